What follows belongs to an exercise in optimizing a design on an open flow for small area; a production flow would make more cautious choices. RTL that was checked went through simulation tests only; none was proved equivalent to the original. The runs stand in the order in which they began. Some may have run side by side, so a run need not build on the results above it, and the first need not be the original design. Not every run is shown, and edits may drop behaviour that the tests do not exercise. For runs 3 and 4, only the layout was checked, not whether the RTL still works. The clock port is modelled as an ideal driver; clocking choices that lean on that would not hold on a real chip. Power is estimated from default activity; no workload was simulated.

$ cat design.v
module decimal_to_7segment_digit(
	input [3:0] decimal,
	output reg [6:0] segments
);
	localparam num0 = 7'b1111110;
	localparam num1 = 7'b0110000;
	localparam num2 = 7'b1101101;
	localparam num3 = 7'b1111001;
	localparam num4 = 7'b0110011;
	localparam num5 = 7'b1011011;
	localparam num6 = 7'b1011111;
	localparam num7 = 7'b1110000;
	localparam num8 = 7'b1111111;
	localparam num9 = 7'b1110011;
	localparam error = 7'b1001111;
	always @ (decimal) begin
		case (decimal)
			4'd0 : segments <= num0;
			4'd1 : segments <= num1;
			4'd2 : segments <= num2;
			4'd3 : segments <= num3;
			4'd4 : segments <= num4;
			4'd5 : segments <= num5;
			4'd6 : segments <= num6;
			4'd7 : segments <= num7;
			4'd8 : segments <= num8;
			4'd9 : segments <= num9;
			default : segments <= error;
		endcase
	end
endmodule
module display(
	input wire clk,
	input wire user_btn,
	output wire [2:0] rgb_led,
	output wire digit_anode1,
	output wire digit_anode2,
	output wire digit_anode3,
	output wire digit_anode4,
	output wire segmentA,
	output wire segmentB,
	output wire segmentC,
	output wire segmentD,
	output wire segmentE,
	output wire segmentF,
	output wire segmentG
);
	localparam five_millis = 'd12;
	localparam one_second = 'd240;
	reg [27:0] one_second_timer;
	reg [19:0] counter;
	always @(posedge clk) begin
		if (user_btn == 0) begin
			counter <= 0;
			one_second_timer <= 0;
		end
		else if (one_second_timer == one_second) begin
			one_second_timer <= 0;
			if (counter == 10_000) counter <= 0;
			else counter <= counter + 1;
		end
		else one_second_timer <= one_second_timer + 1;
	end
	wire [3:0] counter_digit_thousands;
	wire [3:0] counter_digit_cents;
	wire [3:0] counter_digit_tens;
	wire [3:0] counter_digit_ones;
	assign counter_digit_thousands = counter >= 'd1000 ? counter / 'd1000 % 'd10 : 0;
	assign counter_digit_cents = counter >= 'd100 ? counter / 'd100 % 'd10 : 0;
	assign counter_digit_tens = counter >= 'd10 ? counter / 'd10 % 'd10 : 0;
	assign counter_digit_ones = counter >= 'd1 ? counter / 'd1 % 'd10 : 0;
	wire [6:0] digit1_out;
	wire [6:0] digit2_out;
	wire [6:0] digit3_out;
	wire [6:0] digit4_out;
	decimal_to_7segment_digit digit1_converter (counter_digit_thousands, digit1_out);
	decimal_to_7segment_digit digit2_converter (counter_digit_cents, digit2_out);
	decimal_to_7segment_digit digit3_converter (counter_digit_tens, digit3_out);
	decimal_to_7segment_digit digit4_converter (counter_digit_ones, digit4_out);
	reg [19:0] display_timer;
	reg [3:0] digit_selector;
	reg [6:0] segments_out;
	assign rgb_led = 3'b111;
	assign {digit_anode1, digit_anode2, digit_anode3, digit_anode4} = ~digit_selector;
	assign {segmentA, segmentB, segmentC, segmentD, segmentE, segmentF, segmentG} = segments_out;
	always @(posedge clk) begin
		if (user_btn == 0) begin
			display_timer <= 0;
			digit_selector <= 4'b0001;
			segments_out <= 7'b0000000;
		end
		else if (display_timer == five_millis) begin
			display_timer <= 0;
			digit_selector <= {digit_selector[2:0], digit_selector[3]};
		end
		else if (display_timer == 1) begin
			case (digit_selector)
				4'b1000 : segments_out <= digit1_out;
				4'b0100 : segments_out <= digit2_out;
				4'b0010 : segments_out <= digit3_out;
				4'b0001 : segments_out <= digit4_out;
			endcase
			display_timer <= display_timer + 1;
		end
		else display_timer <= display_timer + 1;
	end
endmodule
$ cat run.sh
#!/bin/bash
# synth_recipe.tcl (not shown) runs the flow's synth.tcl, then flattens the netlist and writes it again
# the make line also repeats each setting of config.mk as NAME=value (left out here)
make -C /OpenROAD-flow-scripts/flow DESIGN_CONFIG=/design/flow/config.mk WORK_HOME=/design/flow/orfs CLKGATE_MAP_FILE= SYNTH_SCRIPT=/design/flow/synth_recipe.tcl finish
$ cat config.mk
export PLATFORM = sky130hd
export DESIGN_NAME = display
export DESIGN_NICKNAME = display
export VERILOG_FILES = /design/flow/design.v
export SDC_FILE = /design/flow/constraint.sdc
export NUM_CORES = 4
export LEC_CHECK = 0
export CAP_MARGIN = 20
export CORE_MARGIN = 2
export CORE_UTILIZATION = 40
export SLEW_MARGIN = 20
$ cat constraint.sdc
create_clock -name core_clock -period 20.0 [get_ports {clk}]
set_input_delay 4.0000 -clock core_clock [delete_from_list [all_inputs] [get_ports {clk}]]
set_output_delay 4.0000 -clock core_clock [all_outputs]
set_load 0.01 [all_outputs]
==> qor_table.md, run 1 <==
| Metric | This run |
| --- | --- |
| Run status | timing/DRC/antenna clean |
| Register bit total from synthesis | 79 |
| Cell at the root of the clock tree | clkbuf_16 |
| # IOs | 16 |
| Worst endpoint data arrival time | 11730 ps |
| Number of global-route vias before repair | 13900 |
| Hold buffer count at cts | 0 |
| Number of flops mapped to enable cells by yosys | 0 |
| Number of remaining DRC errors | 0 |
| Antenna diode count | 0 |
| Fmax | 87.0 MHz |
| Wire per inst | 17.2 um |
| Critical path required time | 20230 ps |
| Post-DP HPWL | 30500 um |
| Number of buffers added on ports | 12 |
| Master of the slowest instance on the critical path | a2111oi_0 |
| Gates resized, CTS repair | 0 |
| Worst hold-check slack | 462 ps |
| Routability congestion estimate from global placement | 0.868 |
| Starting density of the core | 40.6% |
| Vias per Instance | 6.40 |
| Number of H-tree levels | 3 |
| Core Rows | 68 |
| Area inside the core boundary | 34500 um^2 |
| Met2 routed wirelength | 19400 um |
| Slack of the critical path | 8500 ps |
| Antenna violations before repair | 0 |
| Most common library cell in the layout ignoring fill and taps | nor2_1 |
| Endpoint of the worst hold path | segments_out[0] |
| Cells after Synth | 2027 |
| Maximum fanout count along the critical path | 33 |
| Category of the critical setup timing path | flop to flop |
| Post-CTS setup buffers | 0 |
| Layout overhead on the synthesized area | 4.36% |
| Worst hold stages | 2 |
| Largest net degree at the start of global routing | 43 |
| Worst skew pair latency | 360 ps |
| Die W | 191 um |
| Worst min path class | flop to flop |
| Clock period minus worst slack | 11500 ps |
| Die extent in y | 191 um |
| Pre-antenna DRT Iters | 5 |
| Final WL | 41400 um |
| Unrepaired setup endpoints after global routing | no |
| Worst Reg2Reg Path Length in Cells | 37 |
| Final layout net count | 1990 |
| Iter 0 DRT Violations | 1355 |
| Leading cell types in the layout, fill and taps excluded | nor2_1, nand2_1, a21oi_1, o21ai_0, nand3_1 |
| Pin slew with the least headroom to its limit | 1060 ps |
| Top cell family by delay on the critical path | compound AO/OA/AOI/OAI gates |
| Clk pin slew, worst setup/hold paths | 70 ps |
| Max incr delay on CP | 810 ps |
| Cell area after synthesis | 14000 um^2 |
| Yosys Warn Count | 2 |
| Fraction of synthesis flops using an asynchronous set or reset pin | 0% |
| Startpoint of the lowest-slack register-to-register path | counter[19] |
| Worst setup EP type | flop |
| WL met1 | 19500 um |
| Number of maximum-capacitance violations | 0 |
| Final-report hold violation count | 0 |
| Cell seen most often among critical-path stages | inv_1 |
| Sum of negative setup slack | 0 ps |
| Largest clock skew in the final design | 9.83 ps |
| Overall overflow remaining after global route | 0 |
| Number of distinct standard cells referenced by the synthesized netlist | 127 |
| Largest buffer count on any clock path | 2 |
| Utilization after layout | 42.3% |
| Share of the cycle needed by the critical path after routing | 57.5% |
| Global-route total usage across every layer | 22.0% |
| Part of the Yosys area used for sequential elements | 11.3% |
| Setup slack of the most critical reg-to-reg path | 8500 ps |
| Number of vias after detailed routing | 15400 |
| Clock net sink count | 79 |
| Dpl ws | 8470 ps |
| TritonCTS clock tree | built |
| Slew headroom | 28.9% |
| Share of post-route cells with drive strength above 1 | 9.17% |
| Die area | 36500 um^2 |
| Average footprint of a synthesized cell | 6.91 um^2 |
| DRT antenna net count | 0 |
| Uppermost layer routed | met4 |
| CTS Buf Count | 9 |
| Fill cell count | 3599 |
| Startpoint type of the worst setup path | flop |
| Setup Viol. Count Final | 0 |
| Worst min-delay path startpoint | segments_out[0] |
| Global-route wire length before repair | 68900 um |
| Dominant synthesized flop cell | dfxtp_1 |
| Number of buffer and inverter instances along the worst setup path | 4 |
| Met3 wire length | 2120 um |
| R2r endpoint | segments_out[4] |
| Final Max Slew Viols | 0 |
-- cell families (layout without fill, tap and decap cells) --
family                     Yosys count  count (layout)  synth area share [%]
xor gates and xnor gates           120             120                  7.50
AOI/OAI and AO/OA                  696             696                  37.4
buffers and inverters              196             120                  5.98
adders and majority gates           49              49                  4.23
DFF                                 79              79                  11.3
and+or+nand+nor                    842             842                  30.2
muxes                               44              44                  3.39
other                                1               3                0.0268
-- worst max path at each step --
stage                            to  slack (ps)         from  depth (start not counted)
floorplan           segments_out[4]       10990  counter[18]                         42
global placement    segments_out[4]        8660  counter[19]                         39
detailed placement  segments_out[4]        8470  counter[19]                         38
CTS                 segments_out[4]        8410  counter[19]                         38
global route        segments_out[4]        7560  counter[19]                         38
finish              segments_out[4]        8500  counter[19]                         37
-- cells in the mapped netlist, drive strengths merged, types with 16 or more instances --
cell	n	area, um^2
o21a	27	203
a31oi	48	349
or2	25	156
nand2	168	633
buf	58	319
a21o	17	128
a22oi	17	133
nor2b	16	103
and3	30	189
a211oi	26	230
dfxtp	79	1580
o211ai	36	285
or3	33	216
o2111ai	22	193
o31ai	23	198
ha	40	500
xor2	43	377
xnor2	77	674
o22ai	21	138
nor3	72	375
a221oi	18	241
nor2	234	898
clkbuf	70	263
nand3	108	546
o21ai	138	724
a21oi	121	621
inv	66	248
mux2	16	180
and2	30	193
nand2b	17	106
nand4	35	219
mux2i	28	295
nor4	23	150
-- per-stage QoR --
step / instances / cell area, um^2
finish: 2408 / 14600
global route: 2408 / 14600
CTS: 2408 / 14600
detailed placement: 2392 / 14300
global placement: 2392 / 14300
floorplan: 2029 / 14000
-- state kept, by name, summed over array words and instances (netlist names) --
signal            cells
counter              20
one_second_timer     28
display_timer        20
digit_selector        4
segments_out          7
-- layer usage --
layer	vias up	track usage, %
li1	7551	-
met1	7326	30.2
met2	492	37.8
met3	35	2.18
met4	0	3.70
met5	-	0
-- worst min-delay path, cell delays in order, from the launching register on --
cell	delay, ps
dfxtp_1	320
nand2_1	50
o21ai_1	50
-- area by class of cell --
cell class                 count  area (um^2)  area share, %
multi-input combinational   1754        11600           79.5
clock inverter                 7         72.6          0.496
clock buffer                   9          225           1.54
sequential                    79         1580           10.8
inverter                      68          255           1.75
timing repair buffer          36          300           2.05
tap                          455          569           3.89
Power of run 1 is not shown: the default activity estimate is doubtful for this run.
==> run 2: changes to the inputs <==
==> design.v (replaced) <==
module decimal_to_7segment_digit(
	input [3:0] decimal,
	output [6:0] segments
);
	wire [15:0] code = 16'd1 << decimal;
	assign segments[6] = |(code & 16'b0000001111101101);  
	assign segments[5] = |(code & 16'b0000001110011111);  
	assign segments[4] = |(code & 16'b0000001111111011);  
	assign segments[3] = |(code & 16'b0000000101101101);  
	assign segments[2] = |(code & 16'b0000000101000101);  
	assign segments[1] = |(code & 16'b0000001101110001);  
	assign segments[0] = |(code & 16'b0000001101111100);  
endmodule
module display(
	input wire clk,
	input wire user_btn,
	output wire [2:0] rgb_led,
	output wire digit_anode1,
	output wire digit_anode2,
	output wire digit_anode3,
	output wire digit_anode4,
	output wire segmentA,
	output wire segmentB,
	output wire segmentC,
	output wire segmentD,
	output wire segmentE,
	output wire segmentF,
	output wire segmentG
);
	wire rst = ~user_btn;
	reg [7:0] t;
	reg [3:0] d;
	wire t_end = &t[7:4];           
	wire d_end = d[3] & d[2];       
	wire d_one = d == 4'd1;
	always @(posedge clk) begin
		if (rst | t_end) t <= 0;
		else t <= t + 1'b1;
		if (rst | d_end) d <= 0;
		else d <= d + 1'b1;
	end
	reg [3:0] c0, c1, c2, c3;
	reg c4;
	wire inc0 = t_end & ~c4;
	wire inc1 = inc0 & (c0 == 4'd9);
	wire inc2 = inc1 & (c1 == 4'd9);
	wire inc3 = inc2 & (c2 == 4'd9);
	wire inc4 = inc3 & (c3 == 4'd9);
	always @(posedge clk) begin
		if (rst) begin
			c0 <= 0; c1 <= 0; c2 <= 0; c3 <= 0; c4 <= 0;
		end else begin
			if (inc0) c0 <= (c0 == 4'd9) ? 4'd0 : c0 + 1'b1;
			if (inc1) c1 <= (c1 == 4'd9) ? 4'd0 : c1 + 1'b1;
			if (inc2) c2 <= (c2 == 4'd9) ? 4'd0 : c2 + 1'b1;
			if (inc3) c3 <= (c3 == 4'd9) ? 4'd0 : c3 + 1'b1;
			if (t_end) c4 <= inc4;
		end
	end
	reg [1:0] s;
	reg [3:0] l;
	always @(posedge clk) begin
		if (rst) begin
			s <= 0;
			l <= 4'd15;
		end else if (d_end) s <= s + 1'b1;
		else if (d_one) begin
			case (s)
				2'd0: l <= c0;
				2'd1: l <= c1;
				2'd2: l <= c2;
				2'd3: l <= c3;
			endcase
		end
	end
	wire [6:0] seg;
	decimal_to_7segment_digit conv (l, seg);
	assign rgb_led = 3'b111;
	assign digit_anode4 = ~(s == 2'd0);
	assign digit_anode3 = ~(s == 2'd1);
	assign digit_anode2 = ~(s == 2'd2);
	assign digit_anode1 = ~(s == 2'd3);
	assign {segmentA, segmentB, segmentC, segmentD, segmentE, segmentF, segmentG} = seg;
endmodule
==> qor_table.md, run 2 <==
| Metric | This run |
| --- | --- |
| Fraction of synthesis flops using an asynchronous set or reset pin | 0% |
| Master of the slowest instance on the critical path | clkdlybuf4s50_1 |
| Average footprint of a synthesized cell | 8.35 um^2 |
| Die W | 72.4 um |
| Vias per Instance | 5.29 |
| Cell area power density | 67.9 nW/um^2 |
| Starting density of the core | 42.3% |
| DRT antenna net count | 0 |
| Register ranked first by flip-flop count | t |
| Number of flops mapped to enable cells by yosys | 0 |
| Most common library cell in the layout ignoring fill and taps | dfxtp_1 |
| Synth Area in Simple Gates | 25.8% |
| Worst setup EP type | primary output |
| Post-CTS setup buffers | 0 |
| Number of buffer and inverter instances along the worst setup path | 1 |
| Layout overhead on the synthesized area | 11.6% |
| Clock net sink count | 35 |
| Category of the critical setup timing path | flop to primary output |
| Cells after Synth | 224 |
| Iter 0 DRT Violations | 81 |
| Cell leakage power | 0.744 nW |
| Antenna violations before repair | 0 |
| Clock period minus worst slack | 5860 ps |
| Worst min path class | flop to flop |
| Register bit total from synthesis | 35 |
| TritonCTS clock tree | built |
| Final Max Slew Viols | 0 |
| Proportion of netlist area held by the largest area contributor | 37.5% |
| R2r endpoint | c4 |
| Slack of the critical path | 14140 ps |
| Worst Reg2Reg Path Length in Cells | 4 |
| Number of distinct standard cells referenced by the synthesized netlist | 49 |
| Critical path required time | 16000 ps |
| Stages on worst setup path | 4 |
| Leading cell types in the layout, fill and taps excluded | dfxtp_1, nand2_1, nor2_1, inv_1, a21oi_1 |
| Yosys Warn Count | 1 |
| Cell area after synthesis | 1870 um^2 |
| Wire per inst | 12.5 um |
| Worst vdd rail ir drop | 0.0305 mV |
| Die area | 5240 um^2 |
| Post-Place Cells | 276 |
| Number of vias after detailed routing | 1502 |
| Antenna diode count | 0 |
| Largest clock skew in the final design | 4.74 ps |
| Post-DP HPWL | 2530 um |
| CTS Buf Count | 5 |
| Area inside the core boundary | 4410 um^2 |
| Worst endpoint data arrival time | 1860 ps |
| Largest family of logic cells by synthesized area | simple AND/OR/NAND/NOR gates |
| Share of post-route cells with drive strength above 1 | 6.03% |
| Sum of negative setup slack | 0 ps |
| # IOs | 16 |
| Pin slew with the least headroom to its limit | 638 ps |
| Number of buffers added on ports | 12 |
| Cell at the root of the clock tree | clkbuf_8 |
| Run status | timing/DRC/antenna clean |
| Part of the Yosys area used for sequential elements | 37.5% |
| Startpoint type of the worst setup path | flop |
| Final WL | 3560 um |
| Multiplexer fraction of the synthesized cell area | 2.21% |
| Number of maximum-capacitance violations | 0 |
| Worst skew pair latency | 280 ps |
| Maximum fanout count along the critical path | 9 |
| Die extent in y | 72.4 um |
| Final-report hold violation count | 0 |
| Pre-antenna DRT Iters | 4 |
| Largest buffer count on any clock path | 2 |
| Fraction of synthesized cell area in xor and xnor cells | 5.15% |
| Final layout net count | 241 |
| Max FFs per register | 8 |
| Core Rows | 24 |
| Top post-synthesis cells by area | dfxtp_1, ha_1, nand2_1 |
| Slew headroom | 57.4% |
| Post-synthesis share of cell area spent on full adders, half adders and majority gates | 5.35% |
| Setup slack of the most critical reg-to-reg path | 17980 ps |
| Leading cell types by count after synthesis | dfxtp_1, nand2_1, nor2_1 |
| Global-route total usage across every layer | 14.4% |
| Cell Count, Final, Fillers Out | 284 |
| Startpoint of the lowest-slack register-to-register path | c0[0] |
| Max incr delay on CP | 550 ps |
| Dominant synthesized flop cell | dfxtp_1 |
| Post-synthesis cell type with the largest combined area | dfxtp_1 |
| Largest net degree at the start of global routing | 21 |
| Fmax | 171 MHz |
| Share of the cycle needed by the critical path after routing | 29.3% |
| Hold buffer count at cts | 0 |
| Dominant cell by count in the synthesized netlist | dfxtp_1 |
| Number of global-route vias before repair | 1348 |
| Cells along the critical path | or2_2, xnor2_1, a31oi_1, clkdlybuf4s50_1 |
| Post-synthesis compound-gate area fraction | 16.7% |
| Number of H-tree levels | 2 |
| Gates resized, CTS repair | 0 |
| Top cell family by delay on the critical path | buffers and inverters |
| Dpl ws | 14340 ps |
| Number of remaining DRC errors | 0 |
| Overall overflow remaining after global route | 0 |
| Utilization after layout | 47.3% |
| Unrepaired setup endpoints after global routing | no |
| Launching instance or port of the critical path | l[1] |
| Global-route wire length before repair | 5970 um |
| Routability congestion estimate from global placement | 0.809 |
| Critical path capture point | segmentG |
| Clk pin slew, worst setup/hold paths | 70 ps |
| Worst hold-check slack | 455 ps |
| Setup Viol. Count Final | 0 |
## run 2: area by class of cell
class                           instances  area, um^2
Sequential cell                        35         701
Inverter                               15        56.3
Timing Repair Buffer                   12         120
Tap cell                               52        65.1
Fill cell                             435        2330
Clock buffer                            8         100
Multi-Input combinational cell        162        1040
## run 2: worst min-delay path by stage
stage                     startpoint  endpoint  slack (ps)  depth (start not counted)
after global routing            t[0]      t[0]         490                          1
after CTS                       t[0]      t[0]         450                          1
after detailed placement        t[0]      t[0]         440                          1
after global placement          t[0]      t[0]         430                          1
after floorplan                 t[0]      t[0]         420                          1
final                           t[0]      t[0]         450                          1
## run 2: through the flow
stage / power, mW / area, um^2
3_5_place_dp: 0.0875 / 1990
6_report: 0.142 / 2090
2_1_floorplan: 0.0836 / 1880
3_3_place_gp: 0.0875 / 1990
4_1_cts: 0.143 / 2090
5_1_grt: 0.148 / 2090
## run 2: kinds of logic (layout without fill, tap and decap cells)
family                   count (synthesis)  after routing
buffers and inverters                   29             35
AO/OA/AOI/OAI                           47             47
AND/OR/NAND/NOR                         89             89
other                                    1              3
flip-flops                              35             35
adder cells (fa/ha/maj)                  8              8
multiplexers                             4              4
XOR/XNOR                                11             11
## run 2: where the power goes
part           switching (mW)  total, mW  leakage [nW]  internal, mW
registers             0.00264     0.0742         0.284        0.0716
logic                 0.00571     0.0117         0.409       0.00596
clock network          0.0243     0.0557        0.0515        0.0314
total                  0.0326      0.142         0.744         0.109
## run 2: metal layers
| layer | routed length (um) | GRT usage (%) | vias up |
|---|---|---|---|
| met3 | 146 | 3.47 | 7 |
| met4 | 61 | 6.71 | 0 |
| met2 | 1530 | 22.4 | 34 |
| li1 | - | - | 793 |
| met1 | 1830 | 18.8 | 668 |
| met5 | 0 | 0 | - |
==> run 3: changes to the inputs <==
--- a/design.v
+++ b/design.v
@@ -30,48 +30,55 @@
 	wire rst = ~user_btn;
 	reg [7:0] t;
 	reg [3:0] d;
-	wire t_end = &t[7:4];           
+	wire tick = &t[7:4];            
 	wire d_end = d[3] & d[2];       
 	wire d_one = d == 4'd1;
 	always @(posedge clk) begin
-		if (rst | t_end) t <= 0;
+		if (rst | tick) t <= 0;
 		else t <= t + 1'b1;
 		if (rst | d_end) d <= 0;
 		else d <= d + 1'b1;
 	end
-	reg [3:0] c0, c1, c2, c3;
-	reg c4;
-	wire inc0 = t_end & ~c4;
-	wire inc1 = inc0 & (c0 == 4'd9);
-	wire inc2 = inc1 & (c1 == 4'd9);
-	wire inc3 = inc2 & (c2 == 4'd9);
-	wire inc4 = inc3 & (c3 == 4'd9);
+	reg [1:0] s;
+	always @(posedge clk) begin
+		if (rst) s <= 0;
+		else if (d_end) s <= s + 1'b1;
+	end
+	reg [3:0] n0, n1, n2, n3;
+	reg cf;       
+	reg p;        
+	reg f;        
+	wire [1:0] ph = s + d[1:0];
+	wire ones_ent = ph == 2'd0;
+	wire thou_ent = ph == 2'd3;
+	wire step = tick | p;
+	wire c_in = ones_ent ? (step & ~f) : cf;
+	wire n3_9 = n3[3] & n3[0];
+	wire c_out = c_in & n3_9;
+	wire [3:0] n3_inc = n3_9 ? 4'd0 : n3 + 1'b1;
 	always @(posedge clk) begin
 		if (rst) begin
-			c0 <= 0; c1 <= 0; c2 <= 0; c3 <= 0; c4 <= 0;
+			n0 <= 0; n1 <= 0; n2 <= 0; n3 <= 0;
+			cf <= 0; p <= 0; f <= 0;
 		end else begin
-			if (inc0) c0 <= (c0 == 4'd9) ? 4'd0 : c0 + 1'b1;
-			if (inc1) c1 <= (c1 == 4'd9) ? 4'd0 : c1 + 1'b1;
-			if (inc2) c2 <= (c2 == 4'd9) ? 4'd0 : c2 + 1'b1;
-			if (inc3) c3 <= (c3 == 4'd9) ? 4'd0 : c3 + 1'b1;
-			if (t_end) c4 <= inc4;
+			n0 <= c_in ? n3_inc : n3;
+			n1 <= n0;
+			n2 <= n1;
+			n3 <= n2;
+			cf <= c_out & ~thou_ent;
+			p <= step & ~ones_ent;
+			f <= (f & ~(ones_ent & step)) | (c_out & thou_ent);
 		end
 	end
-	reg [1:0] s;
+	wire lower9 = (s == 2'd0) | (n1[3] & n1[0] & ((s == 2'd1) |
+	              (n2[3] & n2[0] & ((s == 2'd2) | (n3_9)))));
+	wire corr = p & ~f & lower9;
+	wire n0_9 = n0[3] & n0[0];
+	wire [3:0] sample = corr ? (n0_9 ? 4'd0 : n0 + 1'b1) : n0;
 	reg [3:0] l;
 	always @(posedge clk) begin
-		if (rst) begin
-			s <= 0;
-			l <= 4'd15;
-		end else if (d_end) s <= s + 1'b1;
-		else if (d_one) begin
-			case (s)
-				2'd0: l <= c0;
-				2'd1: l <= c1;
-				2'd2: l <= c2;
-				2'd3: l <= c3;
-			endcase
-		end
+		if (rst) l <= 4'd15;
+		else if (d_one) l <= sample;
 	end
 	wire [6:0] seg;
 	decimal_to_7segment_digit conv (l, seg);
==> flow/run.sh (new file) <==
#!/bin/bash
cp standard.sh standard_sh.log
cp config.mk config_mk.log
bash standard.sh > standard_run.log 2>&1
==> standard.sh (new file) <==
#!/bin/bash
# synth_recipe.tcl (not shown) runs the flow's synth.tcl, then flattens the netlist and writes it again
# the make line also repeats each setting of config.mk as NAME=value (left out here)
make -C /OpenROAD-flow-scripts/flow DESIGN_CONFIG=/design/flow/config.mk WORK_HOME=/design/flow/orfs CLKGATE_MAP_FILE= SYNTH_SCRIPT=/design/flow/synth_recipe.tcl "${@:-finish}"
removed: run.sh
==> qor_table.md, run 3 <==
| Metric | This run |
| --- | --- |
| Run status | timing/DRC/antenna clean |
| Worst vdd rail ir drop | 0.0371 mV |
| Top post-synthesis cells by area | dfxtp_1, ha_1, and2_1 |
| Utilization after layout | 46.1% |
| Worst hold-check slack | 435 ps |
| Unrepaired setup endpoints after global routing | no |
| Dominant cell by count in the synthesized netlist | dfxtp_1 |
| Clk pin slew, worst setup/hold paths | 70 ps |
| Met2 demand-to-capacity share in global routing | 21.3% |
| Share of power burned in the clock network | 33.5% |
| Largest buffer count on any clock path | 2 |
| Post-Place Cells | 256 |
| Largest net degree at the start of global routing | 27 |
| Sequential power share | 56.3% |
| Cell leakage power | 0.753 nW |
| Pre-antenna DRT Iters | 3 |
| Fraction of synthesis flops using an asynchronous set or reset pin | 0% |
| FF/Latch Area | 741 um^2 |
| Final layout net count | 223 |
| Final Max Slew Viols | 0 |
| Average footprint of a synthesized cell | 8.88 um^2 |
| GR Layer Usage met1 | 18.3% |
| Overall overflow remaining after global route | 0 |
| Yosys Warn Count | 1 |
| Met3 capacity usage during global routing | 3.42% |
| Number of flops mapped to enable cells by yosys | 0 |
| Total power after layout | 0.140 mW |
| Final WL | 3160 um |
| Area of the multi-input gates | 952 um^2 |
| Hold buffer count at cts | 0 |
| Iter 0 DRT Violations | 86 |
| TritonCTS clock tree | built |
| Pin slew with the least headroom to its limit | 845 ps |
| Worst Reg2Reg Path Length in Cells | 4 |
| Slew headroom | 43.5% |
| Post-DP HPWL | 2290 um |
| Number of buffers added on ports | 12 |
| Global-route wire length before repair | 5450 um |
| Leading cell types by count after synthesis | dfxtp_1, nor2_1, nand2_1 |
| Core Rows | 24 |
| Starting density of the core | 41.1% |
| Vias per Instance | 5.21 |
| Fmax | 169 MHz |
| Post-CTS setup buffers | 0 |
| Cells after Synth | 200 |
| Gates resized, CTS repair | 0 |
| R2r endpoint | n0[3] |
| Startpoint of the lowest-slack register-to-register path | s[1] |
| Number of remaining DRC errors | 0 |
| Share of the cycle needed by the critical path after routing | 29.5% |
| Worst min path class | flop to flop |
| Most common library cell in the layout ignoring fill and taps | dfxtp_1 |
| Area inside the core boundary | 4320 um^2 |
| Number of maximum-capacitance violations | 0 |
| Worst min-delay path startpoint | n2[2] |
| Combinational cell fraction of total power | 10.2% |
| Critical path required time | 20140 ps |
| Cell Count, Final, Fillers Out | 262 |
| Antenna violations before repair | 0 |
| Setup slack of the most critical reg-to-reg path | 18170 ps |
| Antenna diode count | 0 |
| Wire per inst | 12.1 um |
| Maximum fanout count along the critical path | 26 |
| Die area | 4990 um^2 |
| Dominant synthesized flop cell | dfxtp_1 |
| Worst skew pair latency | 280 ps |
| Post-synthesis cell type with the largest combined area | dfxtp_1 |
| Reported net switching power | 0.0345 mW |
| CTS Buf Count | 5 |
| Worst endpoint data arrival time | 6040 ps |
| Die W | 70.6 um |
| Register bit total from synthesis | 37 |
| Worst setup EP type | flop |
| Max FFs per register | 8 |
| Total internal power | 0.106 mW |
| Setup Viol. Count Final | 0 |
| Largest clock skew in the final design | 5.02 ps |
| Leading cell types in the layout, fill and taps excluded | dfxtp_1, nor2_1, nand2_1, and2_1, clkdlybuf4s50_1 |
| Routability congestion estimate from global placement | 0.781 |
| Final-report hold violation count | 0 |
| Die extent in y | 70.6 um |
| Cell at the root of the clock tree | clkbuf_8 |
| Share of post-route cells with drive strength above 1 | 4.29% |
| Startpoint type of the worst setup path | primary input |
| Part of the Yosys area used for sequential elements | 41.7% |
| # IOs | 16 |
| Layout overhead on the synthesized area | 12.3% |
| Clock net sink count | 37 |
| Number of distinct standard cells referenced by the synthesized netlist | 47 |
| Clock period minus worst slack | 5900 ps |
| Worst hold stages | 1 |
| Global-route total usage across every layer | 14.0% |
| Number of H-tree levels | 2 |
| Register ranked first by flip-flop count | t |
| Endpoint of the worst hold path | n3[2] |
| Fill cell count | 447 |
| Number of global-route vias before repair | 1168 |
| Sum of negative setup slack | 0 ps |
| Switching share of power | 24.6% |
| GRT Max-Usage Layer | met2 |
| Proportion of netlist area held by the largest area contributor | 41.7% |
| Category of the critical setup timing path | primary input to flop |
| Cell area power density | 70.4 nW/um^2 |
| DRT antenna net count | 0 |
| Number of vias after detailed routing | 1364 |
| Cell area after synthesis | 1780 um^2 |
run 3: cell count changes after synthesis, sizes merged, moves of 3 or more:
cell / change
a2111oi: +3
a21oi: -5
a222oi: -4
a41oi: +3
and2: +14
clkbuf: -4
inv: -5
nand2: -9
nand4: -3
nor2b: -3
nor3: +5
o21ai: -7
or3: -7
xor2: -3
run 3: kinds of logic (layout without fill, tap and decap cells):
kind of cell	count (synthesis)	count (layout)	share of synthesized area (%)
and+or+nand+nor	84	84	25.1
other	1	3	0.211
adders and majority gates	10	10	7.05
buffers and inverters	21	29	5.07
muxes	4	4	2.26
xor gates and xnor gates	7	7	4.37
AOI/OAI and AO/OA	36	36	14.2
DFF	37	37	41.7
run 3: worst max path at each step:
stage                         from       end  slack [ps]  cells after the start
after floorplan               l[1]  segmentD       14850                      3
after global placement    user_btn      l[0]       13870                      4
after detailed placement  user_btn      l[0]       13790                      4
after CTS                     l[1]  segmentD       14080                      4
after global routing          l[1]  segmentD       13930                      4
final                     user_btn      l[0]       14100                      4
run 3: layout make-up:
type | instances | share of cell area (%)
Clock inverter | 1 | 0.251
Multi-Input combinational cell | 144 | 47.8
Inverter | 11 | 2.07
Tap cell | 52 | 3.26
Clock buffer | 5 | 3.45
Timing Repair Buffer | 12 | 6.03
Sequential cell | 37 | 37.2
run 3: stage by stage:
stage / setup WS [ps] / cell area [um^2]
after floorplan: 14850 / 1780
after global placement: 13870 / 1920
after detailed placement: 13790 / 1920
after CTS: 14080 / 1990
after global routing: 13930 / 1990
final: 14100 / 1990
run 3: layer usage:
metal  share of wire (%)  vias to the layer above
met5                   0                        -
met4                 1.9                        0
met3                 2.3                        4
met2                  45                       14
met1                  50                      629
li1                    -                      717
run 3: critical path, cell delays in order:
cell,delay [ps]
clkdlybuf4s50_1,1000
clkinv_1,470
a2111oi_0,480
a311oi_1,90
run 3: power by group through the flow:
stage	combinational [mW]	clock, mW	sequential, mW
3_3_place_gp	0.0145	0	0.0807
4_1_cts	0.0146	0.0488	0.0790
6_report	0.0144	0.0470	0.0790
5_1_grt	0.0162	0.0531	0.0794
3_5_place_dp	0.0145	0	0.0807
2_1_floorplan	0.0123	0	0.0784
==> run 4: changes to the inputs <==
==> flow/run.sh (replaced) <==
#!/bin/bash
# Standard layout, with an area-oriented ABC script in synthesis (registers
# untouched), smaller port buffers and a smaller clock tree.
set -euo pipefail
W=$PWD
sed -e "s#SYNTH_SCRIPT=[^ ]*#SYNTH_SCRIPT=$W/flow/my_synth.tcl#" standard.sh > my_standard.sh
export MY_ABC_SCRIPT=$W/flow/area.abc
export BUFFER_PORTS_ARGS="-buffer_cell sky130_fd_sc_hd__buf_1"
export CTS_ARGS="-sink_clustering_enable -repair_clock_nets -dont_use_dummy_load -buf_list {sky130_fd_sc_hd__clkbuf_2 sky130_fd_sc_hd__clkbuf_4}"
bash my_standard.sh > make_flow.log 2>&1
==> flow/area.abc (new file) <==
strash
dc2
dc2
dch -f
amap
topo
==> flow/my_synth.tcl (new file) <==
proc synth {args} { yosys synth -nofsm -noshare {*}$args }
proc extract_fa {args} { }
proc abc {args} {
  set out {}
  set skip 0
  foreach a $args {
    if {$skip} { set skip 0; continue }
    if {$a eq "-script" || $a eq "-D"} { set skip 1; continue }
    lappend out $a
  }
  yosys abc -script $::env(MY_ABC_SCRIPT) {*}$out
}
source $::env(SCRIPTS_DIR)/synth.tcl
# left out here: clear keep_hierarchy, flatten, clean up, hide names made inside functions, write 1_2_yosys.v
==> qor_table.md, run 4 <==
| Metric | This run |
| --- | --- |
| Hold buffer count at cts | 0 |
| Die W | 64.0 um |
| Setup Viol. Count Final | 0 |
| Cell area power density | 76.9 nW/um^2 |
| Number of flops mapped to enable cells by yosys | 0 |
| Post-synthesis cell type with the largest combined area | dfxtp_1 |
| Iter 0 DRT Violations | 35 |
| Switching share of power | 24.8% |
| Layout overhead on the synthesized area | 8.70% |
| Run status | timing/DRC/antenna clean |
| Largest net degree at the start of global routing | 22 |
| Number of global-route vias before repair | 1090 |
| Fraction of synthesis flops using an asynchronous set or reset pin | 0% |
| Die area | 4090 um^2 |
| Clock period minus worst slack | 5590 ps |
| Final Max Slew Viols | 0 |
| Worst setup EP type | primary output |
| Vias per Instance | 4.93 |
| Worst endpoint data arrival time | 1590 ps |
| Number of maximum-capacitance violations | 0 |
| Leading cell types in the layout, fill and taps excluded | nor2_1, dfxtp_1, clkinv_1, nand2_1 |
| Top post-synthesis cells by area | dfxtp_1, nor2_1, clkinv_1 |
| Reported net switching power | 0.0299 mW |
| Worst vdd rail ir drop | 0.0419 mV |
| Category of the critical setup timing path | flop to primary output |
| Leading cell types by count after synthesis | nor2_1, dfxtp_1, clkinv_1 |
| Share of the cycle needed by the critical path after routing | 27.9% |
| Routability congestion estimate from global placement | 0.777 |
| Starting density of the core | 42.5% |
| Register bit total from synthesis | 37 |
| Global-route wire length before repair | 4350 um |
| Number of buffers added on ports | 12 |
| Fill cell count | 348 |
| TritonCTS clock tree | built |
| Utilization after layout | 46.1% |
| Most common library cell in the layout ignoring fill and taps | nor2_1 |
| CTS Buf Count | 5 |
| Post-CTS setup buffers | 0 |
| Final WL | 2580 um |
| Cell leakage power | 0.574 nW |
| Number of remaining DRC errors | 0 |
| Unrepaired setup endpoints after global routing | no |
| Worst min path class | flop to flop |
| Max FFs per register | 8 |
| Yosys Warn Count | 1 |
| Worst skew pair latency | 340 ps |
| Largest buffer count on any clock path | 2 |
| Cells after Synth | 181 |
| Final layout net count | 201 |
| Number of vias after detailed routing | 1198 |
| Total internal power | 0.0904 mW |
| Sequential power share | 63.9% |
| Clock net sink count | 37 |
| Gates resized, CTS repair | 0 |
| Antenna violations before repair | 0 |
| FF/Latch Area | 741 um^2 |
| Share of power burned in the clock network | 27.6% |
| Overall overflow remaining after global route | 0 |
| Post-DP HPWL | 2000 um |
| Global-route total usage across every layer | 13.9% |
| Critical path required time | 16000 ps |
| DRT antenna net count | 0 |
| Share of post-route cells with drive strength above 1 | 2.54% |
| Sum of negative setup slack | 0 ps |
| Pin slew with the least headroom to its limit | 841 ps |
| Clk pin slew, worst setup/hold paths | 100 ps |
| Number of H-tree levels | 2 |
| Part of the Yosys area used for sequential elements | 51.5% |
| Slew headroom | 43.3% |
| Final-report hold violation count | 0 |
| Area inside the core boundary | 3390 um^2 |
| Largest clock skew in the final design | 18.7 ps |
| Area of the multi-input gates | 601 um^2 |
| Register ranked first by flip-flop count | t |
| # IOs | 16 |
| Fmax | 179 MHz |
| Die extent in y | 64.0 um |
| Combinational cell fraction of total power | 8.5% |
| Startpoint type of the worst setup path | flop |
| Maximum fanout count along the critical path | 5 |
| Dominant synthesized flop cell | dfxtp_1 |
| Pre-antenna DRT Iters | 4 |
| Number of distinct standard cells referenced by the synthesized netlist | 27 |
| Cell at the root of the clock tree | clkbuf_4 |
| Dominant cell by count in the synthesized netlist | nor2_1 |
| Core Rows | 21 |
| Wire per inst | 10.6 um |
| Average footprint of a synthesized cell | 7.95 um^2 |
| Antenna diode count | 0 |
| Proportion of netlist area held by the largest area contributor | 51.5% |
| Cell area after synthesis | 1440 um^2 |
## run 4: final cells by class
class	count	area share, %
Tap cell	46	3.68
Clock buffer	5	2.40
Sequential cell	37	47.4
Inverter	22	5.28
Timing Repair Buffer	12	2.88
Multi-Input combinational cell	121	38.4
## run 4: critical path, cell delays in order (launching register included)
cell and delay (ps):
dfxtp_1 420, clkinv_1 160, nor2_1 210, nor2_1 60, a21oi_1 130, o21bai_1 130, buf_1 160
## run 4: path summary, 6_finish.rpt
kind         endpoint  cells past startpoint  start  slack [ps]
max          segmentD                      6   l[0]       14410
min             n2[0]                      2  n1[0]         420
max reg2reg     n0[3]                     12   s[1]       17750
min reg2reg     n2[0]                      2  n1[0]         420
## run 4: logic make-up after synthesis
kind of cell	after synthesis	share of synthesized area, %
and+or+nand+nor	82	25.0
DFF	37	51.5
AOI/OAI and AO/OA	36	15.9
buffers and inverters	25	7.30
other	1	0.261
## run 4: routing by layer
metal | GRT usage (%) | routed length (um) | vias up
li1 | - | - | 622
met1 | 14.4 | 1140 | 538
met2 | 23.6 | 1220 | 30
met3 | 6.34 | 153 | 8
met4 | 6.52 | 69 | 0
met5 | 0 | 0 | -
## run 4: per-stage QoR
step	instance area [um^2]	setup slack (ps)	total power, mW	hold WS (ps)	cells
global placement	1530	14630	0.0885	409	238
floorplan	1450	15010	0.0862	400	183
detailed placement	1530	14540	0.0889	410	238
global route	1560	14250	0.127	439	243
finish	1560	14410	0.120	422	243
CTS	1560	14400	0.122	426	243
## run 4: power by group through the flow
stage / sequential, mW / clock [mW] / combinational, mW
detailed placement: 0.0786 / 0 / 0.0103
CTS: 0.0769 / 0.0346 / 0.0103
floorplan: 0.0782 / 0 / 0.00803
global placement: 0.0785 / 0 / 0.0100
global route: 0.0772 / 0.0381 / 0.0116
finish: 0.0769 / 0.0332 / 0.0102
==> run 5: changes to the inputs <==
--- a/design.v
+++ b/design.v
@@ -28,14 +28,17 @@
 	output wire segmentG
 );
 	wire rst = ~user_btn;
-	reg [7:0] t;
+	localparam [7:0] TM = 8'haa;
+	reg [7:0] ty;
+	wire [7:0] tx = ty ^ TM;
+	wire tick = ~|tx[6:0];
+	wire tz = rst | tick;
+	always @(posedge clk)
+		ty <= (tz ? 8'h51 : {tx[6:0], tx[7] ^ ~(tx[0] ^ tx[1])}) ^ TM;
 	reg [3:0] d;
-	wire tick = &t[7:4];            
 	wire d_end = d[3] & d[2];       
 	wire d_one = d == 4'd1;
 	always @(posedge clk) begin
-		if (rst | tick) t <= 0;
-		else t <= t + 1'b1;
 		if (rst | d_end) d <= 0;
 		else d <= d + 1'b1;
 	end
@@ -44,7 +47,9 @@
 		if (rst) s <= 0;
 		else if (d_end) s <= s + 1'b1;
 	end
-	reg [3:0] n0, n1, n2, n3;
+	reg [3:0] n0, n1y, n2, n3y;
+	wire [3:0] n1 = ~n1y;
+	wire [3:0] n3 = ~n3y;
 	reg cf;       
 	reg p;        
 	reg f;        
@@ -58,13 +63,13 @@
 	wire [3:0] n3_inc = n3_9 ? 4'd0 : n3 + 1'b1;
 	always @(posedge clk) begin
 		if (rst) begin
-			n0 <= 0; n1 <= 0; n2 <= 0; n3 <= 0;
+			n0 <= 0; n1y <= 4'hf; n2 <= 0; n3y <= 4'hf;
 			cf <= 0; p <= 0; f <= 0;
 		end else begin
 			n0 <= c_in ? n3_inc : n3;
-			n1 <= n0;
+			n1y <= ~n0;
 			n2 <= n1;
-			n3 <= n2;
+			n3y <= ~n2;
 			cf <= c_out & ~thou_ent;
 			p <= step & ~ones_ent;
 			f <= (f & ~(ones_ent & step)) | (c_out & thou_ent);
==> qor_table.md, run 5 <==
| Metric | This run |
| --- | --- |
| DRT antenna net count | 0 |
| # IOs | 16 |
| Yosys Warn Count | 1 |
| Setup slack of the most critical reg-to-reg path | 17540 ps |
| Most common library cell in the layout ignoring fill and taps | dfxtp_1 |
| Core Rows | 21 |
| Run status | timing/DRC/antenna clean |
| Largest buffer count on any clock path | 2 |
| Gates resized, CTS repair | 0 |
| Fraction of synthesis flops using an asynchronous set or reset pin | 0% |
| Starting density of the core | 41.4% |
| Register ranked first by flip-flop count | ty |
| Hold buffer count at cts | 0 |
| Slew headroom | 41.5% |
| Number of distinct standard cells referenced by the synthesized netlist | 26 |
| Pin slew with the least headroom to its limit | 869 ps |
| Max FFs per register | 8 |
| Startpoint type of the worst setup path | flop |
| Leading cell types by count after synthesis | dfxtp_1, nor2_1, clkinv_1 |
| Worst min-delay path startpoint | n2[1] |
| Post-synthesis cell type with the largest combined area | dfxtp_1 |
| Sequential power share | 63.8% |
| Share of post-route cells with drive strength above 1 | 2.73% |
| Cell area power density | 82.1 nW/um^2 |
| Worst vdd rail ir drop | 0.0524 mV |
| Unrepaired setup endpoints after global routing | no |
| Largest net degree at the start of global routing | 18 |
| Antenna diode count | 0 |
| Number of vias after detailed routing | 1115 |
| Worst Reg2Reg Path Length in Cells | 11 |
| Number of H-tree levels | 2 |
| Total internal power | 0.0920 mW |
| Pre-antenna DRT Iters | 4 |
| Average footprint of a synthesized cell | 8.20 um^2 |
| Worst setup EP type | primary output |
| Number of global-route vias before repair | 1056 |
| Master of the slowest instance on the critical path | dfxtp_1 |
| Cells after Synth | 167 |
| Number of flops mapped to enable cells by yosys | 0 |
| Overall overflow remaining after global route | 0 |
| Final-report hold violation count | 0 |
| Die extent in y | 62.5 um |
| Startpoint of the lowest-slack register-to-register path | ty[6] |
| Fmax | 182 MHz |
| Layout overhead on the synthesized area | 9.13% |
| Sum of negative setup slack | 0 ps |
| Cells along the critical path | clkinv_1, nor2_1, nor2_1, o21ai_0, buf_1 |
| Leading cell types in the layout, fill and taps excluded | dfxtp_1, nor2_1, clkinv_1, nand2_1 |
| Setup Viol. Count Final | 0 |
| Cell leakage power | 0.531 nW |
| Vias per Instance | 4.87 |
| Critical path required time | 16000 ps |
| Reported net switching power | 0.0307 mW |
| Largest clock skew in the final design | 26.8 ps |
| Top post-synthesis cells by area | dfxtp_1, nor2_1, clkinv_1 |
| Maximum fanout count along the critical path | 5 |
| Final WL | 2530 um |
| Cell seen most often among critical-path stages | nor2_1 |
| Post-DP HPWL | 1930 um |
| Combinational cell fraction of total power | 9.3% |
| Category of the critical setup timing path | flop to primary output |
| Worst skew pair latency | 350 ps |
| Clk pin slew, worst setup/hold paths | 80 ps |
| Endpoint of the worst hold path | n3y[1] |
| Die area | 3910 um^2 |
| Worst hold-check slack | 370 ps |
| Clock period minus worst slack | 5490 ps |
| Switching share of power | 25.0% |
| Post-CTS setup buffers | 0 |
| Max incr delay on CP | 370 ps |
| Proportion of netlist area held by the largest area contributor | 54.1% |
| Register bit total from synthesis | 37 |
| Cell area after synthesis | 1370 um^2 |
| Worst endpoint data arrival time | 1490 ps |
| Number of remaining DRC errors | 0 |
| Share of power burned in the clock network | 26.9% |
| Global-route wire length before repair | 4400 um |
| Routability congestion estimate from global placement | 0.785 |
| Wire per inst | 11.0 um |
| Fill cell count | 347 |
| Final layout net count | 187 |
| Global-route total usage across every layer | 14.3% |
| CTS Buf Count | 5 |
| Area inside the core boundary | 3310 um^2 |
| Final Max Slew Viols | 0 |
| Cell at the root of the clock tree | clkbuf_4 |
| Iter 0 DRT Violations | 30 |
| Dominant cell by count in the synthesized netlist | dfxtp_1 |
| Part of the Yosys area used for sequential elements | 54.1% |
| TritonCTS clock tree | built |
| R2r endpoint | n0[3] |
| Clock net sink count | 37 |
| Share of the cycle needed by the critical path after routing | 27.4% |
| Antenna violations before repair | 0 |
| Worst min path class | flop to flop |
| Worst hold stages | 1 |
| Number of buffers added on ports | 12 |
| Die W | 62.5 um |
| Number of maximum-capacitance violations | 0 |
| Dominant synthesized flop cell | dfxtp_1 |
run 5: cell types whose count changed in the layout (fill, tap and decap cells not counted), moves of 4 or more:
cell     before  now
nor2b_1       9    1
or3_1         2    6
nor2_1       41   33
nor3_1        6    1
run 5: critical path, delay by kind of cell (launching register included):
kind	cells	cell delay, ps
AOI/OAI and AO/OA	1	180
buffers and inverters	2	310
DFF	1	370
and+or+nand+nor	2	310
run 5: layer usage:
metal	vias to the layer above	GRT usage (%)	wire [um]
met3	5	3.78	93
met4	0	9.17	50
met1	503	15.1	1150
met2	18	25.1	1240
li1	589	-	-
met5	-	0	0
run 5: through the flow:
step | utilization (%) | cells | power (mW) | area, um^2 | worst slack (ps)
3_3_place_gp | 44.0 | 224 | 0.0908 | 1460 | 14360
3_5_place_dp | 44.0 | 224 | 0.0914 | 1460 | 14230
6_report | 45.2 | 229 | 0.123 | 1500 | 14510
4_1_cts | 45.2 | 229 | 0.124 | 1500 | 14510
2_1_floorplan | - | 169 | 0.0883 | 1380 | 15030
5_1_grt | 45.2 | 229 | 0.130 | 1500 | 14380
run 5: cell families after synthesis:
group | share of synthesized area, %
AOI/OAI and AO/OA | 15.7
buffers and inverters | 7.40
DFF | 54.1
other | 0.274
and+or+nand+nor | 22.6
run 5: worst max path at each step:
| stage | startpoint | to | slack, ps | depth (start not counted) |
|---|---|---|---|---|
| after floorplan | l[1] | segmentA | 15030 | 4 |
| after global placement | user_btn | f | 14360 | 4 |
| after detailed placement | user_btn | f | 14230 | 4 |
| after CTS | l[0] | segmentD | 14510 | 5 |
| after global routing | l[0] | segmentD | 14380 | 5 |
| final | l[1] | segmentA | 14510 | 5 |
run 5: layout make-up:
class | count | area [um^2] | share of cell area (%)
clock buffers | 5 | 37.5 | 2.51
repair buffers | 12 | 45.0 | 3.01
well taps | 46 | 57.6 | 3.85
multi-input cells | 108 | 536 | 35.8
flip-flops and latches | 37 | 741 | 49.5
inverters | 21 | 78.8 | 5.27
run 5: power by group through the flow:
stage | clock network [mW] | logic (mW) | registers, mW
floorplan | 0 | 0.00876 | 0.0795
global placement | 0 | 0.0109 | 0.0799
detailed placement | 0 | 0.0114 | 0.0800
CTS | 0.0345 | 0.0114 | 0.0783
global route | 0.0381 | 0.0130 | 0.0786
finish | 0.0331 | 0.0114 | 0.0783
==> run 6: changes to the inputs <==
==> flow/run.sh (replaced) <==
#!/bin/bash
# Standard layout, with an area-oriented ABC script in synthesis (registers
# untouched), smaller port buffers and a smaller clock tree.
set -euo pipefail
W=$PWD
sed -e "s#SYNTH_SCRIPT=[^ ]*#SYNTH_SCRIPT=$W/flow/my_synth.tcl#" standard.sh > my_standard.sh
export MY_ABC_SCRIPT=$W/flow/area.abc
export BUFFER_PORTS_ARGS="-buffer_cell sky130_fd_sc_hd__buf_1"
export CTS_ARGS="-repair_clock_nets -dont_use_dummy_load -buf_list {sky130_fd_sc_hd__clkbuf_16}"
bash my_standard.sh > make_flow.log 2>&1
==> qor_table.md, run 6 <==
| Metric | This run |
| --- | --- |
| Unrepaired setup endpoints after global routing | no |
| Clock net sink count | 37 |
| Share of power burned in the clock network | 43.2% |
| Final WL | 2520 um |
| Part of the Yosys area used for sequential elements | 54.1% |
| Cells after Synth | 167 |
| Antenna violations before repair | 0 |
| Post-CTS setup buffers | 0 |
| Cell at the root of the clock tree | clkbuf_16 |
| Fmax | 184 MHz |
| Clk pin slew, worst setup/hold paths | 50 ps |
| Setup slack of the most critical reg-to-reg path | 17580 ps |
| Share of post-route cells with drive strength above 1 | 2.73% |
| Sequential power share | 49.6% |
| Cell area power density | 100 nW/um^2 |
| Critical path capture point | f |
| Slew headroom | 41.3% |
| Area inside the core boundary | 3310 um^2 |
| Number of buffers added on ports | 12 |
| DRT antenna net count | 0 |
| Wire per inst | 11.0 um |
| Dominant synthesized flop cell | dfxtp_1 |
| Number of distinct standard cells referenced by the synthesized netlist | 26 |
| Share of the cycle needed by the critical path after routing | 27.2% |
| TritonCTS clock tree | built |
| Fraction of synthesis flops using an asynchronous set or reset pin | 0% |
| Vias per Instance | 4.91 |
| Die area | 3910 um^2 |
| Iter 0 DRT Violations | 23 |
| Sum of negative setup slack | 0 ps |
| Number of flops mapped to enable cells by yosys | 0 |
| Leading cell types by count after synthesis | dfxtp_1, nor2_1, clkinv_1 |
| # IOs | 16 |
| Final-report hold violation count | 0 |
| Core Rows | 21 |
| Worst skew pair latency | 280 ps |
| Antenna diode count | 0 |
| Pin slew with the least headroom to its limit | 873 ps |
| Global-route total usage across every layer | 14.4% |
| Run status | timing/DRC/antenna clean |
| Most common library cell in the layout ignoring fill and taps | dfxtp_1 |
| Worst vdd rail ir drop | 0.0659 mV |
| Gates resized, CTS repair | 0 |
| Average footprint of a synthesized cell | 8.20 um^2 |
| Number of vias after detailed routing | 1125 |
| CTS Buf Count | 5 |
| Max FFs per register | 8 |
| Pre-antenna DRT Iters | 4 |
| Cell leakage power | 0.570 nW |
| Global-route wire length before repair | 4410 um |
| Category of the critical setup timing path | primary input to flop |
| Largest net degree at the start of global routing | 18 |
| Switching share of power | 21.5% |
| Yosys Warn Count | 1 |
| Total internal power | 0.124 mW |
| R2r endpoint | n0[3] |
| Launching instance or port of the critical path | user_btn |
| Worst min path class | flop to flop |
| Number of H-tree levels | 2 |
| Leading cell types in the layout, fill and taps excluded | dfxtp_1, nor2_1, clkinv_1, nand2_1 |
| Maximum fanout count along the critical path | 17 |
| Largest clock skew in the final design | 10.7 ps |
| Die extent in y | 62.5 um |
| Final layout net count | 187 |
| Startpoint of the lowest-slack register-to-register path | ty[6] |
| Overall overflow remaining after global route | 0 |
| Worst setup EP type | flop |
| Worst endpoint data arrival time | 5610 ps |
| Die W | 62.5 um |
| Reported net switching power | 0.0340 mW |
| Final Max Slew Viols | 0 |
| Post-DP HPWL | 1930 um |
| Register bit total from synthesis | 37 |
| Proportion of netlist area held by the largest area contributor | 54.1% |
| Setup Viol. Count Final | 0 |
| Number of remaining DRC errors | 0 |
| Utilization after layout | 47.8% |
| Hold buffer count at cts | 0 |
| Post-synthesis cell type with the largest combined area | dfxtp_1 |
| Cell area after synthesis | 1370 um^2 |
| Combinational cell fraction of total power | 7.2% |
| Register ranked first by flip-flop count | ty |
| Number of maximum-capacitance violations | 0 |
| Clock period minus worst slack | 5440 ps |
| Largest buffer count on any clock path | 2 |
| Critical path required time | 20170 ps |
| Routability congestion estimate from global placement | 0.785 |
| Dominant cell by count in the synthesized netlist | dfxtp_1 |
| Worst hold-check slack | 361 ps |
| Startpoint type of the worst setup path | primary input |
| Worst Reg2Reg Path Length in Cells | 11 |
| Starting density of the core | 41.4% |
| Top post-synthesis cells by area | dfxtp_1, nor2_1, clkinv_1 |
| Layout overhead on the synthesized area | 15.5% |
| Number of global-route vias before repair | 1053 |
-- run 6: final cells by class --
type                       instances  area, um^2
inverter                          21        78.8
tap                               46        57.6
clock buffer                       5         125
fill                             334        1730
sequential                        37         741
timing repair buffer              12        45.0
multi-input combinational        108         536
-- run 6: how the worst min path moves through the flow --
stage / startpoint / to / slack [ps] / cells after the start
after floorplan: n2[1] / n3y[1] / 340 / 1
after global placement: n2[1] / n3y[1] / 350 / 1
after detailed placement: n2[2] / n3y[2] / 350 / 1
after CTS: n2[1] / n3y[1] / 360 / 1
after global routing: n2[1] / n3y[1] / 380 / 1
final: n2[2] / n3y[2] / 360 / 1
-- run 6: logic make-up after synthesis --
group	Yosys count	synth area share, %
DFF	37	54.1
buffers and inverters	24	7.40
AOI/OAI and AO/OA	35	15.7
and+or+nand+nor	70	22.6
other	1	0.274
-- run 6: power by group through the flow --
stage	Clock [mW]	Combinational (mW)	Sequential, mW
final	0.0684	0.0113	0.0785
after global routing	0.0741	0.0130	0.0787
after CTS	0.0707	0.0114	0.0785
after detailed placement	0	0.0114	0.0800
after global placement	0	0.0109	0.0799
after floorplan	0	0.00876	0.0795
-- run 6: worst max-delay path: stages --
cell and delay [ps]:
buf_1 400, clkinv_1 530, or3_1 530, o32ai_1 130
-- run 6: through the flow --
step,setup WS [ps],instance area [um^2],power [mW],std cells
floorplan,15030,1380,0.0883,169
global placement,14360,1460,0.0908,224
detailed placement,14230,1460,0.0914,224
CTS,14540,1580,0.161,229
global route,14360,1580,0.166,229
finish,14560,1580,0.158,229
-- run 6: per-layer routing --
metal	vias up	global-route usage, %	routed length (um)
li1	592	-	-
met1	510	15.0	1110
met2	17	25.7	1260
met3	6	5.41	104
met4	0	6.67	55
met5	-	0	0
==> run 7: changes to the inputs <==
--- a/flow/run.sh
+++ b/flow/run.sh
@@ -6,5 +6,5 @@
 sed -e "s#SYNTH_SCRIPT=[^ ]*#SYNTH_SCRIPT=$W/flow/my_synth.tcl#" standard.sh > my_standard.sh
 export MY_ABC_SCRIPT=$W/flow/area.abc
 export BUFFER_PORTS_ARGS="-buffer_cell sky130_fd_sc_hd__buf_1"
-export CTS_ARGS="-repair_clock_nets -dont_use_dummy_load -buf_list {sky130_fd_sc_hd__clkbuf_16}"
+export CTS_ARGS="-sink_clustering_enable -repair_clock_nets -dont_use_dummy_load -sink_clustering_size 50 -sink_clustering_max_diameter 500 -buf_list {sky130_fd_sc_hd__clkbuf_8}"
 bash my_standard.sh > make_flow.log 2>&1
==> qor_table.md, run 7 <==
| Metric | This run |
| --- | --- |
| Run status | timing/DRC/antenna clean |
| Number of buffers added on ports | 12 |
| Slew headroom | 40.7% |
| Number of vias after detailed routing | 1108 |
| Worst Reg2Reg Path Length in Cells | 11 |
| Critical path required time | 20180 ps |
| Proportion of netlist area held by the largest area contributor | 54.1% |
| Part of the Yosys area used for sequential elements | 54.1% |
| DRT antenna net count | 0 |
| Most common library cell in the layout ignoring fill and taps | dfxtp_1 |
| Cell area after synthesis | 1370 um^2 |
| Number of maximum-capacitance violations | 0 |
| Antenna diode count | 0 |
| Leading cell types by count after synthesis | dfxtp_1, nor2_1, clkinv_1 |
| Cell at the root of the clock tree | clkbuf_8 |
| Final Max Slew Viols | 0 |
| Post-DP Area | 1460 um^2 |
| Clk pin slew, worst setup/hold paths | 60 ps |
| Startpoint of the lowest-slack register-to-register path | ty[6] |
| Number of global-route vias before repair | 1058 |
| Leading cell types in the layout, fill and taps excluded | dfxtp_1, nor2_1, clkinv_1, nand2_1 |
| TritonCTS clock tree | built |
| Layout overhead on the synthesized area | 11.4% |
| Die extent in y | 62.5 um |
| Final WL | 2550 um |
| Hold buffer count at cts | 0 |
| Unrepaired setup endpoints after global routing | no |
| Pre-antenna DRT Iters | 4 |
| Starting density of the core | 41.4% |
| Fraction of synthesis flops using an asynchronous set or reset pin | 0% |
| Sum of negative setup slack | 0 ps |
| Category of the critical setup timing path | primary input to flop |
| Worst hold stages | 1 |
| R2r endpoint | n0[3] |
| Routability congestion estimate from global placement | 0.785 |
| Clock period minus worst slack | 5430 ps |
| Gates resized, CTS repair | 0 |
| Worst setup EP type | flop |
| Worst vdd rail ir drop | 0.0588 mV |
| Largest clock skew in the final design | 14.5 ps |
| Largest net degree at the start of global routing | 18 |
| Cell area power density | 88.2 nW/um^2 |
| Pin slew with the least headroom to its limit | 882 ps |
| Dominant synthesized flop cell | dfxtp_1 |
| Cells after Synth | 167 |
| Startpoint type of the worst setup path | primary input |
| Overall overflow remaining after global route | 0 |
| Global-route total usage across every layer | 14.5% |
| Fill cell count | 338 |
| Maximum fanout count along the critical path | 17 |
| Number of H-tree levels | 2 |
| Largest buffer count on any clock path | 2 |
| Master of the slowest instance on the critical path | or3_1 |
| Dominant cell by count in the synthesized netlist | dfxtp_1 |
| Setup slack of the most critical reg-to-reg path | 17560 ps |
| Global-route wire length before repair | 4400 um |
| Post-synthesis cell type with the largest combined area | dfxtp_1 |
| Iter 0 DRT Violations | 21 |
| Worst skew pair latency | 290 ps |
| Endpoint of the worst hold path | n3y[1] |
| Wire per inst | 11.1 um |
| Register bit total from synthesis | 37 |
| Vias per Instance | 4.84 |
| # IOs | 16 |
| Share of the cycle needed by the critical path after routing | 27.1% |
| Top post-synthesis cells by area | dfxtp_1, nor2_1, clkinv_1 |
| Clock net sink count | 37 |
| Average footprint of a synthesized cell | 8.20 um^2 |
| Worst endpoint data arrival time | 5600 ps |
| Fmax | 184 MHz |
| Final-report hold violation count | 0 |
| Yosys Warn Count | 1 |
| Setup Viol. Count Final | 0 |
| Number of remaining DRC errors | 0 |
| Number of distinct standard cells referenced by the synthesized netlist | 26 |
| Final standard cell area without fillers | 1530 um^2 |
| Final layout net count | 187 |
| Die area | 3910 um^2 |
| Cell leakage power | 0.544 nW |
| Area inside the core boundary | 3310 um^2 |
| Worst hold-check slack | 364 ps |
| Die W | 62.5 um |
| Max incr delay on CP | 530 ps |
| Post-CTS setup buffers | 0 |
| CTS Buf Count | 5 |
| Register ranked first by flip-flop count | ty |
| Post-DP HPWL | 1930 um |
| Antenna violations before repair | 0 |
| Worst min path class | flop to flop |
| Cells along the critical path | buf_1, clkinv_1, or3_1, o32ai_1 |
| Number of flops mapped to enable cells by yosys | 0 |
| Share of post-route cells with drive strength above 1 | 2.73% |
| Max FFs per register | 8 |
| Worst min-delay path startpoint | n2[1] |
| Core Rows | 21 |
==> run 7: cell types whose count changed in the layout (fill, tap and decap cells not counted) <==
| cell | delta |
|---|---|
| clkbuf_16 | -5 |
| clkbuf_8 | +5 |
==> run 7: worst max-delay path, delay by kind of cell <==
kind | cells | cell delay (ps)
buffers and inverters | 2 | 920
AND/OR/NAND/NOR | 1 | 530
AO/OA/AOI/OAI | 1 | 150
==> run 7: final cells by class <==
type                    instances  area, um^2  share of cell area, %
flip-flops and latches         37         741                   48.5
inverters                      21        78.8                   5.16
clock buffers                   5        68.8                   4.51
multi-input cells             108         536                   35.1
well taps                      46        57.6                   3.77
repair buffers                 12        45.0                   2.95
==> run 7: power by group <==
group	internal [mW]	leakage, nW	switching [mW]
Sequential	0.0764	0.302	0.00198
Clock	0.0224	0.0359	0.0226
Combinational	0.00398	0.206	0.00735
==> run 7: routing by layer <==
metal / global-route usage (%) / wire [um] / up-vias
li1: - / - / 584
met2: 25.3 / 1280 / 12
met4: 8.33 / 65 / 0
met3: 5.41 / 73 / 5
met5: 0 / 0 / -
met1: 14.9 / 1130 / 507
==> run 7: metrics by stage <==
step | power [mW] | util, % | std cells | worst slack (ps)
6_report | 0.135 | 46.1 | 229 | 14570
5_1_grt | 0.141 | 46.1 | 229 | 14380
3_5_place_dp | 0.0914 | 44.0 | 224 | 14230
3_3_place_gp | 0.0908 | 44.0 | 224 | 14360
2_1_floorplan | 0.0883 | - | 169 | 15030
4_1_cts | 0.137 | 46.1 | 229 | 14540
==> run 7: cells by family after synthesis <==
family | count (synthesis) | synth area share [%]
other | 1 | 0.274
and+or+nand+nor | 70 | 22.6
AOI/OAI and AO/OA | 35 | 15.7
buffers and inverters | 24 | 7.40
DFF | 37 | 54.1
==> run 7: worst max path at each step <==
stage / start / to / slack, ps / cells after the start
final: user_btn / f / 14570 / 4
after global routing: user_btn / f / 14380 / 4
after CTS: user_btn / f / 14540 / 4
after detailed placement: user_btn / f / 14230 / 4
after global placement: user_btn / f / 14360 / 4
after floorplan: l[1] / segmentA / 15030 / 4
==> run 8: changes to the inputs <==
==> flow/run.sh (replaced) <==
#!/bin/bash
# Standard layout, with an area-oriented ABC script in synthesis (registers
# untouched), smaller port buffers and a smaller clock tree.
set -euo pipefail
W=$PWD
sed -e "s#SYNTH_SCRIPT=[^ ]*#SYNTH_SCRIPT=$W/flow/my_synth.tcl#" standard.sh > my_standard.sh
export MY_ABC_SCRIPT=$W/flow/area.abc
export BUFFER_PORTS_ARGS="-buffer_cell sky130_fd_sc_hd__buf_1"
export CTS_ARGS="-sink_clustering_enable -repair_clock_nets -dont_use_dummy_load -sink_clustering_size 20 -sink_clustering_max_diameter 200 -buf_list {sky130_fd_sc_hd__clkbuf_4}"
bash my_standard.sh > make_flow.log 2>&1
==> qor_table.md, run 8 <==
| Metric | This run |
| --- | --- |
| DRT antenna net count | 0 |
| Gates resized, CTS repair | 0 |
| Number of flops mapped to enable cells by yosys | 0 |
| Unrepaired setup endpoints after global routing | no |
| Vias per Instance | 4.87 |
| Register ranked first by flip-flop count | ty |
| Core Rows | 21 |
| Die extent in y | 62.5 um |
| Share of post-route cells with drive strength above 1 | 2.73% |
| Worst vdd rail ir drop | 0.0524 mV |
| Worst hold stages | 1 |
| Clock period minus worst slack | 5490 ps |
| Largest clock skew in the final design | 26.8 ps |
| Die area | 3910 um^2 |
| Antenna violations before repair | 0 |
| Largest net degree at the start of global routing | 18 |
| Die W | 62.5 um |
| Worst setup EP type | primary output |
| Number of H-tree levels | 2 |
| Proportion of netlist area held by the largest area contributor | 54.1% |
| Yosys Warn Count | 1 |
| R2r endpoint | n0[3] |
| CTS Buf Count | 5 |
| Sum of negative setup slack | 0 ps |
| Routability congestion estimate from global placement | 0.785 |
| Endpoint of the worst hold path | n3y[1] |
| Cells after Synth | 167 |
| Share of the cycle needed by the critical path after routing | 27.4% |
| TritonCTS clock tree | built |
| Setup Viol. Count Final | 0 |
| Hold buffer count at cts | 0 |
| Dominant cell by count in the synthesized netlist | dfxtp_1 |
| Post-CTS setup buffers | 0 |
| Setup slack of the most critical reg-to-reg path | 17540 ps |
| Overall overflow remaining after global route | 0 |
| Final Max Slew Viols | 0 |
| Number of buffers added on ports | 12 |
| Number of remaining DRC errors | 0 |
| Final-report hold violation count | 0 |
| Iter 0 DRT Violations | 30 |
| Most common library cell in the layout ignoring fill and taps | dfxtp_1 |
| Post-DP HPWL | 1930 um |
| Antenna diode count | 0 |
| Final WL | 2530 um |
| Part of the Yosys area used for sequential elements | 54.1% |
| Worst endpoint data arrival time | 1490 ps |
| Cell area after synthesis | 1370 um^2 |
| Startpoint of the lowest-slack register-to-register path | ty[6] |
| Worst skew pair latency | 350 ps |
| Register bit total from synthesis | 37 |
| Clock net sink count | 37 |
| Fraction of synthesis flops using an asynchronous set or reset pin | 0% |
| # IOs | 16 |
| Cell at the root of the clock tree | clkbuf_4 |
| Leading cell types by count after synthesis | dfxtp_1, nor2_1, clkinv_1 |
| Slew headroom | 41.5% |
| Global-route total usage across every layer | 14.3% |
| Average footprint of a synthesized cell | 8.20 um^2 |
| Top post-synthesis cells by area | dfxtp_1, nor2_1, clkinv_1 |
| Number of global-route vias before repair | 1056 |
| Dominant synthesized flop cell | dfxtp_1 |
| Wire per inst | 11.0 um |
| Number of vias after detailed routing | 1115 |
| Pre-antenna DRT Iters | 4 |
| Worst Reg2Reg Path Length in Cells | 11 |
| Number of distinct standard cells referenced by the synthesized netlist | 26 |
| Fmax | 182 MHz |
| Maximum fanout count along the critical path | 5 |
| Number of maximum-capacitance violations | 0 |
| Cell leakage power | 0.531 nW |
| Largest buffer count on any clock path | 2 |
| Cell area power density | 82.1 nW/um^2 |
| Global-route wire length before repair | 4400 um |
| Leading cell types in the layout, fill and taps excluded | dfxtp_1, nor2_1, clkinv_1, nand2_1 |
| Clk pin slew, worst setup/hold paths | 80 ps |
| Final layout net count | 187 |
| Layout overhead on the synthesized area | 9.13% |
| Critical path required time | 16000 ps |
| Run status | timing/DRC/antenna clean |
| Worst min-delay path startpoint | n2[1] |
| Category of the critical setup timing path | flop to primary output |
| Worst min path class | flop to flop |
| Post-synthesis cell type with the largest combined area | dfxtp_1 |
| Starting density of the core | 41.4% |
| Pin slew with the least headroom to its limit | 869 ps |
| Startpoint type of the worst setup path | flop |
| Worst hold-check slack | 370 ps |
| Area inside the core boundary | 3310 um^2 |
| Max FFs per register | 8 |
-- run 8: stage by stage --
step	instance area, um^2	std cells	utilization [%]	setup WS [ps]	power, mW
floorplan	1380	169	-	15030	0.0883
global placement	1460	224	44.0	14360	0.0908
detailed placement	1460	224	44.0	14230	0.0914
CTS	1500	229	45.2	14510	0.124
global route	1500	229	45.2	14380	0.130
finish	1500	229	45.2	14510	0.123
-- run 8: final cells by class --
type,instances,area [um^2]
clock buffers,5,37.5
fillers,347,1820
inverters,21,78.8
multi-input cells,108,536
flip-flops and latches,37,741
well taps,46,57.6
repair buffers,12,45.0
-- run 8: power by group --
group          total [mW]  switching, mW  internal (mW)
Clock              0.0331         0.0213         0.0117
Combinational      0.0114        0.00738        0.00398
Sequential         0.0783        0.00199         0.0763
Total               0.123         0.0307         0.0920
-- run 8: critical path: stages, from the launching register on --
cell      delay (ps)
dfxtp_1          370
clkinv_1         140
nor2_1           210
nor2_1           100
o21ai_0          180
buf_1            170
-- run 8: logic make-up after synthesis --
logic type,Yosys count,synth area share [%]
buffers and inverters,24,7.40
other,1,0.274
DFF,37,54.1
and+or+nand+nor,70,22.6
AOI/OAI and AO/OA,35,15.7
-- run 8: worst max-delay path by stage --
stage | start | to | cells after the start
floorplan | l[1] | segmentA | 4
global placement | user_btn | f | 4
detailed placement | user_btn | f | 4
CTS | l[0] | segmentD | 5
global route | l[0] | segmentD | 5
finish | l[1] | segmentA | 5
-- run 8: routing by layer --
metal	global-route usage, %	up-vias	part of all wire, %
li1	-	589	-
met1	15.1	503	45
met2	25.1	18	49
met3	3.78	5	3.7
met4	9.17	0	2.0
met5	0	-	0
==> run 9: changes to the inputs <==
--- a/design.v
+++ b/design.v
@@ -2,14 +2,13 @@
 	input [3:0] decimal,
 	output [6:0] segments
 );
-	wire [15:0] code = 16'd1 << decimal;
-	assign segments[6] = |(code & 16'b0000001111101101);  
-	assign segments[5] = |(code & 16'b0000001110011111);  
-	assign segments[4] = |(code & 16'b0000001111111011);  
-	assign segments[3] = |(code & 16'b0000000101101101);  
-	assign segments[2] = |(code & 16'b0000000101000101);  
-	assign segments[1] = |(code & 16'b0000001101110001);  
-	assign segments[0] = |(code & 16'b0000001101111100);  
+	assign segments[6] = (~decimal[0] & ~decimal[2]) | (decimal[0] & ~decimal[1] & decimal[2]) | (decimal[1] & ~decimal[3]) | (~decimal[1] & decimal[3]);  
+	assign segments[5] = (~decimal[0] & ~decimal[1]) | (~decimal[2]) | (decimal[0] & decimal[1] & ~decimal[3]);  
+	assign segments[4] = (~decimal[1]) | (decimal[0] & ~decimal[2]) | (~decimal[0] & decimal[3]) | (decimal[2] & ~decimal[3]);  
+	assign segments[3] = (~decimal[0] & decimal[1]) | (~decimal[0] & ~decimal[2]) | (decimal[1] & ~decimal[2]) | (decimal[0] & ~decimal[1] & decimal[2]);  
+	assign segments[2] = (~decimal[0] & decimal[1]) | (~decimal[0] & ~decimal[2]);  
+	assign segments[1] = (~decimal[0] & ~decimal[1]) | (~decimal[0] & decimal[2]) | (~decimal[1] & decimal[2]) | (~decimal[2] & decimal[3]);  
+	assign segments[0] = (~decimal[0] & decimal[2]) | (~decimal[1] & decimal[2]) | (~decimal[1] & decimal[3]) | (decimal[1] & ~decimal[2] & ~decimal[3]);  
 endmodule
 module display(
 	input wire clk,
@@ -52,34 +51,44 @@
 	wire [3:0] n3 = ~n3y;
 	reg cf;       
 	reg p;        
-	reg f;        
 	wire [1:0] ph = s + d[1:0];
 	wire ones_ent = ph == 2'd0;
 	wire thou_ent = ph == 2'd3;
 	wire step = tick | p;
-	wire c_in = ones_ent ? (step & ~f) : cf;
+	wire n0_10 = n0[3] & n0[1];
+	wire ones_step = ones_ent & step;
+	wire wrap = ones_step & n0_10;
+	wire c_in = ones_ent ? (step & ~n0_10) : cf;
 	wire n3_9 = n3[3] & n3[0];
 	wire c_out = c_in & n3_9;
-	wire [3:0] n3_inc = n3_9 ? 4'd0 : n3 + 1'b1;
+	wire [3:0] n3_inc;
+	assign n3_inc[0] = ~n3[0];
+	assign n3_inc[1] = (~n3[0] & n3[1]) | (n3[0] & ~n3[1] & (~n3[3] | thou_ent));
+	assign n3_inc[2] = (~n3[0] & n3[2]) | (~n3[1] & n3[2]) | (n3[0] & n3[1] & ~n3[2]);
+	assign n3_inc[3] = (n3[0] & n3[1] & n3[2]) | (~n3[0] & n3[3]) | (n3[3] & thou_ent);
 	always @(posedge clk) begin
 		if (rst) begin
-			n0 <= 0; n1y <= 4'hf; n2 <= 0; n3y <= 4'hf;
-			cf <= 0; p <= 0; f <= 0;
+			n0 <= 0; n2 <= 0; n3y <= 4'hf;
+			cf <= 0; p <= 0;
 		end else begin
 			n0 <= c_in ? n3_inc : n3;
-			n1y <= ~n0;
 			n2 <= n1;
 			n3y <= ~n2;
 			cf <= c_out & ~thou_ent;
 			p <= step & ~ones_ent;
-			f <= (f & ~(ones_ent & step)) | (c_out & thou_ent);
 		end
+		if (rst | wrap) n1y <= 4'hf;
+		else n1y <= ~n0;
 	end
 	wire lower9 = (s == 2'd0) | (n1[3] & n1[0] & ((s == 2'd1) |
 	              (n2[3] & n2[0] & ((s == 2'd2) | (n3_9)))));
-	wire corr = p & ~f & lower9;
-	wire n0_9 = n0[3] & n0[0];
-	wire [3:0] sample = corr ? (n0_9 ? 4'd0 : n0 + 1'b1) : n0;
+	wire corr = p & lower9;
+	wire [3:0] n0_inc;
+	assign n0_inc[0] = ~n0[0];
+	assign n0_inc[1] = (~n0[0] & n0[1]) | (n0[0] & ~n0[1] & ~n0[3]);
+	assign n0_inc[2] = (~n0[0] & n0[2]) | (~n0[1] & n0[2]) | (n0[0] & n0[1] & ~n0[2]);
+	assign n0_inc[3] = (n0[0] & n0[1] & n0[2]) | (~n0[0] & n0[3]);
+	wire [3:0] sample = corr ? n0_inc : n0;
 	reg [3:0] l;
 	always @(posedge clk) begin
 		if (rst) l <= 4'd15;
==> flow/run.sh (replaced) <==
#!/bin/bash
# Standard layout, with area-oriented ABC scripts in synthesis (registers
# untouched), smaller port buffers and a smaller clock tree.
set -euo pipefail
W=$PWD
sed -e "s#SYNTH_SCRIPT=[^ ]*#SYNTH_SCRIPT=$W/flow/my_synth.tcl#" standard.sh > my_standard.sh
export MY_FLOW_DIR=$W/flow
export BUFFER_PORTS_ARGS="-buffer_cell sky130_fd_sc_hd__buf_1"
export CTS_ARGS="-sink_clustering_enable -repair_clock_nets -dont_use_dummy_load -buf_list {sky130_fd_sc_hd__clkbuf_2 sky130_fd_sc_hd__clkbuf_4}"
bash my_standard.sh > make_flow.log 2>&1
==> flow/abc_1.script (new file) <==
strash
dc2
dc2
dch -f
amap
topo
==> flow/abc_2.script (new file) <==
strash
&get -n
&deepsyn -T 10
&put
dch -f
amap
topo
==> flow/abc_3.script (new file) <==
strash
&get -n
&deepsyn -T 10 -S 5
&put
dch -f
amap
topo
==> flow/abc_4.script (new file) <==
strash
&get -n
&deepsyn -T 10
&put
dch -f
map -a
topo
==> flow/abc_5.script (new file) <==
strash
&get -n
&deepsyn -T 10 -S 9
&put
dc2
dch -f
amap
topo
==> flow/my_synth.tcl (replaced) <==
# The standard flow's synthesis script, with the technology mapping step replaced: ABC
# maps the combinational logic with several area-oriented scripts and the
# smallest result is kept. Registers are not touched.
proc synth {args} { yosys synth -nofsm -noshare {*}$args }
proc extract_fa {args} { }
proc abc {args} {
  set out {}
  set skip 0
  foreach a $args {
    if {$skip} { set skip 0; continue }
    if {$a eq "-script" || $a eq "-D"} { set skip 1; continue }
    lappend out $a
  }
  set libs {}
  foreach lib $::env(LIB_FILES) { lappend libs -liberty $lib }
  yosys design -save pre_abc
  set best -1
  set best_script {}
  set i 0
  foreach script [lsort [glob $::env(MY_FLOW_DIR)/abc_*.script]] {
    incr i
    yosys design -load pre_abc
    yosys abc -script $script {*}$out
    set st_file $::env(RESULTS_DIR)/abc_stat.txt
    yosys tee -q -o $st_file stat {*}$libs
    set fh [open $st_file]
    set st [read $fh]
    close $fh
    regexp {Chip area for module [^:]*: ([0-9.]+)} $st -> area
    puts "MY_ABC $script area $area"
    yosys design -save abc_result_$i
    if {$best < 0 || $area < $best} {
      set best $area
      set best_script $script
      set best_i $i
    }
  }
  puts "MY_ABC best $best_script area $best"
  yosys design -load abc_result_$best_i
}
source $::env(SCRIPTS_DIR)/synth.tcl
# left out here: clear keep_hierarchy, flatten, clean up, hide names made inside functions, write 1_2_yosys.v
removed: flow/area.abc
==> qor_table.md, run 9 <==
| Metric | This run |
| --- | --- |
| Number of maximum-capacitance violations | 0 |
| Cells after Synth | 158 |
| Number of remaining DRC errors | 0 |
| Hold buffer count at cts | 0 |
| Register ranked first by flip-flop count | ty |
| Post-synthesis share of cell area spent on full adders, half adders and majority gates | 0% |
| Worst min path class | flop to flop |
| Worst vdd rail ir drop | 0.0450 mV |
| Average footprint of a synthesized cell | 8.21 um^2 |
| Category of the critical setup timing path | flop to primary output |
| Antenna diode count | 0 |
| Post-DP HPWL | 1710 um |
| Pin slew with the least headroom to its limit | 688 ps |
| Wire per inst | 10.7 um |
| Number of H-tree levels | 2 |
| Clk pin slew, worst setup/hold paths | 100 ps |
| Max FFs per register | 8 |
| Setup slack of the most critical reg-to-reg path | 17880 ps |
| Dominant synthesized flop cell | dfxtp_1 |
| Post-synthesis compound-gate area fraction | 14.7% |
| Die extent in y | 61.0 um |
| Sum of negative setup slack | 0 ps |
| Register bit total from synthesis | 36 |
| Largest clock skew in the final design | 16.3 ps |
| Worst skew pair latency | 340 ps |
| Number of global-route vias before repair | 977 |
| R2r endpoint | n0[1] |
| Stages on worst setup path | 5 |
| Proportion of netlist area held by the largest area contributor | 55.5% |
| Sequential power share | 62.4% |
| Number of vias after detailed routing | 1076 |
| Leading cell types in the layout, fill and taps excluded | dfxtp_1, nor2_1, nand2_1, clkinv_1, buf_1 |
| Dominant cell by count in the synthesized netlist | dfxtp_1 |
| Run status | timing/DRC/antenna clean |
| Number of distinct standard cells referenced by the synthesized netlist | 23 |
| Final WL | 2340 um |
| Iter 0 DRT Violations | 35 |
| Top cell family by delay on the critical path | flip-flops |
| Die W | 61.0 um |
| Reported net switching power | 0.0320 mW |
| Number of flops mapped to enable cells by yosys | 0 |
| Worst hold stages | 1 |
| Worst endpoint data arrival time | 1420 ps |
| Core Rows | 20 |
| Most common library cell in the layout ignoring fill and taps | dfxtp_1 |
| Fmax | 185 MHz |
| Gates resized, CTS repair | 0 |
| Routability congestion estimate from global placement | 0.791 |
| Cells along the critical path | clkinv_1, o22ai_1, nor2_1, nor2_1, buf_1 |
| Share of post-route cells with drive strength above 1 | 2.87% |
| Top post-synthesis cells by area | dfxtp_1, nor2_1, nand2_1 |
| Area inside the core boundary | 3080 um^2 |
| Layout overhead on the synthesized area | 9.45% |
| Yosys Warn Count | 1 |
| Final-report hold violation count | 0 |
| Worst setup EP type | primary output |
| Share of power burned in the clock network | 26.6% |
| Synth Area in Simple Gates | 23.7% |
| FF/Latch Area | 721 um^2 |
| Fill cell count | 329 |
| Master of the slowest instance on the critical path | dfxtp_1 |
| Switching share of power | 26.0% |
| Fraction of synthesis flops using an asynchronous set or reset pin | 0% |
| Max incr delay on CP | 440 ps |
| Fraction of synthesized cell area in xor and xnor cells | 0% |
| Clock period minus worst slack | 5420 ps |
| Cell leakage power | 0.515 nW |
| Post-synthesis cell type with the largest combined area | dfxtp_1 |
| Final Max Slew Viols | 0 |
| Part of the Yosys area used for sequential elements | 55.5% |
| Post-CTS setup buffers | 0 |
| Final layout net count | 178 |
| Number of buffers added on ports | 12 |
| Maximum fanout count along the critical path | 6 |
| Multiplexer fraction of the synthesized cell area | 0% |
| Share of the cycle needed by the critical path after routing | 27.1% |
| # IOs | 16 |
| Setup Viol. Count Final | 0 |
| Endpoint of the worst hold path | n3y[2] |
| Worst min-delay path startpoint | n2[2] |
| Overall overflow remaining after global route | 0 |
| Global-route wire length before repair | 4180 um |
| Area of the multi-input gates | 509 um^2 |
| Antenna violations before repair | 0 |
| Clock net sink count | 36 |
| Startpoint of the lowest-slack register-to-register path | s[1] |
| Total internal power | 0.0911 mW |
| Combinational cell fraction of total power | 11.0% |
| Leading cell types by count after synthesis | dfxtp_1, nor2_1, nand2_1 |
| Unrepaired setup endpoints after global routing | no |
| Number of buffer and inverter instances along the worst setup path | 2 |
| CTS Buf Count | 5 |
| Largest buffer count on any clock path | 2 |
| Pre-antenna DRT Iters | 4 |
| Cell at the root of the clock tree | clkbuf_4 |
| Die area | 3720 um^2 |
| Cell area after synthesis | 1300 um^2 |
| Critical path required time | 16000 ps |
| Startpoint type of the worst setup path | flop |
| Worst Reg2Reg Path Length in Cells | 11 |
| Largest net degree at the start of global routing | 18 |
| Utilization after layout | 46.1% |
| Starting density of the core | 42.2% |
| TritonCTS clock tree | built |
| Cell area power density | 86.7 nW/um^2 |
| Global-route total usage across every layer | 15.8% |
| DRT antenna net count | 0 |
| Vias per Instance | 4.94 |
| Largest family of logic cells by synthesized area | simple AND/OR/NAND/NOR gates |
| Cell seen most often among critical-path stages | nor2_1 |
| Slew headroom | 54.1% |
-- run 9: logic make-up (layout without fill, tap and decap cells) --
family,Yosys count,after routing
compound gates,29,29
buf+inv,17,31
flops,36,36
other cells,1,3
simple gates,75,75
-- run 9: area by class of cell --
type / instances / area share [%]
clock buffer: 5 / 2.64
inverter: 14 / 3.70
multi-input combinational: 107 / 35.9
sequential: 36 / 50.7
tap: 44 / 3.88
timing repair buffer: 12 / 3.17
-- run 9: worst max-delay path by stage --
stage	from	end	slack, ps
2_1_floorplan	l[3]	segmentC	15060
3_3_place_gp	user_btn	ty[0]	14380
3_5_place_dp	user_btn	ty[0]	14290
4_1_cts	l[1]	segmentG	14580
5_1_grt	l[1]	segmentG	14450
6_report	l[1]	segmentG	14580
-- run 9: metrics by stage --
step / instance area (um^2) / power, mW / worst slack [ps] / hold slack, ps / cells
CTS: 1420 / 0.125 / 14580 / 380 / 218
finish: 1420 / 0.123 / 14580 / 379 / 218
global route: 1420 / 0.131 / 14450 / 396 / 218
detailed placement: 1380 / 0.0922 / 14290 / 355 / 213
floorplan: 1310 / 0.0882 / 15060 / 350 / 160
global placement: 1380 / 0.0919 / 14380 / 354 / 213
-- run 9: worst register-to-register path: stages (launching register included) --
cell and delay, ps:
dfxtp_1 440, clkinv_1 160, o22ai_1 210, o21ai_0 120, o21ai_0 170, nor2_1 100, a22oi_1 230, nor2_1 100
o21ai_0 140, nor3_1 100, o21a_1 180, nor3_1 110
-- run 9: routing by layer --
metal,track usage (%),vias to the layer above,wire length [um]
met2,23.2,22,1020
met5,0,-,0
met1,19.9,488,1130
li1,-,560,-
met4,7.14,0,38
met3,7.04,6,143
-- run 9: power groups by stage --
stage               Combinational (mW)  Sequential, mW  Clock, mW
CTS                             0.0137          0.0768     0.0345
global route                    0.0157          0.0773     0.0377
finish                          0.0136          0.0768     0.0327
detailed placement              0.0137          0.0784          0
floorplan                       0.0103          0.0779          0
global placement                0.0134          0.0785          0
==> run 10: changes to the inputs <==
--- a/design.v
+++ b/design.v
@@ -30,10 +30,11 @@
 	localparam [7:0] TM = 8'haa;
 	reg [7:0] ty;
 	wire [7:0] tx = ty ^ TM;
-	wire tick = ~|tx[6:0];
-	wire tz = rst | tick;
+	wire t52 = ~|tx[5:2];
+	wire tick = tx[6] & t52 & ~tx[1] & ~tx[0];
+	wire win = ~tx[7] & ~tx[6] & t52;
 	always @(posedge clk)
-		ty <= (tz ? 8'h51 : {tx[6:0], tx[7] ^ ~(tx[0] ^ tx[1])}) ^ TM;
+		ty <= ((rst | tick) ? 8'h00 : {tx[6:0], tx[7] ^ ~(tx[2] & tx[6])}) ^ TM;
 	reg [3:0] d;
 	wire d_end = d[3] & d[2];       
 	wire d_one = d == 4'd1;
@@ -47,51 +48,45 @@
 		else if (d_end) s <= s + 1'b1;
 	end
 	reg [3:0] n0, n1y, n2, n3y;
-	wire [3:0] n1 = ~n1y;
-	wire [3:0] n3 = ~n3y;
 	reg cf;       
-	reg p;        
 	wire [1:0] ph = s + d[1:0];
 	wire ones_ent = ph == 2'd0;
 	wire thou_ent = ph == 2'd3;
-	wire step = tick | p;
-	wire n0_10 = n0[3] & n0[1];
-	wire ones_step = ones_ent & step;
-	wire wrap = ones_step & n0_10;
-	wire c_in = ones_ent ? (step & ~n0_10) : cf;
-	wire n3_9 = n3[3] & n3[0];
+	wire n0_9 = (n0[0] & n0[3]);
+	wire n1_9 = (~n1y[0] & ~n1y[3]);
+	wire n2_9 = (n2[0] & n2[3]);
+	wire n3_9 = (~n3y[0] & ~n3y[3]);
+	wire n0_10 = (n0[1] & n0[3]);
+	wire lower9 = (ph == 2'd0) | (n0_9 & ((ph == 2'd1) | (n1_9 & ((ph == 2'd2) | n2_9))));
+	wire wrap = ones_ent & (tick | win) & n0_10 & ~n3_9;
+	wire c_in = tick ? (lower9 & ~wrap) : (win & (ones_ent ? ~wrap : cf));
 	wire c_out = c_in & n3_9;
 	wire [3:0] n3_inc;
-	assign n3_inc[0] = ~n3[0];
-	assign n3_inc[1] = (~n3[0] & n3[1]) | (n3[0] & ~n3[1] & (~n3[3] | thou_ent));
-	assign n3_inc[2] = (~n3[0] & n3[2]) | (~n3[1] & n3[2]) | (n3[0] & n3[1] & ~n3[2]);
-	assign n3_inc[3] = (n3[0] & n3[1] & n3[2]) | (~n3[0] & n3[3]) | (n3[3] & thou_ent);
+	assign n3_inc[0] = (n3y[0] & n3y[1]) | (n3y[0] & n3y[3]);
+	assign n3_inc[1] = (n3y[0] & ~n3y[1] & n3y[3]) | (~n3y[0] & n3y[1] & n3y[3]) | (~n3y[0] & n3y[1] & thou_ent);
+	assign n3_inc[2] = (n3y[0] & ~n3y[2]) | (n3y[1] & ~n3y[2]) | (~n3y[0] & ~n3y[1] & n3y[2]);
+	assign n3_inc[3] = (~n3y[0] & ~n3y[1] & ~n3y[2]) | (n3y[0] & n3y[1] & ~n3y[3]) | (~n3y[0] & ~n3y[3] & thou_ent);
 	always @(posedge clk) begin
 		if (rst) begin
-			n0 <= 0; n2 <= 0; n3y <= 4'hf;
-			cf <= 0; p <= 0;
+			n0 <= 4'h0; n2 <= 4'h0; n3y <= 4'h5;
+			cf <= 0;
 		end else begin
-			n0 <= c_in ? n3_inc : n3;
-			n2 <= n1;
+			n0 <= c_in ? n3_inc : ~n3y;
+			n2 <= ~n1y;
 			n3y <= ~n2;
 			cf <= c_out & ~thou_ent;
-			p <= step & ~ones_ent;
 		end
 		if (rst | wrap) n1y <= 4'hf;
 		else n1y <= ~n0;
 	end
-	wire lower9 = (s == 2'd0) | (n1[3] & n1[0] & ((s == 2'd1) |
-	              (n2[3] & n2[0] & ((s == 2'd2) | (n3_9)))));
-	wire corr = p & lower9;
-	wire [3:0] n0_inc;
-	assign n0_inc[0] = ~n0[0];
-	assign n0_inc[1] = (~n0[0] & n0[1]) | (n0[0] & ~n0[1] & ~n0[3]);
-	assign n0_inc[2] = (~n0[0] & n0[2]) | (~n0[1] & n0[2]) | (n0[0] & n0[1] & ~n0[2]);
-	assign n0_inc[3] = (n0[0] & n0[1] & n0[2]) | (~n0[0] & n0[3]);
-	wire [3:0] sample = corr ? n0_inc : n0;
+	wire [3:0] sample;
+	assign sample[0] = (n0[0]);
+	assign sample[1] = (n0[1]);
+	assign sample[2] = (n0[2]);
+	assign sample[3] = (n0[3]);
 	reg [3:0] l;
 	always @(posedge clk) begin
-		if (rst) l <= 4'd15;
+		if (rst) l <= 4'hf;
 		else if (d_one) l <= sample;
 	end
 	wire [6:0] seg;
==> qor_table.md, run 10 <==
| Metric | This run |
| --- | --- |
| Part of the Yosys area used for sequential elements | 55.0% |
| Worst min path class | flop to flop |
| Iter 0 DRT Violations | 25 |
| DRT antenna net count | 0 |
| Cell leakage power | 0.519 nW |
| Top cell family by delay on the critical path | flip-flops |
| Number of H-tree levels | 2 |
| Number of buffers added on ports | 12 |
| Dominant synthesized flop cell | dfxtp_1 |
| # IOs | 16 |
| Die extent in y | 60.5 um |
| CTS Buf Count | 5 |
| Clock net sink count | 35 |
| Largest buffer count on any clock path | 2 |
| Largest clock skew in the final design | 30.6 ps |
| Register ranked first by flip-flop count | ty |
| Startpoint type of the worst setup path | flop |
| FF/Latch Area | 701 um^2 |
| Leading cell types by count after synthesis | nor2_1, dfxtp_1, nand2_1 |
| Max incr delay on CP | 450 ps |
| Final Max Slew Viols | 0 |
| Number of flops mapped to enable cells by yosys | 0 |
| Number of buffer and inverter instances along the worst setup path | 2 |
| Yosys Warn Count | 1 |
| Area inside the core boundary | 3050 um^2 |
| Starting density of the core | 41.8% |
| Post-synthesis cell type with the largest combined area | dfxtp_1 |
| Dominant cell by count in the synthesized netlist | nor2_1 |
| Worst skew pair latency | 340 ps |
| Core Rows | 20 |
| Worst setup EP type | primary output |
| Fmax | 179 MHz |
| Dpl ws | 14330 ps |
| Pin slew with the least headroom to its limit | 552 ps |
| Cell area power density | 87.6 nW/um^2 |
| Share of post-route cells with drive strength above 1 | 2.98% |
| Gates resized, CTS repair | 0 |
| Worst hold-check slack | 362 ps |
| Worst endpoint data arrival time | 1580 ps |
| Maximum fanout count along the critical path | 7 |
| Cell area after synthesis | 1270 um^2 |
| Clk pin slew, worst setup/hold paths | 110 ps |
| Run status | timing/DRC/antenna clean |
| Pre-antenna DRT Iters | 4 |
| Die area | 3650 um^2 |
| Slew headroom | 62.7% |
| Category of the critical setup timing path | flop to primary output |
| Proportion of netlist area held by the largest area contributor | 55.0% |
| Share of the cycle needed by the critical path after routing | 27.9% |
| Register bit total from synthesis | 35 |
| Vias per Instance | 4.78 |
| Largest net degree at the start of global routing | 16 |
| Global-route wire length before repair | 3970 um |
| Unrepaired setup endpoints after global routing | no |
| Antenna diode count | 0 |
| Wire per inst | 10.6 um |
| Post-DP HPWL | 1700 um |
| Number of remaining DRC errors | 0 |
| Max FFs per register | 8 |
| Cell at the root of the clock tree | clkbuf_4 |
| Hold buffer count at cts | 0 |
| Fraction of synthesis flops using an asynchronous set or reset pin | 0% |
| Average footprint of a synthesized cell | 8.39 um^2 |
| Number of distinct standard cells referenced by the synthesized netlist | 22 |
| Sum of negative setup slack | 0 ps |
| Critical path required time | 16000 ps |
| Final WL | 2240 um |
| Final layout net count | 172 |
| Leading cell types in the layout, fill and taps excluded | nor2_1, dfxtp_1, nand2_1, clkinv_1, buf_1 |
| Layout overhead on the synthesized area | 9.62% |
| Number of global-route vias before repair | 915 |
| Overall overflow remaining after global route | 0 |
| Cells along the critical path | clkinv_1, nor3_1, o22ai_1, buf_1 |
| Number of maximum-capacitance violations | 0 |
| TritonCTS clock tree | built |
| Post-CTS setup buffers | 0 |
| Routability congestion estimate from global placement | 0.716 |
| Global-route total usage across every layer | 15.2% |
| Master of the slowest instance on the critical path | dfxtp_1 |
| Top post-synthesis cells by area | dfxtp_1, nor2_1, nand2_1 |
| Number of vias after detailed routing | 1014 |
| Setup Viol. Count Final | 0 |
| Cells after Synth | 152 |
| Fill cell count | 311 |
| Worst vdd rail ir drop | 0.0432 mV |
| Most common library cell in the layout ignoring fill and taps | nor2_1 |
| Slack of the critical path | 14420 ps |
| Die W | 60.5 um |
| Area of the multi-input gates | 514 um^2 |
| Final-report hold violation count | 0 |
| Antenna violations before repair | 0 |
| Clock period minus worst slack | 5580 ps |
-- run 10: changes by cell type after synthesis, sizes merged, moves of 2 or more --
cell / before / now
nand2: 24 / 17
nor2b: 0 / 4
o21a: 1 / 4
o21ai: 7 / 4
a22oi: 2 / 0
clkinv: 14 / 12
nor4b: 0 / 2
-- run 10: cells by family (layout without fill, tap and decap cells) --
| family | after synthesis | in the layout | synth area share (%) |
|---|---|---|---|
| AO/OA/AOI/OAI | 27 | 27 | 14.2 |
| buffers and inverters | 15 | 29 | 5.30 |
| flip-flops | 35 | 35 | 55.0 |
| other | 1 | 3 | 0.294 |
| AND/OR/NAND/NOR | 74 | 74 | 25.2 |
-- run 10: worst paths after layout --
path,startpoint,to,slack (ps),cells past startpoint
setup / recovery,l[0],segmentC,14420,4
hold / removal,n2[2],n3y[2],360,1
setup reg to reg,s[1],n0[3],17650,15
hold reg to reg,n2[2],n3y[2],360,1
-- run 10: area by class of cell --
cell class / instances / area share [%]
sequential: 35 / 50.1
multi-input combinational: 104 / 36.8
clock buffer: 5 / 2.69
tap: 44 / 3.94
inverter: 12 / 3.22
timing repair buffer: 12 / 3.22
-- run 10: power by group --
part	switching (mW)	internal (mW)
Sequential	0.00307	0.0728
Clock	0.0200	0.0117
Combinational	0.00910	0.00571
Total	0.0322	0.0903
-- run 10: layer usage --
| metal | up-vias | GRT usage, % | part of all wire, % |
|---|---|---|---|
| met5 | - | 0 | 0 |
| met4 | 0 | 6.52 | 1.9 |
| met3 | 5 | 7.04 | 3.7 |
| met2 | 7 | 22.2 | 45 |
| met1 | 458 | 19.4 | 49 |
| li1 | 544 | - | - |
-- run 10: through the flow --
stage          area, um^2  utilization, %  std cells  power [mW]
2_1_floorplan        1280               -        154      0.0881
3_3_place_gp         1360            44.5        207      0.0922
3_5_place_dp         1360            44.5        207      0.0924
4_1_cts              1400            45.8        212       0.124
5_1_grt              1400            45.8        212       0.130
6_report             1400            45.8        212       0.122
==> run 11: changes to the inputs <==
==> flow/run.sh (replaced) <==
#!/bin/bash
# Standard layout, with area-oriented ABC scripts in synthesis (registers
# untouched), smaller port buffers and a smaller clock tree.
set -euo pipefail
W=$PWD
sed -e "s#SYNTH_SCRIPT=[^ ]*#SYNTH_SCRIPT=$W/flow/my_synth.tcl#" standard.sh > my_standard.sh
export MY_FLOW_DIR=$W/flow
export BUFFER_PORTS_ARGS="-buffer_cell sky130_fd_sc_hd__buf_1"
export CTS_ARGS="-sink_clustering_enable -repair_clock_nets -dont_use_dummy_load -sink_clustering_size 12 -buf_list {sky130_fd_sc_hd__clkbuf_4}"
export SKIP_REPAIR_TIE_FANOUT=1
bash my_standard.sh > make_flow.log 2>&1
==> qor_table.md, run 11 <==
| Metric | This run |
| --- | --- |
| Largest clock skew in the final design | 16.4 ps |
| Routability congestion estimate from global placement | 0.830 |
| Core Rows | 20 |
| Pin slew with the least headroom to its limit | 517 ps |
| TritonCTS clock tree | built |
| Launching instance or port of the critical path | l[0] |
| Fill cell count | 321 |
| Final layout net count | 170 |
| Global-route total usage across every layer | 14.8% |
| R2r endpoint | n0[3] |
| Switching share of power | 26.5% |
| Dominant synthesized flop cell | dfxtp_1 |
| Dominant cell by count in the synthesized netlist | nor2_1 |
| Average footprint of a synthesized cell | 8.39 um^2 |
| Cells along the critical path | clkinv_1, nor3_1, o22ai_1, buf_1 |
| Cell area power density | 88.3 nW/um^2 |
| Wire per inst | 10.7 um |
| Register ranked first by flip-flop count | ty |
| Reported net switching power | 0.0325 mW |
| Worst min path class | flop to flop |
| CTS Buf Count | 5 |
| Final Max Slew Viols | 0 |
| Pre-antenna DRT Iters | 4 |
| DRT antenna net count | 0 |
| Part of the Yosys area used for sequential elements | 55.0% |
| Worst vdd rail ir drop | 0.0381 mV |
| Sequential power share | 61.8% |
| Yosys Warn Count | 1 |
| Number of distinct standard cells referenced by the synthesized netlist | 22 |
| Max incr delay on CP | 460 ps |
| Number of H-tree levels | 2 |
| Die extent in y | 60.5 um |
| Utilization after layout | 45.5% |
| Gates resized, CTS repair | 0 |
| Setup slack of the most critical reg-to-reg path | 17570 ps |
| Combinational cell fraction of total power | 12.2% |
| Global-route wire length before repair | 3840 um |
| Category of the critical setup timing path | flop to primary output |
| Number of vias after detailed routing | 1028 |
| Worst setup EP type | primary output |
| Largest net degree at the start of global routing | 16 |
| Vias per Instance | 4.90 |
| Fraction of synthesis flops using an asynchronous set or reset pin | 0% |
| Critical path required time | 16000 ps |
| Post-synthesis cell type with the largest combined area | dfxtp_1 |
| Slack of the critical path | 14380 ps |
| Number of maximum-capacitance violations | 0 |
| Leading cell types by count after synthesis | nor2_1, dfxtp_1, nand2_1 |
| Worst skew pair latency | 330 ps |
| Overall overflow remaining after global route | 0 |
| Layout overhead on the synthesized area | 9.03% |
| Dpl ws | 14310 ps |
| Startpoint type of the worst setup path | flop |
| Post-CTS setup buffers | 0 |
| Number of global-route vias before repair | 933 |
| Final WL | 2260 um |
| Most common library cell in the layout ignoring fill and taps | nor2_1 |
| Starting density of the core | 41.8% |
| Leading cell types in the layout, fill and taps excluded | nor2_1, dfxtp_1, nand2_1, clkinv_1, buf_1 |
| Cell leakage power | 0.512 nW |
| Die area | 3650 um^2 |
| Maximum fanout count along the critical path | 7 |
| Slew headroom | 65.2% |
| Share of post-route cells with drive strength above 1 | 3.01% |
| Number of buffers added on ports | 12 |
| Master of the slowest instance on the critical path | dfxtp_1 |
| Share of the cycle needed by the critical path after routing | 28.1% |
| Share of power burned in the clock network | 26.1% |
| Antenna diode count | 0 |
| Hold buffer count at cts | 0 |
| Cell at the root of the clock tree | clkbuf_4 |
| Iter 0 DRT Violations | 23 |
| Post-DP HPWL | 1690 um |
| Startpoint of the lowest-slack register-to-register path | s[1] |
| Area inside the core boundary | 3050 um^2 |
| Die W | 60.5 um |
| Number of remaining DRC errors | 0 |
| Worst endpoint data arrival time | 1620 ps |
| Unrepaired setup endpoints after global routing | no |
| Critical path capture point | segmentC |
| Setup Viol. Count Final | 0 |
| Cells after Synth | 152 |
| Sum of negative setup slack | 0 ps |
| Run status | timing/DRC/antenna clean |
| Max FFs per register | 8 |
| Clk pin slew, worst setup/hold paths | 100 ps |
| Worst Reg2Reg Path Length in Cells | 15 |
| Clock period minus worst slack | 5620 ps |
| # IOs | 16 |
| Final-report hold violation count | 0 |
| Total internal power | 0.0903 mW |
| Cell area after synthesis | 1270 um^2 |
| Largest buffer count on any clock path | 2 |
| Clock net sink count | 35 |
| Worst hold-check slack | 374 ps |
| Number of flops mapped to enable cells by yosys | 0 |
| Register bit total from synthesis | 35 |
| Proportion of netlist area held by the largest area contributor | 55.0% |
| Fmax | 178 MHz |
| Antenna violations before repair | 0 |
| Top post-synthesis cells by area | dfxtp_1, nor2_1, nand2_1 |
[run 11: cell counts after synthesis]
No cell type changed its count.
[run 11: cell families (layout without fill, tap and decap cells)]
group                  count (synthesis)  in the layout  synth area share, %
and+or+nand+nor                       74             74                 25.2
DFF                                   35             35                 55.0
AOI/OAI and AO/OA                     27             27                 14.2
buffers and inverters                 15             29                 5.30
other                                  1              1                0.294
[run 11: area by class of cell]
type                    count  area, um^2  share of cell area [%]
clock buffers               5        37.5                    2.70
inverters                  12        45.0                    3.24
multi-input cells         102         507                    36.5
flip-flops and latches     35         701                    50.4
well taps                  44        55.1                    3.96
repair buffers             12        45.0                    3.24
[run 11: through the flow]
step,std cells,cell area [um^2],total power [mW]
final,210,1390,0.123
after global routing,210,1390,0.129
after CTS,210,1390,0.124
after detailed placement,205,1350,0.0924
after global placement,205,1350,0.0920
after floorplan,152,1270,0.0881
[run 11: worst min path at each step]
stage	startpoint	end	slack, ps	cells past startpoint
2_1_floorplan	n2[2]	n3y[2]	350	1
3_3_place_gp	n2[2]	n3y[2]	360	1
3_5_place_dp	n2[2]	n3y[2]	360	1
4_1_cts	n2[0]	n3y[0]	380	1
5_1_grt	n2[0]	n3y[0]	390	1
6_report	n2[0]	n3y[0]	370	1
[run 11: worst max-delay path, delay by kind of cell (launching register included)]
family,cells,cell delay [ps]
AO/OA/AOI/OAI,1,150
AND/OR/NAND/NOR,1,380
flip-flops,1,460
buffers and inverters,2,300
[run 11: power by group through the flow]
| stage | Combinational [mW] | Sequential, mW | Clock (mW) |
|---|---|---|---|
| after floorplan | 0.0115 | 0.0766 | 0 |
| after global placement | 0.0146 | 0.0774 | 0 |
| after detailed placement | 0.0150 | 0.0774 | 0 |
| after CTS | 0.0151 | 0.0758 | 0.0334 |
| after global routing | 0.0169 | 0.0764 | 0.0361 |
| final | 0.0150 | 0.0758 | 0.0320 |
[run 11: metal layers]
metal	part of all wire, %	GRT usage [%]	vias up
met5	0	0	-
met4	3.2	9.01	0
met3	4.7	7.04	9
met2	45	22.2	16
li1	-	-	538
met1	47	17.2	465
==> run 12: changes to the inputs <==
==> flow/run.sh (replaced) <==
#!/bin/bash
# Standard layout, with area-oriented ABC scripts in synthesis (registers
# untouched), smaller port buffers and a smaller clock tree.
set -euo pipefail
W=$PWD
sed -e "s#SYNTH_SCRIPT=[^ ]*#SYNTH_SCRIPT=$W/flow/my_synth.tcl#" standard.sh > my_standard.sh
export MY_FLOW_DIR=$W/flow
export BUFFER_PORTS_ARGS="-buffer_cell sky130_fd_sc_hd__buf_1"
export CTS_ARGS="-sink_clustering_enable -repair_clock_nets -dont_use_dummy_load -sink_clustering_size 8 -root_buf sky130_fd_sc_hd__clkbuf_4 -sink_clustering_buffer sky130_fd_sc_hd__clkbuf_2 -buf_list {sky130_fd_sc_hd__clkbuf_2 sky130_fd_sc_hd__clkbuf_4}"
bash my_standard.sh > make_flow.log 2>&1
==> qor_table.md, run 12 <==
| Metric | This run |
| --- | --- |
| DRT antenna net count | 0 |
| Pin slew with the least headroom to its limit | 552 ps |
| Routability congestion estimate from global placement | 0.716 |
| Share of power burned in the clock network | 25.9% |
| Number of buffers added on ports | 12 |
| Slack of the critical path | 14420 ps |
| Number of flops mapped to enable cells by yosys | 0 |
| Leading cell types in the layout, fill and taps excluded | nor2_1, dfxtp_1, nand2_1, clkinv_1, buf_1 |
| Slew headroom | 62.7% |
| Worst min-delay path startpoint | n2[2] |
| Final Max Slew Viols | 0 |
| Number of remaining DRC errors | 0 |
| Fraction of synthesis flops using an asynchronous set or reset pin | 0% |
| TritonCTS clock tree | built |
| Startpoint type of the worst setup path | flop |
| Reported net switching power | 0.0322 mW |
| Average footprint of a synthesized cell | 8.39 um^2 |
| Critical path required time | 16000 ps |
| Die W | 60.5 um |
| Hold buffer count at cts | 0 |
| Clock period minus worst slack | 5580 ps |
| Iter 0 DRT Violations | 25 |
| Final WL | 2240 um |
| Startpoint of the lowest-slack register-to-register path | s[1] |
| Category of the critical setup timing path | flop to primary output |
| Post-DP HPWL | 1700 um |
| Yosys Warn Count | 1 |
| Dominant synthesized flop cell | dfxtp_1 |
| Register bit total from synthesis | 35 |
| Fmax | 179 MHz |
| Max FFs per register | 8 |
| Part of the Yosys area used for sequential elements | 55.0% |
| Register ranked first by flip-flop count | ty |
| Number of global-route vias before repair | 915 |
| Run status | timing/DRC/antenna clean |
| Worst setup EP type | primary output |
| Dpl ws | 14330 ps |
| Cell area after synthesis | 1270 um^2 |
| Cell at the root of the clock tree | clkbuf_4 |
| Area inside the core boundary | 3050 um^2 |
| Cells after Synth | 152 |
| Final layout net count | 172 |
| Post-CTS setup buffers | 0 |
| Launching instance or port of the critical path | l[0] |
| Core Rows | 20 |
| Fill cell count | 311 |
| Share of post-route cells with drive strength above 1 | 2.98% |
| Worst min path class | flop to flop |
| Leading cell types by count after synthesis | nor2_1, dfxtp_1, nand2_1 |
| Number of H-tree levels | 2 |
| Worst skew pair latency | 340 ps |
| Number of maximum-capacitance violations | 0 |
| Antenna violations before repair | 0 |
| Switching share of power | 26.3% |
| Wire per inst | 10.6 um |
| Largest clock skew in the final design | 30.6 ps |
| Largest net degree at the start of global routing | 16 |
| Top post-synthesis cells by area | dfxtp_1, nor2_1, nand2_1 |
| Cell area power density | 87.6 nW/um^2 |
| Overall overflow remaining after global route | 0 |
| Combinational cell fraction of total power | 12.1% |
| Sum of negative setup slack | 0 ps |
| Worst endpoint data arrival time | 1580 ps |
| Dominant cell by count in the synthesized netlist | nor2_1 |
| Antenna diode count | 0 |
| Worst vdd rail ir drop | 0.0432 mV |
| Share of the cycle needed by the critical path after routing | 27.9% |
| Worst Reg2Reg Path Length in Cells | 15 |
| Area of the multi-input gates | 514 um^2 |
| CTS Buf Count | 5 |
| Maximum fanout count along the critical path | 7 |
| Largest buffer count on any clock path | 2 |
| Clk pin slew, worst setup/hold paths | 110 ps |
| Die extent in y | 60.5 um |
| Post-synthesis cell type with the largest combined area | dfxtp_1 |
| Setup Viol. Count Final | 0 |
| Layout overhead on the synthesized area | 9.62% |
| Global-route total usage across every layer | 15.2% |
| Number of distinct standard cells referenced by the synthesized netlist | 22 |
| Pre-antenna DRT Iters | 4 |
| Vias per Instance | 4.78 |
| Number of vias after detailed routing | 1014 |
| Die area | 3650 um^2 |
| Sequential power share | 62.0% |
| Unrepaired setup endpoints after global routing | no |
| Total internal power | 0.0903 mW |
| Most common library cell in the layout ignoring fill and taps | nor2_1 |
| Proportion of netlist area held by the largest area contributor | 55.0% |
| Clock net sink count | 35 |
| Gates resized, CTS repair | 0 |
| Starting density of the core | 41.8% |
| Final-report hold violation count | 0 |
| Cell leakage power | 0.519 nW |
| Worst hold stages | 1 |
| Global-route wire length before repair | 3970 um |
| FF/Latch Area | 701 um^2 |
| # IOs | 16 |
run 12: changes by cell type in the layout (fill, tap and decap cells not counted), sizes merged:
| cell | change |
|---|---|
| conb | +2 |
run 12: logic make-up after synthesis:
kind of cell	count (synthesis)	share of synthesized area, %
buffers and inverters	15	5.30
AO/OA/AOI/OAI	27	14.2
flip-flops	35	55.0
AND/OR/NAND/NOR	74	25.2
other	1	0.294
run 12: power groups by stage:
stage	combinational (mW)	clock (mW)	sequential (mW)
CTS	0.0149	0.0329	0.0759
global placement	0.0147	0	0.0775
global route	0.0172	0.0368	0.0765
floorplan	0.0115	0	0.0766
detailed placement	0.0149	0	0.0775
finish	0.0148	0.0317	0.0759
run 12: final timing paths:
check                                end  slack, ps
worst max-delay path            segmentC      14420
worst min-delay path              n3y[2]        360
worst max register to register     n0[3]      17650
worst min register to register    n3y[2]        360
run 12: worst max-delay path, stage by stage (launching register included):
cell and delay [ps]:
dfxtp_1 450, clkinv_1 140, nor3_1 380, o22ai_1 150, buf_1 140
run 12: per-stage QoR:
| step | total power [mW] | hold slack [ps] | utilization (%) | instances | instance area [um^2] |
|---|---|---|---|---|---|
| floorplan | 0.0881 | 350 | - | 154 | 1280 |
| global route | 0.130 | 375 | 45.8 | 212 | 1400 |
| global placement | 0.0922 | 362 | 44.5 | 207 | 1360 |
| finish | 0.122 | 362 | 45.8 | 212 | 1400 |
| detailed placement | 0.0924 | 363 | 44.5 | 207 | 1360 |
| CTS | 0.124 | 367 | 45.8 | 212 | 1400 |
run 12: layer usage:
| metal | track usage, % | part of all wire, % | vias to the layer above |
|---|---|---|---|
| li1 | - | - | 544 |
| met1 | 19.4 | 49 | 458 |
| met2 | 22.2 | 45 | 7 |
| met3 | 7.04 | 3.7 | 5 |
| met4 | 6.52 | 1.9 | 0 |
| met5 | 0 | 0 | - |
run 12: area by class of cell:
cell class,instances,share of cell area [%]
clock buffers,5,2.69
flip-flops and latches,35,50.1
repair buffers,12,3.22
multi-input cells,104,36.8
well taps,44,3.94
inverters,12,3.22
==> run 13: changes to the inputs <==
==> flow/run.sh (replaced) <==
#!/bin/bash
# Standard layout, with area-oriented ABC scripts in synthesis (registers
# untouched), smaller port buffers and a smaller clock tree.
set -euo pipefail
W=$PWD
sed -e "s#SYNTH_SCRIPT=[^ ]*#SYNTH_SCRIPT=$W/flow/my_synth.tcl#" standard.sh > my_standard.sh
export MY_FLOW_DIR=$W/flow
export BUFFER_PORTS_ARGS="-buffer_cell sky130_fd_sc_hd__buf_1"
export CTS_ARGS="-repair_clock_nets -dont_use_dummy_load -wire_unit 200 -buf_list {sky130_fd_sc_hd__clkbuf_8}"
export SKIP_REPAIR_TIE_FANOUT=1
bash my_standard.sh > make_flow.log 2>&1
==> qor_table.md, run 13 <==
| Metric | This run |
| --- | --- |
| Most common library cell in the layout ignoring fill and taps | nor2_1 |
| Number of remaining DRC errors | 0 |
| Run status | timing/DRC/antenna clean |
| Unrepaired setup endpoints after global routing | no |
| Cell area power density | 94.8 nW/um^2 |
| Post-DP Area | 1350 um^2 |
| Clk pin slew, worst setup/hold paths | 60 ps |
| Worst endpoint data arrival time | 1560 ps |
| Antenna diode count | 0 |
| Dominant synthesized flop cell | dfxtp_1 |
| Number of distinct standard cells referenced by the synthesized netlist | 22 |
| Final WL | 2250 um |
| Clock period minus worst slack | 5560 ps |
| Number of H-tree levels | 2 |
| Number of vias after detailed routing | 1030 |
| Number of flops mapped to enable cells by yosys | 0 |
| Die area | 3650 um^2 |
| Largest buffer count on any clock path | 2 |
| Largest net degree at the start of global routing | 16 |
| # IOs | 16 |
| Register ranked first by flip-flop count | ty |
| Antenna violations before repair | 0 |
| Sum of negative setup slack | 0 ps |
| Cell leakage power | 0.525 nW |
| Fraction of synthesis flops using an asynchronous set or reset pin | 0% |
| Number of buffers added on ports | 12 |
| Dominant cell by count in the synthesized netlist | nor2_1 |
| Startpoint of the lowest-slack register-to-register path | s[1] |
| Hold buffer count at cts | 0 |
| Part of the Yosys area used for sequential elements | 55.0% |
| Yosys Warn Count | 1 |
| Post-synthesis cell type with the largest combined area | dfxtp_1 |
| Register bit total from synthesis | 35 |
| Startpoint type of the worst setup path | flop |
| Die extent in y | 60.5 um |
| Vias per Instance | 4.90 |
| Die W | 60.5 um |
| CTS Buf Count | 5 |
| Maximum fanout count along the critical path | 7 |
| Largest clock skew in the final design | 9.47 ps |
| Category of the critical setup timing path | flop to primary output |
| Worst hold-check slack | 374 ps |
| Pre-antenna DRT Iters | 4 |
| Proportion of netlist area held by the largest area contributor | 55.0% |
| Worst Reg2Reg Path Length in Cells | 15 |
| Setup slack of the most critical reg-to-reg path | 17570 ps |
| Gates resized, CTS repair | 0 |
| Area inside the core boundary | 3050 um^2 |
| Routability congestion estimate from global placement | 0.830 |
| Average footprint of a synthesized cell | 8.39 um^2 |
| Iter 0 DRT Violations | 32 |
| Worst min path class | flop to flop |
| Starting density of the core | 41.8% |
| Share of the cycle needed by the critical path after routing | 27.8% |
| Worst min-delay path startpoint | n1y[1] |
| Cell area after synthesis | 1270 um^2 |
| Post-DP HPWL | 1690 um |
| Global-route wire length before repair | 3830 um |
| Layout overhead on the synthesized area | 11.5% |
| Worst setup EP type | primary output |
| Number of global-route vias before repair | 948 |
| Leading cell types in the layout, fill and taps excluded | nor2_1, dfxtp_1, nand2_1, clkinv_1, buf_1 |
| Cells after Synth | 152 |
| Worst skew pair latency | 280 ps |
| R2r endpoint | n0[3] |
| Final Max Slew Viols | 0 |
| Setup Viol. Count Final | 0 |
| Number of maximum-capacitance violations | 0 |
| Wire per inst | 10.7 um |
| Final standard cell area without fillers | 1420 um^2 |
| Final layout net count | 170 |
| Cell at the root of the clock tree | clkbuf_8 |
| Pin slew with the least headroom to its limit | 521 ps |
| Global-route total usage across every layer | 14.6% |
| Slew headroom | 64.9% |
| Worst hold stages | 1 |
| Top post-synthesis cells by area | dfxtp_1, nor2_1, nand2_1 |
| DRT antenna net count | 0 |
| Fmax | 180 MHz |
| Max FFs per register | 8 |
| Leading cell types by count after synthesis | nor2_1, dfxtp_1, nand2_1 |
| Final-report hold violation count | 0 |
| Clock net sink count | 35 |
| Critical path required time | 16000 ps |
| Overall overflow remaining after global route | 0 |
| Endpoint of the worst hold path | n2[1] |
| Share of post-route cells with drive strength above 1 | 3.01% |
| TritonCTS clock tree | built |
| Worst vdd rail ir drop | 0.0390 mV |
| Core Rows | 20 |
| Post-CTS setup buffers | 0 |
-- run 13: power by group --
group	switching [mW]	internal, mW
clock	0.0214	0.0224
combinational	0.00926	0.00571
sequential	0.00302	0.0730
total	0.0337	0.101
-- run 13: critical path: stages, from the launching register on --
cell	delay (ps)
dfxtp_1	450
clkinv_1	160
nor3_1	380
o22ai_1	150
buf_1	140
-- run 13: area by class of cell --
| cell class | instances | area, um^2 |
|---|---|---|
| Fill cell | 319 | 1630 |
| Inverter | 12 | 45.0 |
| Clock buffer | 5 | 68.8 |
| Multi-Input combinational cell | 102 | 507 |
| Timing Repair Buffer | 12 | 45.0 |
| Tap cell | 44 | 55.1 |
| Sequential cell | 35 | 701 |
-- run 13: logic make-up after synthesis --
group,Yosys count,share of synthesized area [%]
flops,35,55.0
compound gates,27,14.2
other cells,1,0.294
buf+inv,15,5.30
simple gates,74,25.2
-- run 13: through the flow --
step / power, mW / utilization, % / std cells / setup WS, ps
detailed placement: 0.0924 / 44.3 / 205 / 14310
floorplan: 0.0881 / - / 152 / 14980
CTS: 0.136 / 46.6 / 210 / 14430
global placement: 0.0920 / 44.3 / 205 / 14380
finish: 0.135 / 46.6 / 210 / 14440
global route: 0.141 / 46.6 / 210 / 14320
-- run 13: worst max path at each step --
| stage | from | slack [ps] | end | cells after the start |
|---|---|---|---|---|
| 2_1_floorplan | l[0] | 14980 | segmentC | 3 |
| 3_3_place_gp | user_btn | 14380 | ty[0] | 5 |
| 3_5_place_dp | user_btn | 14310 | ty[0] | 5 |
| 4_1_cts | l[0] | 14430 | segmentC | 4 |
| 5_1_grt | l[0] | 14320 | segmentC | 4 |
| 6_report | l[0] | 14440 | segmentC | 4 |
-- run 13: per-layer routing --
metal,GRT usage (%),part of all wire [%],vias to the layer above
li1,-,-,537
met1,17.1,47,468
met2,22.7,46,17
met3,6.40,4.8,8
met4,8.07,2.8,0
met5,0,0,-
==> run 14: changes to the inputs <==
--- a/flow/run.sh
+++ b/flow/run.sh
@@ -6,6 +6,6 @@
 sed -e "s#SYNTH_SCRIPT=[^ ]*#SYNTH_SCRIPT=$W/flow/my_synth.tcl#" standard.sh > my_standard.sh
 export MY_FLOW_DIR=$W/flow
 export BUFFER_PORTS_ARGS="-buffer_cell sky130_fd_sc_hd__buf_1"
-export CTS_ARGS="-repair_clock_nets -dont_use_dummy_load -wire_unit 200 -buf_list {sky130_fd_sc_hd__clkbuf_8}"
+export CTS_ARGS="-sink_clustering_enable -sink_clustering_levels 1 -sink_clustering_size 40 -sink_clustering_max_diameter 1000 -repair_clock_nets -dont_use_dummy_load -buf_list {sky130_fd_sc_hd__clkbuf_8}"
 export SKIP_REPAIR_TIE_FANOUT=1
 bash my_standard.sh > make_flow.log 2>&1
==> qor_table.md, run 14 <==
| Metric | This run |
| --- | --- |
| Sequential power share | 56.4% |
| Cells along the critical path | clkinv_1, nor3_1, o22ai_1, buf_1 |
| Wire per inst | 10.7 um |
| Clock net sink count | 35 |
| Category of the critical setup timing path | flop to primary output |
| Register bit total from synthesis | 35 |
| Cell leakage power | 0.525 nW |
| Number of global-route vias before repair | 948 |
| Master of the slowest instance on the critical path | dfxtp_1 |
| Clock period minus worst slack | 5560 ps |
| Largest clock skew in the final design | 9.47 ps |
| Dominant synthesized flop cell | dfxtp_1 |
| Starting density of the core | 41.8% |
| Most common library cell in the layout ignoring fill and taps | nor2_1 |
| Worst Reg2Reg Path Length in Cells | 15 |
| Startpoint type of the worst setup path | flop |
| Register ranked first by flip-flop count | ty |
| Core Rows | 20 |
| Die area | 3650 um^2 |
| Utilization after layout | 46.6% |
| Fill cell count | 319 |
| Routability congestion estimate from global placement | 0.830 |
| Vias per Instance | 4.90 |
| Run status | timing/DRC/antenna clean |
| Yosys Warn Count | 1 |
| Final WL | 2250 um |
| Area inside the core boundary | 3050 um^2 |
| Dominant cell by count in the synthesized netlist | nor2_1 |
| Antenna diode count | 0 |
| Number of buffer and inverter instances along the worst setup path | 2 |
| Setup Viol. Count Final | 0 |
| Worst endpoint data arrival time | 1560 ps |
| Maximum fanout count along the critical path | 7 |
| Number of remaining DRC errors | 0 |
| Final-report hold violation count | 0 |
| Number of distinct standard cells referenced by the synthesized netlist | 22 |
| Cell at the root of the clock tree | clkbuf_8 |
| Overall overflow remaining after global route | 0 |
| Fraction of synthesized cell area in xor and xnor cells | 0% |
| Cells after Synth | 152 |
| Cell area after synthesis | 1270 um^2 |
| Number of buffers added on ports | 12 |
| Switching share of power | 25.0% |
| Leading cell types by count after synthesis | nor2_1, dfxtp_1, nand2_1 |
| Global-route wire length before repair | 3830 um |
| Worst hold stages | 1 |
| Pin slew with the least headroom to its limit | 521 ps |
| Launching instance or port of the critical path | l[0] |
| Average footprint of a synthesized cell | 8.39 um^2 |
| Unrepaired setup endpoints after global routing | no |
| Layout overhead on the synthesized area | 11.5% |
| Multiplexer fraction of the synthesized cell area | 0% |
| Combinational cell fraction of total power | 11.1% |
| Largest family of logic cells by synthesized area | simple AND/OR/NAND/NOR gates |
| Hold buffer count at cts | 0 |
| Leading cell types in the layout, fill and taps excluded | nor2_1, dfxtp_1, nand2_1, clkinv_1, buf_1 |
| Number of H-tree levels | 2 |
| Pre-antenna DRT Iters | 4 |
| Worst min path class | flop to flop |
| Clk pin slew, worst setup/hold paths | 60 ps |
| Die W | 60.5 um |
| Worst hold-check slack | 374 ps |
| Share of the cycle needed by the critical path after routing | 27.8% |
| Max incr delay on CP | 450 ps |
| Fraction of synthesis flops using an asynchronous set or reset pin | 0% |
| Largest net degree at the start of global routing | 16 |
| Number of vias after detailed routing | 1030 |
| Antenna violations before repair | 0 |
| Startpoint of the lowest-slack register-to-register path | s[1] |
| Slew headroom | 64.9% |
| Stages on worst setup path | 4 |
| Part of the Yosys area used for sequential elements | 55.0% |
| Post-DP HPWL | 1690 um |
| Final Max Slew Viols | 0 |
| Worst setup EP type | primary output |
| Iter 0 DRT Violations | 32 |
| Total internal power | 0.101 mW |
| Max FFs per register | 8 |
| Post-synthesis compound-gate area fraction | 14.2% |
| Critical path required time | 16000 ps |
| Post-synthesis cell type with the largest combined area | dfxtp_1 |
| Sum of negative setup slack | 0 ps |
| Post-CTS setup buffers | 0 |
| # IOs | 16 |
| Post-synthesis share of cell area spent on full adders, half adders and majority gates | 0% |
| Gates resized, CTS repair | 0 |
| Share of post-route cells with drive strength above 1 | 3.01% |
| Number of maximum-capacitance violations | 0 |
| Largest buffer count on any clock path | 2 |
| Proportion of netlist area held by the largest area contributor | 55.0% |
| DRT antenna net count | 0 |
| Synth Area in Simple Gates | 25.2% |
| Reported net switching power | 0.0337 mW |
| Cell area power density | 94.8 nW/um^2 |
| Number of flops mapped to enable cells by yosys | 0 |
| CTS Buf Count | 5 |
| Global-route total usage across every layer | 14.6% |
| Die extent in y | 60.5 um |
| Fmax | 180 MHz |
| Worst vdd rail ir drop | 0.0390 mV |
| Worst min-delay path startpoint | n1y[1] |
| Worst skew pair latency | 280 ps |
| Share of power burned in the clock network | 32.5% |
| TritonCTS clock tree | built |
| Top cell family by delay on the critical path | flip-flops |
| Final layout net count | 170 |
| Top post-synthesis cells by area | dfxtp_1, nor2_1, nand2_1 |
## run 14: cell counts in the layout (fill, tap and decap cells not counted)
No cell type changed its count.
## run 14: layout make-up
cell class | count | area (um^2) | share of cell area (%)
tap | 44 | 55.1 | 3.87
clock buffer | 5 | 68.8 | 4.84
inverter | 12 | 45.0 | 3.17
timing repair buffer | 12 | 45.0 | 3.17
sequential | 35 | 701 | 49.3
multi-input combinational | 102 | 507 | 35.7
## run 14: stage by stage
step / cells / power (mW) / cell area, um^2 / setup WS [ps]
2_1_floorplan: 152 / 0.0881 / 1270 / 14980
3_3_place_gp: 205 / 0.0920 / 1350 / 14380
3_5_place_dp: 205 / 0.0924 / 1350 / 14310
4_1_cts: 210 / 0.136 / 1420 / 14430
5_1_grt: 210 / 0.141 / 1420 / 14320
6_report: 210 / 0.135 / 1420 / 14440
## run 14: cell families (layout without fill, tap and decap cells)
kind of cell | after synthesis | after routing
buf+inv | 15 | 29
simple gates | 74 | 74
other cells | 1 | 1
flops | 35 | 35
compound gates | 27 | 27
## run 14: power groups by stage
stage                     Clock [mW]  Sequential [mW]  Combinational, mW
after floorplan                    0           0.0766             0.0115
after global placement             0           0.0774             0.0146
after detailed placement           0           0.0774             0.0150
after CTS                     0.0452           0.0759             0.0151
after global routing          0.0476           0.0765             0.0170
final                         0.0438           0.0760             0.0150
## run 14: layer usage
layer,vias to the layer above,track usage (%),wire length (um)
met1,468,17.1,1050
met4,0,8.07,64
met3,8,6.40,107
met5,-,0,0
li1,537,-,-
met2,17,22.7,1030
## run 14: final timing paths
check                                 to  slack, ps
worst min-delay path               n2[1]        370
worst min register to register     n2[1]        370
worst max-delay path            segmentC      14440
worst max register to register     n0[3]      17570
==> run 15: changes to the inputs <==
--- a/design.v
+++ b/design.v
@@ -2,13 +2,13 @@
 	input [3:0] decimal,
 	output [6:0] segments
 );
-	assign segments[6] = (~decimal[0] & ~decimal[2]) | (decimal[0] & ~decimal[1] & decimal[2]) | (decimal[1] & ~decimal[3]) | (~decimal[1] & decimal[3]);  
-	assign segments[5] = (~decimal[0] & ~decimal[1]) | (~decimal[2]) | (decimal[0] & decimal[1] & ~decimal[3]);  
-	assign segments[4] = (~decimal[1]) | (decimal[0] & ~decimal[2]) | (~decimal[0] & decimal[3]) | (decimal[2] & ~decimal[3]);  
-	assign segments[3] = (~decimal[0] & decimal[1]) | (~decimal[0] & ~decimal[2]) | (decimal[1] & ~decimal[2]) | (decimal[0] & ~decimal[1] & decimal[2]);  
+	assign segments[6] = (decimal[1]) | (~decimal[0] & ~decimal[2]) | (~decimal[2] & decimal[3]);  
+	assign segments[5] = (decimal[0] & ~decimal[1]) | (~decimal[2]) | (decimal[0] & ~decimal[3]);  
+	assign segments[4] = (decimal[0]) | (~decimal[1] & ~decimal[2]) | (decimal[1] & decimal[2]);  
+	assign segments[3] = (~decimal[0] & decimal[1]) | (~decimal[0] & ~decimal[2]) | (decimal[1] & ~decimal[2]) | (decimal[1] & decimal[3]);  
 	assign segments[2] = (~decimal[0] & decimal[1]) | (~decimal[0] & ~decimal[2]);  
-	assign segments[1] = (~decimal[0] & ~decimal[1]) | (~decimal[0] & decimal[2]) | (~decimal[1] & decimal[2]) | (~decimal[2] & decimal[3]);  
-	assign segments[0] = (~decimal[0] & decimal[2]) | (~decimal[1] & decimal[2]) | (~decimal[1] & decimal[3]) | (decimal[1] & ~decimal[2] & ~decimal[3]);  
+	assign segments[1] = (~decimal[0] & ~decimal[1] & ~decimal[2]) | (~decimal[0] & decimal[1] & decimal[2]) | (decimal[3]);  
+	assign segments[0] = (~decimal[0] & decimal[1]) | (decimal[1] & ~decimal[2]) | (decimal[3]);  
 endmodule
 module display(
 	input wire clk,
@@ -80,13 +80,13 @@
 		else n1y <= ~n0;
 	end
 	wire [3:0] sample;
-	assign sample[0] = (n0[0]);
-	assign sample[1] = (n0[1]);
+	assign sample[0] = (n0[0]) | (~n0[1] & n0[2]);
+	assign sample[1] = (n0[0] & n0[2]) | (n0[1] & ~n0[3]);
 	assign sample[2] = (n0[2]);
-	assign sample[3] = (n0[3]);
+	assign sample[3] = (~n0[1] & n0[2]) | (~n0[1] & n0[3]);
 	reg [3:0] l;
 	always @(posedge clk) begin
-		if (rst) l <= 4'hf;
+		if (rst) l <= 4'h4;
 		else if (d_one) l <= sample;
 	end
 	wire [6:0] seg;
==> flow/run.sh (replaced) <==
#!/bin/bash
# Standard layout, with area-oriented ABC scripts in synthesis (registers
# untouched), smaller port buffers, a smaller clock tree, and one tie cell
# for the constant outputs.
set -euo pipefail
W=$PWD
sed -e "s#SYNTH_SCRIPT=[^ ]*#SYNTH_SCRIPT=$W/flow/my_synth.tcl#" standard.sh > my_standard.sh
export MY_FLOW_DIR=$W/flow
export BUFFER_PORTS_ARGS="-buffer_cell sky130_fd_sc_hd__buf_1"
export CTS_ARGS="-sink_clustering_enable -repair_clock_nets -dont_use_dummy_load -buf_list {sky130_fd_sc_hd__clkbuf_2 sky130_fd_sc_hd__clkbuf_4}"
export SKIP_REPAIR_TIE_FANOUT=1
bash my_standard.sh > make_flow.log 2>&1
==> flow/abc_x08.script (new file) <==
strash
&get -n
&deepsyn -T 8 -S 2
&put
dc2
dch -f
amap
topo
==> flow/abc_x10.script (new file) <==
strash
&get -n
&deepsyn -T 8 -S 3
&put
dch -f
amap
topo
==> flow/abc_x11.script (new file) <==
strash
&get -n
&deepsyn -T 8 -S 3
&put
dc2
dch -f
amap
topo
==> flow/abc_x12.script (new file) <==
strash
&get -n
&deepsyn -T 8 -S 3
&put
dch -f
map -a
topo
==> flow/abc_x22.script (new file) <==
strash
&get -n
&deepsyn -T 8 -S 7
&put
dch -f
amap
topo
==> qor_table.md, run 15 <==
| Metric | This run |
| --- | --- |
| Run status | timing/DRC/antenna clean |
| Startpoint type of the worst setup path | primary input |
| Master of the slowest instance on the critical path | or3_1 |
| Largest net degree at the start of global routing | 18 |
| Worst skew pair latency | 330 ps |
| Core Rows | 20 |
| Global-route wire length before repair | 3890 um |
| Fill cell count | 321 |
| Global-route total usage across every layer | 15.2% |
| Worst hold stages | 1 |
| Share of the cycle needed by the critical path after routing | 28.1% |
| Die W | 60.0 um |
| Top post-synthesis cells by area | dfxtp_1, nor2_1, nand2_1 |
| Max FFs per register | 8 |
| Category of the critical setup timing path | primary input to flop |
| Area inside the core boundary | 3030 um^2 |
| GRT Max-Usage Layer | met2 |
| Overall overflow remaining after global route | 0 |
| Leading cell types by count after synthesis | dfxtp_1, nor2_1, nand2_1 |
| Part of the Yosys area used for sequential elements | 55.9% |
| Fmax | 178 MHz |
| Sum of negative setup slack | 0 ps |
| Gates resized, CTS repair | 0 |
| Met2 demand-to-capacity share in global routing | 24.2% |
| Cell leakage power | 0.497 nW |
| Pre-antenna DRT Iters | 4 |
| Met3 capacity usage during global routing | 6.49% |
| Fraction of synthesis flops using an asynchronous set or reset pin | 0% |
| Most common library cell in the layout ignoring fill and taps | dfxtp_1 |
| Cell area power density | 86.5 nW/um^2 |
| CTS Buf Count | 5 |
| Number of vias after detailed routing | 1025 |
| Worst setup EP type | flop |
| Largest clock skew in the final design | 17.5 ps |
| Starting density of the core | 41.4% |
| Worst min path class | flop to flop |
| Dominant cell by count in the synthesized netlist | dfxtp_1 |
| Die extent in y | 60.0 um |
| Post-CTS setup buffers | 0 |
| Final Max Slew Viols | 0 |
| DRT antenna net count | 0 |
| Pin slew with the least headroom to its limit | 530 ps |
| Proportion of netlist area held by the largest area contributor | 55.9% |
| Setup Viol. Count Final | 0 |
| Post-DP HPWL | 1690 um |
| Final-report hold violation count | 0 |
| Post-synthesis cell type with the largest combined area | dfxtp_1 |
| TritonCTS clock tree | built |
| Number of flops mapped to enable cells by yosys | 0 |
| Number of maximum-capacitance violations | 0 |
| Worst endpoint data arrival time | 5830 ps |
| Number of buffers added on ports | 12 |
| Cell at the root of the clock tree | clkbuf_4 |
| Final WL | 2200 um |
| Utilization after layout | 45.2% |
| Die area | 3600 um^2 |
| Largest buffer count on any clock path | 2 |
| Final layout net count | 167 |
| Cell area after synthesis | 1250 um^2 |
| Cells along the critical path | buf_1, clkinv_1, or3_1, nor4_1, a211oi_1, nor2_1, nor2_1 |
| Yosys Warn Count | 1 |
| Clock period minus worst slack | 5620 ps |
| Critical path required time | 20210 ps |
| Share of post-route cells with drive strength above 1 | 3.07% |
| Layout overhead on the synthesized area | 9.18% |
| Register ranked first by flip-flop count | ty |
| Hold buffer count at cts | 0 |
| Average footprint of a synthesized cell | 8.41 um^2 |
| Unrepaired setup endpoints after global routing | no |
| Worst Reg2Reg Path Length in Cells | 11 |
| Cells after Synth | 149 |
| Antenna violations before repair | 0 |
| Cell seen most often among critical-path stages | nor2_1 |
| Max incr delay on CP | 540 ps |
| # IOs | 16 |
| Routability congestion estimate from global placement | 0.754 |
| GR Layer Usage met1 | 17.7% |
| Antenna diode count | 0 |
| Slew headroom | 64.1% |
| Register bit total from synthesis | 35 |
| Number of H-tree levels | 2 |
| Wire per inst | 10.6 um |
| Iter 0 DRT Violations | 55 |
| Leading cell types in the layout, fill and taps excluded | dfxtp_1, nor2_1, nand2_1, clkinv_1, buf_1 |
| Number of remaining DRC errors | 0 |
| Clock net sink count | 35 |
| Maximum fanout count along the critical path | 17 |
| Clk pin slew, worst setup/hold paths | 100 ps |
| Worst hold-check slack | 357 ps |
| Vias per Instance | 4.95 |
| Number of distinct standard cells referenced by the synthesized netlist | 25 |
| Number of global-route vias before repair | 911 |
| Worst vdd rail ir drop | 0.0319 mV |
| Dominant synthesized flop cell | dfxtp_1 |
==> run 15: worst paths after layout <==
kind                            startpoint     end  slack, ps
worst min-delay path                 n2[1]  n3y[1]        360
worst max-delay path              user_btn   n0[3]      14380
worst min register to register       n2[1]  n3y[1]        360
worst max register to register       ty[2]   n0[3]      17490
==> run 15: layer usage <==
layer  routed length (um)  share of wire [%]
met1                 1010                 46
met2                 1020                 46
met3                  135                6.1
met4                   31                1.4
met5                    0                  0
==> run 15: area by class of cell <==
| class | count | area [um^2] | area share [%] |
|---|---|---|---|
| Clock buffer | 5 | 37.5 | 2.74 |
| Tap cell | 44 | 55.1 | 4.02 |
| Inverter | 14 | 52.6 | 3.84 |
| Timing Repair Buffer | 12 | 45.0 | 3.29 |
| Sequential cell | 35 | 701 | 51.2 |
| Multi-Input combinational cell | 97 | 478 | 34.9 |
==> run 15: where the power goes <==
group,total (mW),switching (mW),internal (mW),leakage (nW)
Clock,0.0314,0.0197,0.0117,0.0230
Sequential,0.0751,0.00249,0.0726,0.287
Combinational,0.0119,0.00767,0.00423,0.187
==> run 15: worst max-delay path, delay by kind of cell <==
kind	cells	cell delay (ps)
buffers and inverters	2	680
AND/OR/NAND/NOR	4	1070
AO/OA/AOI/OAI	1	80
==> run 15: cells by family after synthesis <==
logic type | synth area share, %
AND/OR/NAND/NOR | 22.5
flip-flops | 55.9
AO/OA/AOI/OAI | 15.4
buffers and inverters | 5.99
other | 0.299
==> run 15: stage by stage <==
stage / power (mW) / instance area (um^2) / setup slack (ps) / std cells
6_report: 0.118 / 1370 / 14380 / 207
5_1_grt: 0.126 / 1370 / 14140 / 207
4_1_cts: 0.121 / 1370 / 14400 / 207
3_5_place_dp: 0.0888 / 1330 / 14070 / 202
3_3_place_gp: 0.0886 / 1330 / 14210 / 202
2_1_floorplan: 0.0855 / 1250 / 14700 / 149
==> run 16: changes to the inputs <==
--- a/flow/run.sh
+++ b/flow/run.sh
@@ -7,6 +7,8 @@
 sed -e "s#SYNTH_SCRIPT=[^ ]*#SYNTH_SCRIPT=$W/flow/my_synth.tcl#" standard.sh > my_standard.sh
 export MY_FLOW_DIR=$W/flow
 export BUFFER_PORTS_ARGS="-buffer_cell sky130_fd_sc_hd__buf_1"
-export CTS_ARGS="-sink_clustering_enable -repair_clock_nets -dont_use_dummy_load -buf_list {sky130_fd_sc_hd__clkbuf_2 sky130_fd_sc_hd__clkbuf_4}"
+export CTS_ARGS="-clk_nets clk -repair_clock_nets -dont_use_dummy_load"
+export PRE_CTS_TCL=$W/flow/manual_cts.tcl
+export MY_CLK_NET=clk MY_CLK_BUF=sky130_fd_sc_hd__clkbuf_4 MY_CLK_NBUF=4
 export SKIP_REPAIR_TIE_FANOUT=1
 bash my_standard.sh > make_flow.log 2>&1
==> flow/manual_cts.tcl (new file) <==
# Drive the registers' clock pins from a few clock buffers fed by the clock
# port, split by position, instead of TritonCTS's two-level tree.
set block [ord::get_db_block]
set clknet [$block findNet $::env(MY_CLK_NET)]
set master [[ord::get_db] findMaster $::env(MY_CLK_BUF)]
set nb $::env(MY_CLK_NBUF)
set sinks {}
foreach it [$clknet getITerms] {
  set inst [$it getInst]
  lappend sinks [list [lindex [$inst getLocation] 0] $it]
}
set sinks [lsort -integer -index 0 $sinks]
set n [llength $sinks]
for {set b 0} {$b < $nb} {incr b} {
  set inst [odb::dbInst_create $block $master clkbuf_man_$b]
  set net [odb::dbNet_create $block clk_man_$b]
  $net setSigType CLOCK
  set lo [expr {$b * $n / $nb}]
  set hi [expr {($b + 1) * $n / $nb}]
  set sx 0; set sy 0
  for {set i $lo} {$i < $hi} {incr i} {
    set it [lindex [lindex $sinks $i] 1]
    set loc [[$it getInst] getLocation]
    set sx [expr {$sx + [lindex $loc 0]}]
    set sy [expr {$sy + [lindex $loc 1]}]
    $it disconnect
    $it connect $net
  }
  [$inst findITerm A] connect $clknet
  [$inst findITerm X] connect $net
  $inst setLocation [expr {$sx / ($hi - $lo)}] [expr {$sy / ($hi - $lo)}]
  $inst setPlacementStatus PLACED
}
global_connect
==> qor_table.md, run 16 <==
| Metric | This run |
| --- | --- |
| Switching share of power | 25.2% |
| Leading cell types in the layout, fill and taps excluded | dfxtp_1, nor2_1, nand2_1, clkinv_1, buf_1 |
| Cell area after synthesis | 1250 um^2 |
| Routability congestion estimate from global placement | 0.754 |
| Core Rows | 20 |
| Clock period minus worst slack | 5650 ps |
| Post-DP Area | 1330 um^2 |
| Top post-synthesis cells by area | dfxtp_1, nor2_1, nand2_1 |
| # IOs | 16 |
| Fill cell count | 318 |
| Worst skew pair latency | 420 ps |
| Final layout net count | 169 |
| Worst min path class | flop to flop |
| Pre-antenna DRT Iters | 4 |
| R2r endpoint | n0[1] |
| Register ranked first by flip-flop count | ty |
| Number of maximum-capacitance violations | 0 |
| Fraction of synthesis flops using an asynchronous set or reset pin | 0% |
| Final WL | 2220 um |
| Die extent in y | 60.0 um |
| Starting density of the core | 41.4% |
| Setup Viol. Count Final | 0 |
| Part of the Yosys area used for sequential elements | 55.9% |
| Antenna violations before repair | 0 |
| Worst Reg2Reg Path Length in Cells | 10 |
| Post-synthesis compound-gate area fraction | 15.4% |
| Clk pin slew, worst setup/hold paths | 100 ps |
| Multiplexer fraction of the synthesized cell area | 0% |
| Dominant synthesized flop cell | dfxtp_1 |
| Reported net switching power | 0.0314 mW |
| Share of post-route cells with drive strength above 1 | 4.24% |
| Startpoint of the lowest-slack register-to-register path | ty[2] |
| DRT antenna net count | 0 |
| Share of power burned in the clock network | 30.0% |
| Largest net degree at the start of global routing | 18 |
| Gates resized, CTS repair | 0 |
| Master of the slowest instance on the critical path | dfxtp_1 |
| Maximum fanout count along the critical path | 8 |
| Area of the multi-input gates | 478 um^2 |
| Total internal power | 0.0931 mW |
| Final Max Slew Viols | 0 |
| Cells along the critical path | clkinv_1, nand2_1, o21ai_0, o21ai_0, o21a_1, buf_1 |
| Largest clock skew in the final design | 15.4 ps |
| Post-Place Cells | 202 |
| Worst vdd rail ir drop | 0.0530 mV |
| Register bit total from synthesis | 35 |
| Layout overhead on the synthesized area | 10.4% |
| Number of flops mapped to enable cells by yosys | 0 |
| Pin slew with the least headroom to its limit | 550 ps |
| Final-report hold violation count | 0 |
| Worst min-delay path startpoint | n2[2] |
| Cell area power density | 90.0 nW/um^2 |
| Leading cell types by count after synthesis | dfxtp_1, nor2_1, nand2_1 |
| Dpl ws | 14070 ps |
| Dominant cell by count in the synthesized netlist | dfxtp_1 |
| Die W | 60.0 um |
| Global-route wire length before repair | 4000 um |
| Area inside the core boundary | 3030 um^2 |
| Post-DP HPWL | 1690 um |
| Cell Count, Final, Fillers Out | 209 |
| Overall overflow remaining after global route | 0 |
| Critical path required time | 16000 ps |
| Yosys Warn Count | 1 |
| Die area | 3600 um^2 |
| Average footprint of a synthesized cell | 8.41 um^2 |
| Vias per Instance | 4.86 |
| Post-synthesis cell type with the largest combined area | dfxtp_1 |
| Cell seen most often among critical-path stages | o21ai_0 |
| Hold buffer count at cts | 0 |
| Largest family of logic cells by synthesized area | simple AND/OR/NAND/NOR gates |
| FF/Latch Area | 701 um^2 |
| Proportion of netlist area held by the largest area contributor | 55.9% |
| Combinational cell fraction of total power | 9.6% |
| Cell leakage power | 0.506 nW |
| Share of the cycle needed by the critical path after routing | 28.3% |
| Synth Area in Simple Gates | 22.5% |
| Slack of the critical path | 14350 ps |
| Max incr delay on CP | 340 ps |
| Total power after layout | 0.124 mW |
| Endpoint of the worst hold path | n3y[2] |
| Antenna diode count | 0 |
| Final standard cell area without fillers | 1380 um^2 |
| Max FFs per register | 8 |
| Unrepaired setup endpoints after global routing | no |
| Sum of negative setup slack | 0 ps |
| Post-synthesis share of cell area spent on full adders, half adders and majority gates | 0% |
| Utilization after layout | 45.7% |
| Number of distinct standard cells referenced by the synthesized netlist | 25 |
| Global-route total usage across every layer | 15.0% |
| TritonCTS clock tree | built |
| Wire per inst | 10.6 um |
| Worst setup EP type | primary output |
| Worst hold-check slack | 367 ps |
| Slew headroom | 62.8% |
| Worst endpoint data arrival time | 1650 ps |
| Post-CTS setup buffers | 0 |
| Number of buffers added on ports | 12 |
| Cells after Synth | 149 |
| Category of the critical setup timing path | flop to primary output |
| Setup slack of the most critical reg-to-reg path | 17510 ps |
| Fraction of synthesized cell area in xor and xnor cells | 0% |
| Number of global-route vias before repair | 953 |
| Sequential power share | 60.4% |
| Run status | timing/DRC/antenna clean |
| Number of vias after detailed routing | 1016 |
| Worst hold stages | 1 |
| Startpoint type of the worst setup path | flop |
| Most common library cell in the layout ignoring fill and taps | dfxtp_1 |
| Fmax | 177 MHz |
| Number of remaining DRC errors | 0 |
| Iter 0 DRT Violations | 44 |
| CTS Buf Count | 3 |
-- run 16: cell counts after synthesis --
Identical to the previous run, type by type.
-- run 16: logic make-up (layout without fill, tap and decap cells) --
group           count (synthesis)  after routing
flops                          35             35
compound gates                 29             29
simple gates                   67             67
other cells                     1              1
buf+inv                        17             33
-- run 16: layer usage --
layer  up-vias  wire, um  GRT usage, %
li1        537         -             -
met1       459      1020          16.8
met2        18      1100          26.2
met3         2        78          5.19
met4         0        20          4.76
met5         -         0             0
-- run 16: power by group through the flow --
stage	sequential, mW	combinational [mW]	clock, mW
6_report	0.0752	0.0119	0.0374
5_1_grt	0.0757	0.0139	0.0430
4_1_cts	0.0751	0.0121	0.0393
3_5_place_dp	0.0767	0.0120	0
3_3_place_gp	0.0767	0.0119	0
2_1_floorplan	0.0760	0.00949	0
-- run 16: area by class of cell, clock buffers not listed --
| class | count | share of cell area, % |
|---|---|---|
| buffer | 4 | 2.17 |
| inverter | 14 | 3.80 |
| multi-input combinational | 97 | 34.5 |
| sequential | 35 | 50.6 |
| tap | 44 | 3.98 |
| timing repair buffer | 12 | 3.25 |
-- run 16: critical path, delay by kind of cell (launching register included) --
| family | cells | cell delay [ps] |
|---|---|---|
| AO/OA/AOI/OAI | 3 | 460 |
| buffers and inverters | 2 | 310 |
| flip-flops | 1 | 340 |
| AND/OR/NAND/NOR | 1 | 120 |
-- run 16: worst max-delay path by stage --
stage | depth (start not counted) | to | start
3_5_place_dp | 6 | n0[1] | user_btn
5_1_grt | 6 | segmentA | l[1]
4_1_cts | 6 | segmentA | l[1]
6_report | 6 | segmentA | l[1]
3_3_place_gp | 7 | n0[3] | user_btn
2_1_floorplan | 5 | n0[1] | user_btn
==> run 17: changes to the inputs <==
--- a/flow/run.sh
+++ b/flow/run.sh
@@ -9,6 +9,6 @@
 export BUFFER_PORTS_ARGS="-buffer_cell sky130_fd_sc_hd__buf_1"
 export CTS_ARGS="-clk_nets clk -repair_clock_nets -dont_use_dummy_load"
 export PRE_CTS_TCL=$W/flow/manual_cts.tcl
-export MY_CLK_NET=clk MY_CLK_BUF=sky130_fd_sc_hd__clkbuf_4 MY_CLK_NBUF=4
+export MY_CLK_NET=clk MY_CLK_BUF=sky130_fd_sc_hd__clkbuf_8 MY_CLK_NBUF=2
 export SKIP_REPAIR_TIE_FANOUT=1
 bash my_standard.sh > make_flow.log 2>&1
==> qor_table.md, run 17 <==
| Metric | This run |
| --- | --- |
| Starting density of the core | 41.4% |
| Fmax | 177 MHz |
| Iter 0 DRT Violations | 59 |
| Run status | timing/DRC/antenna clean |
| Max FFs per register | 8 |
| Startpoint type of the worst setup path | flop |
| Slew headroom | 64.2% |
| Post-CTS setup buffers | 0 |
| Worst vdd rail ir drop | 0.0520 mV |
| Fraction of synthesis flops using an asynchronous set or reset pin | 0% |
| Global-route total usage across every layer | 14.4% |
| Final layout net count | 167 |
| Top post-synthesis cells by area | dfxtp_1, nor2_1, nand2_1 |
| Final Max Slew Viols | 0 |
| Cell leakage power | 0.502 nW |
| Proportion of netlist area held by the largest area contributor | 55.9% |
| Worst setup EP type | primary output |
| Cell area power density | 89.0 nW/um^2 |
| Worst skew pair latency | 410 ps |
| Most common library cell in the layout ignoring fill and taps | dfxtp_1 |
| Cell area after synthesis | 1250 um^2 |
| Leading cell types in the layout, fill and taps excluded | dfxtp_1, nor2_1, nand2_1, clkinv_1, buf_1 |
| Pin slew with the least headroom to its limit | 529 ps |
| Worst min path class | flop to flop |
| Number of remaining DRC errors | 0 |
| Number of buffers added on ports | 12 |
| Routability congestion estimate from global placement | 0.754 |
| Average footprint of a synthesized cell | 8.41 um^2 |
| Clk pin slew, worst setup/hold paths | 100 ps |
| Unrepaired setup endpoints after global routing | no |
| Antenna violations before repair | 0 |
| Dominant synthesized flop cell | dfxtp_1 |
| Share of post-route cells with drive strength above 1 | 3.07% |
| Number of global-route vias before repair | 910 |
| Sum of negative setup slack | 0 ps |
| DRT antenna net count | 0 |
| Part of the Yosys area used for sequential elements | 55.9% |
| Slack of the critical path | 14350 ps |
| Clock period minus worst slack | 5650 ps |
| Gates resized, CTS repair | 0 |
| Hold buffer count at cts | 0 |
| Die W | 60.0 um |
| Number of distinct standard cells referenced by the synthesized netlist | 25 |
| Final-report hold violation count | 0 |
| Core Rows | 20 |
| Yosys Warn Count | 1 |
| Number of vias after detailed routing | 1012 |
| TritonCTS clock tree | built |
| Worst endpoint data arrival time | 1650 ps |
| Cells after Synth | 149 |
| Die extent in y | 60.0 um |
| Setup Viol. Count Final | 0 |
| Area inside the core boundary | 3030 um^2 |
| Register ranked first by flip-flop count | ty |
| Critical path required time | 16000 ps |
| Post-synthesis cell type with the largest combined area | dfxtp_1 |
| Share of the cycle needed by the critical path after routing | 28.2% |
| Register bit total from synthesis | 35 |
| Layout overhead on the synthesized area | 10.2% |
| Dominant cell by count in the synthesized netlist | dfxtp_1 |
| Wire per inst | 10.5 um |
| Fill cell count | 316 |
| # IOs | 16 |
| Number of flops mapped to enable cells by yosys | 0 |
| Antenna diode count | 0 |
| Maximum fanout count along the critical path | 8 |
| CTS Buf Count | 3 |
| Post-DP HPWL | 1690 um |
| Pre-antenna DRT Iters | 4 |
| Largest clock skew in the final design | 7.69 ps |
| Final WL | 2180 um |
| Leading cell types by count after synthesis | dfxtp_1, nor2_1, nand2_1 |
| Largest net degree at the start of global routing | 19 |
| Dpl ws | 14070 ps |
| Vias per Instance | 4.89 |
| Global-route wire length before repair | 3890 um |
| Number of maximum-capacitance violations | 0 |
| Overall overflow remaining after global route | 0 |
| Category of the critical setup timing path | flop to primary output |
| Die area | 3600 um^2 |
-- run 17: cell counts after synthesis --
No cell type changed its count.
-- run 17: worst paths after layout --
| kind | from | endpoint | slack [ps] | cells after the start |
|---|---|---|---|---|
| min | n2[2] | n3y[2] | 370 | 1 |
| min reg2reg | n2[2] | n3y[2] | 370 | 1 |
| max | l[1] | segmentA | 14350 | 6 |
| max reg2reg | ty[2] | n0[1] | 17510 | 10 |
-- run 17: cell families after synthesis --
family | Yosys count | share of synthesized area [%]
buf+inv | 17 | 5.99
other cells | 1 | 0.299
flops | 35 | 55.9
simple gates | 67 | 22.5
compound gates | 29 | 15.4
-- run 17: metrics by stage --
step	total power [mW]	instances	cell area (um^2)	util, %	hold slack [ps]
after floorplan	0.0855	149	1250	-	350
after global placement	0.0886	202	1330	44.0	360
after detailed placement	0.0888	202	1330	44.0	358
after CTS	0.125	207	1380	45.6	371
after global routing	0.130	207	1380	45.6	379
final	0.123	207	1380	45.6	371
-- run 17: power breakdown --
part / switching (mW) / internal, mW / total, mW
logic: 0.00771 / 0.00423 / 0.0119
clock network: 0.0199 / 0.0159 / 0.0358
registers: 0.00251 / 0.0727 / 0.0752
-- run 17: area by class of cell, clock buffers not listed --
cell class                      count  area, um^2  area share, %
Multi-Input combinational cell     97         478           34.6
Timing Repair Buffer               12        45.0           3.26
Inverter                           14        52.6           3.80
Sequential cell                    35         701           50.7
Buffer                              2        27.5           1.99
Tap cell                           44        55.1           3.99
-- run 17: layer usage --
| metal | routed length (um) | global-route usage, % | vias to the layer above | share of wire, % |
|---|---|---|---|---|
| met2 | 1020 | 24.4 | 15 | 47 |
| li1 | - | - | 533 | - |
| met1 | 1060 | 17.8 | 462 | 49 |
| met5 | 0 | 0 | - | 0 |
| met3 | 73 | 4.76 | 2 | 3.3 |
| met4 | 21 | 3.17 | 0 | 0.96 |
-- run 17: critical path, cell delays in order (launching register included) --
cell      delay, ps
dfxtp_1         350
clkinv_1        170
nand2_1         120
o21ai_0         100
o21ai_0         220
o21a_1          140
buf_1           140
==> run 18: changes to the inputs <==
--- a/flow/run.sh
+++ b/flow/run.sh
@@ -7,7 +7,7 @@
 sed -e "s#SYNTH_SCRIPT=[^ ]*#SYNTH_SCRIPT=$W/flow/my_synth.tcl#" standard.sh > my_standard.sh
 export MY_FLOW_DIR=$W/flow
 export BUFFER_PORTS_ARGS="-buffer_cell sky130_fd_sc_hd__buf_1"
-export CTS_ARGS="-clk_nets clk -repair_clock_nets -dont_use_dummy_load"
+export CTS_ARGS="-sink_clustering_enable -repair_clock_nets -dont_use_dummy_load"
 export PRE_CTS_TCL=$W/flow/manual_cts.tcl
 export MY_CLK_NET=clk MY_CLK_BUF=sky130_fd_sc_hd__clkbuf_8 MY_CLK_NBUF=2
 export SKIP_REPAIR_TIE_FANOUT=1
--- a/flow/manual_cts.tcl
+++ b/flow/manual_cts.tcl
@@ -32,3 +32,4 @@
   $inst setPlacementStatus PLACED
 }
 global_connect
+set_cts_config -skip_nets $::env(MY_CLK_NET)
==> qor_table.md, run 18 <==
| Metric | This run |
| --- | --- |
| Post-synthesis compound-gate area fraction | 15.4% |
| Final-report hold violation count | 0 |
| Number of global-route vias before repair | 888 |
| Cell area after synthesis | 1250 um^2 |
| Post-DP HPWL | 1690 um |
| Synth Area in Simple Gates | 22.5% |
| Pin slew with the least headroom to its limit | 532 ps |
| Register ranked first by flip-flop count | ty |
| Multiplexer fraction of the synthesized cell area | 0% |
| Antenna violations before repair | 0 |
| Register bit total from synthesis | 35 |
| Category of the critical setup timing path | primary input to flop |
| Average footprint of a synthesized cell | 8.41 um^2 |
| Dominant cell by count in the synthesized netlist | dfxtp_1 |
| Largest net degree at the start of global routing | 19 |
| Antenna diode count | 0 |
| Global-route total usage across every layer | 13.3% |
| # IOs | 16 |
| Core Rows | 20 |
| Routability congestion estimate from global placement | 0.754 |
| Die extent in y | 60.0 um |
| Clock period minus worst slack | 5750 ps |
| Post-synthesis cell type with the largest combined area | dfxtp_1 |
| Largest family of logic cells by synthesized area | simple AND/OR/NAND/NOR gates |
| Number of distinct standard cells referenced by the synthesized netlist | 25 |
| Post-CTS setup buffers | 0 |
| Cells after Synth | 149 |
| Startpoint type of the worst setup path | primary input |
| Number of maximum-capacitance violations | 0 |
| Starting density of the core | 41.4% |
| Die area | 3600 um^2 |
| Post-synthesis share of cell area spent on full adders, half adders and majority gates | 0% |
| Number of flops mapped to enable cells by yosys | 0 |
| Worst vdd rail ir drop | 0.0517 mV |
| Die W | 60.0 um |
| Number of remaining DRC errors | 0 |
| Area inside the core boundary | 3030 um^2 |
| Pre-antenna DRT Iters | 4 |
| DRT antenna net count | 0 |
| Cell area power density | 83.1 nW/um^2 |
| Clk pin slew, worst setup/hold paths | 100 ps |
| Part of the Yosys area used for sequential elements | 55.9% |
| Vias per Instance | 4.82 |
| Slew headroom | 64.0% |
| Worst endpoint data arrival time | 5790 ps |
| Gates resized, CTS repair | 0 |
| Hold buffer count at cts | 0 |
| Leading cell types by count after synthesis | dfxtp_1, nor2_1, nand2_1 |
| Setup Viol. Count Final | 0 |
| Yosys Warn Count | 1 |
| Unrepaired setup endpoints after global routing | no |
| Number of vias after detailed routing | 983 |
| Worst hold stages | 1 |
| Run status | timing/DRC/antenna clean |
| Final layout net count | 164 |
| Layout overhead on the synthesized area | 8.38% |
| Share of post-route cells with drive strength above 1 | 1.25% |
| Total power after layout | 0.113 mW |
| Fraction of synthesis flops using an asynchronous set or reset pin | 0% |
| Critical path required time | 20050 ps |
| Largest clock skew in the final design | 9.28 ps |
| Worst min path class | flop to flop |
| Fmax | 174 MHz |
| Fraction of synthesized cell area in xor and xnor cells | 0% |
| Worst hold-check slack | 369 ps |
| Global-route wire length before repair | 3810 um |
| Dominant synthesized flop cell | dfxtp_1 |
| Leading cell types in the layout, fill and taps excluded | dfxtp_1, nor2_1, nand2_1, clkinv_1, buf_1 |
| Top post-synthesis cells by area | dfxtp_1, nor2_1, nand2_1 |
| Iter 0 DRT Violations | 59 |
| Final WL | 2140 um |
| Worst setup EP type | flop |
| Max FFs per register | 8 |
| Proportion of netlist area held by the largest area contributor | 55.9% |
| Maximum fanout count along the critical path | 17 |
| Most common library cell in the layout ignoring fill and taps | dfxtp_1 |
| Number of buffers added on ports | 12 |
| Overall overflow remaining after global route | 0 |
| Worst Reg2Reg Path Length in Cells | 10 |
| Final Max Slew Viols | 0 |
| Wire per inst | 10.5 um |
| Cell leakage power | 0.488 nW |
| Worst skew pair latency | 160 ps |
| Sum of negative setup slack | 0 ps |
| Share of the cycle needed by the critical path after routing | 28.7% |
-- run 18: kinds of logic (layout without fill, tap and decap cells) --
family | count (synthesis) | count (layout)
AOI/OAI and AO/OA | 29 | 29
buffers and inverters | 17 | 28
DFF | 35 | 35
other | 1 | 1
and+or+nand+nor | 67 | 67
-- run 18: path summary, 6_finish.rpt --
check	from	to	slack [ps]
max	user_btn	n0[1]	14250
min	n2[2]	n3y[2]	370
max reg2reg	ty[2]	n0[1]	17510
min reg2reg	n2[2]	n3y[2]	370
-- run 18: area by class of cell --
class | count | area (um^2)
tap | 44 | 55.1
timing repair buffer | 12 | 45.0
sequential | 35 | 701
fill | 317 | 1670
multi-input combinational | 97 | 478
inverter | 14 | 52.6
buffer | 2 | 27.5
-- run 18: worst max-delay path: stages --
cell and delay [ps]:
buf_1 230, clkinv_1 430, or3_1 540, nor4_1 360
nand3b_1 170, o31ai_1 70
-- run 18: report_power, final --
group	total [mW]	leakage, nW	internal [mW]	switching (mW)
combinational	0.0119	0.187	0.00423	0.00771
clock	0.0258	0.0144	0.00930	0.0165
sequential	0.0752	0.287	0.0727	0.00250
-- run 18: through the flow --
step | area, um^2 | util (%) | cells | worst slack, ps
finish | 1360 | 44.9 | 204 | 14250
global placement | 1330 | 44.0 | 202 | 14210
CTS | 1360 | 44.9 | 204 | 14030
detailed placement | 1330 | 44.0 | 202 | 14070
floorplan | 1250 | - | 149 | 14700
global route | 1360 | 44.9 | 204 | 13970
-- run 18: per-layer routing --
metal  track usage [%]  vias up  share of wire, %
li1                  -      526                 -
met1              17.1      442                48
met2              24.8       12                47
met3             0.866        3               2.9
met4              1.27        0               1.3
met5                 0        -                 0
==> run 19: changes to the inputs <==
--- a/flow/run.sh
+++ b/flow/run.sh
@@ -9,6 +9,6 @@
 export BUFFER_PORTS_ARGS="-buffer_cell sky130_fd_sc_hd__buf_1"
 export CTS_ARGS="-sink_clustering_enable -repair_clock_nets -dont_use_dummy_load"
 export PRE_CTS_TCL=$W/flow/manual_cts.tcl
-export MY_CLK_NET=clk MY_CLK_BUF=sky130_fd_sc_hd__clkbuf_8 MY_CLK_NBUF=2
+export MY_CLK_NET=clk MY_CLK_BUF=sky130_fd_sc_hd__clkbuf_4 MY_CLK_NBUF=4
 export SKIP_REPAIR_TIE_FANOUT=1
 bash my_standard.sh > make_flow.log 2>&1
==> qor_table.md, run 19 <==
| Metric | This run |
| --- | --- |
| Run status | timing/DRC/antenna clean |
| Fmax | 173 MHz |
| Worst min path class | flop to flop |
| Cell area power density | 83.4 nW/um^2 |
| Hold buffer count at cts | 0 |
| Multiplexer fraction of the synthesized cell area | 0% |
| Die area | 3600 um^2 |
| Final Max Slew Viols | 0 |
| GR Layer Usage met1 | 16.8% |
| Dpl ws | 14070 ps |
| Antenna violations before repair | 0 |
| Register ranked first by flip-flop count | ty |
| Global-route wire length before repair | 3940 um |
| # IOs | 16 |
| Slew headroom | 64.7% |
| Post-synthesis compound-gate area fraction | 15.4% |
| Number of remaining DRC errors | 0 |
| Dominant cell by count in the synthesized netlist | dfxtp_1 |
| Setup Viol. Count Final | 0 |
| Leading cell types in the layout, fill and taps excluded | dfxtp_1, nor2_1, nand2_1, clkinv_1, buf_1 |
| Number of distinct standard cells referenced by the synthesized netlist | 25 |
| Worst Reg2Reg Path Length in Cells | 10 |
| Die extent in y | 60.0 um |
| Final standard cell area without fillers | 1360 um^2 |
| Worst endpoint data arrival time | 5810 ps |
| Final WL | 2190 um |
| Part of the Yosys area used for sequential elements | 55.9% |
| FF/Latch Area | 701 um^2 |
| Average footprint of a synthesized cell | 8.41 um^2 |
| Category of the critical setup timing path | primary input to flop |
| Number of buffers added on ports | 12 |
| Setup slack of the most critical reg-to-reg path | 17520 ps |
| Post-DP Area | 1330 um^2 |
| Worst skew pair latency | 160 ps |
| Number of maximum-capacitance violations | 0 |
| Met3 capacity usage during global routing | 1.30% |
| Final-report hold violation count | 0 |
| Startpoint of the lowest-slack register-to-register path | ty[2] |
| Global-route total usage across every layer | 13.7% |
| Number of vias after detailed routing | 992 |
| Area of the multi-input gates | 478 um^2 |
| Number of global-route vias before repair | 920 |
| GRT Max-Usage Layer | met2 |
| Layout overhead on the synthesized area | 8.58% |
| Unrepaired setup endpoints after global routing | no |
| Clk pin slew, worst setup/hold paths | 100 ps |
| Overall overflow remaining after global route | 0 |
| Post-synthesis share of cell area spent on full adders, half adders and majority gates | 0% |
| Cell area after synthesis | 1250 um^2 |
| Share of the cycle needed by the critical path after routing | 28.9% |
| Register bit total from synthesis | 35 |
| Final layout net count | 166 |
| Worst min-delay path startpoint | n2[2] |
| Fraction of synthesized cell area in xor and xnor cells | 0% |
| Largest clock skew in the final design | 12.6 ps |
| Dominant synthesized flop cell | dfxtp_1 |
| Cell leakage power | 0.492 nW |
| Pin slew with the least headroom to its limit | 522 ps |
| Worst setup EP type | flop |
| DRT antenna net count | 0 |
| Slack of the critical path | 14230 ps |
| Starting density of the core | 41.4% |
| Proportion of netlist area held by the largest area contributor | 55.9% |
| Area inside the core boundary | 3030 um^2 |
| Vias per Instance | 4.82 |
| Largest net degree at the start of global routing | 18 |
| Wire per inst | 10.6 um |
| Fraction of synthesis flops using an asynchronous set or reset pin | 0% |
| Post-DP HPWL | 1690 um |
| Sum of negative setup slack | 0 ps |
| Pre-antenna DRT Iters | 4 |
| Cells after Synth | 149 |
| Worst hold-check slack | 371 ps |
| Largest family of logic cells by synthesized area | simple AND/OR/NAND/NOR gates |
| Iter 0 DRT Violations | 36 |
| Synth Area in Simple Gates | 22.5% |
| Max FFs per register | 8 |
| Startpoint type of the worst setup path | primary input |
| Post-CTS setup buffers | 0 |
| Most common library cell in the layout ignoring fill and taps | dfxtp_1 |
| Yosys Warn Count | 1 |
| Worst hold stages | 1 |
| Gates resized, CTS repair | 0 |
| Maximum fanout count along the critical path | 17 |
| Post-synthesis cell type with the largest combined area | dfxtp_1 |
| Antenna diode count | 0 |
| Top post-synthesis cells by area | dfxtp_1, nor2_1, nand2_1 |
| Number of flops mapped to enable cells by yosys | 0 |
| Worst vdd rail ir drop | 0.0477 mV |
| Met2 demand-to-capacity share in global routing | 26.2% |
| Share of post-route cells with drive strength above 1 | 2.47% |
| Clock period minus worst slack | 5770 ps |
| Core Rows | 20 |
| Fill cell count | 319 |
| Routability congestion estimate from global placement | 0.754 |
| Die W | 60.0 um |
| Leading cell types by count after synthesis | dfxtp_1, nor2_1, nand2_1 |
| Endpoint of the worst hold path | n3y[2] |
| R2r endpoint | n0[1] |
| Critical path required time | 20040 ps |
==> run 19: cells by family after synthesis <==
kind of cell / count (synthesis)
buffers and inverters: 17
flip-flops: 35
other: 1
AO/OA/AOI/OAI: 29
AND/OR/NAND/NOR: 67
==> run 19: worst max-delay path, stage by stage <==
cell,delay [ps]
buf_1,230
clkinv_1,440
or3_1,540
nor4_1,360
nand3b_1,170
o31ai_1,70
==> run 19: layout make-up <==
type	instances	area share [%]
inverters	14	3.86
repair buffers	12	3.31
well taps	44	4.04
multi-input cells	97	35.1
plain buffers	4	2.21
flip-flops and latches	35	51.5
==> run 19: worst max-delay path by stage <==
stage             start    end  slack (ps)  depth (start not counted)
6_report       user_btn  n0[1]       14230                          6
5_1_grt        user_btn  n0[3]       13970                          7
3_3_place_gp   user_btn  n0[3]       14210                          7
4_1_cts        user_btn  n0[1]       14030                          6
3_5_place_dp   user_btn  n0[1]       14070                          6
2_1_floorplan  user_btn  n0[1]       14700                          5
==> run 19: layer usage <==
layer / vias to the layer above / routed length, um
met4: 0 / 17
met1: 446 / 1010
met3: 2 / 69
met2: 13 / 1090
li1: 531 / -
met5: - / 0
==> run 19: where the power goes <==
group	switching (mW)	internal (mW)	total (mW)
clock network	0.0169	0.00957	0.0265
logic	0.00769	0.00423	0.0119
registers	0.00251	0.0726	0.0752
==> run 19: per-stage QoR <==
step	power (mW)	utilization (%)	std cells
floorplan	0.0855	-	149
global route	0.120	45.0	206
global placement	0.0886	44.0	202
finish	0.114	45.0	206
detailed placement	0.0888	44.0	202
CTS	0.109	45.0	206
==> run 20: changes to the inputs <==
==> flow/run.sh (replaced) <==
#!/bin/bash
# Standard layout, with area-oriented ABC scripts in synthesis (registers
# untouched), smaller port buffers, a clock tree of two buffers fed by the
# clock port (manual_cts.tcl, in place of TritonCTS's tree), and one tie cell
# for the constant outputs. Each tool's output is in orfs/logs/ and make's in
# make_flow.log.
set -euo pipefail
W=$PWD
sed -e "s#SYNTH_SCRIPT=[^ ]*#SYNTH_SCRIPT=$W/flow/my_synth.tcl#" standard.sh > my_standard.sh
export MY_FLOW_DIR=$W/flow
export BUFFER_PORTS_ARGS="-buffer_cell sky130_fd_sc_hd__buf_1"
export CTS_ARGS="-sink_clustering_enable -repair_clock_nets -dont_use_dummy_load"
export PRE_CTS_TCL=$W/flow/manual_cts.tcl
export MY_CLK_NET=clk MY_CLK_BUF=sky130_fd_sc_hd__clkbuf_8 MY_CLK_NBUF=2
export SKIP_REPAIR_TIE_FANOUT=1
bash my_standard.sh > make_flow.log 2>&1
==> qor_table.md, run 20 <==
| Metric | This run |
| --- | --- |
| Cell area power density | 83.1 nW/um^2 |
| Switching share of power | 23.7% |
| Proportion of netlist area held by the largest area contributor | 55.9% |
| Worst endpoint data arrival time | 5790 ps |
| Utilization after layout | 44.9% |
| Average footprint of a synthesized cell | 8.41 um^2 |
| Top post-synthesis cells by area | dfxtp_1, nor2_1, nand2_1 |
| Total internal power | 0.0862 mW |
| Global-route wire length before repair | 3810 um |
| Max FFs per register | 8 |
| Yosys Warn Count | 1 |
| Largest clock skew in the final design | 9.28 ps |
| Number of distinct standard cells referenced by the synthesized netlist | 25 |
| Pre-antenna DRT Iters | 4 |
| Antenna violations before repair | 0 |
| Maximum fanout count along the critical path | 17 |
| Share of post-route cells with drive strength above 1 | 1.25% |
| Post-synthesis cell type with the largest combined area | dfxtp_1 |
| Clock period minus worst slack | 5750 ps |
| Largest net degree at the start of global routing | 19 |
| Iter 0 DRT Violations | 59 |
| Sum of negative setup slack | 0 ps |
| Final layout net count | 164 |
| Worst hold stages | 1 |
| Number of remaining DRC errors | 0 |
| Setup slack of the most critical reg-to-reg path | 17510 ps |
| Cell Count, Final, Fillers Out | 204 |
| Share of the cycle needed by the critical path after routing | 28.7% |
| Die area | 3600 um^2 |
| # IOs | 16 |
| Register bit total from synthesis | 35 |
| Share of power burned in the clock network | 22.9% |
| Number of flops mapped to enable cells by yosys | 0 |
| Cells after Synth | 149 |
| Hold buffer count at cts | 0 |
| Die extent in y | 60.0 um |
| Setup Viol. Count Final | 0 |
| Run status | timing/DRC/antenna clean |
| Dpl ws | 14070 ps |
| Dominant synthesized flop cell | dfxtp_1 |
| Final WL | 2140 um |
| Cell leakage power | 0.488 nW |
| Unrepaired setup endpoints after global routing | no |
| Worst min path class | flop to flop |
| Cell area after synthesis | 1250 um^2 |
| Worst min-delay path startpoint | n2[2] |
| Core Rows | 20 |
| Number of maximum-capacitance violations | 0 |
| Number of global-route vias before repair | 888 |
| Post-DP HPWL | 1690 um |
| Final Max Slew Viols | 0 |
| Vias per Instance | 4.82 |
| Leading cell types by count after synthesis | dfxtp_1, nor2_1, nand2_1 |
| Fraction of synthesis flops using an asynchronous set or reset pin | 0% |
| Part of the Yosys area used for sequential elements | 55.9% |
| DRT antenna net count | 0 |
| Combinational cell fraction of total power | 10.6% |
| Die W | 60.0 um |
| Routability congestion estimate from global placement | 0.754 |
| Starting density of the core | 41.4% |
| Global-route total usage across every layer | 13.3% |
| Startpoint type of the worst setup path | primary input |
| Worst vdd rail ir drop | 0.0517 mV |
| Layout overhead on the synthesized area | 8.38% |
| R2r endpoint | n0[1] |
| Most common library cell in the layout ignoring fill and taps | dfxtp_1 |
| Gates resized, CTS repair | 0 |
| Post-Place Cells | 202 |
| Worst setup EP type | flop |
| Clk pin slew, worst setup/hold paths | 100 ps |
| Master of the slowest instance on the critical path | or3_1 |
| Sequential power share | 66.6% |
| Worst skew pair latency | 160 ps |
| Area inside the core boundary | 3030 um^2 |
| Critical path required time | 20050 ps |
| Pin slew with the least headroom to its limit | 532 ps |
| Startpoint of the lowest-slack register-to-register path | ty[2] |
| Slack of the critical path | 14250 ps |
| Slew headroom | 64.0% |
| Reported net switching power | 0.0267 mW |
| Post-CTS setup buffers | 0 |
| Worst Reg2Reg Path Length in Cells | 10 |
| Category of the critical setup timing path | primary input to flop |
| Leading cell types in the layout, fill and taps excluded | dfxtp_1, nor2_1, nand2_1, clkinv_1, buf_1 |
| Endpoint of the worst hold path | n3y[2] |
| Antenna diode count | 0 |
| Final-report hold violation count | 0 |
| Wire per inst | 10.5 um |
| Number of vias after detailed routing | 983 |
| Cells along the critical path | buf_1, clkinv_1, or3_1, nor4_1, nand3b_1, o31ai_1 |
| Overall overflow remaining after global route | 0 |
| Dominant cell by count in the synthesized netlist | dfxtp_1 |
| Register ranked first by flip-flop count | ty |
| Number of buffers added on ports | 12 |
| Worst hold-check slack | 369 ps |
| Max incr delay on CP | 540 ps |
| Fmax | 174 MHz |
## run 20: cell types whose count changed in the layout (fill, tap and decap cells not counted)
cell / delta
clkbuf_4: -4
clkbuf_8: +2
## run 20: metal layers
metal / up-vias / share of wire (%) / track usage, %
met4: 0 / 1.3 / 1.27
met3: 3 / 2.9 / 0.866
li1: 526 / - / -
met2: 12 / 47 / 24.8
met5: - / 0 / 0
met1: 442 / 48 / 17.1
## run 20: cell families after synthesis
family / Yosys count / synth area share, %
simple gates: 67 / 22.5
flops: 35 / 55.9
compound gates: 29 / 15.4
other cells: 1 / 0.299
buf+inv: 17 / 5.99
## run 20: area by class of cell
cell class / instances / area (um^2)
Fill cell: 317 / 1670
Sequential cell: 35 / 701
Multi-Input combinational cell: 97 / 478
Tap cell: 44 / 55.1
Inverter: 14 / 52.6
Timing Repair Buffer: 12 / 45.0
Buffer: 2 / 27.5
## run 20: power by group through the flow
stage	Sequential [mW]	Combinational (mW)	Clock (mW)
2_1_floorplan	0.0760	0.00949	0
3_3_place_gp	0.0767	0.0119	0
3_5_place_dp	0.0767	0.0120	0
4_1_cts	0.0768	0.0121	0.0198
5_1_grt	0.0757	0.0139	0.0298
6_report	0.0752	0.0119	0.0258
## run 20: critical path, delay by kind of cell
family | cells | cell delay, ps
AND/OR/NAND/NOR | 3 | 1070
buffers and inverters | 2 | 660
AO/OA/AOI/OAI | 1 | 70
## run 20: worst max path at each step
stage	from	endpoint	slack (ps)	cells past startpoint
global placement	user_btn	n0[3]	14210	7
global route	user_btn	n0[3]	13970	7
detailed placement	user_btn	n0[1]	14070	6
CTS	user_btn	n0[1]	14030	6
finish	user_btn	n0[1]	14250	6
floorplan	user_btn	n0[1]	14700	5
## run 20: through the flow
step / total power, mW / area [um^2]
after floorplan: 0.0855 / 1250
after global placement: 0.0886 / 1330
after detailed placement: 0.0888 / 1330
after CTS: 0.109 / 1360
after global routing: 0.119 / 1360
final: 0.113 / 1360
==> run 21: changes to the inputs <==
--- a/design.v
+++ b/design.v
@@ -48,7 +48,7 @@
 		else if (d_end) s <= s + 1'b1;
 	end
 	reg [3:0] n0, n1y, n2, n3y;
-	reg cf;       
+	reg cf;
 	wire [1:0] ph = s + d[1:0];
 	wire ones_ent = ph == 2'd0;
 	wire thou_ent = ph == 2'd3;
@@ -69,13 +69,12 @@
 	always @(posedge clk) begin
 		if (rst) begin
 			n0 <= 4'h0; n2 <= 4'h0; n3y <= 4'h5;
-			cf <= 0;
 		end else begin
 			n0 <= c_in ? n3_inc : ~n3y;
 			n2 <= ~n1y;
 			n3y <= ~n2;
-			cf <= c_out & ~thou_ent;
 		end
+		cf <= c_out;
 		if (rst | wrap) n1y <= 4'hf;
 		else n1y <= ~n0;
 	end
==> flow/abc_x06.script (new file) <==
strash
&get -n
&deepsyn -T 8 -S 1
&put
dch -f
map -a
topo
==> flow/abc_x15.script (new file) <==
strash
&get -n
&deepsyn -T 8 -S 4
&put
dch -f
map -a
topo
==> flow/abc_x16.script (new file) <==
strash
&get -n
&deepsyn -T 8 -S 5
&put
dch -f
amap
topo
==> flow/abc_x17.script (new file) <==
strash
&get -n
&deepsyn -T 8 -S 5
&put
dc2
dch -f
amap
topo
==> flow/abc_x19.script (new file) <==
strash
&get -n
&deepsyn -T 8 -S 6
&put
dch -f
amap
topo
==> qor_table.md, run 21 <==
| Metric | This run |
| --- | --- |
| Run status | timing/DRC/antenna clean |
| Uppermost layer routed | met4 |
| Fill cell count | 305 |
| Yosys Warn Count | 1 |
| Unrepaired setup endpoints after global routing | no |
| Area of the multi-input gates | 474 um^2 |
| Sum of negative setup slack | 0 ps |
| Dominant synthesized flop cell | dfxtp_1 |
| Critical path required time | 16000 ps |
| Die W | 60.2 um |
| Number of remaining DRC errors | 0 |
| Number of global-route vias before repair | 926 |
| Maximum fanout count along the critical path | 4 |
| Routability congestion estimate from global placement | 0.805 |
| Gates resized, CTS repair | 0 |
| Vias per Instance | 4.83 |
| Final WL | 2330 um |
| Worst min path class | flop to flop |
| WL met1 | 1150 um |
| Global-route total usage across every layer | 13.6% |
| Cell leakage power | 0.488 nW |
| Worst skew pair latency | 160 ps |
| Pin slew with the least headroom to its limit | 531 ps |
| Number of buffers added on ports | 12 |
| Worst setup EP type | primary output |
| Proportion of netlist area held by the largest area contributor | 55.4% |
| Clock period minus worst slack | 5260 ps |
| Antenna diode count | 0 |
| Cell area power density | 82.7 nW/um^2 |
| Clk pin slew, worst setup/hold paths | 110 ps |
| Dominant cell by count in the synthesized netlist | nor2_1 |
| # IOs | 16 |
| Average footprint of a synthesized cell | 8.16 um^2 |
| Largest net degree at the start of global routing | 19 |
| Fmax | 190 MHz |
| Met2 routed wirelength | 1090 um |
| Final layout net count | 170 |
| Starting density of the core | 41.8% |
| Antenna violations before repair | 0 |
| Area inside the core boundary | 3030 um^2 |
| Post-synthesis cell type with the largest combined area | dfxtp_1 |
| Final-report hold violation count | 0 |
| Number of distinct standard cells referenced by the synthesized netlist | 25 |
| Top post-synthesis cells by area | dfxtp_1, nor2_1, nand2_1 |
| Setup Viol. Count Final | 0 |
| Hold buffer count at cts | 0 |
| Cells after Synth | 155 |
| Die area | 3630 um^2 |
| Number of maximum-capacitance violations | 0 |
| Leading cell types by count after synthesis | nor2_1, dfxtp_1, nand2_1 |
| Final Max Slew Viols | 0 |
| Overall overflow remaining after global route | 0 |
| Post-CTS setup buffers | 0 |
| Category of the critical setup timing path | flop to primary output |
| Die extent in y | 60.2 um |
| Met3 wire length | 62 um |
| Fraction of synthesis flops using an asynchronous set or reset pin | 0% |
| Register ranked first by flip-flop count | ty |
| Pre-antenna DRT Iters | 4 |
| Share of the cycle needed by the critical path after routing | 26.3% |
| Wire per inst | 11.1 um |
| Cell area after synthesis | 1260 um^2 |
| Startpoint type of the worst setup path | flop |
| Worst vdd rail ir drop | 0.0477 mV |
| Share of post-route cells with drive strength above 1 | 1.20% |
| Total power after layout | 0.113 mW |
| Layout overhead on the synthesized area | 8.31% |
| Iter 0 DRT Violations | 79 |
| Most common library cell in the layout ignoring fill and taps | nor2_1 |
| Global-route wire length before repair | 3980 um |
| Part of the Yosys area used for sequential elements | 55.4% |
| FF/Latch Area | 701 um^2 |
| Number of vias after detailed routing | 1014 |
| Register bit total from synthesis | 35 |
| Slew headroom | 64.1% |
| Core Rows | 20 |
| Max FFs per register | 8 |
| Worst endpoint data arrival time | 1260 ps |
| Leading cell types in the layout, fill and taps excluded | nor2_1, dfxtp_1, nand2_1, clkinv_1, buf_1 |
| Largest clock skew in the final design | 13.2 ps |
| Number of flops mapped to enable cells by yosys | 0 |
| DRT antenna net count | 0 |
| Post-DP HPWL | 1810 um |
run 21: cell count changes after synthesis, sizes merged, moves of 2 or more:
cell | previous run | this run
nor2 | 32 | 37
clkinv | 14 | 18
a211oi | 6 | 3
a21oi | 4 | 6
a31oi | 0 | 2
nand2 | 21 | 19
o21a | 3 | 1
run 21: critical path: stages (launching register included):
cell,delay (ps)
dfxtp_1,390
nor2b_1,280
nor2_1,100
nor2_1,120
o21ai_0,90
buf_1,140
run 21: final cells by class:
class                           count  share of cell area [%]
Sequential cell                    35                    51.1
Timing Repair Buffer               12                    3.29
Multi-Input combinational cell     99                    34.6
Inverter                           18                    4.93
Tap cell                           44                    4.02
Buffer                              2                    2.01
run 21: stage by stage:
| step | std cells | utilization (%) | cell area (um^2) | hold slack (ps) | setup slack [ps] |
|---|---|---|---|---|---|
| 6_report | 210 | 45.2 | 1370 | 366 | 14740 |
| 5_1_grt | 210 | 45.2 | 1370 | 393 | 14500 |
| 4_1_cts | 210 | 45.2 | 1370 | 368 | 14560 |
| 3_5_place_dp | 208 | 44.3 | 1340 | 363 | 14560 |
| 3_3_place_gp | 208 | 44.3 | 1340 | 362 | 14650 |
| 2_1_floorplan | 155 | - | 1260 | 350 | 14870 |
run 21: layer usage:
metal	up-vias	global-route usage (%)
met4	0	1.59
met2	12	22.4
met3	4	1.08
li1	535	-
met5	-	0
met1	463	20.1
run 21: power breakdown:
group	internal (mW)	total (mW)	leakage (nW)	switching, mW
Sequential	0.0725	0.0746	0.286	0.00213
Clock	0.00931	0.0262	0.0144	0.0169
Combinational	0.00428	0.0125	0.187	0.00822
Total	0.0861	0.113	0.488	0.0272
run 21: final timing paths:
check	from	slack [ps]	to	cells past startpoint
worst max-delay path	l[2]	14740	segmentD	5
worst min-delay path	n1y[1]	370	n2[1]	1
worst max register to register	s[1]	17560	n0[3]	13
worst min register to register	n1y[1]	370	n2[1]	1
run 21: cells by family after synthesis:
logic type      after synthesis  synth area share (%)
flops                        35                  55.4
other cells                   1                 0.296
compound gates               30                  15.1
buf+inv                      21                  7.12
simple gates                 68                  22.1
==> run 22: changes to the inputs <==
--- a/flow/run.sh
+++ b/flow/run.sh
@@ -8,6 +8,7 @@
 W=$PWD
 sed -e "s#SYNTH_SCRIPT=[^ ]*#SYNTH_SCRIPT=$W/flow/my_synth.tcl#" standard.sh > my_standard.sh
 export MY_FLOW_DIR=$W/flow
+export MY_ABC_SEEDS=20
 export BUFFER_PORTS_ARGS="-buffer_cell sky130_fd_sc_hd__buf_1"
 export CTS_ARGS="-sink_clustering_enable -repair_clock_nets -dont_use_dummy_load"
 export PRE_CTS_TCL=$W/flow/manual_cts.tcl
--- a/flow/my_synth.tcl
+++ b/flow/my_synth.tcl
@@ -17,7 +17,22 @@
   set best -1
   set best_script {}
   set i 0
-  foreach script [lsort [glob $::env(MY_FLOW_DIR)/abc_*.script]] {
+  # the fixed scripts, then deepsyn with seeds 0..MY_ABC_SEEDS-1 and two
+  # mapping tails each
+  set scripts [lsort [glob $::env(MY_FLOW_DIR)/abc_*.script]]
+  set tails [list "dch -f\namap" "dc2\ndch -f\namap"]
+  for {set sd 0} {$sd < $::env(MY_ABC_SEEDS)} {incr sd} {
+    set t 0
+    foreach tail $tails {
+      set f $::env(RESULTS_DIR)/abc_seed_${sd}_$t.script
+      set fh [open $f w]
+      puts $fh "strash\n&get -n\n&deepsyn -T 10 -S $sd\n&put\n$tail\ntopo"
+      close $fh
+      lappend scripts $f
+      incr t
+    }
+  }
+  foreach script $scripts {
     incr i
     yosys design -load pre_abc
     yosys abc -script $script {*}$out
==> qor_table.md, run 22 <==
| Metric | This run |
| --- | --- |
| Run status | timing/DRC/antenna clean |
| Post-DP HPWL | 1810 um |
| Final-report hold violation count | 0 |
| # IOs | 16 |
| Global-route wire length before repair | 3980 um |
| Met2 routed wirelength | 1090 um |
| Dominant synthesized flop cell | dfxtp_1 |
| Final Max Slew Viols | 0 |
| Unrepaired setup endpoints after global routing | no |
| Startpoint type of the worst setup path | flop |
| Dominant cell by count in the synthesized netlist | nor2_1 |
| Proportion of netlist area held by the largest area contributor | 55.4% |
| Number of maximum-capacitance violations | 0 |
| Leading cell types by count after synthesis | nor2_1, dfxtp_1, nand2_1 |
| Worst hold stages | 1 |
| Die area | 3630 um^2 |
| Total internal power | 0.0861 mW |
| Worst Reg2Reg Path Length in Cells | 13 |
| Number of flops mapped to enable cells by yosys | 0 |
| Uppermost layer routed | met4 |
| Cell leakage power | 0.488 nW |
| DRT antenna net count | 0 |
| Post-CTS setup buffers | 0 |
| Number of distinct standard cells referenced by the synthesized netlist | 25 |
| WL met1 | 1150 um |
| Largest clock skew in the final design | 13.2 ps |
| Maximum fanout count along the critical path | 4 |
| Average footprint of a synthesized cell | 8.16 um^2 |
| Gates resized, CTS repair | 0 |
| Pre-antenna DRT Iters | 4 |
| Share of post-route cells with drive strength above 1 | 1.20% |
| Global-route total usage across every layer | 13.6% |
| Startpoint of the lowest-slack register-to-register path | s[1] |
| Area inside the core boundary | 3030 um^2 |
| Worst vdd rail ir drop | 0.0477 mV |
| Largest net degree at the start of global routing | 19 |
| Number of buffers added on ports | 12 |
| Iter 0 DRT Violations | 79 |
| Share of the cycle needed by the critical path after routing | 26.3% |
| Layout overhead on the synthesized area | 8.31% |
| Die extent in y | 60.2 um |
| Number of global-route vias before repair | 926 |
| Sequential power share | 65.8% |
| Leading cell types in the layout, fill and taps excluded | nor2_1, dfxtp_1, nand2_1, clkinv_1, buf_1 |
| Final layout net count | 170 |
| Core Rows | 20 |
| Fraction of synthesis flops using an asynchronous set or reset pin | 0% |
| Antenna violations before repair | 0 |
| Sum of negative setup slack | 0 ps |
| Overall overflow remaining after global route | 0 |
| Post-synthesis cell type with the largest combined area | dfxtp_1 |
| Clk pin slew, worst setup/hold paths | 110 ps |
| Worst min-delay path startpoint | n1y[1] |
| Endpoint of the worst hold path | n2[1] |
| Antenna diode count | 0 |
| Worst min path class | flop to flop |
| Starting density of the core | 41.8% |
| Dpl ws | 14560 ps |
| Part of the Yosys area used for sequential elements | 55.4% |
| Hold buffer count at cts | 0 |
| Worst skew pair latency | 160 ps |
| Slack of the critical path | 14740 ps |
| Total power after layout | 0.113 mW |
| Share of power burned in the clock network | 23.1% |
| Pin slew with the least headroom to its limit | 531 ps |
| Yosys Warn Count | 1 |
| Combinational cell fraction of total power | 11.0% |
| Worst endpoint data arrival time | 1260 ps |
| Cell area after synthesis | 1260 um^2 |
| Category of the critical setup timing path | flop to primary output |
| Wire per inst | 11.1 um |
| Switching share of power | 24.0% |
| Final WL | 2330 um |
| Cells after Synth | 155 |
| Met3 wire length | 62 um |
| Max FFs per register | 8 |
| Register bit total from synthesis | 35 |
| Worst setup EP type | primary output |
| Routability congestion estimate from global placement | 0.805 |
| Die W | 60.2 um |
| Number of remaining DRC errors | 0 |
| Fmax | 190 MHz |
| Setup slack of the most critical reg-to-reg path | 17560 ps |
| Utilization after layout | 45.2% |
| Most common library cell in the layout ignoring fill and taps | nor2_1 |
| Vias per Instance | 4.83 |
| Reported net switching power | 0.0272 mW |
| R2r endpoint | n0[3] |
| Cell area power density | 82.7 nW/um^2 |
| Number of vias after detailed routing | 1014 |
| Setup Viol. Count Final | 0 |
| Clock period minus worst slack | 5260 ps |
| Slew headroom | 64.1% |
| Top post-synthesis cells by area | dfxtp_1, nor2_1, nand2_1 |
| Critical path required time | 16000 ps |
| Register ranked first by flip-flop count | ty |
[run 22: cell counts after synthesis]
No cell type changed its count.
[run 22: per-stage QoR]
| stage | hold WS (ps) | std cells | cell area [um^2] |
|---|---|---|---|
| after CTS | 368 | 210 | 1370 |
| after floorplan | 350 | 155 | 1260 |
| after detailed placement | 363 | 208 | 1340 |
| after global placement | 362 | 208 | 1340 |
| after global routing | 393 | 210 | 1370 |
| final | 366 | 210 | 1370 |
[run 22: worst max-delay path, stage by stage (launching register included)]
cell,delay (ps)
dfxtp_1,390
nor2b_1,280
nor2_1,100
nor2_1,120
o21ai_0,90
buf_1,140
[run 22: logic make-up (layout without fill, tap and decap cells)]
logic type	Yosys count	count (layout)	synth area share [%]
AO/OA/AOI/OAI	30	30	15.1
flip-flops	35	35	55.4
AND/OR/NAND/NOR	68	68	22.1
other	1	1	0.296
buffers and inverters	21	32	7.12
[run 22: power groups by stage]
| stage | combinational (mW) | sequential (mW) | clock, mW |
|---|---|---|---|
| finish | 0.0125 | 0.0746 | 0.0262 |
| global route | 0.0144 | 0.0749 | 0.0302 |
| CTS | 0.0125 | 0.0762 | 0.0198 |
| detailed placement | 0.0125 | 0.0762 | 0 |
| global placement | 0.0122 | 0.0762 | 0 |
| floorplan | 0.00979 | 0.0755 | 0 |
[run 22: final cells by class]
type | instances | area [um^2]
fillers | 305 | 1660
multi-input cells | 99 | 474
repair buffers | 12 | 45.0
plain buffers | 2 | 27.5
flip-flops and latches | 35 | 701
inverters | 18 | 67.6
well taps | 44 | 55.1
[run 22: worst max path at each step]
stage                  start       end  slack (ps)
global route        user_btn     ty[0]       14500
finish                  l[2]  segmentD       14740
CTS                 user_btn     ty[0]       14560
detailed placement  user_btn     ty[0]       14560
floorplan               l[2]  segmentA       14870
global placement    user_btn     ty[0]       14650
[run 22: routing by layer]
layer,global-route usage [%],vias up
li1,-,535
met1,20.1,463
met2,22.4,12
met3,1.08,4
met4,1.59,0
met5,0,-
==> run 23: changes to the inputs <==
--- a/design.v
+++ b/design.v
@@ -48,7 +48,7 @@
 		else if (d_end) s <= s + 1'b1;
 	end
 	reg [3:0] n0, n1y, n2, n3y;
-	reg cf;
+	reg cf;       
 	wire [1:0] ph = s + d[1:0];
 	wire ones_ent = ph == 2'd0;
 	wire thou_ent = ph == 2'd3;
@@ -69,12 +69,13 @@
 	always @(posedge clk) begin
 		if (rst) begin
 			n0 <= 4'h0; n2 <= 4'h0; n3y <= 4'h5;
+			cf <= 0;
 		end else begin
 			n0 <= c_in ? n3_inc : ~n3y;
 			n2 <= ~n1y;
 			n3y <= ~n2;
+			cf <= c_out & ~thou_ent;
 		end
-		cf <= c_out;
 		if (rst | wrap) n1y <= 4'hf;
 		else n1y <= ~n0;
 	end
==> qor_table.md, run 23 <==
| Metric | This run |
| --- | --- |
| Post-DP HPWL | 1780 um |
| Die W | 59.9 um |
| Layout overhead on the synthesized area | 7.31% |
| Post-CTS setup buffers | 0 |
| Worst hold stages | 1 |
| Critical path capture point | ty[0] |
| Unrepaired setup endpoints after global routing | no |
| Top post-synthesis cells by area | dfxtp_1, nor2_1, nand2_1 |
| Worst endpoint data arrival time | 5510 ps |
| Startpoint of the lowest-slack register-to-register path | s[1] |
| Worst Reg2Reg Path Length in Cells | 11 |
| Worst min path class | flop to flop |
| Max FFs per register | 8 |
| Critical path required time | 20080 ps |
| Global-route total usage across every layer | 13.2% |
| Final-report hold violation count | 0 |
| Number of vias after detailed routing | 1017 |
| Average footprint of a synthesized cell | 8.49 um^2 |
| Pre-antenna DRT Iters | 4 |
| Global-route wire length before repair | 3860 um |
| Setup Viol. Count Final | 0 |
| Post-Place Cells | 189 |
| Antenna diode count | 0 |
| Part of the Yosys area used for sequential elements | 56.1% |
| Number of flops mapped to enable cells by yosys | 0 |
| Reported net switching power | 0.0264 mW |
| Clock period minus worst slack | 5430 ps |
| Post-synthesis cell type with the largest combined area | dfxtp_1 |
| Sequential power share | 66.8% |
| Maximum fanout count along the critical path | 13 |
| Overall overflow remaining after global route | 0 |
| Post-DP Area | 1310 um^2 |
| Largest net degree at the start of global routing | 19 |
| Final WL | 2320 um |
| Share of power burned in the clock network | 23.2% |
| R2r endpoint | n0[2] |
| Antenna violations before repair | 0 |
| Cells after Synth | 147 |
| Number of global-route vias before repair | 950 |
| Setup slack of the most critical reg-to-reg path | 17390 ps |
| Dpl ws | 14390 ps |
| Die area | 3580 um^2 |
| Final standard cell area without fillers | 1340 um^2 |
| Worst vdd rail ir drop | 0.0643 mV |
| Worst skew pair latency | 160 ps |
| Combinational cell fraction of total power | 10.0% |
| Hold buffer count at cts | 0 |
| FF/Latch Area | 701 um^2 |
| DRT antenna net count | 0 |
| Pin slew with the least headroom to its limit | 547 ps |
| Area inside the core boundary | 3000 um^2 |
| Iter 0 DRT Violations | 38 |
| Gates resized, CTS repair | 0 |
| Leading cell types by count after synthesis | nor2_1, dfxtp_1, nand2_1 |
| Startpoint type of the worst setup path | primary input |
| Worst hold-check slack | 373 ps |
| Fill cell count | 325 |
| Number of buffers added on ports | 12 |
| Cell area power density | 83.6 nW/um^2 |
| Worst setup EP type | flop |
| Met2 demand-to-capacity share in global routing | 24.2% |
| Wire per inst | 12.1 um |
| Slack of the critical path | 14570 ps |
| Number of distinct standard cells referenced by the synthesized netlist | 20 |
| Vias per Instance | 5.32 |
| Dominant cell by count in the synthesized netlist | nor2_1 |
| Share of the cycle needed by the critical path after routing | 27.1% |
| Clk pin slew, worst setup/hold paths | 110 ps |
| Cell area after synthesis | 1250 um^2 |
| Number of maximum-capacitance violations | 0 |
| Routability congestion estimate from global placement | 0.804 |
| Most common library cell in the layout ignoring fill and taps | nor2_1 |
| Die extent in y | 59.9 um |
| Fmax | 184 MHz |
| Register ranked first by flip-flop count | ty |
| Sum of negative setup slack | 0 ps |
| Cell leakage power | 0.480 nW |
| Total internal power | 0.0857 mW |
| Fraction of synthesis flops using an asynchronous set or reset pin | 0% |
| Final Max Slew Viols | 0 |
| Proportion of netlist area held by the largest area contributor | 56.1% |
| Share of post-route cells with drive strength above 1 | 1.27% |
| Starting density of the core | 41.6% |
| Register bit total from synthesis | 35 |
| Number of remaining DRC errors | 0 |
| Area of the multi-input gates | 480 um^2 |
| Yosys Warn Count | 1 |
| # IOs | 16 |
| Dominant synthesized flop cell | dfxtp_1 |
| Largest clock skew in the final design | 8.99 ps |
| Slew headroom | 63.5% |
| Run status | timing/DRC/antenna clean |
| GRT Max-Usage Layer | met2 |
| Switching share of power | 23.5% |
| Met3 capacity usage during global routing | 0.866% |
| Leading cell types in the layout, fill and taps excluded | nor2_1, dfxtp_1, nand2_1, clkinv_1, buf_1 |
| GR Layer Usage met1 | 17.3% |
| Category of the critical setup timing path | primary input to flop |
| Final layout net count | 162 |
| Launching instance or port of the critical path | user_btn |
| Core Rows | 20 |
| Cell Count, Final, Fillers Out | 191 |
## run 23: changes by cell type after synthesis, sizes merged, moves of 3 or more
cell    delta
a211oi     +3
nand3      +4
clkinv     -6
a21oi      -3
nand2      -3
## run 23: per-stage QoR
stage	total power [mW]	utilization, %
2_1_floorplan	0.0844	-
3_3_place_gp	0.0873	43.7
3_5_place_dp	0.0877	43.7
4_1_cts	0.108	44.6
5_1_grt	0.117	44.6
6_report	0.112	44.6
## run 23: worst min path at each step
| stage | endpoint | slack, ps | start |
|---|---|---|---|
| floorplan | n3y[2] | 350 | n2[2] |
| global placement | n3y[2] | 360 | n2[2] |
| detailed placement | n3y[2] | 360 | n2[2] |
| CTS | n3y[2] | 360 | n2[2] |
| global route | n3y[1] | 390 | n2[1] |
| finish | n3y[2] | 370 | n2[2] |
## run 23: worst max-delay path: stages
cell and delay (ps):
buf_1 410, clkinv_1 430, nor2_1 340, clkinv_1 150, a211oi_1 170
## run 23: routing by layer
| metal | routed length [um] | vias to the layer above |
|---|---|---|
| met5 | 0 | - |
| met4 | 20 | 0 |
| met3 | 91 | 2 |
| met2 | 1170 | 16 |
| met1 | 1040 | 471 |
| li1 | - | 528 |
## run 23: logic make-up (layout without fill, tap and decap cells)
logic type,count (synthesis),in the layout,synth area share (%)
other,1,1,0.300
AO/OA/AOI/OAI,31,31,16.7
flip-flops,35,35,56.1
AND/OR/NAND/NOR,65,65,21.4
buffers and inverters,15,26,5.41
## run 23: area by class of cell
type / instances / area share [%]
inverter: 12 / 3.36
sequential: 35 / 52.3
tap: 33 / 3.08
timing repair buffer: 12 / 3.36
buffer: 2 / 2.05
multi-input combinational: 97 / 35.9
## run 23: power groups by stage
| stage | Clock [mW] | Sequential, mW | Combinational, mW |
|---|---|---|---|
| after floorplan | 0 | 0.0758 | 0.00861 |
| after global placement | 0 | 0.0764 | 0.0109 |
| after detailed placement | 0 | 0.0765 | 0.0112 |
| after CTS | 0.0198 | 0.0765 | 0.0112 |
| after global routing | 0.0290 | 0.0754 | 0.0128 |
| final | 0.0260 | 0.0749 | 0.0112 |
==> run 24: changes to the inputs <==
--- a/flow/run.sh
+++ b/flow/run.sh
@@ -8,7 +8,7 @@
 W=$PWD
 sed -e "s#SYNTH_SCRIPT=[^ ]*#SYNTH_SCRIPT=$W/flow/my_synth.tcl#" standard.sh > my_standard.sh
 export MY_FLOW_DIR=$W/flow
-export MY_ABC_SEEDS=20
+export MY_ABC_SEEDS=45
 export BUFFER_PORTS_ARGS="-buffer_cell sky130_fd_sc_hd__buf_1"
 export CTS_ARGS="-sink_clustering_enable -repair_clock_nets -dont_use_dummy_load"
 export PRE_CTS_TCL=$W/flow/manual_cts.tcl
==> qor_table.md, run 24 <==
| Metric | This run |
| --- | --- |
| Worst hold-check slack | 373 ps |
| Number of remaining DRC errors | 0 |
| Startpoint of the lowest-slack register-to-register path | s[1] |
| Wire per inst | 12.1 um |
| Share of the cycle needed by the critical path after routing | 27.1% |
| Worst vdd rail ir drop | 0.0643 mV |
| Yosys Warn Count | 1 |
| Maximum fanout count along the critical path | 13 |
| Cell leakage power | 0.480 nW |
| Number of distinct standard cells referenced by the synthesized netlist | 20 |
| Post-DP Area | 1310 um^2 |
| Post-CTS setup buffers | 0 |
| Global-route wire length before repair | 3860 um |
| Worst endpoint data arrival time | 5510 ps |
| Final standard cell area without fillers | 1340 um^2 |
| Dominant synthesized flop cell | dfxtp_1 |
| Startpoint type of the worst setup path | primary input |
| Worst min path class | flop to flop |
| Largest net degree at the start of global routing | 19 |
| Category of the critical setup timing path | primary input to flop |
| Register bit total from synthesis | 35 |
| Post-synthesis cell type with the largest combined area | dfxtp_1 |
| Part of the Yosys area used for sequential elements | 56.1% |
| Most common library cell in the layout ignoring fill and taps | nor2_1 |
| Slew headroom | 63.5% |
| Global-route total usage across every layer | 13.2% |
| Number of global-route vias before repair | 950 |
| Die area | 3580 um^2 |
| Overall overflow remaining after global route | 0 |
| Layout overhead on the synthesized area | 7.31% |
| Cells after Synth | 147 |
| Fraction of synthesis flops using an asynchronous set or reset pin | 0% |
| Leading cell types in the layout, fill and taps excluded | nor2_1, dfxtp_1, nand2_1, clkinv_1, buf_1 |
| Largest clock skew in the final design | 8.99 ps |
| Clk pin slew, worst setup/hold paths | 110 ps |
| Total power after layout | 0.112 mW |
| Worst setup EP type | flop |
| Vias per Instance | 5.32 |
| Die extent in y | 59.9 um |
| # IOs | 16 |
| Area inside the core boundary | 3000 um^2 |
| Proportion of netlist area held by the largest area contributor | 56.1% |
| Critical path required time | 20080 ps |
| Dominant cell by count in the synthesized netlist | nor2_1 |
| Pre-antenna DRT Iters | 4 |
| Average footprint of a synthesized cell | 8.49 um^2 |
| Worst Reg2Reg Path Length in Cells | 11 |
| Post-DP HPWL | 1780 um |
| Cell area power density | 83.6 nW/um^2 |
| Hold buffer count at cts | 0 |
| Fmax | 184 MHz |
| Cell area after synthesis | 1250 um^2 |
| Worst skew pair latency | 160 ps |
| Share of post-route cells with drive strength above 1 | 1.27% |
| Setup slack of the most critical reg-to-reg path | 17390 ps |
| Final layout net count | 162 |
| R2r endpoint | n0[2] |
| Number of maximum-capacitance violations | 0 |
| Die W | 59.9 um |
| Number of buffers added on ports | 12 |
| Critical path capture point | ty[0] |
| Routability congestion estimate from global placement | 0.804 |
| Clock period minus worst slack | 5430 ps |
| Max FFs per register | 8 |
| Number of vias after detailed routing | 1017 |
| Top post-synthesis cells by area | dfxtp_1, nor2_1, nand2_1 |
| Starting density of the core | 41.6% |
| Unrepaired setup endpoints after global routing | no |
| Pin slew with the least headroom to its limit | 547 ps |
| Leading cell types by count after synthesis | nor2_1, dfxtp_1, nand2_1 |
| Core Rows | 20 |
| Setup Viol. Count Final | 0 |
| Antenna diode count | 0 |
| Fill cell count | 325 |
| DRT antenna net count | 0 |
| Final Max Slew Viols | 0 |
| Number of flops mapped to enable cells by yosys | 0 |
| Run status | timing/DRC/antenna clean |
| Final WL | 2320 um |
| Sum of negative setup slack | 0 ps |
| Gates resized, CTS repair | 0 |
| Register ranked first by flip-flop count | ty |
| Launching instance or port of the critical path | user_btn |
| Iter 0 DRT Violations | 38 |
| Final-report hold violation count | 0 |
| Antenna violations before repair | 0 |
[run 24: cell counts in the layout (fill, tap and decap cells not counted)]
Identical to the previous run, type by type.
[run 24: logic make-up (layout without fill, tap and decap cells)]
logic type	after synthesis	in the layout	share of synthesized area, %
AOI/OAI and AO/OA	31	31	16.7
buffers and inverters	15	26	5.41
other	1	1	0.300
and+or+nand+nor	65	65	21.4
DFF	35	35	56.1
[run 24: power by group]
| part | switching (mW) | total, mW | internal, mW |
|---|---|---|---|
| clock | 0.0167 | 0.0260 | 0.00930 |
| combinational | 0.00727 | 0.0112 | 0.00392 |
| sequential | 0.00243 | 0.0749 | 0.0725 |
| total | 0.0264 | 0.112 | 0.0857 |
[run 24: per-stage QoR]
step | cells | setup WS [ps] | util (%)
6_report | 191 | 14570 | 44.6
4_1_cts | 191 | 14400 | 44.6
3_3_place_gp | 189 | 14460 | 43.7
2_1_floorplan | 147 | 14870 | -
3_5_place_dp | 189 | 14390 | 43.7
5_1_grt | 191 | 14390 | 44.6
[run 24: cell type report]
class	count	area [um^2]	share of cell area, %
flip-flops and latches	35	701	52.3
well taps	33	41.3	3.08
plain buffers	2	27.5	2.05
inverters	12	45.0	3.36
multi-input cells	97	480	35.9
repair buffers	12	45.0	3.36
[run 24: metal layers]
metal / up-vias / wire length (um) / GRT usage, %
met5: - / 0 / 0
met4: 0 / 20 / 1.90
met3: 2 / 91 / 0.866
met2: 16 / 1170 / 24.2
met1: 471 / 1040 / 17.3
li1: 528 / - / -
[run 24: worst min-delay path by stage]
stage / startpoint / to / slack [ps] / cells after the start
after floorplan: n2[2] / n3y[2] / 350 / 1
after global placement: n2[2] / n3y[2] / 360 / 1
after detailed placement: n2[2] / n3y[2] / 360 / 1
after CTS: n2[2] / n3y[2] / 360 / 1
after global routing: n2[1] / n3y[1] / 390 / 1
final: n2[2] / n3y[2] / 370 / 1
[run 24: critical path, cell delays in order]
cell      delay, ps
buf_1           410
clkinv_1        430
nor2_1          340
clkinv_1        150
a211oi_1        170

[what the ideal ports hide]
How much do the figures lean on ideal ports? The routed layouts below were timed once more, with nothing changed but the port constraints.
Step 1 sets driving cells, clkbuf_16 on the clock port and buf_2 on the other inputs (assumed; they add their load-dependent delay and slew).
Step 2 adds t to the input delays and takes it off the output delays; t is the mean of the earliest and latest rising clock arrival at the registers after step 1. Input paths then give back, and output paths get back, about the clock's delay inside the block.
a / b / c = ideal / step 1 / step 2; a / b = the first two.
run | shift t [ns] | slack for setup (ns) | worst setup path after step 2 | clock arrival spread, ns | pins driven straight from the clock port
run 1 | 0.399 | 8.501 / 8.501 / 8.501 | register to register | 0.009 / 0.009 | 1
run 2 | 0.307 | 14.139 / 14.113 / 14.320 | input to register | 0.005 / 0.005 | 1
run 3 | 0.306 | 14.097 / 14.079 / 13.796 | input to register | 0.005 / 0.005 | 1
run 4 | 0.354 | 14.412 / 14.390 / 14.526 | input to register | 0.019 / 0.019 | 1
run 5 | 0.355 | 14.513 / 14.491 / 14.260 | input to register | 0.027 / 0.027 | 1
run 6 | 0.300 | 14.562 / 14.563 / 14.267 | input to register | 0.010 / 0.010 | 1
run 7 | 0.307 | 14.575 / 14.553 / 14.267 | input to register | 0.014 / 0.015 | 1
run 8 | 0.355 | 14.513 / 14.491 / 14.260 | input to register | 0.027 / 0.027 | 1
run 9 | 0.349 | 14.585 / 14.564 / 14.315 | input to register | 0.017 / 0.016 | 1
run 10 | 0.348 | 14.416 / 14.394 / 14.361 | input to register | 0.030 / 0.030 | 1
run 11 | 0.344 | 14.382 / 14.360 / 14.332 | input to register | 0.018 / 0.017 | 1
run 12 | 0.348 | 14.416 / 14.394 / 14.361 | input to register | 0.030 / 0.030 | 1
run 13 | 0.300 | 14.439 / 14.415 / 14.311 | input to register | 0.011 / 0.011 | 1
run 14 | 0.300 | 14.439 / 14.415 / 14.311 | input to register | 0.011 / 0.011 | 1
run 15 | 0.345 | 14.379 / 14.375 / 14.030 | input to register | 0.017 / 0.017 | 1
run 16 | 0.432 | 14.350 / 14.329 / 14.064 | input to register | 0.016 / 0.016 | 1
run 17 | 0.424 | 14.354 / 14.333 / 14.066 | input to register | 0.008 / 0.008 | 1
run 18 | 0.189 | 14.254 / 14.262 / 14.073 | input to register | 0.010 / 0.009 | 2
run 19 | 0.190 | 14.230 / 14.243 / 14.053 | input to register | 0.012 / 0.012 | 4
run 20 | 0.189 | 14.254 / 14.262 / 14.073 | input to register | 0.010 / 0.009 | 2
run 21 | 0.191 | 14.736 / 14.702 / 14.562 | input to register | 0.013 / 0.013 | 2
run 22 | 0.191 | 14.736 / 14.702 / 14.562 | input to register | 0.013 / 0.013 | 2
run 23 | 0.186 | 14.571 / 14.579 / 14.393 | input to register | 0.009 / 0.009 | 2
run 24 | 0.186 | 14.571 / 14.579 / 14.393 | input to register | 0.009 / 0.009 | 2
After both steps every run listed still meets setup and hold. The setup slack of run 15, which loses most, moves by -0.004 ns with the drivers and by -0.349 ns with both steps.
